Source: an optimization exercise on an open RTL-to-GDS flow (aim: small area). Production flows keep margins and buffers that such runs may drop.
At most, simulation tests tie the RTL to the original design; equivalence was not proved.
Runs are listed by start time; runs that overlapped did not see each other's results, and the first one shown may already differ from the original design.
The series may have gaps, and a smaller design here may also do less where the tests do not look.
Only the layout flow was run in runs 1, 6, 7, 12 and 18; the RTL was not checked for function there.
The clock cells of runs 5 to 7 and 9 to 19 come from the design's own scripts or RTL, not from TritonCTS.
The clock port is modelled as an ideal driver, which makes a skipped or thinned clock tree look cheaper than it is; a real chip needs a root buffer or a tree.

==> design.v <==
`timescale 1ns / 1ps
module clock_divider #(
    parameter logic [31:0] DIV_FACTOR = 32'd100_000_000
)(
    input logic clk_in,          
    input logic reset,           
    output logic clk_out         
);
    logic [31:0] counter;
    always_ff @(posedge clk_in or posedge reset) begin
        if (reset) begin
            counter <= 32'b0;
            clk_out <= 1'b0;
        end else begin
            if (counter == (DIV_FACTOR/2) - 1) begin
                clk_out <= ~clk_out;
                counter <= 32'b0;
            end else begin
                counter <= counter + 1;
            end
        end
    end
endmodule
`timescale 1ns / 1ps
module clock_divider_receiver #(
    parameter logic [31:0] DIV_FACTOR = 32'd1302
)(
    input logic clk_in,
    input logic reset,
    output logic clk_out
    );
    logic [31:0] counter;
    always_ff @(posedge clk_in or posedge reset) begin
        if (reset) begin
            counter <= 32'b0;
            clk_out <= 1'b0;
        end else begin
            if (counter == (DIV_FACTOR/2) - 1) begin
                clk_out <= ~clk_out;
                counter <= 32'b0;
            end else begin
                counter <= counter + 1;
            end
        end
    end
endmodule
`timescale 1ns / 1ps
module baud_rate_selector_tt(
    input logic clk_in,
    input logic reset,
    input logic [1:0] S,
    output logic tick            
);
    logic clk_out_0, clk_out_1, clk_out_2, clk_out_3;
    logic clk_out, clk_out_d;
     clock_divider #(.DIV_FACTOR(32'd20_833)) m_6(.clk_in(clk_in), .reset(reset), .clk_out(clk_out_0));   
     clock_divider #(.DIV_FACTOR(32'd10_417)) m_5(.clk_in(clk_in), .reset(reset), .clk_out(clk_out_1));   
     clock_divider #(.DIV_FACTOR(32'd868))    m_7(.clk_in(clk_in), .reset(reset), .clk_out(clk_out_2));   
     clock_divider #(.DIV_FACTOR(32'd1_736))  m_8(.clk_in(clk_in), .reset(reset), .clk_out(clk_out_3));   
 always_ff @(posedge clk_in or posedge reset)
 begin
        if (reset) begin
            clk_out <= 1'b0;
            clk_out_d <= 1'b0;
        end else begin
            case (S)
                2'b00: clk_out <= clk_out_0;
                2'b01: clk_out <= clk_out_1;
                2'b10: clk_out <= clk_out_2;
                2'b11: clk_out <= clk_out_3;
                default: clk_out <= clk_out_3;
            endcase
            clk_out_d <= clk_out;
        end
    end
 assign tick = clk_out & ~clk_out_d;
endmodule
`timescale 1ns / 1ps
module baud_rate_selector_receiver(
    input logic clk_in,
    input logic reset,
    input logic [1:0] S,
    output logic tick            
);
    logic clk_out_0, clk_out_1, clk_out_2, clk_out_3;
    logic clk_out, clk_out_d;
     clock_divider_receiver #(.DIV_FACTOR(32'd1_302))  a_1(.clk_in(clk_in), .reset(reset), .clk_out(clk_out_0));   
     clock_divider_receiver #(.DIV_FACTOR(32'd651))    a_2(.clk_in(clk_in), .reset(reset), .clk_out(clk_out_1));   
     clock_divider_receiver #(.DIV_FACTOR(32'd54))     a_3(.clk_in(clk_in), .reset(reset), .clk_out(clk_out_2));   
     clock_divider_receiver #(.DIV_FACTOR(32'd108))    a_4(.clk_in(clk_in), .reset(reset), .clk_out(clk_out_3));   
 always_ff @(posedge clk_in or posedge reset)
 begin
        if (reset) begin
            clk_out <= 1'b0;
            clk_out_d <= 1'b0;
        end else begin
            case (S)
                2'b00: clk_out <= clk_out_0;
                2'b01: clk_out <= clk_out_1;
                2'b10: clk_out <= clk_out_2;
                2'b11: clk_out <= clk_out_3;
                default: clk_out <= clk_out_3;
            endcase
            clk_out_d <= clk_out;
        end
    end
 assign tick = clk_out & ~clk_out_d;
endmodule
`timescale 1ns / 1ps
module transmitter_controller(input logic clk_in,input logic reset,input logic [1:0]S,
input logic Load,input [7:0]data_board,output logic ser_out);
logic [3:0]state;
logic transmit;
logic tick;
logic [7:0]data_1;
baud_rate_selector_tt s_1(.clk_in(clk_in),.reset(reset),.S(S),.tick(tick));
  logic [1:0]a;
always_ff @(posedge clk_in or posedge reset)
begin
  if (reset) begin
      ser_out <= 1'b1;
      state <= 4'b0000;
  end else if (tick) begin
      case(state)
      4'b0000: begin  ser_out<=1'b1;   if(transmit)  state<=4'b0001;    else state<=4'b0000; end
      4'b0001: begin  ser_out<=1'b0;  state<=4'b0010; end
      4'b0010: begin  ser_out<=data_1[0];   state<=4'b0011;  end
      4'b0011: begin  ser_out<=data_1[1];   state<=4'b0100; end
      4'b0100: begin  ser_out<=data_1[2];   state<=4'b0101; end
      4'b0101: begin  ser_out<=data_1[3];   state<=4'b0110; end
      4'b0110: begin  ser_out<=data_1[4];   state<=4'b0111; end
      4'b0111: begin  ser_out<=data_1[5];   state<=4'b1000;  end
      4'b1000: begin  ser_out<=data_1[6];   state<=4'b1001; end
      4'b1001: begin  ser_out<=data_1[7];   state<=4'b1010; end
      4'b1010: begin  ser_out<=1'b1;  state<=4'b0000; end
      default: begin  ser_out<=1'b1; state<=4'b0000;  end
      endcase
  end
end
always_ff @(posedge clk_in)
begin
  if (tick && state == 4'b0000 && Load) data_1 <= data_board;
end
always_ff @(posedge clk_in or posedge reset)
begin
  if (reset) begin
      transmit <= 1'b0;
      a <= 2'b00;
  end else if (tick) begin
      case(state)
      4'b0000: begin   if(Load) begin a<=2'b01; end  else begin if(a!=2'b00) begin transmit <=1'b1;a<=2'b00; end else begin transmit <=1'b0;  end end end
      default: begin    end
      endcase
  end
end
endmodule
module uart_receiver(
    input logic clk_in,
    input logic reset,
    input logic [1:0] S,
    input logic serial_in,
    output logic [7:0] register
);
logic tick;
logic previous_serial_in;
logic [3:0] state;
logic valid_bit;
logic [3:0] count;
 baud_rate_selector_receiver s_3(clk_in,reset,S,tick);
always_ff @(posedge clk_in or posedge reset) begin
    if (reset) begin
        previous_serial_in <= 1'b1;
        valid_bit <= 1'b0;
    end else if (tick) begin
        previous_serial_in <= serial_in;
        valid_bit <= previous_serial_in & ~serial_in;
    end
end
always_ff @(posedge clk_in or posedge reset) begin
    if (reset) begin
        state <= 4'b0000;
        count <= 4'b0000;
        register <= 8'b00000000;
    end else if (tick) begin
        case (state)
            4'b0000: begin
                if (valid_bit) begin
                    state <= 4'b0001;
                    count <= 4'b0111;
                end
            end
            4'b0001: begin
                if (count == 4'b1111) begin
                    state <= 4'b0010;
                    count <= 4'b0000;
                end else begin
                    count <= count + 1;
                end
            end
            4'b0010: begin
                if (count == 4'b1111) begin
                    register[0] <= serial_in;
                    state <= 4'b0011;
                    count <= 4'b0000;
                end else begin
                    count <= count + 1;
                end
            end
            4'b0011: begin
                if (count == 4'b1111) begin
                    register[1] <= serial_in;
                    state <= 4'b0100;
                    count <= 4'b0000;
                end else begin
                    count <= count + 1;
                end
            end
            4'b0100: begin
                if (count == 4'b1111) begin
                    register[2] <= serial_in;
                    state <= 4'b0101;
                    count <= 4'b0000;
                end else begin
                    count <= count + 1;
                end
            end
            4'b0101: begin
                if (count == 4'b1111) begin
                    register[3] <= serial_in;
                    state <= 4'b0110;
                    count <= 4'b0000;
                end else begin
                    count <= count + 1;
                end
            end
            4'b0110: begin
                if (count == 4'b1111) begin
                    register[4] <= serial_in;
                    state <= 4'b0111;
                    count <= 4'b0000;
                end else begin
                    count <= count + 1;
                end
            end
            4'b0111: begin
                if (count == 4'b1111) begin
                    register[5] <= serial_in;
                    state <= 4'b1000;
                    count <= 4'b0000;
                end else begin
                    count <= count + 1;
                end
            end
            4'b1000: begin
                if (count == 4'b1111) begin
                    register[6] <= serial_in;
                    state <= 4'b1001;
                    count <= 4'b0000;
                end else begin
                    count <= count + 1;
                end
            end
            4'b1001: begin
                if (count == 4'b1111) begin
                    register[7] <= serial_in;
                    state <= 4'b1010;
                    count <= 4'b0000;
                end else begin
                    count <= count + 1;
                end
            end
            4'b1010: begin
                if (count == 4'b1111) begin
                    if (serial_in == 1'b1) begin
                        state <= 4'b0000;
                    end
                    count <= 4'b0000;
                end else begin
                    count <= count + 1;
                end
            end
            default: begin
                state <= 4'b0000;
            end
        endcase
    end
end
endmodule
`timescale 1ns / 1ps
module uart_main(
     input logic clk_in,
     input logic  reset,
     input logic [1:0]S,
     input logic Load,
     input logic [7:0]data_board,
     output logic serial_out,
     input logic serial_in,
     output logic [7:0]register
   );
transmitter_controller tc_1(clk_in,reset,S,Load,data_board,serial_out);
uart_receiver rc_1(clk_in,reset,S,serial_in,register );
endmodule
==> run.sh <==
#!/bin/bash
# synth_recipe.tcl (not shown) runs the flow's synth.tcl, then flattens the netlist and writes it again
# the make line also repeats each setting of config.mk as NAME=value (left out here)
make -C /OpenROAD-flow-scripts/flow DESIGN_CONFIG=/design/flow/config.mk WORK_HOME=/design/flow/orfs CLKGATE_MAP_FILE= SYNTH_SCRIPT=/design/flow/synth_recipe.tcl finish
==> config.mk <==
export PLATFORM = sky130hd
export DESIGN_NAME = uart_main
export DESIGN_NICKNAME = uart_main
export VERILOG_FILES = /design/flow/design.v
export SDC_FILE = /design/flow/constraint.sdc
export NUM_CORES = 4
export LEC_CHECK = 0
export CAP_MARGIN = 20
export CORE_MARGIN = 2
export CORE_UTILIZATION = 40
export SLEW_MARGIN = 20
==> constraint.sdc <==
create_clock -name core_clock -period 10.0 [get_ports {clk_in}]
set_input_delay 2.0000 -clock core_clock [delete_from_list [all_inputs] [get_ports {clk_in}]]
set_output_delay 2.0000 -clock core_clock [all_outputs]
set_load 0.01 [all_outputs]
==> impl_metrics.prom, run 1 <==
# TYPE chip_impl_metric gauge
chip_impl_metric{name="number_of_enable_flip_flop_cells_after_synthesis",unit=""} 8
chip_impl_metric{name="dieWidth",unit="µm"} 192
chip_impl_metric{name="final_layout_size_suffix_gt1_share",unit="%"} 6.93
chip_impl_metric{name="remaining_drc_errors",unit=""} 0
chip_impl_metric{name="number_of_endpoints_failing_setup_at_the_final_stage",unit=""} 0
chip_impl_metric{name="die-area",unit="µm²"} 37000
chip_impl_metric{name="syn-mean-instance-area",unit="µm²"} 10.9
chip_impl_info{name="synth_most_common_cell",value="dfrtp_1"} 1
chip_impl_info{name="synth_top_flop_cell",value="dfrtp_1"} 1
chip_impl_metric{name="global_route.overflow_total",unit=""} 0
chip_impl_metric{name="core-area",unit="µm²"} 34700
chip_impl_info{name="grt_setup_unrepaired",value="false"} 1
chip_impl_metric{name="finClkSkew",unit="ns"} 0.0260
chip_impl_metric{name="critical_path_peak_fanout",unit=""} 2
chip_impl_info{name="result_of_the_run",value="no timing/DRC/antenna violations"} 1
chip_impl_metric{name="detail_route.wirelength",unit="mm"} 25.8
chip_impl_metric{name="num-nets-final",unit=""} 1361
chip_impl_metric{name="worst_skew_pair.late_latency",unit="ns"} 0.52
chip_impl_info{name="startpoint_kind_of_the_worst_setup_timing_path",value="flip-flop"} 1
chip_impl_metric{name="seq_area_frac_synth",unit="%"} 53.4
chip_impl_metric{name="worstPathBufferInverterCount",unit=""} 1
chip_impl_metric{name="cts_hold_repair.buffers",unit=""} 0
chip_impl_info{name="critical_path.top_delay_family",value="buffers and inverters"} 1
chip_impl_metric{name="grtUsageTotal",unit="%"} 14.7
chip_impl_metric{name="critical_path_required",unit="ns"} 8.00
chip_impl_metric{name="postSynth.asyncResetShare",unit="%"} 97.3
chip_impl_metric{name="finalHoldWorstSlack",unit="ns"} 0.446
chip_impl_metric{name="numCtsBuffers",unit=""} 35
chip_impl_metric{name="syn2layout_area_growth",unit="%"} 13.2
chip_impl_metric{name="io_buffers",unit=""} 22
chip_impl_metric{name="synth.lib_cells_used.distinct",unit=""} 56
chip_impl_metric{name="post_cts.resized_instances",unit=""} 0
chip_impl_info{name="hold_class",value="reg2reg"} 1
chip_impl_metric{name="antenna_nets_post_route",unit=""} 0
chip_impl_info{name="start_of_the_worst_register_to_register_path",value="tc_1.s_1.m_6.counter[0]$_DFF_PP0_"} 1
chip_impl_metric{name="place_hpwl",unit="mm"} 16.5
chip_impl_metric{name="start_util",unit="%"} 40.9
chip_impl_metric{name="clock_tree.htree_level_count",unit=""} 2
chip_impl_metric{name="synth_fp_nets",unit=""} 1333
chip_impl_metric{name="crit_cells",unit=""} 1
chip_impl_metric{name="dr_total_vias",unit=""} 9551
chip_impl_metric{name="antenna_found_initial",unit=""} 0
chip_impl_metric{name="layout_worst_path_cycle_share",unit="%"} 35.7
chip_impl_metric{name="synthCells",unit=""} 1305
chip_impl_metric{name="critPathArrivalTime",unit="ns"} 1.57
chip_impl_info{name="netlist.top_cell.by_area",value="dfrtp_1"} 1
chip_impl_metric{name="wl_per_cell",unit="µm"} 14.2
chip_impl_metric{name="final.min_clock_period",unit="ns"} 3.57
chip_impl_info{name="ys_top_cells_by_area",value="dfrtp_1 (51%), xnor2_1 (8.6%), xor2_1 (6.5%)"} 1
chip_impl_info{name="post_synth_most_frequent_cells",value="dfrtp_1 (291), xnor2_1 (140), xor2_1 (105)"} 1
chip_impl_metric{name="total_standard_cell_area_after_synthesis",unit="µm²"} 14200
chip_impl_metric{name="max_slew_margin",unit="%"} 29.2
chip_impl_metric{name="worst_path_largest_cell_delay",unit="ns"} 0.53
chip_impl_metric{name="floorplan.io_pins",unit=""} 23
chip_impl_info{name="criticalPathCategory",value="reg2out"} 1
chip_impl_info{name="cp_cell_sequence",value="clkdlybuf4s50_1"} 1
chip_impl_metric{name="layout.cell_area.non_filler",unit="µm²"} 16100
chip_impl_metric{name="synth_top_area_share",unit="%"} 51.3
chip_impl_info{name="cts_root_buffer",value="clkbuf_16"} 1
chip_impl_metric{name="total_iterations_of_the_first_detailed_routing_run",unit=""} 5
chip_impl_metric{name="timing.max_cap.violations",unit=""} 0
chip_impl_metric{name="cts_buffer_depth",unit=""} 3
chip_impl_metric{name="r2r_cells",unit=""} 5
chip_impl_metric{name="ys.warnings.count",unit=""} 12
chip_impl_info{name="slowest_stage",value="clkdlybuf4s50_1"} 1
chip_impl_metric{name="initialDrtViolationCount",unit=""} 665
chip_impl_metric{name="antennaDiodeCount",unit=""} 0
chip_impl_metric{name="detail_route.vias_per_cell",unit=""} 5.27
chip_impl_metric{name="die_height",unit="µm"} 192
chip_impl_metric{name="drv_slew",unit=""} 0
chip_impl_metric{name="placed_area",unit="µm²"} 14900
chip_impl_metric{name="num-fill-cells",unit=""} 3222
chip_impl_metric{name="first_global_vias",unit=""} 9464
chip_impl_info{name="hold_path.startpoint",value="rc_1.s_3.clk_out$_DFF_PP0_"} 1
chip_impl_metric{name="max_freq",unit="GHz"} 0.280
chip_impl_metric{name="min_path_cells",unit=""} 0
chip_impl_info{name="rr_endpoint",value="tc_1.s_1.m_6.counter[20]$_DFF_PP0_"} 1
chip_impl_metric{name="cts.clk_slew.worst_paths",unit="ns"} 0.06
chip_impl_metric{name="post_cts.repair.setup_buffers",unit=""} 0
chip_impl_metric{name="fin_tns_setup",unit="ns"} 0
chip_impl_metric{name="floorplan.rows",unit=""} 68
chip_impl_metric{name="max_slew.worst_pin.slew",unit="ns"} 1.05
chip_impl_metric{name="globalplace.congestion",unit=""} 0.746
chip_impl_info{name="cts_tree",value="yes"} 1
chip_impl_info{name="worstHoldEndpoint",value="rc_1.s_3.clk_out_d$_DFF_PP0_"} 1
chip_impl_metric{name="report.final.hold_viol_count",unit=""} 0
chip_impl_metric{name="yosys_register_bits",unit=""} 301
chip_impl_metric{name="cts.sinks",unit=""} 301
chip_impl_metric{name="grt_pass1_wl",unit="mm"} 45.6
chip_impl_info{name="critPathCaptureType",value="primary output"} 1
chip_impl_metric{name="grt_max_degree",unit=""} 164
chip_impl_metric{name="reg2reg_slack",unit="ns"} 7.88
## placed cells by master, fill, tap and decap left out, types with 4 or more instances in the layout
master and count:
a21o_1 5, a21oi_1 6, and2_1 14, and3_1 31, and4_1 31, bufinv_16 5, clkbuf_1 8, clkbuf_16 36
clkbuf_8 5, clkdlybuf4s50_1 22, dfrtp_1 291, edfxtp_1 8, ha_1 14, inv_1 41, mux2_2 10, mux2i_1 5
nand2_1 81, nand2b_1 4, nand3_1 90, nand4_1 87, nor2_1 103, nor2b_1 8, nor3_1 53, nor4_1 53
nor4_2 10, nor4b_1 16, nor4bb_1 6, o21ai_0 10, or4_1 4, xnor2_1 140, xor2_1 105
## layer usage
metal	up-vias	track usage (%)	part of all wire [%]
met1	4688	20.4	49
met2	118	23.5	45
met3	50	2.38	3.2
met4	0	5.26	2.6
li1	4695	-	-
met5	-	0	0
## area by class of cell
| class | count | area, µm² | area share, % |
|---|---|---|---|
| clock buffers | 49 | 1000 | 6.23 |
| well taps | 455 | 569 | 3.55 |
| inverters | 42 | 161 | 1.01 |
| repair buffers | 25 | 255 | 1.59 |
| clock inverters | 11 | 199 | 1.24 |
| flip-flops and latches | 301 | 7570 | 47.2 |
| multi-input cells | 928 | 6300 | 39.2 |
## flip-flops by register name (all words and copies together) (netlist names), 8 cells and up
signal and cells:
rc_1.register 8, rc_1.s_3.a_1.counter 32, rc_1.s_3.a_2.counter 32, rc_1.s_3.a_3.counter 32, rc_1.s_3.a_4.counter 32, tc_1.data_1 8, tc_1.s_1.m_5.counter 32, tc_1.s_1.m_6.counter 32
tc_1.s_1.m_7.counter 32, tc_1.s_1.m_8.counter 32
## worst max path at each step
stage | startpoint | to
detailed placement | reset | rc_1.s_3.a_3.counter[21]$_DFF_PP0_
global placement | reset | rc_1.s_3.a_3.counter[23]$_DFF_PP0_
floorplan | reset | rc_1.count[0]$_DFFE_PP0P_
CTS | reset | rc_1.s_3.a_3.counter[0]$_DFF_PP0_
global route | reset | rc_1.s_3.a_4.counter[10]$_DFF_PP0_
finish | tc_1.ser_out$_DFFE_PP1P_ | serial_out
## cells by family (layout without fill, tap and decap cells)
group | after synthesis | count (layout) | synth area share (%)
adders and majority gates | 14 | 14 | 1.23
muxes | 17 | 17 | 1.46
buffers and inverters | 76 | 127 | 2.20
and+or+nand+nor | 613 | 613 | 24.7
AOI/OAI and AO/OA | 39 | 39 | 1.85
xor gates and xnor gates | 245 | 245 | 15.1
DFF | 301 | 301 | 53.4
## through the flow
| step | worst slack, ns | cells | utilization (%) |
|---|---|---|---|
| after CTS | 6.37 | 1811 | 46.3 |
| final | 6.43 | 1811 | 46.3 |
| after global placement | 5.84 | 1751 | 42.8 |
| after floorplan | 4.11 | 1305 | - |
| after global routing | 6.14 | 1811 | 46.3 |
| after detailed placement | 5.83 | 1751 | 42.8 |
Power of run 1 is not shown: the default activity estimate is doubtful for this run.
==> inputs of run 2 (changes only) <==
==> design.v (replaced) <==
`timescale 1ns / 1ps
module uart_main(
     input logic clk_in,
     input logic  reset,
     input logic [1:0]S,
     input logic Load,
     input logic [7:0]data_board,
     output logic serial_out,
     input logic serial_in,
     output logic [7:0]register
   );
    logic [13:0] txc;
    logic txt;
    wire txeq = (txc == 14'd10530);
    wire txtick = txeq & txt;
    always_ff @(posedge clk_in or posedge reset) begin
        if (reset) begin
            txc <= 14'd13457;
            txt <= 1'b0;
        end else begin
            txt <= txt ^ txeq;
            if (txeq) begin
                case (S)
            2'd0: txc <= 14'd12990;
            2'd1: txc <= 14'd4840;
            2'd2: txc <= 14'd12336;
            2'd3: txc <= 14'd4770;
                endcase
            end else begin
                txc <= {txc[12:0], txc[13] ^ txc[0]};
            end
        end
    end
    logic [9:0] rxc;
    logic rxt;
    wire rxeq = (rxc == 10'd40);
    wire rxtick = rxeq & rxt;
    always_ff @(posedge clk_in or posedge reset) begin
        if (reset) begin
            rxc <= 10'd20;
            rxt <= 1'b0;
        end else begin
            rxt <= rxt ^ rxeq;
            if (rxeq) begin
                case (S)
            2'd0: rxc <= 10'd398;
            2'd1: rxc <= 10'd450;
            2'd2: rxc <= 10'd286;
            2'd3: rxc <= 10'd346;
                endcase
            end else begin
                rxc <= {rxc[8:0], rxc[9] ^ rxc[6]};
            end
        end
    end
    logic [3:0] e;
    logic transmit, a;
    logic [7:0] data_1;
    always_ff @(posedge clk_in or posedge reset) begin
        if (reset) begin
            e <= 4'd8;
            transmit <= 1'b0;
            a <= 1'b0;
        end else if (txtick) begin
            if (e == 4'd8) begin
                a <= Load;
                if (!Load) transmit <= a;
                if (transmit) e <= 4'd14;
            end else begin
                e <= e + 4'd1;
            end
        end
    end
    always_ff @(posedge clk_in) begin
        if (txtick && e == 4'd8 && Load) data_1 <= data_board;
    end
    assign serial_out = e[3] ? ~(e[2] & e[1] & e[0]) : data_1[e[2:0]];
    logic prev, valid;
    logic [3:0] st, cnt;
    always_ff @(posedge clk_in or posedge reset) begin
        if (reset) begin
            prev <= 1'b1;
            valid <= 1'b0;
            st <= 4'd1;
            cnt <= 4'd7;
            register <= 8'd0;
        end else if (rxtick) begin
            prev <= serial_in;
            valid <= prev & ~serial_in;
            if (st == 4'd1) begin
                cnt <= 4'd7;
                if (valid) st <= 4'd7;
            end else begin
                cnt <= cnt + 4'd1;
                if (cnt == 4'd15) begin
                    if (st[3]) register[st[2:0]] <= serial_in;
                    if (st != 4'd0 || serial_in) st <= st + 4'd1;
                end
            end
        end
    end
endmodule
==> impl_metrics.prom, run 2 <==
# TYPE chip_impl_metric gauge
chip_impl_info{name="worstHoldEndpoint",value="txc[10]$_DFF_PP1_"} 1
chip_impl_metric{name="ys.warnings.count",unit=""} 1
chip_impl_metric{name="synth_top_area_share",unit="%"} 33.8
chip_impl_metric{name="wl_per_cell",unit="µm"} 13.9
chip_impl_info{name="top_register",value="txc"} 1
chip_impl_metric{name="max_freq",unit="GHz"} 0.249
chip_impl_metric{name="antenna_nets_post_route",unit=""} 0
chip_impl_metric{name="antennaDiodeCount",unit=""} 0
chip_impl_info{name="startpoint_kind_of_the_worst_setup_timing_path",value="flip-flop"} 1
chip_impl_metric{name="worst_skew_pair.late_latency",unit="ns"} 0.33
chip_impl_metric{name="globalplace.congestion",unit=""} 0.787
chip_impl_metric{name="final.min_clock_period",unit="ns"} 4.01
chip_impl_metric{name="critPathArrivalTime",unit="ns"} 2.01
chip_impl_metric{name="cts.sinks",unit=""} 58
chip_impl_metric{name="floorplan.rows",unit=""} 29
chip_impl_metric{name="max_slew.worst_pin.slew",unit="ns"} 0.831
chip_impl_metric{name="r2r_cells",unit=""} 9
chip_impl_info{name="worst_setup_path_startpoint",value="e[0]$_DFFE_PP0P_"} 1
chip_impl_metric{name="antenna_found_initial",unit=""} 0
chip_impl_metric{name="min_path_cells",unit=""} 0
chip_impl_metric{name="cts_buffer_depth",unit=""} 2
chip_impl_metric{name="postSynth.asyncResetShare",unit="%"} 86.2
chip_impl_info{name="criticalPathCategory",value="reg2out"} 1
chip_impl_metric{name="cts_hold_repair.buffers",unit=""} 0
chip_impl_info{name="synth_most_common_cell",value="dfrtp_1"} 1
chip_impl_metric{name="first_global_vias",unit=""} 1691
chip_impl_metric{name="number_of_enable_flip_flop_cells_after_synthesis",unit=""} 8
chip_impl_metric{name="syn2layout_area_growth",unit="%"} 18.1
chip_impl_metric{name="number_of_endpoints_failing_setup_at_the_final_stage",unit=""} 0
chip_impl_metric{name="clock_tree.htree_level_count",unit=""} 3
chip_impl_metric{name="synth.lib_cells_used.distinct",unit=""} 51
chip_impl_metric{name="detail_route.wirelength",unit="mm"} 4.58
chip_impl_info{name="cts_root_buffer",value="clkbuf_8"} 1
chip_impl_info{name="critPathCaptureType",value="primary output"} 1
chip_impl_metric{name="cts.clk_slew.worst_paths",unit="ns"} 0.07
chip_impl_metric{name="reg2reg_slack",unit="ns"} 6.91
chip_impl_metric{name="drv_slew",unit=""} 0
chip_impl_metric{name="grt_max_degree",unit=""} 51
chip_impl_metric{name="max_reg_flops",unit=""} 14
chip_impl_metric{name="dieWidth",unit="µm"} 85.7
chip_impl_metric{name="layout_worst_path_cycle_share",unit="%"} 40.1
chip_impl_metric{name="grtUsageTotal",unit="%"} 14.6
chip_impl_metric{name="synthCells",unit=""} 226
chip_impl_metric{name="total_standard_cell_area_after_synthesis",unit="µm²"} 2670
chip_impl_metric{name="yosys_register_bits",unit=""} 58
chip_impl_info{name="ys_top_cells_by_area",value="dfrtp_1 (34%), dfstp_2 (14%), edfxtp_1 (9.0%)"} 1
chip_impl_metric{name="io_buffers",unit=""} 22
chip_impl_metric{name="numCtsBuffers",unit=""} 9
chip_impl_metric{name="num-fill-cells",unit=""} 579
chip_impl_info{name="grt_setup_unrepaired",value="false"} 1
chip_impl_metric{name="timing.max_cap.violations",unit=""} 0
chip_impl_metric{name="die_height",unit="µm"} 85.7
chip_impl_metric{name="finClkSkew",unit="ns"} 0.00961
chip_impl_metric{name="total_iterations_of_the_first_detailed_routing_run",unit=""} 4
chip_impl_metric{name="post_cts.resized_instances",unit=""} 0
chip_impl_metric{name="initialDrtViolationCount",unit=""} 80
chip_impl_metric{name="core-area",unit="µm²"} 6390
chip_impl_info{name="netlist.top_cell.by_area",value="dfrtp_1"} 1
chip_impl_info{name="rr_endpoint",value="register[4]$_DFFE_PP0P_"} 1
chip_impl_info{name="post_synth_most_frequent_cells",value="dfrtp_1 (36), ha_1 (16), nor2_1 (15)"} 1
chip_impl_info{name="cts_tree",value="yes"} 1
chip_impl_metric{name="dr_total_vias",unit=""} 1702
chip_impl_metric{name="seq_area_frac_synth",unit="%"} 56.6
chip_impl_metric{name="critical_path_required",unit="ns"} 8.00
chip_impl_metric{name="post_cts.repair.setup_buffers",unit=""} 0
chip_impl_info{name="synth_top_flop_cell",value="dfrtp_1"} 1
chip_impl_metric{name="critical_path_peak_fanout",unit=""} 7
chip_impl_info{name="hold_class",value="reg2reg"} 1
chip_impl_metric{name="synth_fp_nets",unit=""} 256
chip_impl_info{name="reg.largest.list",value="txc x14, rxc x10"} 1
chip_impl_info{name="most_common_cell_after_layout_fill_and_taps_aside",value="dfrtp_1"} 1
chip_impl_metric{name="fin_tns_setup",unit="ns"} 0
chip_impl_metric{name="place_hpwl",unit="mm"} 3.15
chip_impl_metric{name="syn-mean-instance-area",unit="µm²"} 11.8
chip_impl_metric{name="max_slew_margin",unit="%"} 44.6
chip_impl_metric{name="start_util",unit="%"} 41.8
chip_impl_info{name="layout.cells.most_common_list",value="dfrtp_1 (36), clkdlybuf4s50_1 (22), ha_1 (16)"} 1
chip_impl_metric{name="detail_route.vias_per_cell",unit=""} 5.17
chip_impl_metric{name="floorplan.io_pins",unit=""} 23
chip_impl_metric{name="report.final.hold_viol_count",unit=""} 0
chip_impl_metric{name="grt_pass1_wl",unit="mm"} 8.28
chip_impl_metric{name="global_route.overflow_total",unit=""} 0
chip_impl_metric{name="final_layout_size_suffix_gt1_share",unit="%"} 16.3
chip_impl_metric{name="remaining_drc_errors",unit=""} 0
chip_impl_info{name="result_of_the_run",value="no timing/DRC/antenna violations"} 1
chip_impl_metric{name="die-area",unit="µm²"} 7340
chip_impl_info{name="hold_path.startpoint",value="txc[9]$_DFF_PP0_"} 1
chip_impl_metric{name="num-nets-final",unit=""} 277
chip_impl_info{name="start_of_the_worst_register_to_register_path",value="rxc[6]$_DFF_PP0_"} 1
-- run 2: how the worst max path moves through the flow --
stage | to | slack (ns)
2_1_floorplan | a$_DFFE_PP0P_ | 6.82
3_3_place_gp | serial_out | 6.37
3_5_place_dp | serial_out | 6.35
4_1_cts | serial_out | 5.97
5_1_grt | serial_out | 5.85
6_report | serial_out | 5.99
-- run 2: area by class of cell --
class	instances	area [µm²]	share of cell area (%)
inverters	12	46.3	1.47
well taps	77	96.3	3.06
multi-input cells	144	1060	33.6
flip-flops and latches	58	1510	47.9
clock buffers	11	141	4.49
clock inverters	5	77.6	2.46
repair buffers	22	220	6.99
-- run 2: logic make-up (layout without fill, tap and decap cells) --
group,after synthesis,count (layout),synth area share [%]
simple gates,73,73,15.4
mux,7,7,3.38
xor+xnor,5,5,2.35
compound gates,43,43,11.1
fa+ha+maj,16,16,7.50
buf+inv,24,50,3.70
flops,58,58,56.6
-- run 2: per-stage QoR --
step           utilization, %  setup slack [ns]  instances  instance area, µm²  hold slack, ns
4_1_cts                  49.3              5.97        329                3150           0.397
6_report                 49.3              5.99        329                3150           0.389
3_3_place_gp             45.9              6.37        313                2930           0.372
5_1_grt                  49.3              5.85        329                3150           0.407
2_1_floorplan               -              6.82        226                2670           0.424
3_5_place_dp             45.9              6.35        313                2930           0.371
-- run 2: metal layers --
metal | vias up | global-route usage (%) | share of wire (%)
li1 | 845 | - | -
met3 | 8 | 3.37 | 2.9
met5 | - | 0 | 0
met2 | 18 | 20.4 | 44
met4 | 0 | 8.23 | 2.0
met1 | 831 | 20.8 | 51
-- run 2: worst max-delay path, stage by stage, from the launching register on --
cell	delay, ns
dfrtp_1	0.46
mux4_2	0.53
nor3_1	0.14
a21oi_1	0.06
clkdlybuf4s50_1	0.48
Power of run 2 is not shown: the default activity estimate is doubtful for this run.
==> inputs of run 3 (changes only) <==
--- a/config.mk
+++ b/config.mk
@@ -10,2 +10,5 @@
 export CORE_UTILIZATION = 40
+export CTS_BUF_LIST = sky130_fd_sc_hd__clkbuf_8
+export CTS_CLUSTER_DIAMETER = 500
+export CTS_CLUSTER_SIZE = 100
 export SLEW_MARGIN = 20
==> impl_metrics.prom, run 3 <==
# TYPE chip_impl_metric gauge
chip_impl_metric{name="report.final.hold_viol_count",unit=""} 0
chip_impl_metric{name="floorplan.rows",unit=""} 29
chip_impl_metric{name="io_buffers",unit=""} 22
chip_impl_metric{name="worstPathBufferInverterCount",unit=""} 1
chip_impl_metric{name="core-area",unit="µm²"} 6390
chip_impl_metric{name="critPathArrivalTime",unit="ns"} 2.01
chip_impl_metric{name="globalplace.congestion",unit=""} 0.787
chip_impl_metric{name="syn-mean-instance-area",unit="µm²"} 11.8
chip_impl_metric{name="initialDrtViolationCount",unit=""} 80
chip_impl_metric{name="grt_max_degree",unit=""} 51
chip_impl_metric{name="max_reg_flops",unit=""} 14
chip_impl_metric{name="remaining_drc_errors",unit=""} 0
chip_impl_metric{name="grt_pass1_wl",unit="mm"} 8.28
chip_impl_metric{name="reg2reg_slack",unit="ns"} 6.91
chip_impl_metric{name="max_freq",unit="GHz"} 0.249
chip_impl_metric{name="first_global_vias",unit=""} 1691
chip_impl_metric{name="die_height",unit="µm"} 85.7
chip_impl_metric{name="timing.max_cap.violations",unit=""} 0
chip_impl_info{name="startpoint_kind_of_the_worst_setup_timing_path",value="flip-flop"} 1
chip_impl_metric{name="synth_top_area_share",unit="%"} 33.8
chip_impl_metric{name="post_cts.resized_instances",unit=""} 0
chip_impl_metric{name="worst_setup_margin",unit="ns"} 5.99
chip_impl_metric{name="floorplan.io_pins",unit=""} 23
chip_impl_metric{name="grtUsageTotal",unit="%"} 14.6
chip_impl_metric{name="critical_path_peak_fanout",unit=""} 7
chip_impl_info{name="critPathCaptureType",value="primary output"} 1
chip_impl_info{name="layout.cells.most_common_list",value="dfrtp_1 (36), clkdlybuf4s50_1 (22), ha_1 (16)"} 1
chip_impl_metric{name="critical_path_required",unit="ns"} 8.00
chip_impl_metric{name="place_hpwl",unit="mm"} 3.15
chip_impl_info{name="top_register",value="txc"} 1
chip_impl_metric{name="detail_route.wirelength",unit="mm"} 4.57
chip_impl_metric{name="worst_skew_pair.late_latency",unit="ns"} 0.33
chip_impl_metric{name="finClkSkew",unit="ns"} 0.00973
chip_impl_metric{name="synth_fp_nets",unit=""} 256
chip_impl_metric{name="m1WireLength",unit="mm"} 2.32
chip_impl_metric{name="wl_per_cell",unit="µm"} 13.9
chip_impl_info{name="hold_class",value="reg2reg"} 1
chip_impl_metric{name="max_slew_margin",unit="%"} 44.6
chip_impl_metric{name="total_iterations_of_the_first_detailed_routing_run",unit=""} 4
chip_impl_metric{name="fin_tns_setup",unit="ns"} 0
chip_impl_metric{name="seq_area_frac_synth",unit="%"} 56.6
chip_impl_metric{name="yosys_register_bits",unit=""} 58
chip_impl_info{name="synth_top_flop_cell",value="dfrtp_1"} 1
chip_impl_info{name="cts_root_buffer",value="clkbuf_8"} 1
chip_impl_metric{name="postSynth.asyncResetShare",unit="%"} 86.2
chip_impl_metric{name="post_cts.repair.setup_buffers",unit=""} 0
chip_impl_metric{name="detail_route.vias_per_cell",unit=""} 5.17
chip_impl_metric{name="num-nets-final",unit=""} 277
chip_impl_metric{name="cts.sinks",unit=""} 58
chip_impl_info{name="cp_cell_sequence",value="mux4_2 -> nor3_1 -> a21oi_1 -> clkdlybuf4s50_1"} 1
chip_impl_metric{name="cts_hold_repair.buffers",unit=""} 0
chip_impl_info{name="criticalPathCategory",value="reg2out"} 1
chip_impl_info{name="cts_tree",value="yes"} 1
chip_impl_metric{name="wl_met2",unit="mm"} 2.03
chip_impl_metric{name="numCtsBuffers",unit=""} 9
chip_impl_metric{name="number_of_endpoints_failing_setup_at_the_final_stage",unit=""} 0
chip_impl_metric{name="total_standard_cell_area_after_synthesis",unit="µm²"} 2670
chip_impl_metric{name="worst_path_largest_cell_delay",unit="ns"} 0.53
chip_impl_metric{name="placement.setup.worst_slack",unit="ns"} 6.35
chip_impl_metric{name="max_slew.worst_pin.slew",unit="ns"} 0.831
chip_impl_metric{name="num-fill-cells",unit=""} 579
chip_impl_metric{name="antenna_nets_post_route",unit=""} 0
chip_impl_info{name="result_of_the_run",value="no timing/DRC/antenna violations"} 1
chip_impl_metric{name="antennaDiodeCount",unit=""} 0
chip_impl_metric{name="drv_slew",unit=""} 0
chip_impl_metric{name="cts.clk_slew.worst_paths",unit="ns"} 0.07
chip_impl_metric{name="syn2layout_area_growth",unit="%"} 18.1
chip_impl_metric{name="antenna_found_initial",unit=""} 0
chip_impl_metric{name="global_route.overflow_total",unit=""} 0
chip_impl_metric{name="dieWidth",unit="µm"} 85.7
chip_impl_metric{name="dr_total_vias",unit=""} 1702
chip_impl_metric{name="synth.lib_cells_used.distinct",unit=""} 51
chip_impl_info{name="grt_setup_unrepaired",value="false"} 1
chip_impl_info{name="netlist.top_cell.by_area",value="dfrtp_1"} 1
chip_impl_metric{name="start_util",unit="%"} 41.8
chip_impl_metric{name="synthCells",unit=""} 226
chip_impl_metric{name="number_of_enable_flip_flop_cells_after_synthesis",unit=""} 8
chip_impl_metric{name="final_layout_size_suffix_gt1_share",unit="%"} 16.3
chip_impl_info{name="reg.largest.list",value="txc x14, rxc x10"} 1
chip_impl_metric{name="final.min_clock_period",unit="ns"} 4.01
chip_impl_info{name="critical_path.top_delay_family",value="multiplexers"} 1
chip_impl_info{name="synth_most_common_cell",value="dfrtp_1"} 1
chip_impl_info{name="slowest_stage",value="mux4_2"} 1
chip_impl_metric{name="clock_tree.htree_level_count",unit=""} 3
chip_impl_metric{name="ys.warnings.count",unit=""} 1
chip_impl_metric{name="met3WireLength",unit="µm"} 134
chip_impl_metric{name="die-area",unit="µm²"} 7340
chip_impl_info{name="ys_top_cells_by_area",value="dfrtp_1 (34%), dfstp_2 (14%), edfxtp_1 (9.0%)"} 1
chip_impl_metric{name="layout_worst_path_cycle_share",unit="%"} 40.1
chip_impl_info{name="most_common_cell_after_layout_fill_and_taps_aside",value="dfrtp_1"} 1
chip_impl_info{name="topmost_layer_with_routed_signal_wires",value="met4"} 1
chip_impl_info{name="post_synth_most_frequent_cells",value="dfrtp_1 (36), ha_1 (16), nor2_1 (15)"} 1
chip_impl_metric{name="cts_buffer_depth",unit=""} 2
==> run 3: cells by family after synthesis <==
family	count (synthesis)	share of synthesized area (%)
simple gates	73	15.4
flops	58	56.6
compound gates	43	11.1
buf+inv	24	3.70
fa+ha+maj	16	7.50
mux	7	3.38
xor+xnor	5	2.35
==> run 3: path summary, 6_finish.rpt <==
kind                       cells after the start                      end             start
hold / removal                                 0        txc[10]$_DFF_PP1_  txc[9]$_DFF_PP0_
hold reg to reg                                0        txc[10]$_DFF_PP1_  txc[9]$_DFF_PP0_
min in group asynchronous                      2        txc[11]$_DFF_PP0_             reset
setup reg to reg                               9  register[4]$_DFFE_PP0P_  rxc[6]$_DFF_PP0_
max in group asynchronous                      2        st[2]$_DFFE_PP0P_             reset
setup / recovery                               4               serial_out  e[0]$_DFFE_PP0P_
==> run 3: worst reg2reg max path: stages (launching register included) <==
cell and delay [ns]:
dfrtp_1 0.40, nor4_1 0.40, nand3_1 0.14, or2_1 0.31, inv_1 0.08, ha_1 0.52
nand2_1 0.19, or3_4 0.44, nor4_4 0.14, mux2_1 0.34
==> run 3: metal layers <==
metal  up-vias  track usage (%)
met4         0             8.23
li1        845                -
met2        18             20.4
met5         -                0
met1       831             20.8
met3         8             3.37
==> run 3: stage by stage <==
step | hold WS (ns) | area (µm²) | util (%) | std cells
2_1_floorplan | 0.424 | 2670 | - | 226
3_3_place_gp | 0.372 | 2930 | 45.9 | 313
3_5_place_dp | 0.371 | 2930 | 45.9 | 313
4_1_cts | 0.397 | 3150 | 49.3 | 329
5_1_grt | 0.407 | 3150 | 49.3 | 329
6_report | 0.389 | 3150 | 49.3 | 329
==> run 3: final cells by class <==
type	count	area [µm²]	area share, %
sequential	58	1510	47.9
multi-input combinational	144	1060	33.6
timing repair buffer	22	220	6.99
clock buffer	10	138	4.37
tap	77	96.3	3.06
clock inverter	6	81.3	2.58
inverter	12	46.3	1.47
Power of run 3 is not shown: the default activity estimate is doubtful for this run.
==> inputs of run 4 (changes only) <==
==> flow/run.sh (new file) <==
#!/bin/bash
# Standard ORFS flow with smaller port buffers and a flatter clock tree.
bash standard.sh \
  BUFFER_PORTS_ARGS="-buffer_cell sky130_fd_sc_hd__buf_1" \
  CTS_ARGS="-sink_clustering_enable -repair_clock_nets -dont_use_dummy_load -buf_list sky130_fd_sc_hd__clkbuf_16 -root_buf sky130_fd_sc_hd__clkbuf_16 -sink_clustering_size 100 -sink_clustering_max_diameter 500" \
  finish > standard.log 2>&1
==> standard.sh (new file) <==
#!/bin/bash
# synth_recipe.tcl (not shown) runs the flow's synth.tcl, then flattens the netlist and writes it again
# the make line also repeats each setting of config.mk as NAME=value (left out here)
make -C /OpenROAD-flow-scripts/flow DESIGN_CONFIG=/design/flow/config.mk WORK_HOME=/design/flow/orfs CLKGATE_MAP_FILE= SYNTH_SCRIPT=/design/flow/synth_recipe.tcl "${@:-finish}"
--- a/config.mk
+++ b/config.mk
@@ -10,5 +10,2 @@
 export CORE_UTILIZATION = 40
-export CTS_BUF_LIST = sky130_fd_sc_hd__clkbuf_8
-export CTS_CLUSTER_DIAMETER = 500
-export CTS_CLUSTER_SIZE = 100
 export SLEW_MARGIN = 20
removed: run.sh
==> impl_metrics.prom, run 4 <==
# TYPE chip_impl_metric gauge
chip_impl_metric{name="global_route.overflow_total",unit=""} 0
chip_impl_metric{name="worst_skew_pair.late_latency",unit="ns"} 0.32
chip_impl_metric{name="postSynth.asyncResetShare",unit="%"} 86.2
chip_impl_info{name="top_register",value="txc"} 1
chip_impl_metric{name="die-area",unit="µm²"} 7340
chip_impl_metric{name="start_util",unit="%"} 41.8
chip_impl_info{name="hold_class",value="reg2reg"} 1
chip_impl_metric{name="total_standard_cell_area_after_synthesis",unit="µm²"} 2670
chip_impl_metric{name="grt_pass1_wl",unit="mm"} 8.03
chip_impl_metric{name="critical_path_required",unit="ns"} 8.00
chip_impl_metric{name="synth_top_area_share",unit="%"} 33.8
chip_impl_metric{name="ys.warnings.count",unit=""} 1
chip_impl_metric{name="number_of_endpoints_failing_setup_at_the_final_stage",unit=""} 0
chip_impl_metric{name="multi_input_area",unit="µm²"} 1060
chip_impl_metric{name="floorplan.io_pins",unit=""} 23
chip_impl_metric{name="post_cts.resized_instances",unit=""} 0
chip_impl_info{name="layout.cells.most_common_list",value="dfrtp_1 (36), buf_1 (22), ha_1 (16)"} 1
chip_impl_metric{name="finalCoreUtilization",unit="%"} 47.3
chip_impl_metric{name="initialDrtViolationCount",unit=""} 85
chip_impl_info{name="reg.largest.list",value="txc x14, rxc x10"} 1
chip_impl_metric{name="wl_met2",unit="mm"} 2.07
chip_impl_metric{name="detail_route.wirelength",unit="mm"} 4.59
chip_impl_metric{name="antenna_nets_post_route",unit=""} 0
chip_impl_metric{name="dieWidth",unit="µm"} 85.7
chip_impl_metric{name="synth_fp_nets",unit=""} 256
chip_impl_metric{name="max_slew.worst_pin.slew",unit="ns"} 0.823
chip_impl_metric{name="numCtsBuffers",unit=""} 9
chip_impl_metric{name="max_reg_flops",unit=""} 14
chip_impl_metric{name="drv_slew",unit=""} 0
chip_impl_metric{name="worst_path_largest_cell_delay",unit="ns"} 0.52
chip_impl_metric{name="floorplan.rows",unit=""} 29
chip_impl_metric{name="area_taken_by_flip_flops_and_latches",unit="µm²"} 1510
chip_impl_metric{name="num-nets-final",unit=""} 277
chip_impl_metric{name="synth.lib_cells_used.distinct",unit=""} 51
chip_impl_metric{name="grtUsageTotal",unit="%"} 14.3
chip_impl_metric{name="syn2layout_area_growth",unit="%"} 13.2
chip_impl_metric{name="syn-mean-instance-area",unit="µm²"} 11.8
chip_impl_metric{name="place_hpwl",unit="mm"} 3.17
chip_impl_metric{name="num-fill-cells",unit=""} 574
chip_impl_metric{name="core-area",unit="µm²"} 6390
chip_impl_metric{name="detail_route.vias_per_cell",unit=""} 5.18
chip_impl_metric{name="total_iterations_of_the_first_detailed_routing_run",unit=""} 4
chip_impl_metric{name="number_of_enable_flip_flop_cells_after_synthesis",unit=""} 8
chip_impl_metric{name="dr_total_vias",unit=""} 1668
chip_impl_metric{name="seq_area_frac_synth",unit="%"} 56.6
chip_impl_metric{name="worstPathBufferInverterCount",unit=""} 1
chip_impl_metric{name="post_cts.repair.setup_buffers",unit=""} 0
chip_impl_metric{name="layout.cell_area.non_filler",unit="µm²"} 3020
chip_impl_info{name="synth_top_flop_cell",value="dfrtp_1"} 1
chip_impl_info{name="cp_cell_sequence",value="mux4_2 -> nor3_1 -> a21oi_1 -> buf_1"} 1
chip_impl_info{name="topmost_layer_with_routed_signal_wires",value="met4"} 1
chip_impl_info{name="grt_setup_unrepaired",value="false"} 1
chip_impl_metric{name="synthCells",unit=""} 226
chip_impl_metric{name="timing.max_cap.violations",unit=""} 0
chip_impl_metric{name="report.final.hold_viol_count",unit=""} 0
chip_impl_metric{name="die_height",unit="µm"} 85.7
chip_impl_metric{name="yosys_register_bits",unit=""} 58
chip_impl_info{name="synth_most_common_cell",value="dfrtp_1"} 1
chip_impl_metric{name="critPathArrivalTime",unit="ns"} 1.61
chip_impl_metric{name="min_path_cells",unit=""} 0
chip_impl_metric{name="cts.clk_slew.worst_paths",unit="ns"} 0.05
chip_impl_metric{name="max_freq",unit="GHz"} 0.277
chip_impl_metric{name="m1WireLength",unit="mm"} 2.22
chip_impl_info{name="cts_root_buffer",value="clkbuf_16"} 1
chip_impl_metric{name="remaining_drc_errors",unit=""} 0
chip_impl_info{name="criticalPathCategory",value="reg2out"} 1
chip_impl_metric{name="first_global_vias",unit=""} 1703
chip_impl_info{name="netlist.top_cell.by_area",value="dfrtp_1"} 1
chip_impl_info{name="critPathCaptureType",value="primary output"} 1
chip_impl_info{name="critical_path.top_delay_family",value="multiplexers"} 1
chip_impl_metric{name="max_slew_margin",unit="%"} 45.0
chip_impl_info{name="post_synth_most_frequent_cells",value="dfrtp_1 (36), ha_1 (16), nor2_1 (15)"} 1
chip_impl_metric{name="r2r_cells",unit=""} 9
chip_impl_metric{name="cts_hold_repair.buffers",unit=""} 0
chip_impl_metric{name="layout_worst_path_cycle_share",unit="%"} 36.1
chip_impl_info{name="startpoint_kind_of_the_worst_setup_timing_path",value="flip-flop"} 1
chip_impl_metric{name="fin_tns_setup",unit="ns"} 0
chip_impl_metric{name="cts_buffer_depth",unit=""} 2
chip_impl_metric{name="clock_tree.htree_level_count",unit=""} 3
chip_impl_metric{name="cts.sinks",unit=""} 58
chip_impl_metric{name="io_buffers",unit=""} 22
chip_impl_metric{name="globalplace.congestion",unit=""} 0.836
chip_impl_info{name="cts_tree",value="yes"} 1
chip_impl_metric{name="wl_per_cell",unit="µm"} 14.2
chip_impl_info{name="result_of_the_run",value="no timing/DRC/antenna violations"} 1
chip_impl_metric{name="final_layout_size_suffix_gt1_share",unit="%"} 14.3
chip_impl_metric{name="met3WireLength",unit="µm"} 217
chip_impl_metric{name="finClkSkew",unit="ns"} 0.0187
chip_impl_info{name="slowest_stage",value="mux4_2"} 1
chip_impl_metric{name="antennaDiodeCount",unit=""} 0
chip_impl_metric{name="grt_max_degree",unit=""} 51
chip_impl_metric{name="crit_cells",unit=""} 4
chip_impl_metric{name="final.min_clock_period",unit="ns"} 3.61
chip_impl_info{name="most_common_cell_after_layout_fill_and_taps_aside",value="dfrtp_1"} 1
chip_impl_metric{name="placed_area",unit="µm²"} 2790
chip_impl_metric{name="antenna_found_initial",unit=""} 0
chip_impl_info{name="ys_top_cells_by_area",value="dfrtp_1 (34%), dfstp_2 (14%), edfxtp_1 (9.0%)"} 1
chip_impl_metric{name="critical_path_peak_fanout",unit=""} 7
run 4: path summary, 6_finish.rpt:
check	from	end	slack (ns)
min	txc[9]$_DFF_PP0_	txc[10]$_DFF_PP1_	0.38
max reg2reg	rxc[0]$_DFF_PP0_	register[4]$_DFFE_PP0P_	6.87
min in group asynchronous	reset	txc[8]$_DFF_PP0_	1.79
max in group asynchronous	reset	st[3]$_DFFE_PP0P_	7.69
min reg2reg	txc[9]$_DFF_PP0_	txc[10]$_DFF_PP1_	0.38
max	e[0]$_DFFE_PP0P_	serial_out	6.39
run 4: worst reg2reg max path: stages (launching register included):
cell	delay [ns]
dfrtp_1	0.38
nor4b_1	0.44
nand3_1	0.14
or2_1	0.31
inv_1	0.08
ha_1	0.53
nand2_1	0.20
or3_4	0.44
nor4_4	0.14
mux2_1	0.33
run 4: kinds of logic after synthesis:
group                      share of synthesized area (%)
xor gates and xnor gates                            2.35
adders and majority gates                           7.50
buffers and inverters                               3.70
muxes                                               3.38
DFF                                                 56.6
and+or+nand+nor                                     15.4
AOI/OAI and AO/OA                                   11.1
run 4: metrics by stage:
step,setup WS (ns),hold WS [ns],instances
after floorplan,6.82,0.424,226
after global placement,6.72,0.371,313
after detailed placement,6.72,0.372,313
after CTS,6.37,0.382,322
after global routing,6.32,0.385,322
final,6.39,0.379,322
run 4: routing by layer:
layer  GRT usage, %  vias to the layer above
met5              0                        -
met4           5.63                        0
met3           6.06                        8
met2           21.7                       29
met1           18.3                      798
li1               -                      833
run 4: final cells by class:
type | instances | share of cell area (%)
multi-input cells | 144 | 35.1
clock buffers | 9 | 7.46
inverters | 12 | 1.53
flip-flops and latches | 58 | 50.0
repair buffers | 22 | 2.74
well taps | 77 | 3.19
Power of run 4 is not shown: the default activity estimate is doubtful for this run.
==> inputs of run 5 (changes only) <==
==> flow/run.sh (replaced) <==
#!/bin/bash
# Standard ORFS flow, with buf_1 port buffers and a one-level clock tree (flow/cts_clusters.tcl).
export CLK_BUF=sky130_fd_sc_hd__clkbuf_8
export CLK_CLUSTERS=4
bash standard.sh \
  BUFFER_PORTS_ARGS="-buffer_cell sky130_fd_sc_hd__buf_1" \
  PRE_CTS_TCL="$PWD/flow/cts_clusters.tcl" \
  finish > standard.log 2>&1
==> flow/cts_clusters.tcl (new file) <==
# Sourced by ORFS cts.tcl before clock tree synthesis (PRE_CTS_TCL).
# The design has a few dozen flip-flops: instead of an H-tree, split the clock sinks into
# CLK_CLUSTERS (1, 2 or 4) groups by position and drive each group from one clock buffer of
# type CLK_BUF placed at the group's centroid. The buffers are alike and their loads similar,
# so every register sees about the same clock arrival.
rename clock_tree_synthesis orfs_clock_tree_synthesis

proc cts_split { items key } {
  # split a list of {iterm x y} in two halves by coordinate key (1 = x, 2 = y)
  set s [lsort -integer -index $key $items]
  set h [expr {[llength $s] / 2}]
  return [list [lrange $s 0 [expr {$h - 1}]] [lrange $s $h end]]
}

proc clock_tree_synthesis { args } {
  set block [ord::get_db_block]
  set master [[ord::get_db] findMaster $::env(CLK_BUF)]
  set port_net [$block findNet clk_in]
  set items {}
  foreach iterm [$port_net getITerms] {
    set loc [[$iterm getInst] getLocation]
    lappend items [list $iterm [lindex $loc 0] [lindex $loc 1]]
  }
  set groups [list $items]
  set nclust $::env(CLK_CLUSTERS)
  if { $nclust >= 2 } { set groups [cts_split $items 1] }
  if { $nclust >= 4 } {
    set g {}
    foreach grp $groups { lappend g {*}[cts_split $grp 2] }
    set groups $g
  }
  $port_net setSigType CLOCK
  set i 0
  foreach grp $groups {
    set buf [odb::dbInst_create $block $master clkbuf_leaf_$i]
    set net [odb::dbNet_create $block clknet_leaf_$i]
    $net setSigType CLOCK
    set sx 0
    set sy 0
    foreach it $grp {
      set iterm [lindex $it 0]
      $iterm disconnect
      $iterm connect $net
      set sx [expr {$sx + [lindex $it 1]}]
      set sy [expr {$sy + [lindex $it 2]}]
    }
    set n [llength $grp]
    [$buf findITerm A] connect $port_net
    [$buf findITerm X] connect $net
    $buf setLocation [expr {int($sx / $n)}] [expr {int($sy / $n)}]
    $buf setPlacementStatus PLACED
    puts "clock buffer clkbuf_leaf_$i ($::env(CLK_BUF)) drives $n sinks"
    incr i
  }
}
==> impl_metrics.prom, run 5 <==
# TYPE chip_impl_metric gauge
chip_impl_info{name="post_synth_most_frequent_cells",value="dfrtp_1 (36), ha_1 (16), nor2_1 (15)"} 1
chip_impl_metric{name="grt_pass1_wl",unit="mm"} 7.76
chip_impl_metric{name="cts.clk_slew.worst_paths",unit="ns"} 0.09
chip_impl_info{name="worst_setup_path_startpoint",value="e[0]$_DFFE_PP0P_"} 1
chip_impl_metric{name="seq_area_frac_synth",unit="%"} 56.6
chip_impl_info{name="hold_class",value="reg2reg"} 1
chip_impl_metric{name="area_taken_by_flip_flops_and_latches",unit="µm²"} 1510
chip_impl_metric{name="initialDrtViolationCount",unit=""} 77
chip_impl_metric{name="layout_worst_path_cycle_share",unit="%"} 34.6
chip_impl_info{name="ys_top_cells_by_area",value="dfrtp_1 (34%), dfstp_2 (14%), edfxtp_1 (9.0%)"} 1
chip_impl_metric{name="max_reg_flops",unit=""} 14
chip_impl_metric{name="post_cts.resized_instances",unit=""} 0
chip_impl_info{name="startpoint_kind_of_the_worst_setup_timing_path",value="flip-flop"} 1
chip_impl_metric{name="worst_path_largest_cell_delay",unit="ns"} 0.52
chip_impl_metric{name="antenna_nets_post_route",unit=""} 0
chip_impl_metric{name="ys.warnings.count",unit=""} 1
chip_impl_metric{name="final_layout_size_suffix_gt1_share",unit="%"} 12.5
chip_impl_metric{name="reg2reg_slack",unit="ns"} 6.89
chip_impl_info{name="rr_endpoint",value="register[4]$_DFFE_PP0P_"} 1
chip_impl_metric{name="dieWidth",unit="µm"} 85.7
chip_impl_info{name="netlist.top_cell.by_area",value="dfrtp_1"} 1
chip_impl_metric{name="num-fill-cells",unit=""} 592
chip_impl_metric{name="cts_hold_repair.buffers",unit=""} 0
chip_impl_metric{name="post_cts.repair.setup_buffers",unit=""} 0
chip_impl_metric{name="wl_per_cell",unit="µm"} 14.0
chip_impl_metric{name="total_standard_cell_area_after_synthesis",unit="µm²"} 2670
chip_impl_info{name="cp_cell_sequence",value="mux4_2 -> nor3_1 -> a21oi_1 -> buf_1"} 1
chip_impl_metric{name="antennaDiodeCount",unit=""} 0
chip_impl_metric{name="core-area",unit="µm²"} 6390
chip_impl_metric{name="floorplan.rows",unit=""} 29
chip_impl_metric{name="detail_route.vias_per_cell",unit=""} 5.17
chip_impl_info{name="start_of_the_worst_register_to_register_path",value="rxc[6]$_DFF_PP0_"} 1
chip_impl_metric{name="globalplace.congestion",unit=""} 0.836
chip_impl_metric{name="timing.max_cap.violations",unit=""} 0
chip_impl_info{name="synth_most_common_cell",value="dfrtp_1"} 1
chip_impl_info{name="most_common_cell_after_layout_fill_and_taps_aside",value="dfrtp_1"} 1
chip_impl_metric{name="critical_path_required",unit="ns"} 8.00
chip_impl_metric{name="syn2layout_area_growth",unit="%"} 6.80
chip_impl_metric{name="grtUsageTotal",unit="%"} 12.5
chip_impl_metric{name="synth_top_area_share",unit="%"} 33.8
chip_impl_metric{name="dr_total_vias",unit=""} 1640
chip_impl_metric{name="critical_path_peak_fanout",unit=""} 7
chip_impl_info{name="reg.largest.list",value="txc x14, rxc x10"} 1
chip_impl_metric{name="finClkSkew",unit="ns"} 0.0103
chip_impl_metric{name="antenna_found_initial",unit=""} 0
chip_impl_metric{name="floorplan.io_pins",unit=""} 23
chip_impl_metric{name="number_of_endpoints_failing_setup_at_the_final_stage",unit=""} 0
chip_impl_metric{name="multi_input_area",unit="µm²"} 1060
chip_impl_metric{name="max_slew.worst_pin.slew",unit="ns"} 0.827
chip_impl_info{name="synth_top_flop_cell",value="dfrtp_1"} 1
chip_impl_metric{name="critPathArrivalTime",unit="ns"} 1.46
chip_impl_metric{name="fin_tns_setup",unit="ns"} 0
chip_impl_metric{name="synthCells",unit=""} 226
chip_impl_info{name="layout.cells.most_common_list",value="dfrtp_1 (36), buf_1 (22), ha_1 (16)"} 1
chip_impl_metric{name="worst_skew_pair.late_latency",unit="ns"} 0.16
chip_impl_metric{name="start_util",unit="%"} 41.8
chip_impl_metric{name="die_height",unit="µm"} 85.7
chip_impl_metric{name="yosys_register_bits",unit=""} 58
chip_impl_metric{name="final.min_clock_period",unit="ns"} 3.46
chip_impl_metric{name="grt_max_degree",unit=""} 51
chip_impl_metric{name="place_hpwl",unit="mm"} 3.17
chip_impl_metric{name="detail_route.wirelength",unit="mm"} 4.44
chip_impl_metric{name="max_freq",unit="GHz"} 0.289
chip_impl_metric{name="global_route.overflow_total",unit=""} 0
chip_impl_metric{name="postSynth.asyncResetShare",unit="%"} 86.2
chip_impl_info{name="result_of_the_run",value="no timing/DRC/antenna violations"} 1
chip_impl_info{name="critPathCaptureType",value="primary output"} 1
chip_impl_metric{name="synth_fp_nets",unit=""} 256
chip_impl_metric{name="number_of_enable_flip_flop_cells_after_synthesis",unit=""} 8
chip_impl_metric{name="die-area",unit="µm²"} 7340
chip_impl_metric{name="syn-mean-instance-area",unit="µm²"} 11.8
chip_impl_metric{name="drv_slew",unit=""} 0
chip_impl_metric{name="synth.lib_cells_used.distinct",unit=""} 51
chip_impl_metric{name="max_slew_margin",unit="%"} 44.8
chip_impl_metric{name="report.final.hold_viol_count",unit=""} 0
chip_impl_info{name="criticalPathCategory",value="reg2out"} 1
chip_impl_metric{name="remaining_drc_errors",unit=""} 0
chip_impl_info{name="grt_setup_unrepaired",value="false"} 1
chip_impl_info{name="hold_path.startpoint",value="txc[9]$_DFF_PP0_"} 1
chip_impl_info{name="top_register",value="txc"} 1
chip_impl_metric{name="first_global_vias",unit=""} 1632
chip_impl_info{name="slowest_stage",value="mux4_2"} 1
chip_impl_metric{name="io_buffers",unit=""} 22
chip_impl_metric{name="num-nets-final",unit=""} 272
chip_impl_metric{name="total_iterations_of_the_first_detailed_routing_run",unit=""} 4
chip_impl_metric{name="r2r_cells",unit=""} 9
chip_impl_info{name="cp-endpoint",value="serial_out"} 1
==> run 5: logic make-up after synthesis <==
| kind of cell | synth area share [%] |
|---|---|
| and+or+nand+nor | 15.4 |
| DFF | 56.6 |
| buffers and inverters | 3.70 |
| muxes | 3.38 |
| AOI/OAI and AO/OA | 11.1 |
| adders and majority gates | 7.50 |
| xor gates and xnor gates | 2.35 |
==> run 5: through the flow <==
step	setup WS (ns)	cells	utilization [%]	hold slack (ns)	instance area (µm²)
after floorplan	6.82	226	-	0.424	2670
after global placement	6.72	313	43.7	0.371	2790
after detailed placement	6.72	313	43.7	0.372	2790
after CTS	6.71	317	44.6	0.374	2850
after global routing	6.46	317	44.6	0.394	2850
final	6.54	317	44.6	0.389	2850
==> run 5: worst max-delay path, delay by kind of cell (launching register included) <==
family	cells	cell delay, ns
mux	1	0.52
flops	1	0.46
simple gates	1	0.14
buf+inv	1	0.13
compound gates	1	0.06
==> run 5: area by class of cell <==
type | count | share of cell area, %
Buffer | 4 | 1.93
Inverter | 12 | 1.62
Multi-Input combinational cell | 144 | 37.2
Sequential cell | 58 | 53.0
Tap cell | 77 | 3.38
Timing Repair Buffer | 22 | 2.90
==> run 5: how the worst min path moves through the flow <==
| stage | end | slack (ns) | cells past startpoint |
|---|---|---|---|
| detailed placement | txc[12]$_DFF_PP1_ | 0.37 | 0 |
| finish | txc[10]$_DFF_PP1_ | 0.39 | 0 |
| floorplan | txc[12]$_DFF_PP1_ | 0.42 | 1 |
| global route | txc[10]$_DFF_PP1_ | 0.39 | 0 |
| global placement | txc[10]$_DFF_PP1_ | 0.37 | 0 |
| CTS | txc[10]$_DFF_PP1_ | 0.37 | 0 |
==> run 5: routing by layer <==
layer  up-vias  share of wire, %  track usage [%]
met5         -                 0                0
met2        24                45             20.7
met1       791                51             18.3
met4         0               1.6             1.59
met3         5               2.5             1.35
li1        820                 -                -
Power of run 5 is not shown: the default activity estimate is doubtful for this run.
==> inputs of run 6 (changes only) <==
==> design.v (replaced) <==
`timescale 1ns / 1ps
module uart_main(
     input logic clk_in,
     input logic  reset,
     input logic [1:0]S,
     input logic Load,
     input logic [7:0]data_board,
     output logic serial_out,
     input logic serial_in,
     output logic [7:0]register
   );
    logic [12:0] txc, txcn;
    logic [1:0] txq;
    wire txeq = (txc == 13'd673);
    wire txdbl = S[1] ~^ S[0];
    wire txtick = txeq & (txdbl ? (txq[1] & ~txq[0]) : txq[0]);
    assign txcn[0] = txeq ? 1'b1 : txc[12] ^ txc[9];
    assign txcn[1] = txeq ? 1'b1 : txc[0];
    assign txcn[2] = txeq ? 1'b0 : txc[1];
    assign txcn[3] = txeq ? 1'b1 : txc[2];
    assign txcn[4] = txeq ? 1'b0 : txc[3];
    assign txcn[5] = txeq ? 1'b1 : txc[4];
    assign txcn[6] = txeq ? 1'b1 : txc[5];
    assign txcn[7] = txeq ? 1'b0 : txc[6];
    assign txcn[8] = txeq ? 1'b1 : txc[7];
    assign txcn[9] = txeq ? 1'b0 : txc[8];
    assign txcn[10] = txeq ? ~S[1] : txc[9];
    assign txcn[11] = txeq ? 1'b1 : txc[10];
    assign txcn[12] = txeq ? 1'b0 : txc[11];
    always_ff @(posedge clk_in or posedge reset) begin
        if (reset) begin
            txc <= 13'd4432;
            txq <= 2'd0;
        end else begin
            txc <= txcn;
            if (txeq) txq <= txq + 2'd1;
        end
    end
    logic [9:0] rxc, rxcn;
    logic rxt;
    wire rxeq = (rxc == 10'd40);
    wire rxtick = rxeq & rxt;
    assign rxcn[0] = rxeq ? 1'b0 : rxc[9] ^ rxc[6];
    assign rxcn[1] = rxeq ? 1'b1 : rxc[0];
    assign rxcn[2] = rxeq ? ~S[0] : rxc[1];
    assign rxcn[3] = rxeq ? ~(~S[1] & S[0]) : rxc[2];
    assign rxcn[4] = rxeq ? S[1] : rxc[3];
    assign rxcn[5] = rxeq ? 1'b0 : rxc[4];
    assign rxcn[6] = rxeq ? S[0] : rxc[5];
    assign rxcn[7] = rxeq ? ~S[1] : rxc[6];
    assign rxcn[8] = rxeq ? 1'b1 : rxc[7];
    assign rxcn[9] = rxeq ? 1'b0 : rxc[8];
    always_ff @(posedge clk_in or posedge reset) begin
        if (reset) begin
            rxc <= 10'd20;
            rxt <= 1'b0;
        end else begin
            rxc <= rxcn;
            rxt <= rxt ^ rxeq;
        end
    end
    logic [3:0] e;
    logic transmit, a;
    logic [7:0] data_1;
    wire tx_idle = e[3] & ~e[1];
    always_ff @(posedge clk_in or posedge reset) begin
        if (reset) begin
            e <= 4'd8;
            transmit <= 1'b0;
            a <= 1'b0;
        end else if (txtick) begin
            if (tx_idle) begin
                a <= Load;
                if (!Load) transmit <= a;
                if (transmit) e <= 4'd14;
            end else begin
                e <= e + 4'd1;
            end
        end
    end
    always_ff @(posedge clk_in) begin
        if (txtick && tx_idle && Load) data_1 <= data_board;
    end
    assign serial_out = e[3] ? ~e[0] : data_1[e[2:0]];
    logic prev;
    logic [3:0] st, cnt;
    wire rx_idle = st[3] & ~st[1] & st[0];
    wire rx_last = (cnt == 4'd9);
    wire [3:0] st_inc = (st[3] & ~st[0] & ~serial_in) ? st : st + 4'd1;
    always_ff @(posedge clk_in or posedge reset) begin
        if (reset) begin
            prev <= 1'b1;
            st <= 4'd9;
            cnt <= 4'd0;
        end else if (rxtick) begin
            prev <= serial_in;
            cnt <= rx_idle ? 4'd0 : cnt + 4'd1;
            if (rx_idle) begin
                if (prev & ~serial_in) st <= 4'd15;
            end else if (rx_last) begin
                st <= st_inc;
            end
        end
    end
    genvar i;
    for (i = 0; i < 8; i = i + 1) begin : g_reg
        always_ff @(posedge clk_in or posedge reset) begin
            if (reset) register[i] <= 1'b0;
            else if (rxtick && rx_last && st == i) register[i] <= serial_in;
        end
    end
endmodule
--- a/flow/run.sh
+++ b/flow/run.sh
@@ -3,3 +3,3 @@
 export CLK_BUF=sky130_fd_sc_hd__clkbuf_8
-export CLK_CLUSTERS=4
+export CLK_CLUSTERS=3
 bash standard.sh \
--- a/flow/cts_clusters.tcl
+++ b/flow/cts_clusters.tcl
@@ -2,12 +2,24 @@
 # The design has a few dozen flip-flops: instead of an H-tree, split the clock sinks into
-# CLK_CLUSTERS (1, 2 or 4) groups by position and drive each group from one clock buffer of
-# type CLK_BUF placed at the group's centroid. The buffers are alike and their loads similar,
-# so every register sees about the same clock arrival.
+# CLK_CLUSTERS groups by position (recursive bisection along the wider side) and drive each
+# group from one clock buffer of type CLK_BUF placed at the group's centroid, straight from the
+# clock port. The buffers are alike and their loads similar, so every register sees about the
+# same clock arrival.
 rename clock_tree_synthesis orfs_clock_tree_synthesis
 
-proc cts_split { items key } {
-  # split a list of {iterm x y} in two halves by coordinate key (1 = x, 2 = y)
+proc cts_bisect { items k } {
+  # split a list of {iterm x y} into k groups of about equal size
+  if { $k <= 1 } { return [list $items] }
+  set xs {}
+  set ys {}
+  foreach it $items { lappend xs [lindex $it 1]; lappend ys [lindex $it 2] }
+  set xs [lsort -integer $xs]
+  set ys [lsort -integer $ys]
+  set key 1
+  if { [lindex $ys end] - [lindex $ys 0] > [lindex $xs end] - [lindex $xs 0] } { set key 2 }
   set s [lsort -integer -index $key $items]
-  set h [expr {[llength $s] / 2}]
-  return [list [lrange $s 0 [expr {$h - 1}]] [lrange $s $h end]]
+  set k1 [expr {$k / 2}]
+  set n1 [expr {([llength $s] * $k1 + $k / 2) / $k}]
+  set a [lrange $s 0 [expr {$n1 - 1}]]
+  set b [lrange $s $n1 end]
+  return [concat [cts_bisect $a $k1] [cts_bisect $b [expr {$k - $k1}]]]
 }
@@ -23,13 +35,5 @@
   }
-  set groups [list $items]
-  set nclust $::env(CLK_CLUSTERS)
-  if { $nclust >= 2 } { set groups [cts_split $items 1] }
-  if { $nclust >= 4 } {
-    set g {}
-    foreach grp $groups { lappend g {*}[cts_split $grp 2] }
-    set groups $g
-  }
   $port_net setSigType CLOCK
   set i 0
-  foreach grp $groups {
+  foreach grp [cts_bisect $items $::env(CLK_CLUSTERS)] {
     set buf [odb::dbInst_create $block $master clkbuf_leaf_$i]
--- a/config.mk
+++ b/config.mk
@@ -9,3 +9,3 @@
 export CORE_MARGIN = 2
-export CORE_UTILIZATION = 40
+export CORE_UTILIZATION = 70
 export SLEW_MARGIN = 20
==> impl_metrics.prom, run 6 <==
# TYPE chip_impl_metric gauge
chip_impl_info{name="slowest_stage",value="mux4_2"} 1
chip_impl_metric{name="global_route.overflow_total",unit=""} 0
chip_impl_metric{name="core-area",unit="µm²"} 3390
chip_impl_metric{name="number_of_enable_flip_flop_cells_after_synthesis",unit=""} 8
chip_impl_metric{name="remaining_drc_errors",unit=""} 0
chip_impl_info{name="criticalPathCategory",value="reg2out"} 1
chip_impl_info{name="startpoint_kind_of_the_worst_setup_timing_path",value="flip-flop"} 1
chip_impl_metric{name="post_cts.resized_instances",unit=""} 0
chip_impl_metric{name="synth_top_area_share",unit="%"} 38.6
chip_impl_metric{name="report.final.hold_viol_count",unit=""} 0
chip_impl_info{name="result_of_the_run",value="no timing/DRC/antenna violations"} 1
chip_impl_info{name="post_synth_most_frequent_cells",value="dfrtp_1 (39), nand2_1 (15)"} 1
chip_impl_metric{name="place_hpwl",unit="mm"} 2.95
chip_impl_info{name="hold_class",value="reg2reg"} 1
chip_impl_metric{name="timing.max_cap.violations",unit=""} 0
chip_impl_metric{name="fin_tns_setup",unit="ns"} 0
chip_impl_metric{name="grtUsageTotal",unit="%"} 21.4
chip_impl_metric{name="globalplace.congestion",unit=""} 0.838
chip_impl_metric{name="post_cts.repair.setup_buffers",unit=""} 0
chip_impl_metric{name="final.min_clock_period",unit="ns"} 3.54
chip_impl_info{name="synth_top_flop_cell",value="dfrtp_1"} 1
chip_impl_metric{name="detail_route.vias_per_cell",unit=""} 5.74
chip_impl_metric{name="dieWidth",unit="µm"} 64.1
chip_impl_metric{name="layout_worst_path_cycle_share",unit="%"} 35.4
chip_impl_metric{name="drv_slew",unit=""} 0
chip_impl_metric{name="critical_path_required",unit="ns"} 8.00
chip_impl_metric{name="floorplan.rows",unit=""} 21
chip_impl_metric{name="cts_hold_repair.buffers",unit=""} 0
chip_impl_metric{name="initialDrtViolationCount",unit=""} 105
chip_impl_metric{name="critPathArrivalTime",unit="ns"} 1.54
chip_impl_metric{name="syn-mean-instance-area",unit="µm²"} 13.0
chip_impl_info{name="critPathCaptureType",value="primary output"} 1
chip_impl_metric{name="synth_fp_nets",unit=""} 218
chip_impl_metric{name="die_height",unit="µm"} 64.1
chip_impl_metric{name="start_util",unit="%"} 74.5
chip_impl_metric{name="grt_max_degree",unit=""} 50
chip_impl_info{name="synth_most_common_cell",value="dfrtp_1"} 1
chip_impl_metric{name="worst_skew_pair.late_latency",unit="ns"} 0.16
chip_impl_metric{name="critical_path_peak_fanout",unit=""} 7
chip_impl_metric{name="dr_total_vias",unit=""} 1447
chip_impl_metric{name="ys.warnings.count",unit=""} 1
chip_impl_metric{name="antenna_found_initial",unit=""} 0
chip_impl_metric{name="max_slew_margin",unit="%"} 61.8
chip_impl_info{name="reg.largest.list",value="txc x13, rxc x10"} 1
chip_impl_info{name="layout.cells.most_common_list",value="dfrtp_1 (39), buf_1 (22), nand2_1 (15)"} 1
chip_impl_metric{name="total_iterations_of_the_first_detailed_routing_run",unit=""} 5
chip_impl_metric{name="finClkSkew",unit="ns"} 0.00186
chip_impl_info{name="top_register",value="txc"} 1
chip_impl_metric{name="max_freq",unit="GHz"} 0.283
chip_impl_metric{name="detail_route.wirelength",unit="mm"} 3.95
chip_impl_info{name="cp_cell_sequence",value="mux4_2 -> o21ai_0 -> nand2_1 -> buf_1"} 1
chip_impl_metric{name="worst_path_largest_cell_delay",unit="ns"} 0.53
chip_impl_metric{name="total_standard_cell_area_after_synthesis",unit="µm²"} 2530
chip_impl_metric{name="antennaDiodeCount",unit=""} 0
chip_impl_metric{name="floorplan.io_pins",unit=""} 23
chip_impl_metric{name="num-nets-final",unit=""} 232
chip_impl_metric{name="synthCells",unit=""} 194
chip_impl_metric{name="first_global_vias",unit=""} 1480
chip_impl_metric{name="final_layout_size_suffix_gt1_share",unit="%"} 16.5
chip_impl_metric{name="synth.lib_cells_used.distinct",unit=""} 49
chip_impl_metric{name="number_of_endpoints_failing_setup_at_the_final_stage",unit=""} 0
chip_impl_metric{name="antenna_nets_post_route",unit=""} 0
chip_impl_metric{name="wl_per_cell",unit="µm"} 15.7
chip_impl_metric{name="finalHoldWorstSlack",unit="ns"} 0.397
chip_impl_metric{name="grt_pass1_wl",unit="mm"} 7.04
chip_impl_metric{name="cts.clk_slew.worst_paths",unit="ns"} 0.10
chip_impl_metric{name="seq_area_frac_synth",unit="%"} 58.5
chip_impl_info{name="most_common_cell_after_layout_fill_and_taps_aside",value="dfrtp_1"} 1
chip_impl_info{name="netlist.top_cell.by_area",value="dfrtp_1"} 1
chip_impl_metric{name="die-area",unit="µm²"} 4110
chip_impl_metric{name="max_slew.worst_pin.slew",unit="ns"} 0.573
chip_impl_metric{name="postSynth.asyncResetShare",unit="%"} 86.0
chip_impl_info{name="ys_top_cells_by_area",value="dfrtp_1 (39%), dfstp_2 (10%), edfxtp_1 (9.5%)"} 1
chip_impl_info{name="grt_setup_unrepaired",value="false"} 1
chip_impl_metric{name="max_reg_flops",unit=""} 13
chip_impl_metric{name="io_buffers",unit=""} 22
chip_impl_metric{name="yosys_register_bits",unit=""} 57
chip_impl_metric{name="syn2layout_area_growth",unit="%"} 4.66
-- run 6: changes by cell type in the layout (fill, tap and decap cells not counted), sizes merged, moves of 4 or more --
| cell | change |
|---|---|
| nand3 | -7 |
| mux2 | +7 |
| o21a | -4 |
| nor2 | -12 |
| dfstp | -4 |
| ha | -6 |
-- run 6: final cells by class --
| type | instances | area (µm²) |
|---|---|---|
| plain buffers | 3 | 41.3 |
| fillers | 218 | 746 |
| inverters | 10 | 37.5 |
| multi-input cells | 113 | 938 |
| flip-flops and latches | 57 | 1480 |
| well taps | 46 | 57.6 |
| repair buffers | 23 | 90.1 |
-- run 6: layer usage --
layer | vias up | GRT usage (%) | part of all wire, %
met2 | 22 | 34.0 | 47
met5 | - | 0 | 0
met3 | 6 | 1.23 | 2.4
li1 | 697 | - | -
met4 | 0 | 2.99 | 1.4
met1 | 722 | 33.8 | 49
-- run 6: worst max-delay path, delay by kind of cell, from the launching register on --
kind,cells,cell delay [ns]
flip-flops,1,0.50
AO/OA/AOI/OAI,1,0.15
multiplexers,1,0.53
AND/OR/NAND/NOR,1,0.07
buffers and inverters,1,0.12
-- run 6: through the flow --
stage	util (%)	setup slack (ns)	cell area (µm²)	cells
2_1_floorplan	-	6.62	2530	194
3_3_place_gp	76.8	6.37	2600	249
3_5_place_dp	76.8	6.32	2600	249
4_1_cts	78.0	6.32	2640	252
5_1_grt	78.0	6.39	2640	252
6_report	78.0	6.46	2640	252
-- run 6: logic make-up after synthesis --
logic type / count (synthesis) / synth area share [%]
flops: 57 / 58.5
fa+ha+maj: 10 / 4.95
compound gates: 22 / 5.65
xor+xnor: 6 / 2.08
simple gates: 59 / 16.0
mux: 16 / 8.47
buf+inv: 24 / 4.31
-- run 6: path summary, 6_finish.rpt --
path / start / endpoint / slack [ns] / cells past startpoint
max: e[1]$_DFFE_PP0P_ / serial_out / 6.46 / 4
min: txc[7]$_DFF_PP0_ / txc[8]$_DFF_PP1_ / 0.40 / 0
max reg2reg: rxc[1]$_DFF_PP0_ / register[2]$_DFFE_PP0P_ / 7.15 / 8
min reg2reg: txc[7]$_DFF_PP0_ / txc[8]$_DFF_PP1_ / 0.40 / 0
max in group asynchronous: reset / e[3]$_DFFE_PP1P_ / 7.67 / 3
min in group asynchronous: reset / txc[10]$_DFF_PP0_ / 1.95 / 3
Power of run 6 is not shown: the default activity estimate is doubtful for this run.
==> inputs of run 7 (changes only) <==
--- a/config.mk
+++ b/config.mk
@@ -9,3 +9,3 @@
 export CORE_MARGIN = 2
-export CORE_UTILIZATION = 70
+export CORE_UTILIZATION = 40
 export SLEW_MARGIN = 20
==> impl_metrics.prom, run 7 <==
# TYPE chip_impl_metric gauge
chip_impl_info{name="result_of_the_run",value="no timing/DRC/antenna violations"} 1
chip_impl_metric{name="fin_tns_setup",unit="ns"} 0
chip_impl_metric{name="max_reg_flops",unit=""} 13
chip_impl_metric{name="first_global_vias",unit=""} 1471
chip_impl_metric{name="detail_route.wirelength",unit="mm"} 3.72
chip_impl_metric{name="synth_top_area_share",unit="%"} 38.6
chip_impl_metric{name="total_iterations_of_the_first_detailed_routing_run",unit=""} 4
chip_impl_metric{name="worst_setup_margin",unit="ns"} 6.45
chip_impl_info{name="reg.largest.list",value="txc x13, rxc x10"} 1
chip_impl_metric{name="die-area",unit="µm²"} 6970
chip_impl_info{name="top_register",value="txc"} 1
chip_impl_metric{name="syn2layout_area_growth",unit="%"} 5.84
chip_impl_metric{name="start_util",unit="%"} 41.9
chip_impl_metric{name="floorplan.io_pins",unit=""} 23
chip_impl_metric{name="critical_path_peak_fanout",unit=""} 7
chip_impl_metric{name="wl_per_cell",unit="µm"} 13.3
chip_impl_metric{name="worst_skew_pair.late_latency",unit="ns"} 0.17
chip_impl_info{name="synth_most_common_cell",value="dfrtp_1"} 1
chip_impl_metric{name="grt_pass1_wl",unit="mm"} 6.73
chip_impl_info{name="ys_top_cells_by_area",value="dfrtp_1 (39%), dfstp_2 (10%), edfxtp_1 (9.5%)"} 1
chip_impl_metric{name="max_slew_margin",unit="%"} 45.7
chip_impl_metric{name="number_of_endpoints_failing_setup_at_the_final_stage",unit=""} 0
chip_impl_metric{name="initialDrtViolationCount",unit=""} 42
chip_impl_metric{name="post_cts.repair.setup_buffers",unit=""} 0
chip_impl_info{name="grt_setup_unrepaired",value="false"} 1
chip_impl_metric{name="remaining_drc_errors",unit=""} 0
chip_impl_metric{name="drv_slew",unit=""} 0
chip_impl_metric{name="grt_max_degree",unit=""} 50
chip_impl_metric{name="critical_path_required",unit="ns"} 8.00
chip_impl_metric{name="report.final.hold_viol_count",unit=""} 0
chip_impl_metric{name="cts.clk_slew.worst_paths",unit="ns"} 0.11
chip_impl_metric{name="placement.setup.worst_slack",unit="ns"} 6.28
chip_impl_info{name="layout.cells.most_common_list",value="dfrtp_1 (39), buf_1 (22), nand2_1 (15)"} 1
chip_impl_metric{name="synthCells",unit=""} 194
chip_impl_metric{name="postSynth.asyncResetShare",unit="%"} 86.0
chip_impl_metric{name="num-nets-final",unit=""} 231
chip_impl_metric{name="finClkSkew",unit="ns"} 0.00965
chip_impl_metric{name="core-area",unit="µm²"} 6030
chip_impl_metric{name="final.min_clock_period",unit="ns"} 3.55
chip_impl_metric{name="synth_fp_nets",unit=""} 218
chip_impl_metric{name="place_hpwl",unit="mm"} 2.63
chip_impl_metric{name="dieWidth",unit="µm"} 83.5
chip_impl_info{name="criticalPathCategory",value="reg2out"} 1
chip_impl_metric{name="number_of_enable_flip_flop_cells_after_synthesis",unit=""} 8
chip_impl_metric{name="timing.max_cap.violations",unit=""} 0
chip_impl_metric{name="grtUsageTotal",unit="%"} 11.1
chip_impl_info{name="critPathCaptureType",value="primary output"} 1
chip_impl_metric{name="ys.warnings.count",unit=""} 1
chip_impl_info{name="startpoint_kind_of_the_worst_setup_timing_path",value="flip-flop"} 1
chip_impl_metric{name="final_layout_size_suffix_gt1_share",unit="%"} 16.6
chip_impl_metric{name="yosys_register_bits",unit=""} 57
chip_impl_metric{name="cts_hold_repair.buffers",unit=""} 0
chip_impl_metric{name="global_route.overflow_total",unit=""} 0
chip_impl_metric{name="layout_worst_path_cycle_share",unit="%"} 35.5
chip_impl_metric{name="die_height",unit="µm"} 83.5
chip_impl_metric{name="synth.lib_cells_used.distinct",unit=""} 49
chip_impl_metric{name="antenna_found_initial",unit=""} 0
chip_impl_info{name="synth_top_flop_cell",value="dfrtp_1"} 1
chip_impl_info{name="hold_class",value="reg2reg"} 1
chip_impl_metric{name="max_freq",unit="GHz"} 0.282
chip_impl_metric{name="syn-mean-instance-area",unit="µm²"} 13.0
chip_impl_metric{name="total_standard_cell_area_after_synthesis",unit="µm²"} 2530
chip_impl_metric{name="globalplace.congestion",unit=""} 0.736
chip_impl_info{name="most_common_cell_after_layout_fill_and_taps_aside",value="dfrtp_1"} 1
chip_impl_metric{name="antenna_nets_post_route",unit=""} 0
chip_impl_info{name="netlist.top_cell.by_area",value="dfrtp_1"} 1
chip_impl_metric{name="antennaDiodeCount",unit=""} 0
chip_impl_metric{name="dr_total_vias",unit=""} 1395
chip_impl_metric{name="seq_area_frac_synth",unit="%"} 58.5
chip_impl_metric{name="max_slew.worst_pin.slew",unit="ns"} 0.813
chip_impl_metric{name="finalCoreUtilization",unit="%"} 44.4
chip_impl_metric{name="floorplan.rows",unit=""} 28
chip_impl_info{name="post_synth_most_frequent_cells",value="dfrtp_1 (39), nand2_1 (15)"} 1
chip_impl_metric{name="io_buffers",unit=""} 22
chip_impl_metric{name="critPathArrivalTime",unit="ns"} 1.55
chip_impl_metric{name="detail_route.vias_per_cell",unit=""} 4.98
chip_impl_metric{name="post_cts.resized_instances",unit=""} 0
chip_impl_metric{name="reg2reg_slack",unit="ns"} 7.29
==> run 7: layer usage <==
metal  vias up  part of all wire, %  GRT usage (%)
li1        691                    -              -
met2        13                   46           18.8
met5         -                    0              0
met3         4                  2.3          0.890
met1       687                   50           16.2
met4         0                  1.4           1.17
==> run 7: kinds of logic (layout without fill, tap and decap cells) <==
kind of cell	after synthesis	in the layout	synth area share [%]
AO/OA/AOI/OAI	22	22	5.65
multiplexers	16	16	8.47
AND/OR/NAND/NOR	59	59	16.0
flip-flops	57	57	58.5
buffers and inverters	24	35	4.31
adder cells (fa/ha/maj)	10	10	4.95
XOR/XNOR	6	6	2.08
==> run 7: final timing paths <==
check,from,end,cells after the start
max,e[1]$_DFFE_PP0P_,serial_out,4
min,txc[7]$_DFF_PP0_,txc[8]$_DFF_PP1_,0
max reg2reg,rxc[1]$_DFF_PP0_,st[1]$_DFFE_PP0P_,7
min reg2reg,txc[7]$_DFF_PP0_,txc[8]$_DFF_PP1_,0
max in group asynchronous,reset,e[2]$_DFFE_PP0P_,2
min in group asynchronous,reset,register[1]$_DFFE_PP0P_,2
==> run 7: worst max-delay path, stage by stage (launching register included) <==
cell and delay, ns:
dfrtp_1 0.50, mux4_2 0.53, o21ai_0 0.17, nand2_1 0.07, buf_1 0.12
==> run 7: per-stage QoR <==
step	instance area (µm²)	hold slack [ns]	cells
6_report	2670	0.382	280
5_1_grt	2670	0.395	280
4_1_cts	2670	0.356	280
3_5_place_dp	2630	0.356	277
3_3_place_gp	2630	0.352	277
2_1_floorplan	2530	0.423	194
==> run 7: layout make-up <==
class,count,area (µm²)
tap,75,93.8
sequential,57,1480
fill,581,3350
multi-input combinational,113,938
buffer,3,41.3
inverter,10,38.8
timing repair buffer,22,82.6
Power of run 7 is not shown: the default activity estimate is doubtful for this run.
==> inputs of run 8 (changes only) <==
--- a/design.v
+++ b/design.v
@@ -13,16 +13,16 @@
     logic [1:0] txq;
-    wire txeq = (txc == 13'd673);
+    wire txeq = (txc == 13'd5339);
     wire txdbl = S[1] ~^ S[0];
     wire txtick = txeq & (txdbl ? (txq[1] & ~txq[0]) : txq[0]);
-    assign txcn[0] = txeq ? 1'b1 : txc[12] ^ txc[9];
+    assign txcn[0] = txeq ? ~S[1] : txc[12] ^ txc[7];
     assign txcn[1] = txeq ? 1'b1 : txc[0];
-    assign txcn[2] = txeq ? 1'b0 : txc[1];
-    assign txcn[3] = txeq ? 1'b1 : txc[2];
-    assign txcn[4] = txeq ? 1'b0 : txc[3];
+    assign txcn[2] = txeq ? 1'b1 : txc[1];
+    assign txcn[3] = txeq ? 1'b0 : txc[2];
+    assign txcn[4] = txeq ? 1'b1 : txc[3];
     assign txcn[5] = txeq ? 1'b1 : txc[4];
     assign txcn[6] = txeq ? 1'b1 : txc[5];
-    assign txcn[7] = txeq ? 1'b0 : txc[6];
+    assign txcn[7] = txeq ? 1'b1 : txc[6];
     assign txcn[8] = txeq ? 1'b1 : txc[7];
     assign txcn[9] = txeq ? 1'b0 : txc[8];
-    assign txcn[10] = txeq ? ~S[1] : txc[9];
+    assign txcn[10] = txeq ? 1'b0 : txc[9];
     assign txcn[11] = txeq ? 1'b1 : txc[10];
@@ -31,3 +31,3 @@
         if (reset) begin
-            txc <= 13'd4432;
+            txc <= 13'd6765;
             txq <= 2'd0;
==> flow/run.sh (replaced) <==
#!/bin/bash
# Standard ORFS flow (standard.sh, with its synthesis unchanged), except:
#  - ports are buffered with buf_1 instead of the default buffer;
#  - before CTS, flow/cts_hook.tcl downsizes the logic and builds a one-level clock tree of
#    CLK_CLUSTERS clock buffers (flow/cts_clusters.tcl) in place of the H-tree.
# Each tool's full output is in the ORFS logs under orfs/logs; make's output is in standard.log.
export CLK_BUF=sky130_fd_sc_hd__clkbuf_8
export CLK_CLUSTERS=3
bash standard.sh \
  BUFFER_PORTS_ARGS="-buffer_cell sky130_fd_sc_hd__buf_1" \
  PRE_CTS_TCL="$PWD/flow/cts_hook.tcl" \
  finish > standard.log 2>&1
==> flow/cts_hook.tcl (new file) <==
# PRE_CTS_TCL hook: downsize the logic, then replace ORFS's H-tree with a one-level clock tree.
set_dont_use $::env(DONT_USE_CELLS)
source [file join [file dirname [info script]] downsize.tcl]
downsize_all
estimate_parasitics -placement
repair_design
source [file join [file dirname [info script]] cts_clusters.tcl]
==> flow/downsize.tcl (new file) <==
# Give every combinational cell the smallest-area cell of the same function (the design has
# several ns of slack everywhere), then let repair_design fix any slew, capacitance or fanout
# limit that this breaks. Flip-flops keep the cells synthesis gave them.
proc downsize_all {} {
  sta::make_equiv_cells [get_libs *]
  set saved 0.0
  set n 0
  foreach inst [get_cells *] {
    set lc [get_lib_cells -of_objects $inst]
    if { $lc eq "" || $lc eq "NULL" } { continue }
    if { [get_property $lc is_sequential] } { continue }
    set eq [sta::find_equiv_cells $lc]
    if { $eq eq "" } { continue }
    set best $lc
    set barea [get_property $lc area]
    foreach c $eq {
      if { [get_property $c dont_use] } { continue }
      set a [get_property $c area]
      if { $a < $barea } { set best $c; set barea $a }
    }
    if { $best ne $lc } {
      set saved [expr {$saved + [get_property $lc area] - $barea}]
      incr n
      replace_cell $inst $best
    }
  }
  puts "downsize: $n cells, [format %.1f $saved] um2 less"
}
==> impl_metrics.prom, run 8 <==
# TYPE chip_impl_metric gauge
chip_impl_info{name="result_of_the_run",value="did not finish"} 1
chip_impl_info{name="last-stage-reached",value="clock tree synthesis"} 1
chip_impl_info{name="error_line",value="Error: cts.tcl, 6 liberty_cell objects do not have a is_sequential property."} 1
chip_impl_info{name="synth_top_flop_cell",value="dfrtp_1"} 1
chip_impl_metric{name="yosys_register_bits",unit=""} 57
chip_impl_metric{name="floorplan.io_pins",unit=""} 23
chip_impl_metric{name="number_of_enable_flip_flop_cells_after_synthesis",unit=""} 8
chip_impl_metric{name="ys.warnings.count",unit=""} 1
chip_impl_metric{name="synth_top_area_share",unit="%"} 35.8
chip_impl_metric{name="placement.setup.worst_slack",unit="ns"} 6.31
chip_impl_metric{name="synth_fp_nets",unit=""} 218
chip_impl_metric{name="seq_area_frac_synth",unit="%"} 60.7
chip_impl_metric{name="total_standard_cell_area_after_synthesis",unit="µm²"} 2440
chip_impl_info{name="post_synth_most_frequent_cells",value="dfrtp_1 (35), clkbuf_1 (15), nand2_1 (15)"} 1
chip_impl_metric{name="synthCells",unit=""} 194
chip_impl_metric{name="dieWidth",unit="µm"} 82.2
chip_impl_metric{name="start_util",unit="%"} 41.3
chip_impl_metric{name="globalplace.congestion",unit=""} 0.678
chip_impl_info{name="synth_most_common_cell",value="dfrtp_1"} 1
chip_impl_info{name="netlist.top_cell.by_area",value="dfrtp_1"} 1
chip_impl_metric{name="floorplan.rows",unit=""} 28
chip_impl_metric{name="dpl.cell_count",unit=""} 274
chip_impl_metric{name="postSynth.asyncResetShare",unit="%"} 86.0
chip_impl_metric{name="synth.lib_cells_used.distinct",unit=""} 42
chip_impl_metric{name="syn-mean-instance-area",unit="µm²"} 12.6
chip_impl_metric{name="die_height",unit="µm"} 82.2
chip_impl_info{name="ys_top_cells_by_area",value="dfrtp_1 (36%), dfstp_2 (15%), edfxtp_1 (9.8%)"} 1
chip_impl_metric{name="io_buffers",unit=""} 22
chip_impl_metric{name="placed_area",unit="µm²"} 2540
chip_impl_metric{name="place_hpwl",unit="mm"} 2.62
[run 8: how the worst max path moves through the flow]
stage / to / start / slack [ns]
3_5_place_dp: data_1[7]$_DFFE_PP_ / S[1] / 6.31
2_1_floorplan: data_1[0]$_DFFE_PP_ / S[1] / 6.72
3_3_place_gp: data_1[5]$_DFFE_PP_ / S[1] / 6.37
[run 8: stage by stage]
stage | util (%) | hold slack [ns]
3_5_place_dp | 43.0 | 0.358
3_3_place_gp | 43.0 | 0.352
2_1_floorplan | - | 0.422
[run 8: logic make-up after synthesis]
logic type / Yosys count / share of synthesized area, %
DFF: 57 / 60.7
and+or+nand+nor: 55 / 13.0
buffers and inverters: 27 / 4.71
AOI/OAI and AO/OA: 22 / 5.68
muxes: 17 / 8.65
adders and majority gates: 10 / 5.12
xor gates and xnor gates: 6 / 2.15
==> inputs of run 9 (changes only) <==
--- a/flow/downsize.tcl
+++ b/flow/downsize.tcl
@@ -10,3 +10,3 @@
     if { $lc eq "" || $lc eq "NULL" } { continue }
-    if { [get_property $lc is_sequential] } { continue }
+    if { [string match "*df*" [get_name $lc]] } { continue }
     set eq [sta::find_equiv_cells $lc]
==> impl_metrics.prom, run 9 <==
# TYPE chip_impl_metric gauge
chip_impl_metric{name="syn2layout_area_growth",unit="%"} 5.32
chip_impl_metric{name="report.final.hold_viol_count",unit=""} 0
chip_impl_metric{name="yosys_register_bits",unit=""} 57
chip_impl_metric{name="place_hpwl",unit="mm"} 2.62
chip_impl_metric{name="wl_per_cell",unit="µm"} 13.6
chip_impl_info{name="critPathCaptureType",value="primary output"} 1
chip_impl_metric{name="ys.warnings.count",unit=""} 1
chip_impl_metric{name="layout_worst_path_cycle_share",unit="%"} 35.7
chip_impl_metric{name="die-area",unit="µm²"} 6750
chip_impl_metric{name="dieWidth",unit="µm"} 82.2
chip_impl_metric{name="worst_setup_margin",unit="ns"} 6.43
chip_impl_info{name="criticalPathCategory",value="reg2out"} 1
chip_impl_info{name="top_register",value="txc"} 1
chip_impl_metric{name="reg2reg_slack",unit="ns"} 7.07
chip_impl_metric{name="synth.lib_cells_used.distinct",unit=""} 42
chip_impl_metric{name="antenna_nets_post_route",unit=""} 0
chip_impl_info{name="synth_most_common_cell",value="dfrtp_1"} 1
chip_impl_metric{name="max_slew_margin",unit="%"} 45.1
chip_impl_metric{name="worst_skew_pair.late_latency",unit="ns"} 0.16
chip_impl_metric{name="total_iterations_of_the_first_detailed_routing_run",unit=""} 4
chip_impl_metric{name="dr_total_vias",unit=""} 1360
chip_impl_metric{name="floorplan.io_pins",unit=""} 23
chip_impl_metric{name="final_layout_size_suffix_gt1_share",unit="%"} 16.3
chip_impl_metric{name="seq_area_frac_synth",unit="%"} 60.7
chip_impl_info{name="reg.largest.list",value="txc x13, rxc x10"} 1
chip_impl_info{name="post_synth_most_frequent_cells",value="dfrtp_1 (35), clkbuf_1 (15), nand2_1 (15)"} 1
chip_impl_metric{name="io_buffers",unit=""} 22
chip_impl_info{name="layout.cells.most_common_list",value="dfrtp_1 (35), buf_1 (22), nand2_1 (15)"} 1
chip_impl_metric{name="global_route.overflow_total",unit=""} 0
chip_impl_metric{name="die_height",unit="µm"} 82.2
chip_impl_info{name="start_of_the_worst_register_to_register_path",value="rxc[6]$_DFF_PP0_"} 1
chip_impl_info{name="rr_endpoint",value="register[3]$_DFFE_PP0P_"} 1
chip_impl_metric{name="fin_tns_setup",unit="ns"} 0
chip_impl_metric{name="globalplace.congestion",unit=""} 0.678
chip_impl_metric{name="critical_path_peak_fanout",unit=""} 7
chip_impl_metric{name="antennaDiodeCount",unit=""} 0
chip_impl_metric{name="start_util",unit="%"} 41.3
chip_impl_info{name="hold_path.startpoint",value="txc[11]$_DFF_PP1_"} 1
chip_impl_metric{name="remaining_drc_errors",unit=""} 0
chip_impl_metric{name="cts.clk_slew.worst_paths",unit="ns"} 0.11
chip_impl_metric{name="postSynth.asyncResetShare",unit="%"} 86.0
chip_impl_metric{name="number_of_enable_flip_flop_cells_after_synthesis",unit=""} 8
chip_impl_metric{name="grt_pass1_wl",unit="mm"} 6.36
chip_impl_metric{name="synth_top_area_share",unit="%"} 35.8
chip_impl_metric{name="grtUsageTotal",unit="%"} 11.6
chip_impl_info{name="grt_setup_unrepaired",value="false"} 1
chip_impl_info{name="ys_top_cells_by_area",value="dfrtp_1 (36%), dfstp_2 (15%), edfxtp_1 (9.8%)"} 1
chip_impl_info{name="most_common_cell_after_layout_fill_and_taps_aside",value="dfrtp_1"} 1
chip_impl_metric{name="total_standard_cell_area_after_synthesis",unit="µm²"} 2440
chip_impl_metric{name="syn-mean-instance-area",unit="µm²"} 12.6
chip_impl_info{name="netlist.top_cell.by_area",value="dfrtp_1"} 1
chip_impl_metric{name="post_cts.resized_instances",unit=""} 0
chip_impl_metric{name="num-nets-final",unit=""} 228
chip_impl_metric{name="timing.max_cap.violations",unit=""} 0
chip_impl_metric{name="first_global_vias",unit=""} 1326
chip_impl_metric{name="detail_route.vias_per_cell",unit=""} 4.91
chip_impl_metric{name="initialDrtViolationCount",unit=""} 71
chip_impl_info{name="worstHoldEndpoint",value="txc[12]$_DFF_PP1_"} 1
chip_impl_metric{name="antenna_found_initial",unit=""} 0
chip_impl_info{name="result_of_the_run",value="no timing/DRC/antenna violations"} 1
chip_impl_metric{name="synth_fp_nets",unit=""} 218
chip_impl_metric{name="r2r_cells",unit=""} 8
chip_impl_metric{name="placement.setup.worst_slack",unit="ns"} 6.31
chip_impl_metric{name="max_slew.worst_pin.slew",unit="ns"} 0.823
chip_impl_metric{name="floorplan.rows",unit=""} 28
chip_impl_metric{name="detail_route.wirelength",unit="mm"} 3.76
chip_impl_metric{name="final.min_clock_period",unit="ns"} 3.57
chip_impl_metric{name="finClkSkew",unit="ns"} 0.00255
chip_impl_metric{name="max_reg_flops",unit=""} 13
chip_impl_metric{name="drv_slew",unit=""} 0
chip_impl_metric{name="grt_max_degree",unit=""} 50
chip_impl_metric{name="num-fill-cells",unit=""} 563
chip_impl_metric{name="max_freq",unit="GHz"} 0.280
chip_impl_metric{name="min_path_cells",unit=""} 0
chip_impl_metric{name="synthCells",unit=""} 194
chip_impl_metric{name="post_cts.repair.setup_buffers",unit=""} 0
chip_impl_info{name="startpoint_kind_of_the_worst_setup_timing_path",value="flip-flop"} 1
chip_impl_metric{name="finalHoldWorstSlack",unit="ns"} 0.375
chip_impl_metric{name="number_of_endpoints_failing_setup_at_the_final_stage",unit=""} 0
chip_impl_info{name="hold_class",value="reg2reg"} 1
chip_impl_metric{name="cts_hold_repair.buffers",unit=""} 0
chip_impl_metric{name="core-area",unit="µm²"} 5920
chip_impl_info{name="synth_top_flop_cell",value="dfrtp_1"} 1
chip_impl_metric{name="critPathArrivalTime",unit="ns"} 1.57
chip_impl_metric{name="critical_path_required",unit="ns"} 8.00
[run 9: cell type report]
cell class                      count  area (µm²)  area share (%)
Buffer                              3        41.3            1.60
Timing Repair Buffer               22        82.6            3.21
Multi-Input combinational cell    110         835            32.4
Sequential cell                    57        1480            57.6
Inverter                           10        38.8            1.51
Tap cell                           75        93.8            3.64
[run 9: worst max-delay path: stages, from the launching register on]
cell     delay, ns
dfrtp_1       0.53
mux4_2        0.53
o21ai_0       0.15
nand2_1       0.07
buf_1         0.12
[run 9: through the flow]
| step | util (%) | cell area (µm²) | instances |
|---|---|---|---|
| after floorplan | - | 2440 | 194 |
| after global placement | 43.0 | 2540 | 274 |
| after detailed placement | 43.0 | 2540 | 274 |
| after CTS | 43.5 | 2570 | 277 |
| after global routing | 43.5 | 2570 | 277 |
| final | 43.5 | 2570 | 277 |
[run 9: cells by family (layout without fill, tap and decap cells)]
family | Yosys count | in the layout | synth area share [%]
flip-flops | 57 | 57 | 60.7
AND/OR/NAND/NOR | 55 | 55 | 13.0
multiplexers | 17 | 17 | 8.65
AO/OA/AOI/OAI | 22 | 22 | 5.68
XOR/XNOR | 6 | 6 | 2.15
buffers and inverters | 27 | 35 | 4.71
adder cells (fa/ha/maj) | 10 | 10 | 5.12
[run 9: metal layers]
| metal | vias up | part of all wire, % | global-route usage [%] |
|---|---|---|---|
| met4 | 0 | 1.5 | 1.33 |
| met2 | 12 | 43 | 17.7 |
| li1 | 682 | - | - |
| met3 | 4 | 2.2 | 0.761 |
| met5 | - | 0 | 0 |
| met1 | 662 | 54 | 18.8 |
[run 9: worst max path at each step]
| stage | from | to | slack [ns] | cells past startpoint |
|---|---|---|---|---|
| floorplan | S[1] | data_1[0]$_DFFE_PP_ | 6.72 | 5 |
| global placement | S[1] | data_1[5]$_DFFE_PP_ | 6.37 | 6 |
| detailed placement | S[1] | data_1[7]$_DFFE_PP_ | 6.31 | 6 |
| CTS | S[1] | data_1[7]$_DFFE_PP_ | 6.29 | 6 |
| global route | S[1] | data_1[0]$_DFFE_PP_ | 6.31 | 6 |
| finish | e[1]$_DFFE_PP0P_ | serial_out | 6.43 | 4 |
Power of run 9 is not shown: the default activity estimate is doubtful for this run.
==> inputs of run 10 (changes only) <==
==> flow/run.sh (replaced) <==
#!/bin/bash
# Layout flow: the standard ORFS flow (standard.sh), with its synthesis unchanged, except that
#  - the combinational logic of the synthesized netlist is re-mapped for area by ABC
#    (flow/resynth.sh); every flip-flop keeps its instance name, cell type and connections;
#  - ports are buffered with buf_1 instead of the default port buffer;
#  - before CTS, flow/cts_hook.tcl gives the logic the smallest cells of the same function
#    and builds a one-level clock tree of CLK_CLUSTERS clock buffers in place of the H-tree.
# Logs: standard_synth.log and standard.log (make), resynth/ (yosys), orfs/logs (each step).
set -euo pipefail
export CLK_BUF=sky130_fd_sc_hd__clkbuf_8
export CLK_CLUSTERS=3
R=$PWD/orfs/results/sky130hd/uart_main/base
bash standard.sh synth > standard_synth.log 2>&1
cp $R/1_2_yosys.v $R/1_2_yosys_standard.v
bash flow/resynth.sh $R/1_2_yosys_standard.v $R/1_2_yosys.v $PWD > resynth.log 2>&1
bash standard.sh \
  BUFFER_PORTS_ARGS="-buffer_cell sky130_fd_sc_hd__buf_1" \
  PRE_CTS_TCL="$PWD/flow/cts_hook.tcl" \
  finish > standard.log 2>&1
==> flow/abc_area1.script (new file) <==
&get -n; &st; &dch; &nf -a; &put; topo; dnsize
==> flow/abc_area2.script (new file) <==
&get -n; &st; &syn2; &dch; &nf -a; &put; topo; dnsize
==> flow/abc_area3.script (new file) <==
&get -n; &st; &syn2; &dch; &nf -a; &st; &syn2; &dch; &nf -a; &put; topo; dnsize
==> flow/abc_area4.script (new file) <==
&get -n; &st; &syn2; &if -K 6 -a; &st; &dch; &nf -a; &put; topo; dnsize
==> flow/resynth.sh (new file) <==
#!/bin/bash
# resynth.sh IN.v OUT.v LOGDIR
# Re-map the combinational logic of the standard synthesis netlist IN.v for area, keeping every
# flip-flop instance (its name, cell type and connections) as it is. The library cells of IN.v
# are read as their liberty functions, the flip-flops are kept as black boxes, and ABC maps the
# logic in between with a few area scripts; the smallest result is written to OUT.v.
set -euo pipefail
IN=$1; OUT=$2; LOGDIR=$3
HERE=$(cd "$(dirname "$0")" && pwd)
YOSYS=$(command -v yosys || echo /OpenROAD-flow-scripts/tools/install/yosys/bin/yosys)
PLAT=${FLOW_HOME:-/OpenROAD-flow-scripts/flow}/platforms/sky130hd
LIB=$PLAT/lib/sky130_fd_sc_hd__tt_025C_1v80.lib
DU=$(sed -n '/DONT_USE_CELLS += /,/^#/p' $PLAT/config.mk | grep -o "sky130_fd_sc_hd__[a-z0-9_]*" | sed 's/^/-dont_use /' | tr '\n' ' ')
WORK=$LOGDIR/resynth
mkdir -p $WORK
best=""; best_area=""
for s in $HERE/abc_area*.script; do
  n=$(basename $s .script)
  cat > $WORK/$n.ys <<EOS
read_liberty -ignore_miss_func $LIB
read_verilog $IN
hierarchy -top ${FLOW_TOP:-uart_main}
blackbox sky130_fd_sc_hd__df* sky130_fd_sc_hd__edf*
flatten -noscopeinfo
opt -purge
abc -liberty $LIB $DU -script $s
opt_clean -purge
hilomap -singleton -hicell sky130_fd_sc_hd__conb_1 HI -locell sky130_fd_sc_hd__conb_1 LO
rename -hide w:*.*
opt_clean -purge
tee -o $WORK/$n.stat stat -liberty $LIB
write_verilog -noattr -nohex -nodec $WORK/$n.v
EOS
  if $YOSYS -s $WORK/$n.ys > $WORK/$n.log 2>&1; then
    a=$(grep "Chip area" $WORK/$n.stat | awk '{print $NF}')
    echo "$n: $a"
    if [[ -z "$best_area" ]] || awk "BEGIN{exit !($a < $best_area)}"; then best=$n; best_area=$a; fi
  else
    echo "$n: failed"
  fi
done
[[ -n "$best" ]] || { echo "no resynthesis result"; exit 1; }
echo "best: $best ($best_area)"
cp $WORK/$best.v $OUT
==> impl_metrics.prom, run 10 <==
# TYPE chip_impl_metric gauge
chip_impl_info{name="result_of_the_run",value="no timing/DRC/antenna violations"} 1
chip_impl_metric{name="cts.clk_slew.worst_paths",unit="ns"} 0.11
chip_impl_info{name="most_common_cell_after_layout_fill_and_taps_aside",value="dfrtp_1"} 1
chip_impl_metric{name="detail_route.wirelength",unit="mm"} 3.66
chip_impl_metric{name="synthCells",unit=""} 176
chip_impl_metric{name="die_height",unit="µm"} 79.1
chip_impl_metric{name="floorplan.rows",unit=""} 27
chip_impl_metric{name="critical_path_peak_fanout",unit=""} 8
chip_impl_metric{name="layout.cell_area.non_filler",unit="µm²"} 2470
chip_impl_metric{name="synth_fp_nets",unit=""} 190
chip_impl_metric{name="num-fill-cells",unit=""} 524
chip_impl_metric{name="globalplace.congestion",unit=""} 0.740
chip_impl_info{name="worstHoldEndpoint",value="txc[3]$_DFF_PP1_"} 1
chip_impl_metric{name="io_buffers",unit=""} 22
chip_impl_metric{name="report.final.hold_viol_count",unit=""} 0
chip_impl_metric{name="place_hpwl",unit="mm"} 2.60
chip_impl_metric{name="finClkSkew",unit="ns"} 0.00425
chip_impl_metric{name="first_global_vias",unit=""} 1323
chip_impl_metric{name="core-area",unit="µm²"} 5470
chip_impl_metric{name="max_slew_margin",unit="%"} 42.0
chip_impl_metric{name="dieWidth",unit="µm"} 79.1
chip_impl_metric{name="drv_slew",unit=""} 0
chip_impl_metric{name="floorplan.io_pins",unit=""} 23
chip_impl_metric{name="final.min_clock_period",unit="ns"} 3.77
chip_impl_metric{name="fin_tns_setup",unit="ns"} 0
chip_impl_metric{name="r2r_cells",unit=""} 5
chip_impl_metric{name="initialDrtViolationCount",unit=""} 63
chip_impl_info{name="startpoint_kind_of_the_worst_setup_timing_path",value="input pin"} 1
chip_impl_info{name="grt_setup_unrepaired",value="false"} 1
chip_impl_info{name="start_of_the_worst_register_to_register_path",value="rxc[6]$_DFF_PP0_"} 1
chip_impl_metric{name="number_of_endpoints_failing_setup_at_the_final_stage",unit=""} 0
chip_impl_metric{name="grtUsageTotal",unit="%"} 11.6
chip_impl_metric{name="global_route.overflow_total",unit=""} 0
chip_impl_info{name="hold_class",value="reg2reg"} 1
chip_impl_metric{name="timing.max_cap.violations",unit=""} 0
chip_impl_metric{name="remaining_drc_errors",unit=""} 0
chip_impl_info{name="hold_path.startpoint",value="txc[2]$_DFF_PP1_"} 1
chip_impl_metric{name="worst_setup_margin",unit="ns"} 6.23
chip_impl_metric{name="layout_worst_path_cycle_share",unit="%"} 37.7
chip_impl_metric{name="num-nets-final",unit=""} 217
chip_impl_metric{name="worst_skew_pair.late_latency",unit="ns"} 0.17
chip_impl_metric{name="reg2reg_slack",unit="ns"} 7.41
chip_impl_info{name="critPathCaptureType",value="flip-flop"} 1
chip_impl_metric{name="max_freq",unit="GHz"} 0.265
chip_impl_metric{name="multi_input_area",unit="µm²"} 752
chip_impl_metric{name="antennaDiodeCount",unit=""} 0
chip_impl_info{name="reg.largest.list",value="txc x13, rxc x10"} 1
chip_impl_metric{name="die-area",unit="µm²"} 6260
chip_impl_info{name="rr_endpoint",value="register[3]$_DFFE_PP0P_"} 1
chip_impl_metric{name="grt_util_met1",unit="%"} 17.8
chip_impl_metric{name="gr-usage-met3",unit="%"} 0.909
chip_impl_metric{name="syn2layout_area_growth",unit="%"} 9.53
chip_impl_info{name="layout.cells.most_common_list",value="dfrtp_1 (35), buf_1 (22), nand2_1 (17)"} 1
chip_impl_metric{name="placement.setup.worst_slack",unit="ns"} 6.01
chip_impl_metric{name="antenna_found_initial",unit=""} 0
chip_impl_metric{name="final_layout_size_suffix_gt1_share",unit="%"} 9.95
chip_impl_metric{name="wl_per_cell",unit="µm"} 13.4
chip_impl_info{name="criticalPathCategory",value="in2reg"} 1
chip_impl_info{name="top_register",value="txc"} 1
chip_impl_metric{name="dr_total_vias",unit=""} 1365
chip_impl_metric{name="dpl.cell_count",unit=""} 270
chip_impl_metric{name="grt.met2_usage",unit="%"} 18.9
chip_impl_metric{name="min_path_cells",unit=""} 0
chip_impl_metric{name="detail_route.vias_per_cell",unit=""} 5.00
chip_impl_metric{name="post_cts.resized_instances",unit=""} 0
chip_impl_info{name="most_utilized_layer_in_the_global_route_result",value="met2"} 1
chip_impl_metric{name="number_of_standard_cells_in_the_final_layout_excluding_fillers",unit=""} 273
chip_impl_metric{name="total_iterations_of_the_first_detailed_routing_run",unit=""} 4
chip_impl_metric{name="post_cts.repair.setup_buffers",unit=""} 0
chip_impl_metric{name="grt_max_degree",unit=""} 50
chip_impl_metric{name="cts_hold_repair.buffers",unit=""} 0
chip_impl_metric{name="start_util",unit="%"} 41.3
chip_impl_metric{name="area_taken_by_flip_flops_and_latches",unit="µm²"} 1480
chip_impl_metric{name="max_slew.worst_pin.slew",unit="ns"} 0.863
chip_impl_metric{name="total_standard_cell_area_after_synthesis",unit="µm²"} 2260
chip_impl_metric{name="grt_pass1_wl",unit="mm"} 6.11
chip_impl_metric{name="critPathArrivalTime",unit="ns"} 3.62
chip_impl_metric{name="critical_path_required",unit="ns"} 9.85
chip_impl_metric{name="ys.warnings.count",unit=""} 1
chip_impl_metric{name="syn-mean-instance-area",unit="µm²"} 12.8
chip_impl_metric{name="placed_area",unit="µm²"} 2430
chip_impl_metric{name="max_reg_flops",unit=""} 13
chip_impl_metric{name="antenna_nets_post_route",unit=""} 0
run 10: how the worst max path moves through the flow:
stage | start | endpoint | slack [ns] | depth (start not counted)
after floorplan | S[0] | data_1[0]$_DFFE_PP_ | 6.45 | 4
after global placement | S[1] | data_1[1]$_DFFE_PP_ | 6.04 | 5
after detailed placement | S[1] | data_1[7]$_DFFE_PP_ | 6.01 | 5
after CTS | S[1] | data_1[7]$_DFFE_PP_ | 6.00 | 5
after global routing | S[1] | data_1[5]$_DFFE_PP_ | 6.06 | 5
final | S[1] | data_1[5]$_DFFE_PP_ | 6.23 | 5
run 10: critical path: stages:
cell,delay (ns)
buf_1,0.18
xnor2_1,0.18
mux2i_1,0.12
nor4_1,0.67
and3_1,0.46
run 10: routing by layer:
layer  vias up  routed length [µm]
li1        673                   -
met1       661                1830
met2        27                1650
met3         4                 130
met4         0                  49
met5         -                   0
run 10: through the flow:
stage / hold slack [ns] / utilization (%)
finish: 0.389 / 45.2
global route: 0.391 / 45.2
CTS: 0.373 / 45.2
detailed placement: 0.367 / 44.4
global placement: 0.355 / 44.4
floorplan: 0.355 / -
run 10: cell type report:
type / count / area share, %
flip-flops and latches: 57 / 60.0
multi-input cells: 113 / 30.4
well taps: 72 / 3.64
repair buffers: 22 / 3.34
plain buffers: 3 / 1.67
inverters: 6 / 0.961
Power of run 10 is not shown: the default activity estimate is doubtful for this run.
==> inputs of run 11 (changes only) <==
--- a/design.v
+++ b/design.v
@@ -29,3 +29,3 @@
     assign txcn[12] = txeq ? 1'b0 : txc[11];
-    always_ff @(posedge clk_in or posedge reset) begin
+    always_ff @(posedge clk_in) begin   
         if (reset) begin
@@ -52,3 +52,3 @@
     assign rxcn[9] = rxeq ? 1'b0 : rxc[8];
-    always_ff @(posedge clk_in or posedge reset) begin
+    always_ff @(posedge clk_in) begin   
         if (reset) begin
@@ -68,8 +68,4 @@
             e <= 4'd8;
-            transmit <= 1'b0;
-            a <= 1'b0;
         end else if (txtick) begin
             if (tx_idle) begin
-                a <= Load;
-                if (!Load) transmit <= a;
                 if (transmit) e <= 4'd14;
@@ -78,2 +74,11 @@
             end
+        end
+    end
+    always_ff @(posedge clk_in) begin   
+        if (reset) begin
+            transmit <= 1'b0;
+            a <= 1'b0;
+        end else if (txtick && tx_idle) begin
+            a <= Load;
+            if (!Load) transmit <= a;
         end
@@ -89,3 +94,3 @@
     wire [3:0] st_inc = (st[3] & ~st[0] & ~serial_in) ? st : st + 4'd1;
-    always_ff @(posedge clk_in or posedge reset) begin
+    always_ff @(posedge clk_in) begin   
         if (reset) begin
--- a/flow/resynth.sh
+++ b/flow/resynth.sh
@@ -5,6 +5,5 @@
 # are read as their liberty functions, the flip-flops are kept as black boxes, and ABC maps the
-# logic in between with a few area scripts; the smallest result is written to OUT.v.
+# logic in between with several area scripts; the smallest result is written to OUT.v.
 set -euo pipefail
 IN=$1; OUT=$2; LOGDIR=$3
-HERE=$(cd "$(dirname "$0")" && pwd)
 YOSYS=$(command -v yosys || echo /OpenROAD-flow-scripts/tools/install/yosys/bin/yosys)
@@ -15,6 +14,10 @@
 mkdir -p $WORK
-best=""; best_area=""
-for s in $HERE/abc_area*.script; do
-  n=$(basename $s .script)
-  cat > $WORK/$n.ys <<EOS
+i=0
+for pre in "&st; &syn2" "&st; &synch2" "&st; &dc2" "&st; &syn3" "&st; &syn2; &dc2" \
+           "&st; &if -K 6 -a; &st; &syn2" "&st; &syn4" "&st"; do
+  for core in "&dch; &nf -a" "&dch -f; &nf -a" "&dch; &nf -a; &st; &dch; &nf -a" "&dch -f; &nf -a -p"; do
+    i=$((i+1))
+    n=area$i
+    echo "&get -n; $pre; $core; &put; topo; dnsize" > $WORK/$n.abc
+    cat > $WORK/$n.ys <<EOS
 read_liberty -ignore_miss_func $LIB
@@ -25,3 +28,3 @@
 opt -purge
-abc -liberty $LIB $DU -script $s
+abc -liberty $LIB $DU -script $WORK/$n.abc
 opt_clean -purge
@@ -33,9 +36,14 @@
 EOS
-  if $YOSYS -s $WORK/$n.ys > $WORK/$n.log 2>&1; then
-    a=$(grep "Chip area" $WORK/$n.stat | awk '{print $NF}')
-    echo "$n: $a"
-    if [[ -z "$best_area" ]] || awk "BEGIN{exit !($a < $best_area)}"; then best=$n; best_area=$a; fi
-  else
-    echo "$n: failed"
-  fi
+    ( $YOSYS -s $WORK/$n.ys > $WORK/$n.log 2>&1 || true ) &
+    while [ $(jobs -r | wc -l) -ge ${NUM_CORES:-4} ]; do sleep 0.2; done
+  done
+done
+wait
+best=""; best_area=""
+for k in $(seq 1 $i); do
+  n=area$k
+  a=$(grep -s "Chip area" $WORK/$n.stat | awk '{print $NF}' || true)
+  if [[ -z "$a" ]]; then echo "$n: failed"; continue; fi
+  echo "$n: $a  ($(cat $WORK/$n.abc))"
+  if [[ -z "$best_area" ]] || awk "BEGIN{exit !($a < $best_area)}"; then best=$n; best_area=$a; fi
 done
removed: flow/abc_area1.script
removed: flow/abc_area2.script
removed: flow/abc_area3.script
removed: flow/abc_area4.script
==> impl_metrics.prom, run 11 <==
# TYPE chip_impl_metric gauge
chip_impl_metric{name="critical_path_required",unit="ns"} 10.05
chip_impl_info{name="hold_class",value="reg2reg"} 1
chip_impl_metric{name="timing.max_cap.violations",unit=""} 0
chip_impl_metric{name="max_freq",unit="GHz"} 0.277
chip_impl_metric{name="report.final.hold_viol_count",unit=""} 0
chip_impl_metric{name="floorplan.io_pins",unit=""} 23
chip_impl_metric{name="area_taken_by_flip_flops_and_latches",unit="µm²"} 1280
chip_impl_metric{name="syn-mean-instance-area",unit="µm²"} 10.9
chip_impl_metric{name="finClkSkew",unit="ns"} 0.0105
chip_impl_metric{name="detail_route.vias_per_cell",unit=""} 4.91
chip_impl_metric{name="synth_fp_nets",unit=""} 211
chip_impl_metric{name="final_layout_size_suffix_gt1_share",unit="%"} 3.14
chip_impl_metric{name="detail_route.wirelength",unit="mm"} 3.50
chip_impl_metric{name="remaining_drc_errors",unit=""} 0
chip_impl_info{name="top_register",value="txc"} 1
chip_impl_info{name="critPathCaptureType",value="flip-flop"} 1
chip_impl_info{name="criticalPathCategory",value="in2reg"} 1
chip_impl_metric{name="finalCoreUtilization",unit="%"} 46.1
chip_impl_metric{name="layout_worst_path_cycle_share",unit="%"} 36.1
chip_impl_metric{name="num-fill-cells",unit=""} 526
chip_impl_metric{name="multi_input_area",unit="µm²"} 852
chip_impl_metric{name="die_height",unit="µm"} 77.4
chip_impl_metric{name="num-nets-final",unit=""} 239
chip_impl_metric{name="worst_skew_pair.late_latency",unit="ns"} 0.17
chip_impl_metric{name="critPathArrivalTime",unit="ns"} 3.65
chip_impl_metric{name="globalplace.congestion",unit=""} 0.778
chip_impl_info{name="layout.cells.most_common_list",value="dfxtp_1 (37), buf_1 (22), nor2_1 (18)"} 1
chip_impl_metric{name="antenna_found_initial",unit=""} 0
chip_impl_metric{name="io_buffers",unit=""} 22
chip_impl_metric{name="dr_total_vias",unit=""} 1438
chip_impl_metric{name="cts.clk_slew.worst_paths",unit="ns"} 0.11
chip_impl_metric{name="grt_pass1_wl",unit="mm"} 6.24
chip_impl_info{name="most_common_cell_after_layout_fill_and_taps_aside",value="dfxtp_1"} 1
chip_impl_metric{name="antennaDiodeCount",unit=""} 0
chip_impl_metric{name="max_slew_margin",unit="%"} 48.4
chip_impl_info{name="grt_setup_unrepaired",value="false"} 1
chip_impl_metric{name="synthCells",unit=""} 197
chip_impl_metric{name="total_iterations_of_the_first_detailed_routing_run",unit=""} 4
chip_impl_metric{name="worst_path_largest_cell_delay",unit="ns"} 0.62
chip_impl_metric{name="total_standard_cell_area_after_synthesis",unit="µm²"} 2150
chip_impl_info{name="result_of_the_run",value="no timing/DRC/antenna violations"} 1
chip_impl_metric{name="dieWidth",unit="µm"} 77.4
chip_impl_metric{name="first_global_vias",unit=""} 1335
chip_impl_info{name="reg.largest.list",value="txc x13, rxc x10"} 1
chip_impl_metric{name="placement.setup.worst_slack",unit="ns"} 6.35
chip_impl_metric{name="max_slew.worst_pin.slew",unit="ns"} 0.767
chip_impl_metric{name="die-area",unit="µm²"} 5990
chip_impl_metric{name="grt_max_degree",unit=""} 31
chip_impl_metric{name="final.min_clock_period",unit="ns"} 3.61
chip_impl_info{name="startpoint_kind_of_the_worst_setup_timing_path",value="input pin"} 1
chip_impl_metric{name="global_route.overflow_total",unit=""} 0
chip_impl_metric{name="floorplan.rows",unit=""} 26
chip_impl_metric{name="start_util",unit="%"} 41.9
chip_impl_metric{name="fin_tns_setup",unit="ns"} 0
chip_impl_metric{name="core-area",unit="µm²"} 5140
chip_impl_metric{name="worst_setup_margin",unit="ns"} 6.39
chip_impl_metric{name="initialDrtViolationCount",unit=""} 64
chip_impl_metric{name="place_hpwl",unit="mm"} 2.54
chip_impl_metric{name="antenna_nets_post_route",unit=""} 0
chip_impl_metric{name="number_of_endpoints_failing_setup_at_the_final_stage",unit=""} 0
chip_impl_metric{name="syn2layout_area_growth",unit="%"} 10.1
chip_impl_metric{name="wl_per_cell",unit="µm"} 11.9
chip_impl_metric{name="grtUsageTotal",unit="%"} 12.1
chip_impl_metric{name="post_cts.repair.setup_buffers",unit=""} 0
chip_impl_metric{name="max_reg_flops",unit=""} 13
chip_impl_metric{name="drv_slew",unit=""} 0
chip_impl_info{name="cp_cell_sequence",value="buf_1 -> clkbuf_2 -> clkinv_1 -> o21ai_0 -> nor3_1"} 1
chip_impl_metric{name="cts_hold_repair.buffers",unit=""} 0
chip_impl_metric{name="ys.warnings.count",unit=""} 1
chip_impl_metric{name="critical_path_peak_fanout",unit=""} 30
chip_impl_info{name="slowest_stage",value="clkinv_1"} 1
chip_impl_metric{name="post_cts.resized_instances",unit=""} 0
==> run 11: per-stage QoR <==
step	std cells	hold WS [ns]	instance area (µm²)
3_5_place_dp	290	0.425	2330
6_report	293	0.449	2370
3_3_place_gp	290	0.426	2330
5_1_grt	293	0.476	2370
2_1_floorplan	197	0.406	2150
4_1_cts	293	0.428	2370
==> run 11: worst max-delay path, delay by kind of cell <==
family,cells,cell delay (ns)
compound gates,1,0.40
buf+inv,3,1.14
simple gates,1,0.11
==> run 11: worst paths after layout <==
kind / start / to / slack, ns / depth (start not counted)
setup reg to reg: txc[8]$_SDFF_PP0_ / data_1[0]$_DFFE_PP_ / 7.57 / 4
hold reg to reg: a$_SDFFE_PP0P_ / transmit$_SDFFE_PP0P_ / 0.45 / 2
setup / recovery: reset / cnt[0]$_SDFFE_PP0P_ / 6.39 / 5
min in group asynchronous: reset / e[1]$_DFFE_PP0P_ / 2.26 / 3
hold / removal: a$_SDFFE_PP0P_ / transmit$_SDFFE_PP0P_ / 0.45 / 2
max in group asynchronous: reset / e[3]$_DFFE_PP1P_ / 7.43 / 3
==> run 11: area by class of cell <==
| class | instances | area share, % |
|---|---|---|
| Multi-Input combinational cell | 135 | 36.0 |
| Sequential cell | 57 | 54.1 |
| Tap cell | 70 | 3.70 |
| Timing Repair Buffer | 23 | 3.70 |
| Buffer | 3 | 1.74 |
| Inverter | 5 | 0.792 |
==> run 11: routing by layer <==
metal | global-route usage, % | up-vias | part of all wire, %
li1 | - | 754 | -
met1 | 18.0 | 655 | 52
met5 | 0 | - | 0
met3 | 0.930 | 5 | 3.3
met2 | 20.1 | 24 | 43
met4 | 1.61 | 0 | 1.6
Power of run 11 is not shown: the default activity estimate is doubtful for this run.
==> inputs of run 12 (changes only) <==
--- a/design.v
+++ b/design.v
@@ -13,9 +13,9 @@
     logic [1:0] txq;
-    wire txeq = (txc == 13'd5339);
+    wire txeq = (txc == 13'd6765);
     wire txdbl = S[1] ~^ S[0];
     wire txtick = txeq & (txdbl ? (txq[1] & ~txq[0]) : txq[0]);
-    assign txcn[0] = txeq ? ~S[1] : txc[12] ^ txc[7];
+    assign txcn[0] = txeq ? 1'b1 : txc[12] ^ txc[7];
     assign txcn[1] = txeq ? 1'b1 : txc[0];
-    assign txcn[2] = txeq ? 1'b1 : txc[1];
-    assign txcn[3] = txeq ? 1'b0 : txc[2];
+    assign txcn[2] = txeq ? 1'b0 : txc[1];
+    assign txcn[3] = txeq ? 1'b1 : txc[2];
     assign txcn[4] = txeq ? 1'b1 : txc[3];
@@ -24,10 +24,10 @@
     assign txcn[7] = txeq ? 1'b1 : txc[6];
-    assign txcn[8] = txeq ? 1'b1 : txc[7];
+    assign txcn[8] = txeq ? 1'b0 : txc[7];
     assign txcn[9] = txeq ? 1'b0 : txc[8];
-    assign txcn[10] = txeq ? 1'b0 : txc[9];
-    assign txcn[11] = txeq ? 1'b1 : txc[10];
-    assign txcn[12] = txeq ? 1'b0 : txc[11];
+    assign txcn[10] = txeq ? 1'b1 : txc[9];
+    assign txcn[11] = txeq ? 1'b0 : txc[10];
+    assign txcn[12] = txeq ? S[1] : txc[11];
     always_ff @(posedge clk_in) begin   
         if (reset) begin
-            txc <= 13'd6765;
+            txc <= 13'd7478;
             txq <= 2'd0;
@@ -89,3 +89,2 @@
     assign serial_out = e[3] ? ~e[0] : data_1[e[2:0]];
-    logic prev;
     logic [3:0] st, cnt;
@@ -96,3 +95,2 @@
         if (reset) begin
-            prev <= 1'b1;
             st <= 4'd9;
@@ -100,6 +98,5 @@
         end else if (rxtick) begin
-            prev <= serial_in;
             cnt <= rx_idle ? 4'd0 : cnt + 4'd1;
             if (rx_idle) begin
-                if (prev & ~serial_in) st <= 4'd15;
+                st <= serial_in ? 4'd9 : (st[2] ? 4'd13 : 4'd15);
             end else if (rx_last) begin
--- a/flow/resynth.sh
+++ b/flow/resynth.sh
@@ -15,2 +15,3 @@
 i=0
+jobs_list=()
 for pre in "&st; &syn2" "&st; &synch2" "&st; &dc2" "&st; &syn3" "&st; &syn2; &dc2" \
@@ -18,5 +19,17 @@
   for core in "&dch; &nf -a" "&dch -f; &nf -a" "&dch; &nf -a; &st; &dch; &nf -a" "&dch -f; &nf -a -p"; do
+    jobs_list+=("&get -n; $pre; $core; &put; topo; dnsize")
+  done
+done
+for pre in "strash; dch -f" "strash; dc2; dch -f" "strash; &get -n; &st; &syn2; &dch -f; &put" \
+           "strash; &get -n; &st; &synch2; &put; dch -f" "strash; dc2; dc2; dch -f" \
+           "strash; &get -n; &st; &dc2; &dch -f; &put" "strash; ifraig; dc2; dch -f" \
+           "strash; &get -n; &st; &syn3; &put; dch -f"; do
+  for m in "amap -m" "amap -F 3 -A 8" "amap -m -F 3 -A 8" "amap"; do
+    jobs_list+=("$pre; $m; topo; dnsize")
+  done
+done
+for script in "${jobs_list[@]}"; do
     i=$((i+1))
     n=area$i
-    echo "&get -n; $pre; $core; &put; topo; dnsize" > $WORK/$n.abc
+    echo "$script" > $WORK/$n.abc
     cat > $WORK/$n.ys <<EOS
@@ -38,3 +51,2 @@
     while [ $(jobs -r | wc -l) -ge ${NUM_CORES:-4} ]; do sleep 0.2; done
-  done
 done
==> impl_metrics.prom, run 12 <==
# TYPE chip_impl_metric gauge
chip_impl_info{name="layout.cells.most_common_list",value="nor2_1 (43), dfxtp_1 (36), clkinv_1 (32)"} 1
chip_impl_metric{name="synth_fp_nets",unit=""} 240
chip_impl_metric{name="die_height",unit="µm"} 76.9
chip_impl_metric{name="worst_skew_pair.late_latency",unit="ns"} 0.16
chip_impl_metric{name="number_of_endpoints_failing_setup_at_the_final_stage",unit=""} 0
chip_impl_metric{name="dpl.cell_count",unit=""} 319
chip_impl_info{name="cp_cell_sequence",value="buf_1 -> clkbuf_2 -> clkinv_1 -> o21ai_0 -> clkinv_1 -> o311a_1 -> o22a_1"} 1
chip_impl_info{name="startpoint_kind_of_the_worst_setup_timing_path",value="input pin"} 1
chip_impl_metric{name="dr_total_vias",unit=""} 1592
chip_impl_metric{name="max_slew.worst_pin.slew",unit="ns"} 0.622
chip_impl_info{name="criticalPathCategory",value="in2reg"} 1
chip_impl_metric{name="syn2layout_area_growth",unit="%"} 10.2
chip_impl_info{name="most_common_cell_after_layout_fill_and_taps_aside",value="nor2_1"} 1
chip_impl_metric{name="cts_hold_repair.buffers",unit=""} 0
chip_impl_metric{name="worst_path_largest_cell_delay",unit="ns"} 0.65
chip_impl_metric{name="drv_slew",unit=""} 0
chip_impl_metric{name="max_freq",unit="GHz"} 0.247
chip_impl_metric{name="cts.clk_slew.worst_paths",unit="ns"} 0.11
chip_impl_metric{name="start_util",unit="%"} 41.6
chip_impl_metric{name="remaining_drc_errors",unit=""} 0
chip_impl_metric{name="antennaDiodeCount",unit=""} 0
chip_impl_metric{name="die-area",unit="µm²"} 5910
chip_impl_info{name="reg.largest.list",value="txc x13, rxc x10"} 1
chip_impl_metric{name="grt_max_degree",unit=""} 27
chip_impl_metric{name="antenna_nets_post_route",unit=""} 0
chip_impl_metric{name="final.min_clock_period",unit="ns"} 4.06
chip_impl_metric{name="fin_tns_setup",unit="ns"} 0
chip_impl_metric{name="post_cts.resized_instances",unit=""} 0
chip_impl_metric{name="layout.cell_area.non_filler",unit="µm²"} 2340
chip_impl_metric{name="critical_path_required",unit="ns"} 10.07
chip_impl_metric{name="floorplan.io_pins",unit=""} 23
chip_impl_metric{name="timing.max_cap.violations",unit=""} 0
chip_impl_metric{name="report.final.hold_viol_count",unit=""} 0
chip_impl_metric{name="post_cts.repair.setup_buffers",unit=""} 0
chip_impl_metric{name="initialDrtViolationCount",unit=""} 65
chip_impl_metric{name="io_buffers",unit=""} 22
chip_impl_metric{name="number_of_standard_cells_in_the_final_layout_excluding_fillers",unit=""} 322
chip_impl_info{name="grt_setup_unrepaired",value="false"} 1
chip_impl_metric{name="wl_per_cell",unit="µm"} 11.6
chip_impl_metric{name="finalCoreUtilization",unit="%"} 45.8
chip_impl_metric{name="detail_route.vias_per_cell",unit=""} 4.94
chip_impl_metric{name="detail_route.wirelength",unit="mm"} 3.72
chip_impl_metric{name="ys.warnings.count",unit=""} 1
chip_impl_info{name="slowest_stage",value="clkinv_1"} 1
chip_impl_metric{name="floorplan.rows",unit=""} 26
chip_impl_metric{name="critPathArrivalTime",unit="ns"} 4.12
chip_impl_metric{name="core-area",unit="µm²"} 5110
chip_impl_info{name="result_of_the_run",value="no timing/DRC/antenna violations"} 1
chip_impl_metric{name="total_iterations_of_the_first_detailed_routing_run",unit=""} 4
chip_impl_metric{name="max_slew_margin",unit="%"} 58.3
chip_impl_metric{name="grtUsageTotal",unit="%"} 12.7
chip_impl_metric{name="syn-mean-instance-area",unit="µm²"} 9.40
chip_impl_metric{name="first_global_vias",unit=""} 1503
chip_impl_metric{name="finClkSkew",unit="ns"} 0.00679
chip_impl_info{name="crit_top_cell",value="clkinv_1"} 1
chip_impl_info{name="hold_class",value="reg2reg"} 1
chip_impl_metric{name="total_standard_cell_area_after_synthesis",unit="µm²"} 2120
chip_impl_metric{name="globalplace.congestion",unit=""} 0.830
chip_impl_metric{name="placed_area",unit="µm²"} 2300
chip_impl_info{name="top_register",value="txc"} 1
chip_impl_metric{name="grt_pass1_wl",unit="mm"} 6.56
chip_impl_metric{name="antenna_found_initial",unit=""} 0
chip_impl_metric{name="final_layout_size_suffix_gt1_share",unit="%"} 1.98
chip_impl_metric{name="layout_worst_path_cycle_share",unit="%"} 40.6
chip_impl_info{name="critPathCaptureType",value="flip-flop"} 1
chip_impl_metric{name="dieWidth",unit="µm"} 76.9
chip_impl_metric{name="global_route.overflow_total",unit=""} 0
chip_impl_metric{name="critical_path_peak_fanout",unit=""} 26
chip_impl_metric{name="synthCells",unit=""} 226
chip_impl_metric{name="place_hpwl",unit="mm"} 2.75
chip_impl_metric{name="num-nets-final",unit=""} 268
chip_impl_metric{name="max_reg_flops",unit=""} 13
## run 12: stage by stage
| step | setup slack, ns | hold slack (ns) |
|---|---|---|
| after CTS | 5.05 | 0.410 |
| after floorplan | 6.76 | 0.398 |
| final | 5.94 | 0.420 |
| after global placement | 5.99 | 0.405 |
| after detailed placement | 5.93 | 0.410 |
| after global routing | 5.60 | 0.445 |
## run 12: critical path: cells and delay by family
family,cells,cell delay [ns]
AO/OA/AOI/OAI,3,0.80
buffers and inverters,4,1.30
## run 12: final timing paths
check / depth (start not counted) / slack [ns] / end / from
max reg2reg: 8 / 7.11 / st[1]$_SDFFE_PP0P_ / rxc[2]$_SDFF_PP1_
max: 7 / 5.94 / st[1]$_SDFFE_PP0P_ / reset
max in group asynchronous: 3 / 7.44 / e[3]$_DFFE_PP1P_ / reset
min in group asynchronous: 3 / 2.23 / e[0]$_DFFE_PP0P_ / reset
min reg2reg: 2 / 0.42 / txc[3]$_SDFF_PP0_ / txc[2]$_SDFF_PP1_
min: 2 / 0.42 / txc[3]$_SDFF_PP0_ / txc[2]$_SDFF_PP1_
## run 12: area by class of cell
| type | instances | area [µm²] |
|---|---|---|
| plain buffers | 3 | 41.3 |
| fillers | 517 | 2770 |
| inverters | 32 | 120 |
| multi-input cells | 138 | 742 |
| flip-flops and latches | 56 | 1260 |
| well taps | 70 | 87.6 |
| repair buffers | 23 | 87.6 |
## run 12: layer usage
layer	global-route usage, %	part of all wire (%)	vias to the layer above
met4	2.73	1.9	0
met3	1.18	4.1	6
met2	21.3	44	34
met5	0	0	-
li1	-	-	841
met1	17.8	50	711
Power of run 12 is not shown: the default activity estimate is doubtful for this run.
==> inputs of run 13 (changes only) <==
--- a/design.v
+++ b/design.v
@@ -13,3 +13,3 @@
     logic [1:0] txq;
-    wire txeq = (txc == 13'd6765);
+    wire txeq = (txc == 13'd7478);
     wire txdbl = S[1] ~^ S[0];
@@ -17,4 +17,4 @@
     assign txcn[0] = txeq ? 1'b1 : txc[12] ^ txc[7];
-    assign txcn[1] = txeq ? 1'b1 : txc[0];
-    assign txcn[2] = txeq ? 1'b0 : txc[1];
+    assign txcn[1] = txeq ? 1'b0 : txc[0];
+    assign txcn[2] = txeq ? 1'b1 : txc[1];
     assign txcn[3] = txeq ? 1'b1 : txc[2];
@@ -23,11 +23,11 @@
     assign txcn[6] = txeq ? 1'b1 : txc[5];
-    assign txcn[7] = txeq ? 1'b1 : txc[6];
+    assign txcn[7] = txeq ? 1'b0 : txc[6];
     assign txcn[8] = txeq ? 1'b0 : txc[7];
-    assign txcn[9] = txeq ? 1'b0 : txc[8];
-    assign txcn[10] = txeq ? 1'b1 : txc[9];
-    assign txcn[11] = txeq ? 1'b0 : txc[10];
-    assign txcn[12] = txeq ? S[1] : txc[11];
+    assign txcn[9] = txeq ? 1'b1 : txc[8];
+    assign txcn[10] = txeq ? 1'b0 : txc[9];
+    assign txcn[11] = txeq ? S[1] : txc[10];
+    assign txcn[12] = txeq ? 1'b1 : txc[11];
     always_ff @(posedge clk_in) begin   
         if (reset) begin
-            txc <= 13'd7478;
+            txc <= 13'd7835;
             txq <= 2'd0;
@@ -40,17 +40,17 @@
     logic rxt;
-    wire rxeq = (rxc == 10'd40);
+    wire rxeq = (rxc == 10'd362);
     wire rxtick = rxeq & rxt;
-    assign rxcn[0] = rxeq ? 1'b0 : rxc[9] ^ rxc[6];
-    assign rxcn[1] = rxeq ? 1'b1 : rxc[0];
-    assign rxcn[2] = rxeq ? ~S[0] : rxc[1];
+    assign rxcn[0] = rxeq ? 1'b1 : rxc[9] ^ rxc[6];
+    assign rxcn[1] = rxeq ? 1'b0 : rxc[0];
+    assign rxcn[2] = rxeq ? 1'b1 : rxc[1];
     assign rxcn[3] = rxeq ? ~(~S[1] & S[0]) : rxc[2];
-    assign rxcn[4] = rxeq ? S[1] : rxc[3];
-    assign rxcn[5] = rxeq ? 1'b0 : rxc[4];
-    assign rxcn[6] = rxeq ? S[0] : rxc[5];
-    assign rxcn[7] = rxeq ? ~S[1] : rxc[6];
+    assign rxcn[4] = rxeq ? ~S[1] : rxc[3];
+    assign rxcn[5] = rxeq ? ~S[0] : rxc[4];
+    assign rxcn[6] = rxeq ? ~(S[1] & S[0]) : rxc[5];
+    assign rxcn[7] = rxeq ? 1'b1 : rxc[6];
     assign rxcn[8] = rxeq ? 1'b1 : rxc[7];
-    assign rxcn[9] = rxeq ? 1'b0 : rxc[8];
+    assign rxcn[9] = rxeq ? S[0] : rxc[8];
     always_ff @(posedge clk_in) begin   
         if (reset) begin
-            rxc <= 10'd20;
+            rxc <= 10'd181;
             rxt <= 1'b0;
==> impl_metrics.prom, run 13 <==
# TYPE chip_impl_metric gauge
chip_impl_metric{name="antenna_nets_post_route",unit=""} 0
chip_impl_metric{name="cts_hold_repair.buffers",unit=""} 0
chip_impl_metric{name="ys.warnings.count",unit=""} 1
chip_impl_metric{name="synth_fp_nets",unit=""} 232
chip_impl_metric{name="first_global_vias",unit=""} 1343
chip_impl_metric{name="remaining_drc_errors",unit=""} 0
chip_impl_info{name="most_common_cell_after_layout_fill_and_taps_aside",value="dfxtp_1"} 1
chip_impl_metric{name="syn-mean-instance-area",unit="µm²"} 9.52
chip_impl_info{name="top_register",value="txc"} 1
chip_impl_info{name="startpoint_kind_of_the_worst_setup_timing_path",value="input pin"} 1
chip_impl_metric{name="max_reg_flops",unit=""} 13
chip_impl_metric{name="synthCells",unit=""} 218
chip_impl_metric{name="antennaDiodeCount",unit=""} 0
chip_impl_info{name="layout.cells.most_common_list",value="dfxtp_1 (36), nor2_1 (31), clkinv_1 (25)"} 1
chip_impl_metric{name="report.final.hold_viol_count",unit=""} 0
chip_impl_metric{name="grtUsageTotal",unit="%"} 12.3
chip_impl_info{name="grt_setup_unrepaired",value="false"} 1
chip_impl_metric{name="critical_path_required",unit="ns"} 9.80
chip_impl_metric{name="grt_max_degree",unit=""} 24
chip_impl_info{name="result_of_the_run",value="no timing/DRC/antenna violations"} 1
chip_impl_metric{name="floorplan.io_pins",unit=""} 23
chip_impl_metric{name="max_slew_margin",unit="%"} 38.2
chip_impl_metric{name="initialDrtViolationCount",unit=""} 109
chip_impl_metric{name="grt_pass1_wl",unit="mm"} 6.16
chip_impl_metric{name="detail_route.wirelength",unit="mm"} 3.61
chip_impl_metric{name="critPathArrivalTime",unit="ns"} 4.18
chip_impl_metric{name="cts.clk_slew.worst_paths",unit="ns"} 0.11
chip_impl_metric{name="core-area",unit="µm²"} 5040
chip_impl_metric{name="start_util",unit="%"} 41.2
chip_impl_metric{name="wl_per_cell",unit="µm"} 11.5
chip_impl_metric{name="finClkSkew",unit="ns"} 0.00815
chip_impl_metric{name="timing.max_cap.violations",unit=""} 0
chip_impl_metric{name="fin_tns_setup",unit="ns"} 0
chip_impl_metric{name="drv_slew",unit=""} 0
chip_impl_metric{name="num-nets-final",unit=""} 261
chip_impl_metric{name="max_freq",unit="GHz"} 0.229
chip_impl_metric{name="detail_route.vias_per_cell",unit=""} 4.83
chip_impl_info{name="critPathCaptureType",value="flip-flop"} 1
chip_impl_metric{name="post_cts.resized_instances",unit=""} 0
chip_impl_metric{name="syn2layout_area_growth",unit="%"} 10.5
chip_impl_metric{name="finalCoreUtilization",unit="%"} 45.5
chip_impl_metric{name="antenna_found_initial",unit=""} 0
chip_impl_info{name="hold_class",value="reg2reg"} 1
chip_impl_metric{name="io_buffers",unit=""} 22
chip_impl_metric{name="die_height",unit="µm"} 76.0
chip_impl_metric{name="critical_path_peak_fanout",unit=""} 9
chip_impl_metric{name="number_of_endpoints_failing_setup_at_the_final_stage",unit=""} 0
chip_impl_metric{name="final.min_clock_period",unit="ns"} 4.37
chip_impl_metric{name="layout_worst_path_cycle_share",unit="%"} 43.7
chip_impl_metric{name="dieWidth",unit="µm"} 76.0
chip_impl_metric{name="post_cts.repair.setup_buffers",unit=""} 0
chip_impl_metric{name="total_iterations_of_the_first_detailed_routing_run",unit=""} 4
chip_impl_metric{name="total_standard_cell_area_after_synthesis",unit="µm²"} 2080
chip_impl_info{name="criticalPathCategory",value="in2reg"} 1
chip_impl_metric{name="dr_total_vias",unit=""} 1520
chip_impl_info{name="reg.largest.list",value="txc x13, rxc x10"} 1
chip_impl_metric{name="die-area",unit="µm²"} 5780
chip_impl_metric{name="final_layout_size_suffix_gt1_share",unit="%"} 1.63
chip_impl_metric{name="global_route.overflow_total",unit=""} 0
chip_impl_metric{name="max_slew.worst_pin.slew",unit="ns"} 0.927
chip_impl_metric{name="num-fill-cells",unit=""} 512
chip_impl_metric{name="worst_skew_pair.late_latency",unit="ns"} 0.17
chip_impl_metric{name="globalplace.congestion",unit=""} 0.782
chip_impl_metric{name="place_hpwl",unit="mm"} 2.59
chip_impl_metric{name="floorplan.rows",unit=""} 26
[run 13: worst max-delay path: stages]
cell and delay (ns):
buf_1 0.10, clkinv_1 0.09, o21ai_0 0.26, a21oi_1 0.07, a211oi_1 0.37, clkinv_1 0.20
nor3_1 0.31, clkinv_1 0.19, nor2b_1 0.59
[run 13: worst paths after layout]
check	start	end	slack, ns	cells past startpoint
min	txc[3]$_SDFF_PP1_	txc[4]$_SDFF_PP1_	0.45	1
min reg2reg	txc[3]$_SDFF_PP1_	txc[4]$_SDFF_PP1_	0.45	1
min in group asynchronous	reset	register[6]$_DFFE_PP0P_	2.40	3
max in group asynchronous	reset	e[3]$_DFFE_PP1P_	7.23	3
max	S[1]	data_1[4]$_DFFE_PP_	5.63	9
max reg2reg	txc[3]$_SDFF_PP1_	data_1[4]$_DFFE_PP_	6.81	9
[run 13: final cells by class]
class | instances | area [µm²] | share of cell area (%)
well taps | 70 | 87.6 | 3.82
inverters | 25 | 93.8 | 4.09
flip-flops and latches | 56 | 1260 | 55.0
plain buffers | 3 | 41.3 | 1.80
repair buffers | 24 | 90.1 | 3.93
multi-input cells | 137 | 719 | 31.4
[run 13: stage by stage]
stage	cells	hold WS [ns]	setup slack, ns	area (µm²)
after global routing	315	0.480	5.31	2290
after global placement	312	0.431	5.54	2260
final	315	0.452	5.63	2290
after floorplan	218	0.406	6.02	2080
after CTS	315	0.432	5.42	2290
after detailed placement	312	0.432	5.44	2260
[run 13: metal layers]
metal	share of wire [%]	track usage (%)	wire length, µm
met5	0	0	0
met4	1.2	1.09	42
met3	3.2	1.07	114
met2	43	20.2	1560
met1	53	18.5	1900
Power of run 13 is not shown: the default activity estimate is doubtful for this run.
==> inputs of run 14 (changes only) <==
--- a/config.mk
+++ b/config.mk
@@ -10,2 +10,3 @@
 export CORE_UTILIZATION = 40
+export GPL_TIMING_DRIVEN = 0
 export SLEW_MARGIN = 20
==> impl_metrics.prom, run 14 <==
# TYPE chip_impl_metric gauge
chip_impl_info{name="result_of_the_run",value="no timing/DRC/antenna violations"} 1
chip_impl_metric{name="floorplan.io_pins",unit=""} 23
chip_impl_metric{name="finClkSkew",unit="ns"} 0.00955
chip_impl_metric{name="detail_route.wirelength",unit="mm"} 3.48
chip_impl_info{name="worst_setup_path_startpoint",value="S[1]"} 1
chip_impl_metric{name="r2r_cells",unit=""} 9
chip_impl_metric{name="worst_skew_pair.late_latency",unit="ns"} 0.17
chip_impl_metric{name="critPathArrivalTime",unit="ns"} 4.10
chip_impl_info{name="slowest_stage",value="nor2b_1"} 1
chip_impl_metric{name="worst_path_largest_cell_delay",unit="ns"} 0.60
chip_impl_metric{name="report.final.hold_viol_count",unit=""} 0
chip_impl_metric{name="first_global_vias",unit=""} 1372
chip_impl_metric{name="io_buffers",unit=""} 22
chip_impl_metric{name="max_freq",unit="GHz"} 0.232
chip_impl_metric{name="cts_hold_repair.buffers",unit=""} 0
chip_impl_metric{name="grt_max_degree",unit=""} 24
chip_impl_metric{name="dieWidth",unit="µm"} 76.0
chip_impl_metric{name="core-area",unit="µm²"} 5040
chip_impl_info{name="most_common_cell_after_layout_fill_and_taps_aside",value="dfxtp_1"} 1
chip_impl_info{name="startpoint_kind_of_the_worst_setup_timing_path",value="input pin"} 1
chip_impl_metric{name="antenna_nets_post_route",unit=""} 0
chip_impl_metric{name="die-area",unit="µm²"} 5780
chip_impl_metric{name="floorplan.rows",unit=""} 26
chip_impl_info{name="rr_endpoint",value="data_1[6]$_DFFE_PP_"} 1
chip_impl_metric{name="post_cts.repair.setup_buffers",unit=""} 0
chip_impl_metric{name="dr_total_vias",unit=""} 1503
chip_impl_metric{name="wl_per_cell",unit="µm"} 11.1
chip_impl_metric{name="gr-usage-met3",unit="%"} 0.948
chip_impl_metric{name="syn2layout_area_growth",unit="%"} 10.2
chip_impl_metric{name="critical_path_required",unit="ns"} 9.80
chip_impl_metric{name="grt.met2_usage",unit="%"} 19.1
chip_impl_info{name="crit_top_cell",value="clkinv_1"} 1
chip_impl_info{name="most_utilized_layer_in_the_global_route_result",value="met2"} 1
chip_impl_metric{name="detail_route.vias_per_cell",unit=""} 4.80
chip_impl_metric{name="reg2reg_slack",unit="ns"} 6.80
chip_impl_metric{name="place_hpwl",unit="mm"} 2.51
chip_impl_info{name="critPathCaptureType",value="flip-flop"} 1
chip_impl_metric{name="initialDrtViolationCount",unit=""} 116
chip_impl_metric{name="globalplace.congestion",unit=""} 0.807
chip_impl_info{name="cp_cell_sequence",value="buf_1 -> clkinv_1 -> o21ai_0 -> a21oi_1 -> a211oi_1 -> clkinv_1 -> nor3_1 -> clkinv_1 -> nor2b_1"} 1
chip_impl_metric{name="drv_slew",unit=""} 0
chip_impl_metric{name="die_height",unit="µm"} 76.0
chip_impl_metric{name="fin_tns_setup",unit="ns"} 0
chip_impl_metric{name="grt_util_met1",unit="%"} 18.4
chip_impl_metric{name="total_iterations_of_the_first_detailed_routing_run",unit=""} 4
chip_impl_metric{name="final_layout_size_suffix_gt1_share",unit="%"} 1.65
chip_impl_info{name="top_register",value="txc"} 1
chip_impl_metric{name="grt_pass1_wl",unit="mm"} 6.07
chip_impl_info{name="grt_setup_unrepaired",value="false"} 1
chip_impl_metric{name="antenna_found_initial",unit=""} 0
chip_impl_info{name="reg.largest.list",value="txc x13, rxc x10"} 1
chip_impl_metric{name="worstPathBufferInverterCount",unit=""} 4
chip_impl_metric{name="antennaDiodeCount",unit=""} 0
chip_impl_info{name="criticalPathCategory",value="in2reg"} 1
chip_impl_metric{name="start_util",unit="%"} 41.2
chip_impl_metric{name="layout_worst_path_cycle_share",unit="%"} 43.0
chip_impl_metric{name="grtUsageTotal",unit="%"} 12.0
chip_impl_metric{name="number_of_endpoints_failing_setup_at_the_final_stage",unit=""} 0
chip_impl_metric{name="global_route.overflow_total",unit=""} 0
chip_impl_info{name="hold_path.startpoint",value="txc[7]$_SDFF_PP1_"} 1
chip_impl_metric{name="total_standard_cell_area_after_synthesis",unit="µm²"} 2080
chip_impl_metric{name="synthCells",unit=""} 218
chip_impl_info{name="hold_class",value="reg2reg"} 1
chip_impl_metric{name="cts.clk_slew.worst_paths",unit="ns"} 0.11
chip_impl_metric{name="timing.max_cap.violations",unit=""} 0
chip_impl_metric{name="synth_fp_nets",unit=""} 232
chip_impl_info{name="cp-endpoint",value="data_1[6]$_DFFE_PP_"} 1
chip_impl_metric{name="crit_cells",unit=""} 9
chip_impl_info{name="critical_path.top_delay_family",value="simple AND/OR/NAND/NOR gates"} 1
chip_impl_metric{name="max_slew.worst_pin.slew",unit="ns"} 0.913
chip_impl_info{name="start_of_the_worst_register_to_register_path",value="txc[3]$_SDFF_PP1_"} 1
chip_impl_metric{name="final.min_clock_period",unit="ns"} 4.30
chip_impl_metric{name="post_cts.resized_instances",unit=""} 0
chip_impl_metric{name="max_slew_margin",unit="%"} 39.1
chip_impl_metric{name="ys.warnings.count",unit=""} 1
chip_impl_metric{name="max_reg_flops",unit=""} 13
chip_impl_metric{name="critical_path_peak_fanout",unit=""} 9
chip_impl_metric{name="remaining_drc_errors",unit=""} 0
chip_impl_metric{name="syn-mean-instance-area",unit="µm²"} 9.52
chip_impl_metric{name="num-nets-final",unit=""} 259
chip_impl_info{name="layout.cells.most_common_list",value="dfxtp_1 (36), nor2_1 (31), clkinv_1 (25)"} 1
[run 14: through the flow]
| step | area [µm²] | util, % | hold WS, ns | setup WS, ns | std cells |
|---|---|---|---|---|---|
| after floorplan | 2080 | - | 0.406 | 6.02 | 218 |
| after global placement | 2250 | 44.5 | 0.425 | 5.48 | 310 |
| after detailed placement | 2250 | 44.5 | 0.425 | 5.45 | 310 |
| after CTS | 2290 | 45.4 | 0.426 | 5.44 | 313 |
| after global routing | 2290 | 45.4 | 0.471 | 5.34 | 313 |
| final | 2290 | 45.4 | 0.441 | 5.70 | 313 |
[run 14: routing by layer]
layer  wire [µm]  part of all wire [%]
met3          90                   2.6
met4          55                   1.6
met2        1480                    43
met5           0                     0
met1        1850                    53
[run 14: worst min path at each step]
stage                     slack (ns)                end  cells past startpoint
after global routing            0.47  txc[8]$_SDFF_PP0_                      2
after CTS                       0.43  txc[8]$_SDFF_PP0_                      2
final                           0.44  txc[8]$_SDFF_PP0_                      2
after detailed placement        0.42  txc[8]$_SDFF_PP0_                      2
after floorplan                 0.41  txc[7]$_SDFF_PP1_                      1
after global placement          0.42  txc[8]$_SDFF_PP0_                      2
[run 14: layout make-up]
class,instances,area (µm²)
Multi-Input combinational cell,137,719
Timing Repair Buffer,22,82.6
Tap cell,70,87.6
Inverter,25,93.8
Fill cell,505,2760
Buffer,3,41.3
Sequential cell,56,1260
[run 14: worst reg2reg max path: stages, from the launching register on]
cell and delay, ns:
dfxtp_1 0.32, nor4_1 0.30, nand4b_1 0.12, nor3_1 0.23
clkinv_1 0.19, a211oi_1 0.40, clkinv_1 0.18, nor3_1 0.29
clkinv_1 0.19, nor2b_1 0.60
Power of run 14 is not shown: the default activity estimate is doubtful for this run.
==> inputs of run 15 (changes only) <==
--- a/design.v
+++ b/design.v
@@ -91,3 +91,3 @@
     wire rx_idle = st[3] & ~st[1] & st[0];
-    wire rx_last = (cnt == 4'd9);
+    wire rx_last = (cnt == 4'd15);
     wire [3:0] st_inc = (st[3] & ~st[0] & ~serial_in) ? st : st + 4'd1;
@@ -96,5 +96,5 @@
             st <= 4'd9;
-            cnt <= 4'd0;
+            cnt <= 4'd6;
         end else if (rxtick) begin
-            cnt <= rx_idle ? 4'd0 : cnt + 4'd1;
+            cnt <= rx_idle ? 4'd6 : cnt + 4'd1;
             if (rx_idle) begin
==> impl_metrics.prom, run 15 <==
# TYPE chip_impl_metric gauge
chip_impl_metric{name="remaining_drc_errors",unit=""} 0
chip_impl_metric{name="synth_fp_nets",unit=""} 227
chip_impl_metric{name="timing.max_cap.violations",unit=""} 0
chip_impl_metric{name="detail_route.vias_per_cell",unit=""} 5.01
chip_impl_info{name="top_register",value="txc"} 1
chip_impl_metric{name="syn2layout_area_growth",unit="%"} 10.2
chip_impl_metric{name="worst_path_largest_cell_delay",unit="ns"} 0.87
chip_impl_metric{name="worst_skew_pair.late_latency",unit="ns"} 0.16
chip_impl_metric{name="start_util",unit="%"} 41.1
chip_impl_metric{name="number_of_endpoints_failing_setup_at_the_final_stage",unit=""} 0
chip_impl_info{name="grt_setup_unrepaired",value="false"} 1
chip_impl_metric{name="drv_slew",unit=""} 0
chip_impl_metric{name="final_layout_size_suffix_gt1_share",unit="%"} 1.68
chip_impl_info{name="startpoint_kind_of_the_worst_setup_timing_path",value="input pin"} 1
chip_impl_metric{name="worstPathBufferInverterCount",unit=""} 3
chip_impl_metric{name="finClkSkew",unit="ns"} 0.00632
chip_impl_metric{name="grtUsageTotal",unit="%"} 12.0
chip_impl_metric{name="synthCells",unit=""} 213
chip_impl_metric{name="die-area",unit="µm²"} 5770
chip_impl_metric{name="critPathArrivalTime",unit="ns"} 4.23
chip_impl_metric{name="first_global_vias",unit=""} 1417
chip_impl_metric{name="antenna_nets_post_route",unit=""} 0
chip_impl_info{name="topmost_layer_with_routed_signal_wires",value="met4"} 1
chip_impl_info{name="result_of_the_run",value="no timing/DRC/antenna violations"} 1
chip_impl_info{name="most_common_cell_after_layout_fill_and_taps_aside",value="dfxtp_1"} 1
chip_impl_metric{name="place_hpwl",unit="mm"} 2.48
chip_impl_metric{name="max_slew_margin",unit="%"} 42.8
chip_impl_metric{name="report.final.hold_viol_count",unit=""} 0
chip_impl_metric{name="wl_per_cell",unit="µm"} 11.0
chip_impl_metric{name="fin_tns_setup",unit="ns"} 0
chip_impl_info{name="hold_class",value="reg2reg"} 1
chip_impl_metric{name="max_slew.worst_pin.slew",unit="ns"} 0.858
chip_impl_metric{name="layout_worst_path_cycle_share",unit="%"} 41.4
chip_impl_info{name="criticalPathCategory",value="in2reg"} 1
chip_impl_metric{name="floorplan.io_pins",unit=""} 23
chip_impl_metric{name="final.min_clock_period",unit="ns"} 4.14
chip_impl_info{name="reg.largest.list",value="txc x13, rxc x10"} 1
chip_impl_info{name="slowest_stage",value="clkinv_1"} 1
chip_impl_metric{name="syn-mean-instance-area",unit="µm²"} 9.72
chip_impl_info{name="layout.cells.most_common_list",value="dfxtp_1 (36), nor2_1 (29), clkinv_1 (23)"} 1
chip_impl_metric{name="grt_max_degree",unit=""} 25
chip_impl_metric{name="num-nets-final",unit=""} 254
chip_impl_metric{name="io_buffers",unit=""} 22
chip_impl_metric{name="critical_path_required",unit="ns"} 10.10
chip_impl_metric{name="wl_met2",unit="mm"} 1.56
chip_impl_metric{name="floorplan.rows",unit=""} 26
chip_impl_metric{name="post_cts.repair.setup_buffers",unit=""} 0
chip_impl_metric{name="max_freq",unit="GHz"} 0.242
chip_impl_metric{name="max_reg_flops",unit=""} 13
chip_impl_metric{name="ys.warnings.count",unit=""} 1
chip_impl_metric{name="antenna_found_initial",unit=""} 0
chip_impl_metric{name="post_cts.resized_instances",unit=""} 0
chip_impl_metric{name="die_height",unit="µm"} 76.0
chip_impl_metric{name="core-area",unit="µm²"} 5040
chip_impl_metric{name="detail_route.wirelength",unit="mm"} 3.38
chip_impl_metric{name="dieWidth",unit="µm"} 76.0
chip_impl_info{name="critPathCaptureType",value="flip-flop"} 1
chip_impl_info{name="cp_cell_sequence",value="buf_1 -> clkinv_1 -> o21ai_0 -> clkinv_1 -> o21ai_0"} 1
chip_impl_metric{name="critical_path_peak_fanout",unit=""} 24
chip_impl_metric{name="m1WireLength",unit="mm"} 1.67
chip_impl_metric{name="antennaDiodeCount",unit=""} 0
chip_impl_metric{name="total_standard_cell_area_after_synthesis",unit="µm²"} 2070
chip_impl_metric{name="global_route.overflow_total",unit=""} 0
chip_impl_metric{name="cts.clk_slew.worst_paths",unit="ns"} 0.11
chip_impl_metric{name="met3WireLength",unit="µm"} 101
chip_impl_metric{name="total_iterations_of_the_first_detailed_routing_run",unit=""} 4
chip_impl_metric{name="cts_hold_repair.buffers",unit=""} 0
chip_impl_metric{name="grt_pass1_wl",unit="mm"} 6.14
chip_impl_metric{name="globalplace.congestion",unit=""} 0.760
chip_impl_info{name="critical_path.top_delay_family",value="buffers and inverters"} 1
chip_impl_metric{name="initialDrtViolationCount",unit=""} 84
chip_impl_metric{name="dr_total_vias",unit=""} 1542
[run 15: routing by layer]
metal,vias to the layer above,global-route usage [%]
met5,-,0
li1,805,-
met1,710,16.8
met2,23,21.0
met4,0,1.64
met3,4,0.833
[run 15: final cells by class]
| cell class | count | area, µm² |
|---|---|---|
| sequential | 56 | 1260 |
| tap | 70 | 87.6 |
| buffer | 3 | 41.3 |
| inverter | 23 | 86.3 |
| timing repair buffer | 22 | 82.6 |
| fill | 519 | 2760 |
| multi-input combinational | 134 | 722 |
[run 15: metrics by stage]
step                      hold slack, ns  instance area (µm²)  util [%]  instances  setup slack (ns)
after floorplan                    0.400                 2070         -        213              6.86
after global placement             0.411                 2240      44.4        305              5.50
after detailed placement           0.423                 2240      44.4        305              5.56
after CTS                          0.423                 2280      45.3        308              5.55
after global routing               0.466                 2280      45.3        308              5.44
final                              0.440                 2280      45.3        308              5.86
[run 15: worst paths after layout]
| path | slack [ns] | cells past startpoint | endpoint | start |
|---|---|---|---|---|
| max in group asynchronous | 7.36 | 2 | e[3]$_DFFE_PP1P_ | reset |
| worst min register to register | 0.44 | 2 | rxc[6]$_SDFF_PP0_ | rxc[5]$_SDFF_PP1_ |
| min in group asynchronous | 2.27 | 2 | e[0]$_DFFE_PP0P_ | reset |
| worst max-delay path | 5.86 | 5 | cnt[1]$_SDFFE_PP1P_ | reset |
| worst min-delay path | 0.44 | 2 | rxc[6]$_SDFF_PP0_ | rxc[5]$_SDFF_PP1_ |
| worst max register to register | 6.88 | 11 | register[0]$_DFFE_PP0P_ | rxc[0]$_SDFF_PP1_ |
[run 15: worst register-to-register path: cells and delay by family, from the launching register on]
family	cells	cell delay (ns)
and+or+nand+nor	7	2.05
DFF	1	0.32
buffers and inverters	2	0.32
AOI/OAI and AO/OA	2	0.31
Power of run 15 is not shown: the default activity estimate is doubtful for this run.
==> inputs of run 16 (changes only) <==
--- a/design.v
+++ b/design.v
@@ -40,17 +40,17 @@
     logic rxt;
-    wire rxeq = (rxc == 10'd362);
+    wire rxeq = (rxc == 10'd181);
     wire rxtick = rxeq & rxt;
-    assign rxcn[0] = rxeq ? 1'b1 : rxc[9] ^ rxc[6];
-    assign rxcn[1] = rxeq ? 1'b0 : rxc[0];
-    assign rxcn[2] = rxeq ? 1'b1 : rxc[1];
-    assign rxcn[3] = rxeq ? ~(~S[1] & S[0]) : rxc[2];
-    assign rxcn[4] = rxeq ? ~S[1] : rxc[3];
-    assign rxcn[5] = rxeq ? ~S[0] : rxc[4];
-    assign rxcn[6] = rxeq ? ~(S[1] & S[0]) : rxc[5];
+    assign rxcn[0] = rxeq ? 1'b0 : rxc[9] ^ rxc[6];
+    assign rxcn[1] = rxeq ? 1'b1 : rxc[0];
+    assign rxcn[2] = rxeq ? ~(~S[1] & S[0]) : rxc[1];
+    assign rxcn[3] = rxeq ? ~S[1] : rxc[2];
+    assign rxcn[4] = rxeq ? ~S[0] : rxc[3];
+    assign rxcn[5] = rxeq ? ~(S[1] & S[0]) : rxc[4];
+    assign rxcn[6] = rxeq ? 1'b1 : rxc[5];
     assign rxcn[7] = rxeq ? 1'b1 : rxc[6];
-    assign rxcn[8] = rxeq ? 1'b1 : rxc[7];
-    assign rxcn[9] = rxeq ? S[0] : rxc[8];
+    assign rxcn[8] = rxeq ? S[0] : rxc[7];
+    assign rxcn[9] = rxeq ? 1'b0 : rxc[8];
     always_ff @(posedge clk_in) begin   
         if (reset) begin
-            rxc <= 10'd181;
+            rxc <= 10'd90;
             rxt <= 1'b0;
==> impl_metrics.prom, run 16 <==
# TYPE chip_impl_metric gauge
chip_impl_info{name="result_of_the_run",value="no timing/DRC/antenna violations"} 1
chip_impl_info{name="reg.largest.list",value="txc x13, rxc x10"} 1
chip_impl_metric{name="cts_hold_repair.buffers",unit=""} 0
chip_impl_metric{name="post_cts.resized_instances",unit=""} 0
chip_impl_metric{name="detail_route.wirelength",unit="mm"} 3.58
chip_impl_metric{name="antennaDiodeCount",unit=""} 0
chip_impl_metric{name="detail_route.vias_per_cell",unit=""} 4.85
chip_impl_metric{name="synthCells",unit=""} 216
chip_impl_info{name="grt_setup_unrepaired",value="false"} 1
chip_impl_metric{name="total_iterations_of_the_first_detailed_routing_run",unit=""} 4
chip_impl_metric{name="start_util",unit="%"} 40.9
chip_impl_metric{name="dr_total_vias",unit=""} 1513
chip_impl_info{name="start_of_the_worst_register_to_register_path",value="txc[9]$_SDFF_PP1_"} 1
chip_impl_metric{name="timing.max_cap.violations",unit=""} 0
chip_impl_metric{name="num-nets-final",unit=""} 258
chip_impl_metric{name="placement.setup.worst_slack",unit="ns"} 5.83
chip_impl_info{name="criticalPathCategory",value="in2reg"} 1
chip_impl_metric{name="min_path_cells",unit=""} 1
chip_impl_metric{name="max_freq",unit="GHz"} 0.268
chip_impl_metric{name="initialDrtViolationCount",unit=""} 59
chip_impl_metric{name="antenna_found_initial",unit=""} 0
chip_impl_info{name="hold_path.startpoint",value="txc[9]$_SDFF_PP1_"} 1
chip_impl_metric{name="critical_path_required",unit="ns"} 9.81
chip_impl_metric{name="antenna_nets_post_route",unit=""} 0
chip_impl_metric{name="io_buffers",unit=""} 22
chip_impl_metric{name="floorplan.io_pins",unit=""} 23
chip_impl_metric{name="first_global_vias",unit=""} 1381
chip_impl_metric{name="critical_path_peak_fanout",unit=""} 8
chip_impl_metric{name="wl_per_cell",unit="µm"} 11.5
chip_impl_info{name="worstHoldEndpoint",value="txc[10]$_SDFF_PP1_"} 1
chip_impl_metric{name="global_route.overflow_total",unit=""} 0
chip_impl_metric{name="dpl.cell_count",unit=""} 308
chip_impl_info{name="most_common_cell_after_layout_fill_and_taps_aside",value="dfxtp_1"} 1
chip_impl_info{name="layout.cells.most_common_list",value="dfxtp_1 (36), nor2_1 (32), clkinv_1 (29)"} 1
chip_impl_metric{name="number_of_endpoints_failing_setup_at_the_final_stage",unit=""} 0
chip_impl_metric{name="globalplace.congestion",unit=""} 0.800
chip_impl_metric{name="cts.clk_slew.worst_paths",unit="ns"} 0.11
chip_impl_metric{name="die-area",unit="µm²"} 5750
chip_impl_metric{name="num-fill-cells",unit=""} 509
chip_impl_metric{name="worst_setup_margin",unit="ns"} 6.26
chip_impl_info{name="critPathCaptureType",value="flip-flop"} 1
chip_impl_metric{name="r2r_cells",unit=""} 7
chip_impl_metric{name="core-area",unit="µm²"} 5040
chip_impl_metric{name="die_height",unit="µm"} 75.8
chip_impl_metric{name="final_layout_size_suffix_gt1_share",unit="%"} 2.07
chip_impl_metric{name="syn2layout_area_growth",unit="%"} 10.8
chip_impl_metric{name="critPathArrivalTime",unit="ns"} 3.55
chip_impl_metric{name="layout_worst_path_cycle_share",unit="%"} 37.4
chip_impl_metric{name="finClkSkew",unit="ns"} 0.00699
chip_impl_metric{name="max_reg_flops",unit=""} 13
chip_impl_metric{name="syn-mean-instance-area",unit="µm²"} 9.56
chip_impl_metric{name="grtUsageTotal",unit="%"} 13.1
chip_impl_metric{name="grt_max_degree",unit=""} 28
chip_impl_metric{name="floorplan.rows",unit=""} 26
chip_impl_metric{name="reg2reg_slack",unit="ns"} 6.92
chip_impl_metric{name="remaining_drc_errors",unit=""} 0
chip_impl_metric{name="dieWidth",unit="µm"} 75.8
chip_impl_metric{name="ys.warnings.count",unit=""} 1
chip_impl_metric{name="max_slew_margin",unit="%"} 49.2
chip_impl_info{name="startpoint_kind_of_the_worst_setup_timing_path",value="input pin"} 1
chip_impl_metric{name="grt_pass1_wl",unit="mm"} 6.13
chip_impl_info{name="top_register",value="txc"} 1
chip_impl_metric{name="max_slew.worst_pin.slew",unit="ns"} 0.756
chip_impl_metric{name="post_cts.repair.setup_buffers",unit=""} 0
chip_impl_metric{name="total_standard_cell_area_after_synthesis",unit="µm²"} 2060
chip_impl_info{name="rr_endpoint",value="data_1[6]$_DFFE_PP_"} 1
chip_impl_metric{name="finalHoldWorstSlack",unit="ns"} 0.444
chip_impl_metric{name="synth_fp_nets",unit=""} 230
chip_impl_metric{name="drv_slew",unit=""} 0
chip_impl_info{name="hold_class",value="reg2reg"} 1
chip_impl_metric{name="report.final.hold_viol_count",unit=""} 0
chip_impl_metric{name="worst_skew_pair.late_latency",unit="ns"} 0.16
chip_impl_metric{name="place_hpwl",unit="mm"} 2.58
chip_impl_metric{name="number_of_standard_cells_in_the_final_layout_excluding_fillers",unit=""} 312
chip_impl_metric{name="final.min_clock_period",unit="ns"} 3.74
chip_impl_metric{name="fin_tns_setup",unit="ns"} 0
-- run 16: through the flow --
step / utilization, % / area, µm²
after floorplan: - / 2060
after global placement: 44.3 / 2230
after detailed placement: 44.3 / 2230
after CTS: 45.1 / 2280
after global routing: 45.4 / 2290
final: 45.4 / 2290
-- run 16: worst max-delay path by stage --
stage | from | endpoint | slack, ns | cells past startpoint
after floorplan | S[1] | data_1[0]$_DFFE_PP_ | 6.51 | 6
after global placement | reset | st[2]$_SDFFE_PP0P_ | 5.83 | 4
after detailed placement | reset | st[2]$_SDFFE_PP0P_ | 5.83 | 4
after CTS | reset | st[2]$_SDFFE_PP0P_ | 5.76 | 4
after global routing | S[1] | data_1[4]$_DFFE_PP_ | 6.02 | 7
final | S[1] | data_1[6]$_DFFE_PP_ | 6.26 | 7
-- run 16: layout make-up --
type / instances / area [µm²] / share of cell area [%]
inverters: 29 / 109 / 4.76
plain buffers: 3 / 41.3 / 1.81
multi-input cells: 131 / 693 / 30.3
flip-flops and latches: 56 / 1260 / 55.2
well taps: 70 / 87.6 / 3.83
repair buffers: 23 / 93.8 / 4.10
-- run 16: worst max-delay path, stage by stage --
cell and delay [ns]:
buf_1 0.09, clkinv_1 0.12, o22ai_1 0.20, o211ai_1 0.21
nor2_1 0.23, clkinv_1 0.13, nor2b_1 0.56
-- run 16: per-layer routing --
metal  GRT usage [%]  wire, µm  up-vias
met5               0         0        -
met3           0.926        92        5
met2            23.1      1660       17
li1                -         -      806
met1            18.3      1770      685
met4            1.36        49        0
Power of run 16 is not shown: the default activity estimate is doubtful for this run.
==> inputs of run 17 (changes only) <==
--- a/flow/cts_hook.tcl
+++ b/flow/cts_hook.tcl
@@ -4,2 +4,3 @@
 downsize_all
+upsize_loaded_buffers
 estimate_parasitics -placement
--- a/flow/downsize.tcl
+++ b/flow/downsize.tcl
@@ -28 +28,19 @@
 }
+
+# A buf_1 port buffer (the reset input) that drives many pins gets a buf_2: otherwise the
+# repair after global routing buffers its net with a much larger cell.
+proc upsize_loaded_buffers { {min_loads 16} } {
+  set buf2 [get_lib_cells */sky130_fd_sc_hd__buf_2]
+  foreach inst [get_cells *] {
+    set lc [get_lib_cells -of_objects $inst]
+    if { $lc eq "" || $lc eq "NULL" } { continue }
+    if { [get_name $lc] ne "sky130_fd_sc_hd__buf_1" } { continue }
+    set out [get_pins -of_objects $inst -filter "direction == output"]
+    set net [get_nets -of_objects $out]
+    set loads [llength [get_pins -of_objects $net -filter "direction == input"]]
+    if { $loads >= $min_loads } {
+      puts "upsize [get_full_name $inst] to buf_2: $loads loads"
+      replace_cell $inst $buf2
+    }
+  }
+}
==> impl_metrics.prom, run 17 <==
# TYPE chip_impl_metric gauge
chip_impl_metric{name="max_reg_flops",unit=""} 13
chip_impl_info{name="worst_setup_path_startpoint",value="S[1]"} 1
chip_impl_metric{name="antennaDiodeCount",unit=""} 0
chip_impl_metric{name="syn-mean-instance-area",unit="µm²"} 9.56
chip_impl_metric{name="antenna_nets_post_route",unit=""} 0
chip_impl_info{name="crit_top_cell",value="clkinv_1"} 1
chip_impl_metric{name="number_of_endpoints_failing_setup_at_the_final_stage",unit=""} 0
chip_impl_metric{name="floorplan.io_pins",unit=""} 23
chip_impl_metric{name="die_height",unit="µm"} 75.8
chip_impl_metric{name="start_util",unit="%"} 40.9
chip_impl_metric{name="report.final.hold_viol_count",unit=""} 0
chip_impl_info{name="most_common_cell_after_layout_fill_and_taps_aside",value="dfxtp_1"} 1
chip_impl_metric{name="dieWidth",unit="µm"} 75.8
chip_impl_metric{name="num-nets-final",unit=""} 257
chip_impl_metric{name="antenna_found_initial",unit=""} 0
chip_impl_metric{name="cts_hold_repair.buffers",unit=""} 0
chip_impl_metric{name="worst_skew_pair.late_latency",unit="ns"} 0.16
chip_impl_info{name="result_of_the_run",value="no timing/DRC/antenna violations"} 1
chip_impl_info{name="layout.cells.most_common_list",value="dfxtp_1 (36), nor2_1 (32), clkinv_1 (29)"} 1
chip_impl_info{name="top_register",value="txc"} 1
chip_impl_metric{name="final_layout_size_suffix_gt1_share",unit="%"} 2.07
chip_impl_metric{name="place_hpwl",unit="mm"} 2.58
chip_impl_metric{name="worst_setup_margin",unit="ns"} 6.26
chip_impl_metric{name="globalplace.congestion",unit=""} 0.800
chip_impl_metric{name="critical_path_peak_fanout",unit=""} 8
chip_impl_info{name="hold_path.startpoint",value="txc[9]$_SDFF_PP1_"} 1
chip_impl_metric{name="post_cts.resized_instances",unit=""} 0
chip_impl_metric{name="critPathArrivalTime",unit="ns"} 3.55
chip_impl_metric{name="total_iterations_of_the_first_detailed_routing_run",unit=""} 4
chip_impl_metric{name="fin_tns_setup",unit="ns"} 0
chip_impl_metric{name="wl_per_cell",unit="µm"} 11.4
chip_impl_metric{name="io_buffers",unit=""} 22
chip_impl_metric{name="max_slew_margin",unit="%"} 49.2
chip_impl_info{name="grt_setup_unrepaired",value="false"} 1
chip_impl_info{name="cp_cell_sequence",value="buf_1 -> clkinv_1 -> o22ai_1 -> o211ai_1 -> nor2_1 -> clkinv_1 -> nor2b_1"} 1
chip_impl_metric{name="drv_slew",unit=""} 0
chip_impl_metric{name="remaining_drc_errors",unit=""} 0
chip_impl_info{name="slowest_stage",value="nor2b_1"} 1
chip_impl_metric{name="layout_worst_path_cycle_share",unit="%"} 37.4
chip_impl_metric{name="cts.clk_slew.worst_paths",unit="ns"} 0.11
chip_impl_metric{name="area_taken_by_flip_flops_and_latches",unit="µm²"} 1260
chip_impl_metric{name="timing.max_cap.violations",unit=""} 0
chip_impl_info{name="critPathCaptureType",value="flip-flop"} 1
chip_impl_info{name="reg.largest.list",value="txc x13, rxc x10"} 1
chip_impl_metric{name="floorplan.rows",unit=""} 26
chip_impl_info{name="criticalPathCategory",value="in2reg"} 1
chip_impl_metric{name="synthCells",unit=""} 216
chip_impl_metric{name="grt_max_degree",unit=""} 28
chip_impl_metric{name="total_standard_cell_area_after_synthesis",unit="µm²"} 2060
chip_impl_metric{name="post_cts.repair.setup_buffers",unit=""} 0
chip_impl_metric{name="worst_path_largest_cell_delay",unit="ns"} 0.56
chip_impl_metric{name="dr_total_vias",unit=""} 1512
chip_impl_info{name="hold_class",value="reg2reg"} 1
chip_impl_metric{name="core-area",unit="µm²"} 5040
chip_impl_metric{name="placement.setup.worst_slack",unit="ns"} 5.83
chip_impl_metric{name="critical_path_required",unit="ns"} 9.81
chip_impl_metric{name="multi_input_area",unit="µm²"} 693
chip_impl_metric{name="finClkSkew",unit="ns"} 0.00712
chip_impl_metric{name="first_global_vias",unit=""} 1381
chip_impl_metric{name="die-area",unit="µm²"} 5750
chip_impl_metric{name="final.min_clock_period",unit="ns"} 3.74
chip_impl_info{name="startpoint_kind_of_the_worst_setup_timing_path",value="input pin"} 1
chip_impl_metric{name="max_freq",unit="GHz"} 0.267
chip_impl_metric{name="max_slew.worst_pin.slew",unit="ns"} 0.755
chip_impl_metric{name="global_route.overflow_total",unit=""} 0
chip_impl_metric{name="syn2layout_area_growth",unit="%"} 10.3
chip_impl_metric{name="detail_route.wirelength",unit="mm"} 3.54
chip_impl_metric{name="synth_fp_nets",unit=""} 230
chip_impl_metric{name="num-fill-cells",unit=""} 510
chip_impl_metric{name="ys.warnings.count",unit=""} 1
chip_impl_metric{name="initialDrtViolationCount",unit=""} 45
chip_impl_metric{name="grtUsageTotal",unit="%"} 13.1
chip_impl_metric{name="worstPathBufferInverterCount",unit=""} 3
chip_impl_info{name="start_of_the_worst_register_to_register_path",value="txc[9]$_SDFF_PP1_"} 1
chip_impl_metric{name="detail_route.vias_per_cell",unit=""} 4.86
chip_impl_metric{name="grt_pass1_wl",unit="mm"} 6.13
chip_impl_info{name="critical_path.top_delay_family",value="simple AND/OR/NAND/NOR gates"} 1
-- run 17: cell type report --
class | instances | share of cell area, %
tap | 70 | 3.85
inverter | 29 | 4.78
buffer | 3 | 1.81
sequential | 56 | 55.4
timing repair buffer | 22 | 3.68
multi-input combinational | 131 | 30.4
-- run 17: final timing paths --
| path | depth (start not counted) | slack, ns | to |
|---|---|---|---|
| setup / recovery | 7 | 6.26 | data_1[6]$_DFFE_PP_ |
| hold / removal | 1 | 0.44 | txc[10]$_SDFF_PP1_ |
| setup reg to reg | 7 | 6.91 | data_1[6]$_DFFE_PP_ |
| hold reg to reg | 1 | 0.44 | txc[10]$_SDFF_PP1_ |
| max in group asynchronous | 2 | 7.63 | e[3]$_DFFE_PP1P_ |
| min in group asynchronous | 2 | 2.04 | e[1]$_DFFE_PP0P_ |
-- run 17: metrics by stage --
step	instances	utilization [%]	instance area, µm²	hold slack (ns)
after CTS	311	45.2	2280	0.421
after global routing	311	45.2	2280	0.483
after detailed placement	308	44.3	2230	0.421
final	311	45.2	2280	0.444
after floorplan	216	-	2060	0.400
after global placement	308	44.3	2230	0.419
-- run 17: per-layer routing --
layer | wire length (µm) | global-route usage [%]
met3 | 86 | 0.926
met5 | 0 | 0
met2 | 1650 | 23.1
met4 | 49 | 1.36
met1 | 1750 | 18.3
Power of run 17 is not shown: the default activity estimate is doubtful for this run.
==> inputs of run 18 (changes only) <==
--- a/design.v
+++ b/design.v
@@ -11,3 +11,4 @@
    );
-    logic [12:0] txc, txcn;
+    logic [12:0] txs, txc, txcn;
+    assign txc = txs ^ 13'd2730;
     logic [1:0] txq;
@@ -31,6 +32,6 @@
         if (reset) begin
-            txc <= 13'd7835;
+            txs <= 13'd5169;
             txq <= 2'd0;
         end else begin
-            txc <= txcn;
+            txs <= txcn ^ 13'd2730;
             if (txeq) txq <= txq + 2'd1;
@@ -38,3 +39,4 @@
     end
-    logic [9:0] rxc, rxcn;
+    logic [9:0] rxs, rxc, rxcn;
+    assign rxc = rxs ^ 10'd341;
     logic rxt;
@@ -54,6 +56,6 @@
         if (reset) begin
-            rxc <= 10'd90;
+            rxs <= 10'd271;
             rxt <= 1'b0;
         end else begin
-            rxc <= rxcn;
+            rxs <= rxcn ^ 10'd341;
             rxt <= rxt ^ rxeq;
--- a/flow/resynth.sh
+++ b/flow/resynth.sh
@@ -13,3 +13,4 @@
 WORK=$LOGDIR/resynth
-mkdir -p $WORK
+mkdir -p $WORK $WORK/tmp
+export TMPDIR=$WORK/tmp   # yosys-abc temporary folders stay inside the work folder
 i=0
==> impl_metrics.prom, run 18 <==
# TYPE chip_impl_metric gauge
chip_impl_metric{name="die_height",unit="µm"} 75.5
chip_impl_metric{name="placement.setup.worst_slack",unit="ns"} 5.21
chip_impl_metric{name="fin_tns_setup",unit="ns"} 0
chip_impl_info{name="layout.cells.most_common_list",value="dfxtp_1 (36), nor2_1 (34), clkinv_1 (22)"} 1
chip_impl_metric{name="wl_per_cell",unit="µm"} 11.5
chip_impl_metric{name="post_cts.repair.setup_buffers",unit=""} 0
chip_impl_metric{name="globalplace.congestion",unit=""} 0.858
chip_impl_metric{name="grt_max_degree",unit=""} 26
chip_impl_metric{name="crit_cells",unit=""} 6
chip_impl_metric{name="post_cts.resized_instances",unit=""} 0
chip_impl_metric{name="ys.warnings.count",unit=""} 1
chip_impl_info{name="reg.largest.list",value="txs x13, rxs x10"} 1
chip_impl_metric{name="report.final.hold_viol_count",unit=""} 0
chip_impl_metric{name="first_global_vias",unit=""} 1314
chip_impl_metric{name="floorplan.io_pins",unit=""} 23
chip_impl_info{name="critical_path.top_delay_family",value="buffers and inverters"} 1
chip_impl_metric{name="drv_slew",unit=""} 0
chip_impl_metric{name="max_reg_flops",unit=""} 13
chip_impl_metric{name="final.min_clock_period",unit="ns"} 3.88
chip_impl_metric{name="core-area",unit="µm²"} 5010
chip_impl_metric{name="grt_util_met1",unit="%"} 17.2
chip_impl_metric{name="layout_worst_path_cycle_share",unit="%"} 38.8
chip_impl_info{name="cp_cell_sequence",value="buf_2 -> clkinv_1 -> o21ai_0 -> clkinv_1 -> o311ai_0 -> o31ai_1"} 1
chip_impl_metric{name="worst_path_largest_cell_delay",unit="ns"} 0.74
chip_impl_metric{name="remaining_drc_errors",unit=""} 0
chip_impl_metric{name="critical_path_peak_fanout",unit=""} 25
chip_impl_metric{name="die-area",unit="µm²"} 5690
chip_impl_metric{name="finalHoldWorstSlack",unit="ns"} 0.395
chip_impl_metric{name="critical_path_required",unit="ns"} 10.06
chip_impl_info{name="result_of_the_run",value="no timing/DRC/antenna violations"} 1
chip_impl_metric{name="cts.clk_slew.worst_paths",unit="ns"} 0.11
chip_impl_metric{name="gr-usage-met3",unit="%"} 1.19
chip_impl_info{name="critPathCaptureType",value="flip-flop"} 1
chip_impl_metric{name="global_route.overflow_total",unit=""} 0
chip_impl_metric{name="number_of_standard_cells_in_the_final_layout_excluding_fillers",unit=""} 305
chip_impl_metric{name="cts_hold_repair.buffers",unit=""} 0
chip_impl_metric{name="total_iterations_of_the_first_detailed_routing_run",unit=""} 4
chip_impl_metric{name="antennaDiodeCount",unit=""} 0
chip_impl_info{name="most_common_cell_after_layout_fill_and_taps_aside",value="dfxtp_1"} 1
chip_impl_metric{name="num-nets-final",unit=""} 251
chip_impl_metric{name="grt_pass1_wl",unit="mm"} 5.61
chip_impl_metric{name="max_freq",unit="GHz"} 0.258
chip_impl_metric{name="max_slew_margin",unit="%"} 46.2
chip_impl_metric{name="start_util",unit="%"} 40.8
chip_impl_metric{name="floorplan.rows",unit=""} 26
chip_impl_metric{name="max_slew.worst_pin.slew",unit="ns"} 0.802
chip_impl_metric{name="detail_route.vias_per_cell",unit=""} 5.04
chip_impl_metric{name="worst_setup_margin",unit="ns"} 6.12
chip_impl_info{name="most_utilized_layer_in_the_global_route_result",value="met2"} 1
chip_impl_metric{name="worst_skew_pair.late_latency",unit="ns"} 0.17
chip_impl_metric{name="initialDrtViolationCount",unit=""} 81
chip_impl_metric{name="detail_route.wirelength",unit="mm"} 3.50
chip_impl_metric{name="total_standard_cell_area_after_synthesis",unit="µm²"} 2040
chip_impl_metric{name="timing.max_cap.violations",unit=""} 0
chip_impl_info{name="hold_class",value="reg2reg"} 1
chip_impl_info{name="slowest_stage",value="clkinv_1"} 1
chip_impl_metric{name="dr_total_vias",unit=""} 1537
chip_impl_metric{name="antenna_found_initial",unit=""} 0
chip_impl_info{name="crit_top_cell",value="clkinv_1"} 1
chip_impl_info{name="top_register",value="txs"} 1
chip_impl_metric{name="min_path_cells",unit=""} 1
chip_impl_metric{name="syn-mean-instance-area",unit="µm²"} 9.72
chip_impl_metric{name="final_layout_size_suffix_gt1_share",unit="%"} 2.13
chip_impl_metric{name="synth_fp_nets",unit=""} 224
chip_impl_metric{name="grtUsageTotal",unit="%"} 12.0
chip_impl_metric{name="dieWidth",unit="µm"} 75.5
chip_impl_metric{name="finClkSkew",unit="ns"} 0.00984
chip_impl_metric{name="number_of_endpoints_failing_setup_at_the_final_stage",unit=""} 0
chip_impl_info{name="criticalPathCategory",value="in2reg"} 1
chip_impl_metric{name="worstPathBufferInverterCount",unit=""} 3
chip_impl_info{name="grt_setup_unrepaired",value="false"} 1
chip_impl_metric{name="antenna_nets_post_route",unit=""} 0
chip_impl_metric{name="r2r_cells",unit=""} 6
chip_impl_metric{name="place_hpwl",unit="mm"} 2.49
chip_impl_metric{name="synthCells",unit=""} 210
chip_impl_metric{name="grt.met2_usage",unit="%"} 20.0
chip_impl_metric{name="critPathArrivalTime",unit="ns"} 3.93
chip_impl_info{name="startpoint_kind_of_the_worst_setup_timing_path",value="input pin"} 1
chip_impl_metric{name="syn2layout_area_growth",unit="%"} 10.4
chip_impl_metric{name="dpl.cell_count",unit=""} 302
chip_impl_metric{name="io_buffers",unit=""} 22
run 18: through the flow:
stage	cell area, µm²	utilization (%)
6_report	2250	45.0
5_1_grt	2250	45.0
4_1_cts	2250	45.0
3_5_place_dp	2210	44.2
3_3_place_gp	2210	44.2
2_1_floorplan	2040	-
run 18: path summary, 6_finish.rpt:
path,slack (ns),start,to
hold reg to reg,0.39,txs[11]$_SDFF_PP0_,txs[12]$_SDFF_PP1_
max in group asynchronous,7.56,reset,e[2]$_DFFE_PP0P_
min in group asynchronous,2.06,reset,e[0]$_DFFE_PP0P_
setup reg to reg,7.16,txs[1]$_SDFF_PP0_,data_1[7]$_DFFE_PP_
setup / recovery,6.12,reset,st[2]$_SDFFE_PP0P_
hold / removal,0.39,txs[11]$_SDFF_PP0_,txs[12]$_SDFF_PP1_
run 18: area by class of cell:
class | count | area (µm²)
Timing Repair Buffer | 22 | 83.8
Tap cell | 70 | 87.6
Fill cell | 525 | 2760
Multi-Input combinational cell | 132 | 697
Buffer | 3 | 41.3
Sequential cell | 56 | 1260
Inverter | 22 | 82.6
run 18: layer usage:
| layer | vias up | part of all wire, % |
|---|---|---|
| li1 | 801 | - |
| met1 | 714 | 51 |
| met4 | 0 | 1.9 |
| met5 | - | 0 |
| met2 | 15 | 44 |
| met3 | 7 | 2.7 |
Power of run 18 is not shown: the default activity estimate is doubtful for this run.
==> inputs of run 19 (changes only) <==
--- a/design.v
+++ b/design.v
@@ -14,3 +14,3 @@
     logic [1:0] txq;
-    wire txeq = (txc == 13'd7478);
+    wire txeq = (txc == 13'd4006);
     wire txdbl = S[1] ~^ S[0];
@@ -18,13 +18,13 @@
     assign txcn[0] = txeq ? 1'b1 : txc[12] ^ txc[7];
-    assign txcn[1] = txeq ? 1'b0 : txc[0];
+    assign txcn[1] = txeq ? 1'b1 : txc[0];
     assign txcn[2] = txeq ? 1'b1 : txc[1];
     assign txcn[3] = txeq ? 1'b1 : txc[2];
-    assign txcn[4] = txeq ? 1'b1 : txc[3];
-    assign txcn[5] = txeq ? 1'b1 : txc[4];
+    assign txcn[4] = txeq ? 1'b0 : txc[3];
+    assign txcn[5] = txeq ? 1'b0 : txc[4];
     assign txcn[6] = txeq ? 1'b1 : txc[5];
     assign txcn[7] = txeq ? 1'b0 : txc[6];
-    assign txcn[8] = txeq ? 1'b0 : txc[7];
+    assign txcn[8] = txeq ? S[1] : txc[7];
     assign txcn[9] = txeq ? 1'b1 : txc[8];
-    assign txcn[10] = txeq ? 1'b0 : txc[9];
-    assign txcn[11] = txeq ? S[1] : txc[10];
+    assign txcn[10] = txeq ? 1'b1 : txc[9];
+    assign txcn[11] = txeq ? 1'b1 : txc[10];
     assign txcn[12] = txeq ? 1'b1 : txc[11];
@@ -32,3 +32,3 @@
         if (reset) begin
-            txs <= 13'd5169;
+            txs <= 13'd7545;
             txq <= 2'd0;
@@ -42,17 +42,17 @@
     logic rxt;
-    wire rxeq = (rxc == 10'd181);
+    wire rxeq = (rxc == 10'd362);
     wire rxtick = rxeq & rxt;
-    assign rxcn[0] = rxeq ? 1'b0 : rxc[9] ^ rxc[6];
-    assign rxcn[1] = rxeq ? 1'b1 : rxc[0];
-    assign rxcn[2] = rxeq ? ~(~S[1] & S[0]) : rxc[1];
-    assign rxcn[3] = rxeq ? ~S[1] : rxc[2];
-    assign rxcn[4] = rxeq ? ~S[0] : rxc[3];
-    assign rxcn[5] = rxeq ? ~(S[1] & S[0]) : rxc[4];
-    assign rxcn[6] = rxeq ? 1'b1 : rxc[5];
+    assign rxcn[0] = rxeq ? 1'b1 : rxc[9] ^ rxc[6];
+    assign rxcn[1] = rxeq ? 1'b0 : rxc[0];
+    assign rxcn[2] = rxeq ? 1'b1 : rxc[1];
+    assign rxcn[3] = rxeq ? ~(~S[1] & S[0]) : rxc[2];
+    assign rxcn[4] = rxeq ? ~S[1] : rxc[3];
+    assign rxcn[5] = rxeq ? ~S[0] : rxc[4];
+    assign rxcn[6] = rxeq ? ~(S[1] & S[0]) : rxc[5];
     assign rxcn[7] = rxeq ? 1'b1 : rxc[6];
-    assign rxcn[8] = rxeq ? S[0] : rxc[7];
-    assign rxcn[9] = rxeq ? 1'b0 : rxc[8];
+    assign rxcn[8] = rxeq ? 1'b1 : rxc[7];
+    assign rxcn[9] = rxeq ? S[0] : rxc[8];
     always_ff @(posedge clk_in) begin   
         if (reset) begin
-            rxs <= 10'd271;
+            rxs <= 10'd480;
             rxt <= 1'b0;
==> impl_metrics.prom, run 19 <==
# TYPE chip_impl_metric gauge
chip_impl_info{name="result_of_the_run",value="no timing/DRC/antenna violations"} 1
chip_impl_metric{name="critical_path_required",unit="ns"} 9.81
chip_impl_metric{name="synthCells",unit=""} 210
chip_impl_metric{name="critical_path_peak_fanout",unit=""} 8
chip_impl_metric{name="dr_total_vias",unit=""} 1475
chip_impl_info{name="rr_endpoint",value="data_1[0]$_DFFE_PP_"} 1
chip_impl_metric{name="final_layout_size_suffix_gt1_share",unit="%"} 2.13
chip_impl_metric{name="first_global_vias",unit=""} 1350
chip_impl_metric{name="ys.warnings.count",unit=""} 1
chip_impl_metric{name="global_route.overflow_total",unit=""} 0
chip_impl_metric{name="r2r_cells",unit=""} 6
chip_impl_metric{name="max_slew.worst_pin.slew",unit="ns"} 0.906
chip_impl_metric{name="max_freq",unit="GHz"} 0.256
chip_impl_info{name="hold_class",value="reg2reg"} 1
chip_impl_metric{name="globalplace.congestion",unit=""} 0.781
chip_impl_metric{name="post_cts.resized_instances",unit=""} 0
chip_impl_info{name="criticalPathCategory",value="in2reg"} 1
chip_impl_metric{name="finClkSkew",unit="ns"} 0.00399
chip_impl_metric{name="num-nets-final",unit=""} 251
chip_impl_info{name="critical_path.top_delay_family",value="simple AND/OR/NAND/NOR gates"} 1
chip_impl_metric{name="antenna_found_initial",unit=""} 0
chip_impl_metric{name="max_reg_flops",unit=""} 13
chip_impl_info{name="startpoint_kind_of_the_worst_setup_timing_path",value="input pin"} 1
chip_impl_metric{name="placed_area",unit="µm²"} 2190
chip_impl_metric{name="reg2reg_slack",unit="ns"} 7.10
chip_impl_metric{name="start_util",unit="%"} 42.1
chip_impl_metric{name="syn2layout_area_growth",unit="%"} 10.3
chip_impl_info{name="start_of_the_worst_register_to_register_path",value="txs[4]$_SDFF_PP1_"} 1
chip_impl_metric{name="floorplan.io_pins",unit=""} 23
chip_impl_metric{name="initialDrtViolationCount",unit=""} 48
chip_impl_metric{name="synth_fp_nets",unit=""} 224
chip_impl_info{name="layout.cells.most_common_list",value="nor2_1 (41), dfxtp_1 (36), nand2_1 (23)"} 1
chip_impl_metric{name="dieWidth",unit="µm"} 75.2
chip_impl_metric{name="die-area",unit="µm²"} 5650
chip_impl_metric{name="min_path_cells",unit=""} 1
chip_impl_metric{name="layout.cell_area.non_filler",unit="µm²"} 2240
chip_impl_metric{name="worst_setup_margin",unit="ns"} 6.09
chip_impl_metric{name="finalHoldWorstSlack",unit="ns"} 0.399
chip_impl_metric{name="final.min_clock_period",unit="ns"} 3.91
chip_impl_info{name="critPathCaptureType",value="flip-flop"} 1
chip_impl_metric{name="report.final.hold_viol_count",unit=""} 0
chip_impl_metric{name="drv_slew",unit=""} 0
chip_impl_metric{name="die_height",unit="µm"} 75.2
chip_impl_info{name="grt_setup_unrepaired",value="false"} 1
chip_impl_info{name="most_common_cell_after_layout_fill_and_taps_aside",value="nor2_1"} 1
chip_impl_info{name="cp_cell_sequence",value="buf_1 -> clkinv_1 -> o22ai_1 -> nor2_1 -> a211o_1 -> or2_0 -> nor2b_1"} 1
chip_impl_info{name="hold_path.startpoint",value="txs[4]$_SDFF_PP1_"} 1
chip_impl_metric{name="detail_route.wirelength",unit="mm"} 3.50
chip_impl_metric{name="wl_per_cell",unit="µm"} 11.6
chip_impl_metric{name="antennaDiodeCount",unit=""} 0
chip_impl_info{name="cp-endpoint",value="data_1[0]$_DFFE_PP_"} 1
chip_impl_metric{name="floorplan.rows",unit=""} 25
chip_impl_metric{name="remaining_drc_errors",unit=""} 0
chip_impl_metric{name="critPathArrivalTime",unit="ns"} 3.72
chip_impl_metric{name="crit_cells",unit=""} 7
chip_impl_info{name="top_register",value="txs"} 1
chip_impl_metric{name="grt_max_degree",unit=""} 32
chip_impl_metric{name="num-fill-cells",unit=""} 468
chip_impl_metric{name="antenna_nets_post_route",unit=""} 0
chip_impl_metric{name="placement.setup.worst_slack",unit="ns"} 5.56
chip_impl_metric{name="layout_worst_path_cycle_share",unit="%"} 39.1
chip_impl_info{name="reg.largest.list",value="txs x13, rxs x10"} 1
chip_impl_metric{name="max_slew_margin",unit="%"} 39.2
chip_impl_info{name="slowest_stage",value="nor2b_1"} 1
chip_impl_metric{name="grt_pass1_wl",unit="mm"} 5.98
chip_impl_metric{name="worst_path_largest_cell_delay",unit="ns"} 0.58
chip_impl_metric{name="post_cts.repair.setup_buffers",unit=""} 0
chip_impl_metric{name="detail_route.vias_per_cell",unit=""} 4.88
chip_impl_metric{name="total_iterations_of_the_first_detailed_routing_run",unit=""} 4
chip_impl_info{name="worst_setup_path_startpoint",value="S[1]"} 1
chip_impl_metric{name="fin_tns_setup",unit="ns"} 0
chip_impl_metric{name="cts.clk_slew.worst_paths",unit="ns"} 0.11
chip_impl_metric{name="core-area",unit="µm²"} 4820
chip_impl_metric{name="total_standard_cell_area_after_synthesis",unit="µm²"} 2030
chip_impl_metric{name="cts_hold_repair.buffers",unit=""} 0
chip_impl_metric{name="number_of_endpoints_failing_setup_at_the_final_stage",unit=""} 0
chip_impl_metric{name="worstPathBufferInverterCount",unit=""} 2
chip_impl_metric{name="timing.max_cap.violations",unit=""} 0
chip_impl_metric{name="syn-mean-instance-area",unit="µm²"} 9.65
chip_impl_metric{name="worst_skew_pair.late_latency",unit="ns"} 0.16
chip_impl_metric{name="grtUsageTotal",unit="%"} 12.8
chip_impl_metric{name="place_hpwl",unit="mm"} 2.44
chip_impl_metric{name="io_buffers",unit=""} 22
==> run 19: cell types whose count changed in the layout (fill, tap and decap cells not counted), sizes merged, moves of 2 or more <==
| cell | change |
|---|---|
| nand4 | +2 |
| nor3 | -3 |
| a211oi | +2 |
| a22oi | +2 |
| a21oi | +2 |
| nand2 | +8 |
| nand4b | -2 |
| o21bai | +2 |
| o31ai | -8 |
| o21ai | -8 |
| nor2 | +7 |
| a31oi | +2 |
| clkinv | -5 |
==> run 19: area by class of cell <==
cell class / instances / area [µm²] / area share (%)
multi-input cells: 137 / 701 / 31.3
flip-flops and latches: 56 / 1260 / 56.5
plain buffers: 3 / 41.3 / 1.85
well taps: 67 / 83.8 / 3.75
inverters: 17 / 63.8 / 2.85
repair buffers: 22 / 83.8 / 3.75
==> run 19: worst reg2reg max path, delay by kind of cell (launching register included) <==
family           cells  cell delay, ns
AO/OA/AOI/OAI        1            0.32
AND/OR/NAND/NOR      5            1.89
flip-flops           1            0.32
==> run 19: metrics by stage <==
stage	cells	util, %
after CTS	302	46.4
final	302	46.4
after detailed placement	299	45.5
after global routing	302	46.4
after global placement	299	45.5
after floorplan	210	-
==> run 19: per-layer routing <==
layer  track usage [%]  vias to the layer above  wire length (µm)
met5                 0                        -                 0
met4              1.75                        0                53
met3             0.937                        4               118
met2              20.1                       23              1400
met1              19.9                      656              1920
li1                  -                      792                 -
==> run 19: how the worst min path moves through the flow <==
stage	endpoint	slack, ns
after detailed placement	txs[10]$_SDFF_PP1_	0.37
final	txs[5]$_SDFF_PP1_	0.40
after global routing	txs[5]$_SDFF_PP1_	0.42
after floorplan	txs[6]$_SDFF_PP1_	0.36
after CTS	txs[10]$_SDFF_PP1_	0.38
after global placement	txs[5]$_SDFF_PP1_	0.37
Power of run 19 is not shown: the default activity estimate is doubtful for this run.

what the ideal ports hide:
Ports are ideal in the flow. The routed layouts listed here were re-timed in OpenROAD.
Step 1: set_driving_cell puts a clkbuf_16 on clk_in and a buf_2 on each other input, an assumption about the parent block.
Step 2 adds t to the input delays and takes it off the output delays; t is the mean of the earliest and latest rising clock arrival at the registers after step 1. Input paths then give back, and output paths get back, about the clock's delay inside the block.
Slacks: ideal / step 1 / step 2; pairs: ideal / step 1.
run	t, ns	setup WS [ns]	hold WS [ns]	latest minus earliest clock arrival (ns)
run 1	0.562	6.427 / 6.377 / 5.933	0.446 / 0.446 / 0.446	0.030 / 0.030
run 2	0.355	5.988 / 5.961 / 6.316	0.389 / 0.389 / 0.389	0.010 / 0.011
run 3	0.355	5.988 / 5.960 / 6.316	0.389 / 0.389 / 0.389	0.010 / 0.011
run 4	0.347	6.394 / 6.361 / 6.707	0.379 / 0.379 / 0.379	0.020 / 0.019
run 5	0.207	6.541 / 6.483 / 6.690	0.389 / 0.389 / 0.389	0.016 / 0.016
run 6	0.204	6.461 / 6.416 / 6.344	0.397 / 0.397 / 0.397	0.001 / 0.002
run 7	0.211	6.454 / 6.406 / 6.303	0.382 / 0.382 / 0.382	0.010 / 0.010
run 9	0.208	6.430 / 6.384 / 6.312	0.375 / 0.375 / 0.375	0.003 / 0.003
run 10	0.212	6.231 / 6.259 / 6.047	0.389 / 0.389 / 0.389	0.005 / 0.004
run 11	0.210	6.394 / 6.420 / 6.210	0.449 / 0.449 / 0.449	0.011 / 0.010
run 12	0.207	5.944 / 5.969 / 5.762	0.420 / 0.420 / 0.420	0.007 / 0.007
run 13	0.210	5.627 / 5.654 / 5.444	0.452 / 0.452 / 0.452	0.009 / 0.009
run 14	0.208	5.697 / 5.724 / 5.516	0.441 / 0.441 / 0.441	0.010 / 0.010
run 15	0.208	5.862 / 5.882 / 5.674	0.440 / 0.440 / 0.440	0.007 / 0.007
run 16	0.206	6.265 / 6.287 / 6.081	0.444 / 0.444 / 0.444	0.008 / 0.008
run 17	0.206	6.259 / 6.281 / 6.075	0.444 / 0.444 / 0.444	0.008 / 0.008
run 18	0.212	6.124 / 6.152 / 5.940	0.395 / 0.395 / 0.395	0.010 / 0.010
run 19	0.210	6.090 / 6.108 / 5.897	0.399 / 0.399 / 0.399	0.005 / 0.005
After both steps every run listed still meets setup and hold. The setup slack of run 1, which loses most, moves by -0.050 ns with the drivers and by -0.494 ns with both steps. The worst setup slack also covers recovery checks on asynchronous resets.
